This is an optimization exercise on Yosys and OpenROAD, whose aim is small area, a short achievable clock period and few clock cycles per item, not a production implementation. Where RTL was checked, it was by simulation tests only, not by an equivalence proof against the original. Order is by start time. A run may have started before the one above it ended, and the first run may already hold edits. The series may have gaps, and a smaller design here may also do less where the tests do not look. No functional check of the RTL was part of runs 2 to 12, 18 to 20, 23, 25 to 27 and 34. Power figures rest on the tool's default switching activity, not on a simulated workload.

$ cat design/flow/constraint.sdc
create_clock -name core_clock -period 6.0 [get_ports {clk}]
set_input_delay 1.2000 -clock core_clock [delete_from_list [all_inputs] [get_ports {clk}]]
set_output_delay 1.2000 -clock core_clock [all_outputs]
set_load 0.01 [all_outputs]
$ cat design/flow/run.sh
#!/bin/bash
# synth_recipe.tcl (not shown) runs the flow's synth.tcl, then flattens the netlist and writes it again
# the make line also repeats each setting of config.mk as NAME=value (left out here)
make -C /OpenROAD-flow-scripts/flow DESIGN_CONFIG=/design/flow/config.mk WORK_HOME=/design/flow/orfs CLKGATE_MAP_FILE= SYNTH_SCRIPT=/design/flow/synth_recipe.tcl finish
$ cat design/flow/design.v
module cache_controller(
    input  logic         clk,
    input  logic         rst_n,
    input  logic         read_req,      
    input  logic         write_req,     
    input  logic         cache_flush,   
    input  logic [31:0]  p_addr,        
    output logic [31:0]  m_addr,        
    input  logic [31:0]  p_w_data,      
    output logic [31:0]  p_r_data,      
    input  logic [127:0] m_r_data,      
    output logic [127:0] m_w_data,      
    input  logic         main_mem_ack,  
    output logic         mem_write,     
    output logic         mem_read,      
    output logic         stall,         
    output logic         p_ready        
);
    logic [127:0] line;     
    logic [27:0]  tag;      
    logic         valid;
    logic         dirty;
    logic [1:0]   off;
    logic         rw, hit, wb, fill, fill_done;
    logic [3:0]   wsel;
    assign off  = p_addr[3:2];
    assign rw   = read_req | write_req;
    assign hit  = valid && (tag == p_addr[31:4]);
    assign wb   = dirty && ((rw && !hit) || cache_flush);
    assign fill = rw && !hit && !dirty;
    assign mem_write = wb;
    assign mem_read  = fill;
    assign m_addr    = {(wb ? tag : p_addr[31:4]), 4'b0000};
    assign m_w_data  = line;
    assign fill_done = fill && main_mem_ack;
    assign p_ready   = (rw && hit) || fill_done || (cache_flush && (!dirty || main_mem_ack));
    assign stall     = (read_req | write_req | cache_flush) & ~p_ready;
    always_comb begin
        case (off)
        2'd0: p_r_data = hit ? line[31:0]   : m_r_data[31:0];
        2'd1: p_r_data = hit ? line[63:32]  : m_r_data[63:32];
        2'd2: p_r_data = hit ? line[95:64]  : m_r_data[95:64];
        default: p_r_data = hit ? line[127:96] : m_r_data[127:96];
        endcase
    end
    always_comb begin
        for (int k = 0; k < 4; k++)
            wsel[k] = write_req && (hit || fill_done) && (off == 2'(k));
    end
    always_ff @(posedge clk) begin
        for (int k = 0; k < 4; k++) begin
            if (wsel[k])
                line[32*k +: 32] <= p_w_data;
            else if (fill_done)
                line[32*k +: 32] <= m_r_data[32*k +: 32];
        end
        if (fill_done)
            tag <= p_addr[31:4];
    end
    always_ff @(posedge clk or negedge rst_n) begin
        if (!rst_n) begin
            valid <= 1'b0;
            dirty <= 1'b0;
        end else begin
            if (fill_done)
                valid <= 1'b1;
            if (wb && main_mem_ack)
                dirty <= 1'b0;
            else if (write_req && (hit || fill_done))
                dirty <= 1'b1;
        end
    end
endmodule
$ cat design/flow/config.mk
export PLATFORM = sky130hd
export DESIGN_NAME = cache_controller
export DESIGN_NICKNAME = cache_controller
export VERILOG_FILES = /design/flow/design.v
export SDC_FILE = /design/flow/constraint.sdc
export NUM_CORES = 4
export LEC_CHECK = 0
export CAP_MARGIN = 20
export CORE_MARGIN = 2
export CORE_UTILIZATION = 40
export SLEW_MARGIN = 20
==> results of run 1 <==
==> power breakdown <==
group | internal [mW] | leakage, nW | total (mW) | switching (mW)
sequential | 1.32 | 1.49 | 1.37 | 0.0459
combinational | 0.495 | 2.97 | 0.832 | 0.337
clock | 0.579 | 0.267 | 1.06 | 0.478
total | 2.39 | 4.72 | 3.25 | 0.861
==> kinds of logic after synthesis <==
kind of cell / after synthesis / share of synthesized area [%]
simple gates: 29 / 1.99
compound gates: 22 / 1.60
xor+xnor: 23 / 2.23
other cells: 1 / 0.0414
flops: 158 / 52.3
buf+inv: 47 / 2.52
mux: 252 / 39.3
==> critical path, stage by stage <==
cell and delay [ps]:
clkdlybuf4s50_1 520, xnor2_1 130, nand4_1 130, nor4_1 420, buf_4 190, nand4_4 100, a31oi_2 190, buf_4 370
mux2_2 390, clkdlybuf4s50_1 490
==> registers in the layout, summed over array words and instances (netlist names) <==
| name | cells |
|---|---|
| line | 128 |
| tag | 28 |
| dirty | 1 |
| valid | 1 |
==> cells in the mapped netlist, types with 2 or more instances <==
master / number
buf_2: 20
o21ai_0: 3
mux4_2: 64
and2_1: 2
clkbuf_1: 8
nand4_1: 5
a31oi_1: 2
xnor2_1: 20
a21oi_1: 6
nand2_1: 2
a21oi_2: 4
dfrtp_1: 2
nand3b_1: 3
mux2i_1: 2
inv_1: 9
xor2_1: 3
nand2b_1: 2
mux2_2: 174
edfxtp_1: 156
buf_1: 4
o22ai_1: 3
buf_4: 5
nor4_1: 3
nor2_1: 4
mux2_1: 12
==> layout make-up <==
class | instances | share of cell area (%)
repair buffers | 403 | 29.1
inverters | 9 | 0.242
clock inverters | 14 | 0.961
multi-input cells | 330 | 30.1
diodes | 3 | 0.0539
well taps | 285 | 2.56
flip-flops and latches | 158 | 34.0
clock buffers | 18 | 3.08
==> cells in the final DEF, fill, tap and decap left out, types with 4 or more instances in the layout <==
cell type / n
clkdlybuf4s50_1: 385
mux2_2: 174
edfxtp_1: 156
mux4_2: 64
xnor2_1: 20
clkbuf_16: 17
buf_4: 13
mux2_1: 12
inv_1: 9
a21oi_4: 8
nand4_1: 5
buf_12: 5
conb_1: 4
inv_6: 4
==> worst paths after layout <==
check	to	slack [ps]	depth (start not counted)	startpoint
hold / removal	valid	480	1	valid
max in group asynchronous	valid	4940	1	rst_n
setup reg to reg	line[62]	2530	9	tag[5]
setup / recovery	m_addr[21]	650	10	p_addr[5]
hold reg to reg	valid	480	1	valid
min in group asynchronous	dirty	940	1	rst_n
==> layer usage <==
layer / share of wire, % / GRT usage, % / vias to the layer above / wire length, um
met5: 0 / 0 / - / 0
met4: 2.5 / 9.17 / 0 / 771
met3: 8.5 / 8.13 / 49 / 2630
met2: 52 / 46.7 / 319 / 16300
met1: 37 / 29.8 / 3362 / 11400
li1: - / - / 2955 / -
==> through the flow <==
step           utilization, %  power, mW  hold WS (ps)  setup slack [ps]  area (um^2)
2_1_floorplan               -       1.74           436              1390         9060
3_3_place_gp             59.6       2.21           471               631        13400
3_5_place_dp             59.6       2.22           469               611        13400
4_1_cts                  62.1       3.28           489               587        13900
5_1_grt                  62.1       3.37           512               403        13900
6_report                 62.1       3.25           485               647        13900
==> summary.txt, run 1 <==
outcome=complete, no violations; Clock Path Buffers=2; Setup-failing EPs final=0; multi-input logic area=4190 um^2; RSZ-0062 raised after global routing=false; Syn. warnings=1; Core Footprint=22400 um^2; Clock Root Buffer=clkbuf_16; row count=55; Port Buffers=387; Crit. End Element=output port; final WL=31000 um; Cells after Synth=532; minimum clock period=5350 ps; io pins=394; HPWL after DPL=21900 um; largest net degree at the start of global routing=69; Die Wd=154 um; GRT overflow=0; fmax=187 MHz; prevailing post-synth register cell=edfxtp_1; Die Ht=154 um; area of the die=23800 um^2; Reg area=4730 um^2; DR pass1 iterations=4; Post-Synthesis Cell Area=9050 um^2; Final Hold Fails=0; Area contributors post-synth=edfxtp_1 (52%), mux2_2 (22%), mux4_2 (16%); max-cap viol count=0; drt via density=5.48; number of antenna violations at the first check in global routing=4; ys async rst share=1.27%; Area Overhead vs Synth=54.0%; H-tree depth reported by CTS=4; Avg Inst Size Synth=17.0 um^2; Clock Latency Late Sink=430 ps; # nets final=1117; total setup buffers inserted after CTS=0; TritonCTS buffer count=17; GP Congestion=0.876; CTS tree=done; Routed Antenna Nets=0; vias in the first global route=7420; CTS Hold Bufs=0; first-pass GRT wire length=46200 um; clock sink total=158; initial drt markers=328; setup TNS=0 ps; worst endpoint required time=4800 ps; GRT Total Usage=26.2%; initial core utilization=40.3%; Slew @ Worst Pin=1060 ps; power density over cell area=233 nW/um^2; Post-synth EDFFs=156; leakage=4.72 nW; # resized after CTS=0; startpoint types=primary input; DR vias=6685; CP Class=in2out; final cell count without fillers=1220; worst min path class=reg2reg; placed cell count=1185; Worst-path clk slew=60 ps; critical path arrival=4150 ps; WL/cell=25.4 um; post-synthesis register bit count=158; CP max FO=29; DRC Markers=0; Worst VDD drop=0.182 mV; number of distinct library cells after synthesis=39; largest area contributor in the netlist=edfxtp_1; ratio of cells with drive above 1 in the final layout=32.0%; fill cell count=1686; Final period util=89.2%; Layout Skew=9.80 ps; final-report max-slew violation count=0; register area share after synthesis=52.3%; top cell type's share of synthesized area=51.8%; slew margin rel.=29.6%
Testbench counts, summed over its fixed seeds: cycles 62,113, items 12,008.
==> run 2: changes to the inputs <==
--- a/design/flow/design.v
+++ b/design/flow/design.v
@@ -22,4 +22,7 @@
     logic         dirty;
+    logic         hit_r;    
+    logic         rd_r;     
+    logic         wr_r;     
     logic [1:0]   off;
-    logic         rw, hit, wb, fill, fill_done;
+    logic         rw, idle, hit, fill_done;
     logic [3:0]   wsel;
@@ -27,11 +30,10 @@
     assign rw   = read_req | write_req;
+    assign idle = !hit_r && !rd_r && !wr_r;
     assign hit  = valid && (tag == p_addr[31:4]);
-    assign wb   = dirty && ((rw && !hit) || cache_flush);
-    assign fill = rw && !hit && !dirty;
-    assign mem_write = wb;
-    assign mem_read  = fill;
-    assign m_addr    = {(wb ? tag : p_addr[31:4]), 4'b0000};
+    assign mem_write = wr_r;
+    assign mem_read  = rd_r;
+    assign m_addr    = {(wr_r ? tag : p_addr[31:4]), 4'b0000};
     assign m_w_data  = line;
-    assign fill_done = fill && main_mem_ack;
-    assign p_ready   = (rw && hit) || fill_done || (cache_flush && (!dirty || main_mem_ack));
+    assign fill_done = rd_r && main_mem_ack;
+    assign p_ready   = hit_r || fill_done || (cache_flush && ((idle && !dirty) || (wr_r && main_mem_ack)));
     assign stall     = (read_req | write_req | cache_flush) & ~p_ready;
@@ -39,6 +41,6 @@
         case (off)
-        2'd0: p_r_data = hit ? line[31:0]   : m_r_data[31:0];
-        2'd1: p_r_data = hit ? line[63:32]  : m_r_data[63:32];
-        2'd2: p_r_data = hit ? line[95:64]  : m_r_data[95:64];
-        default: p_r_data = hit ? line[127:96] : m_r_data[127:96];
+        2'd0: p_r_data = main_mem_ack ? m_r_data[31:0]   : line[31:0];
+        2'd1: p_r_data = main_mem_ack ? m_r_data[63:32]  : line[63:32];
+        2'd2: p_r_data = main_mem_ack ? m_r_data[95:64]  : line[95:64];
+        default: p_r_data = main_mem_ack ? m_r_data[127:96] : line[127:96];
         endcase
@@ -47,3 +49,3 @@
         for (int k = 0; k < 4; k++)
-            wsel[k] = write_req && (hit || fill_done) && (off == 2'(k));
+            wsel[k] = write_req && ((idle && hit) || fill_done) && (off == 2'(k));
     end
@@ -63,9 +65,32 @@
             dirty <= 1'b0;
+            hit_r <= 1'b0;
+            rd_r  <= 1'b0;
+            wr_r  <= 1'b0;
         end else begin
-            if (fill_done)
+            hit_r <= 1'b0;
+            if (idle) begin
+                if (rw) begin
+                    if (hit) begin
+                        hit_r <= 1'b1;
+                        if (write_req)
+                            dirty <= 1'b1;
+                    end else if (dirty) begin
+                        wr_r <= 1'b1;
+                    end else begin
+                        rd_r <= 1'b1;
+                    end
+                end else if (cache_flush && dirty) begin
+                    wr_r <= 1'b1;
+                end
+            end
+            if (wr_r && main_mem_ack) begin
+                wr_r  <= 1'b0;
+                dirty <= 1'b0;
+                rd_r  <= rw;
+            end
+            if (fill_done) begin
+                rd_r  <= 1'b0;
                 valid <= 1'b1;
-            if (wb && main_mem_ack)
-                dirty <= 1'b0;
-            else if (write_req && (hit || fill_done))
-                dirty <= 1'b1;
+                dirty <= write_req;
+            end
         end
==> run 2 against run 1 <==
Critical path depth down 5. Combinational power increased by 85%. Critical endpoint is now p_r_data[10]. Via count rose by 1.8%. Non-clock buffer count rose by 5. Clock skew up 5.9 ps. Still clean.
==> summary.txt, run 2 <==
placed cell count=1236; initial drt markers=371; io pins=394; final-report max-slew violation count=0; largest net degree at the start of global routing=52; Avg Inst Size Synth=17.3 um^2; total setup buffers inserted after CTS=0; Synth top cells by count=edfxtp_1 (156), mux2_2 (134), mux4_2 (64), mux2_4 (50), xor2_1 (18); ys async rst share=3.11%; post-synthesis register bit count=161; outcome=complete, no violations; adder-cell area share of the yosys netlist=0%; worst endpoint required time=4800 ps; DR pass1 iterations=5; Placed Area=13700 um^2; Worst VDD drop=0.207 mV; Clock Path Buffers=2; number of antenna violations at the first check in global routing=4; GRT overflow=0; Top Family by Delay on Critical Path=buffers and inverters; CTS tree=done; ratio of cells with drive above 1 in the final layout=32.6%; commonest non-fill, non-tap cell in the layout=clkdlybuf4s50_1; mux share of post-synthesis cell area=39.4%; CP max FO=51; first-pass GRT wire length=45900 um; TritonCTS buffer count=17; CP Class=in2out; Die Wd=158 um; vias in the first global route=7385; Bufs and invs on worst path=3; Reg with most FFs=line; row count=56; leading registers by flop count=line: 128 flops, tag: 28 flops; max-cap viol count=0; Core Footprint=23300 um^2; Setup-failing EPs final=0; worst min path class=reg2reg; Crit. End Element=output port; initial core utilization=40.4%; Routed Antenna Nets=0; Post-Synthesis Cell Area=9430 um^2; drt via density=5.36; xor and xnor area share after synthesis=1.95%; final WL=31800 um; RSZ-0062 raised after global routing=false; total power=4.32 mW; largest area contributor in the netlist=edfxtp_1; startpoint types=primary input; DRC Markers=0; DR vias=6807; Clock Latency Late Sink=420 ps; Clock Root Buffer=clkbuf_16; number of distinct library cells after synthesis=40; critical path arrival=3690 ps; Die Ht=158 um; Crit path top cell by count=buf_4; clock sink total=161; fmax=205 MHz; area of the die=24800 um^2; largest family of logic cells by synthesized area=multiplexers; # nets final=1134; fin area=14300 um^2; slowest stage cell, crit path=buf_4; Port Buffers=387; HPWL after DPL=23600 um; GP Congestion=0.821; slew margin rel.=31.0%; Synth Area in Simple Gates=2.48%; final cell count without fillers=1271; Area Overhead vs Synth=52.0%; minimum clock period=4890 ps; Layout Skew=15.7 ps; # resized after CTS=0; crit path cell chain=buf_4, buf_4, mux4_2, mux2_2, clkdlybuf4s50_1; Syn. warnings=1; Post-Place Worst Slack=1020 ps; most used cells in the layout excluding fill and tap cells=clkdlybuf4s50_1 (384), edfxtp_1 (156), mux2_2 (134); Final period util=81.5%; H-tree depth reported by CTS=4; Worst-path clk slew=60 ps; Post-synth EDFFs=156; register area share after synthesis=51.0%; GRT Total Usage=25.4%; Cells after Synth=545; WL/cell=25.1 um; prevailing post-synth register cell=edfxtp_1; Final Hold Fails=0; top cell type's share of synthesized area=49.7%; Util after Layout=61.4%; power density over cell area=301 nW/um^2; Area contributors post-synth=edfxtp_1 (50%), mux2_2 (16%), mux4_2 (15%); CTS Hold Bufs=0; leakage=4.97 nW; number of flip-flops in the largest register=128; hold_ws=518 ps; Slew @ Worst Pin=1040 ps; Worst Slack Setup Final=1110 ps; Synth Area in Compound Gates=2.04%; slowest cell delay on critical path=690 ps; setup TNS=0 ps; top-count cell post-synth=edfxtp_1
[run 2: cell families (layout without fill, tap and decap cells)]
logic type,count (synthesis),after routing
AND/OR/NAND/NOR,42,42
flip-flops,161,161
buffers and inverters,48,448
XOR/XNOR,21,21
AO/OA/AOI/OAI,23,23
other,1,8
multiplexers,249,249
[run 2: routing by layer]
layer / GRT usage, % / up-vias / routed length, um / share of wire (%)
met5: 0 / - / 13 / 0.041
met4: 7.32 / 2 / 631 / 2.0
met3: 9.17 / 38 / 2870 / 9.0
met2: 43.8 / 322 / 16200 / 51
met1: 29.9 / 3441 / 12200 / 38
li1: - / 3004 / - / -
[run 2: area by class of cell]
cell class,count,area [um^2]
clock buffer,19,433
fill,1769,9000
tap,319,399
timing repair buffer,408,4080
sequential,161,4810
clock inverter,12,184
multi-input combinational,339,4380
inverter,9,33.8
antenna,4,10.0
[run 2: final timing paths]
path	startpoint	endpoint	slack [ps]	cells after the start
max in group asynchronous	rst_n	wr_r	4780	1
setup reg to reg	tag[4]	line[52]	2240	7
hold reg to reg	valid	valid	520	1
setup / recovery	p_addr[2]	p_r_data[10]	1110	5
hold / removal	valid	valid	520	1
min in group asynchronous	rst_n	valid	1020	1
[run 2: power by group]
part,switching (mW),total [mW],internal (mW)
logic,0.672,1.54,0.868
clock network,0.457,1.15,0.698
registers,0.123,1.62,1.50
total,1.25,4.32,3.07
==> run 3: changes to the inputs <==
==> design/flow/design.v (replaced) <==
module cache_controller(
    input  logic         clk,
    input  logic         rst_n,
    input  logic         read_req,      
    input  logic         write_req,     
    input  logic         cache_flush,   
    input  logic [31:0]  p_addr,        
    output logic [31:0]  m_addr,        
    input  logic [31:0]  p_w_data,      
    output logic [31:0]  p_r_data,      
    input  logic [127:0] m_r_data,      
    output logic [127:0] m_w_data,      
    input  logic         main_mem_ack,  
    output logic         mem_write,     
    output logic         mem_read,      
    output logic         stall,         
    output logic         p_ready        
);
    logic [127:0] line;     
    logic [27:0]  tag;      
    logic         valid;
    logic         dirty;
    logic [1:0]   off;
    logic         rw, hit, wb, fill, fill_done;
    logic [3:0]   wsel;
    assign off  = p_addr[3:2];
    assign rw   = read_req | write_req;
    assign hit  = valid && (tag == p_addr[31:4]);
    assign wb   = dirty && ((rw && !hit) || cache_flush);
    assign fill = rw && !hit && !dirty;
    assign mem_write = wb;
    assign mem_read  = fill;
    assign m_addr    = {(dirty ? tag : p_addr[31:4]), 4'b0000};
    assign m_w_data  = line;
    assign fill_done = fill && main_mem_ack;
    assign p_ready   = (rw && hit) || fill_done || (cache_flush && (!dirty || main_mem_ack));
    assign stall     = (read_req | write_req | cache_flush) & ~p_ready;
    always_comb begin
        case (off)
        2'd0: p_r_data = main_mem_ack ? m_r_data[31:0] : line[31:0];
        2'd1: p_r_data = main_mem_ack ? m_r_data[63:32] : line[63:32];
        2'd2: p_r_data = main_mem_ack ? m_r_data[95:64] : line[95:64];
        default: p_r_data = main_mem_ack ? m_r_data[127:96] : line[127:96];
        endcase
    end
    always_comb begin
        for (int k = 0; k < 4; k++)
            wsel[k] = write_req && (hit || fill_done) && (off == 2'(k));
    end
    always_ff @(posedge clk) begin
        for (int k = 0; k < 4; k++) begin
            if (wsel[k])
                line[32*k +: 32] <= p_w_data;
            else if (fill_done)
                line[32*k +: 32] <= m_r_data[32*k +: 32];
        end
        if (fill_done)
            tag <= p_addr[31:4];
    end
    always_ff @(posedge clk or negedge rst_n) begin
        if (!rst_n) begin
            valid <= 1'b0;
            dirty <= 1'b0;
        end else begin
            if (fill_done)
                valid <= 1'b1;
            if (wb && main_mem_ack)
                dirty <= 1'b0;
            else if (write_req && (hit || fill_done))
                dirty <= 1'b1;
        end
    end
endmodule
==> design/flow/flow/run.sh (new file) <==
#!/bin/bash
# Standard layout, with plain buffers on the ports.
cp standard.sh standard_sh_copy.txt
export BUFFER_PORTS_ARGS="-buffer_cell sky130_fd_sc_hd__buf_2"
bash standard.sh > standard.log 2>&1
==> design/flow/standard.sh (new file) <==
#!/bin/bash
# synth_recipe.tcl (not shown) runs the flow's synth.tcl, then flattens the netlist and writes it again
# the make line also repeats each setting of config.mk as NAME=value (left out here)
make -C /OpenROAD-flow-scripts/flow DESIGN_CONFIG=/design/flow/config.mk WORK_HOME=/design/flow/orfs CLKGATE_MAP_FILE= SYNTH_SCRIPT=/design/flow/synth_recipe.tcl "${@:-finish}"
removed: design/flow/run.sh
==> run 3 against run 2 <==
Still clean. Utilization is 12 points lower. Sequential power is 13% lower. Critical path depth is 4 higher. Combinational power is 39% lower. Non-clock buffer count is 1 lower. Clock-buffer cell count is 2 lower. Critical path type unchanged. Largest cell class is now multi-input combinational cells.
==> summary.txt, run 3 <==
Final Hold Fails=0; most used cells in the layout excluding fill and tap cells=buf_2 (384), edfxtp_1 (156), nor4_1 (131); clock sink total=158; DR vias=11743; Die Ht=180 um; setup TNS=0 ps; Post-Place Worst Slack=977 ps; Bufs and invs on worst path=4; Syn. warnings=1; area of the die=32200 um^2; number of flip-flops in the largest register=128; fmax=197 MHz; worst min path class=reg2reg; minimum clock period=5080 ps; Synth top cells by count=edfxtp_1 (156), a311o_1 (132), nor4_1 (131), a21o_1 (129), a21boi_0 (128); io pins=394; number of distinct library cells after synthesis=36; RSZ-0062 raised after global routing=false; commonest non-fill, non-tap cell in the layout=buf_2; Post-Synthesis Cell Area=12300 um^2; ratio of cells with drive above 1 in the final layout=42.2%; R2R depth=8; worst endpoint required time=4800 ps; Util after Layout=49.0%; HPWL after DPL=29200 um; GRT overflow=0; routed wl met2=21800 um; Port Buffers=387; Reg with most FFs=line; H-tree depth reported by CTS=4; final cell count without fillers=1779; GP Congestion=0.811; row count=64; TritonCTS buffer count=17; number of antenna violations at the first check in global routing=7; total setup buffers inserted after CTS=0; Metal-1 WL=19500 um; fill cell count=2822; top-count cell post-synth=edfxtp_1; leakage=5.90 nW; critical path arrival=3880 ps; drt via density=6.60; CTS tree=done; # resized after CTS=0; Worst-path clk slew=70 ps; first-pass GRT wire length=69600 um; power density over cell area=232 nW/um^2; post-synthesis register bit count=158; Clock Path Buffers=2; top sig layer=met5; Die Wd=180 um; Setup-failing EPs final=0; final WL=45800 um; Avg Inst Size Synth=11.4 um^2; slew margin rel.=26.9%; slowest cell delay on critical path=860 ps; Clock Latency Late Sink=440 ps; Min-Delay Path Depth=1; Clock Root Buffer=clkbuf_16; leading registers by flop count=line: 128 flops, tag: 28 flops; Crit. End Element=output port; DR pass1 iterations=5; outcome=complete, no violations; Core Footprint=30400 um^2; Final period util=84.7%; CTS Hold Bufs=0; Hold Crit Endpoint=valid; DRC Markers=0; placed cell count=1740; CP Class=in2out; initial core utilization=40.5%; crit path cell chain=buf_2, xor2_1, nor4_1, nand4_1, buf_4, buf_4, nor2_1, nor3_1, buf_2; Hold Crit Start=valid; top cell type's share of synthesized area=38.0%; largest net degree at the start of global routing=91; final-report max-slew violation count=0; Top Family by Delay on Critical Path=buffers and inverters; Layout Skew=10.4 ps; Worst VDD drop=0.195 mV; # nets final=1561; register area share after synthesis=38.4%; CP max FO=84; WL/cell=25.7 um; R2R Path Start=tag[9]; Area Overhead vs Synth=21.0%; ys async rst share=1.27%; R2R Path End=line[96]; prevailing post-synth register cell=edfxtp_1; Routed Antenna Nets=0; initial drt markers=1139; GRT Total Usage=27.4%; Post-synth EDFFs=156; Slew @ Worst Pin=1100 ps; R2R Setup Slk=1850 ps; slowest stage cell, crit path=buf_4; Met3 Wirelength=3240 um; vias in the first global route=11258; Cells after Synth=1083; hold_ws=521 ps; largest area contributor in the netlist=edfxtp_1; startpoint types=primary input; Worst Slack Setup Final=917 ps; max-cap viol count=0; Area contributors post-synth=edfxtp_1 (38%), mux4_2 (12%), a311o_1 (11%)
[run 3: layout make-up]
| cell class | instances | area (um^2) | area share [%] |
|---|---|---|---|
| Clock buffer | 17 | 425 | 2.85 |
| Timing Repair Buffer | 407 | 2110 | 14.1 |
| Multi-Input combinational cell | 779 | 6980 | 46.8 |
| Tap cell | 396 | 495 | 3.32 |
| Antenna cell | 7 | 17.5 | 0.117 |
| Sequential cell | 158 | 4730 | 31.8 |
| Clock inverter | 15 | 148 | 0.990 |
[run 3: worst max-delay path by stage]
stage               cells after the start        from  slack (ps)       end
floorplan                               5   write_req        1540    tag[0]
global placement                        9  p_addr[13]        1010  mem_read
detailed placement                      9  p_addr[13]         980  mem_read
CTS                                     9  p_addr[13]         970  mem_read
global route                            9  p_addr[13]         790  mem_read
finish                                  9  p_addr[13]         920  mem_read
[run 3: per-stage QoR]
step                      area (um^2)  total power, mW
after global placement          14300             2.35
after global routing            14900             3.60
after CTS                       14900             3.47
after detailed placement        14300             2.37
after floorplan                 12300             1.98
final                           14900             3.45
[run 3: kinds of logic (layout without fill, tap and decap cells)]
logic type	count (synthesis)	after routing	share of synthesized area, %
compound gates	400	400	27.0
xor+xnor	28	28	1.99
buf+inv	149	439	5.46
flops	158	158	38.4
mux	124	124	17.2
other cells	1	11	0.0304
simple gates	223	223	9.87
[run 3: metal layers]
layer / vias to the layer above / GRT usage, %
met3: 71 / 4.15
met2: 620 / 43.4
met1: 5960 / 38.3
met4: 2 / 9.63
met5: - / 0
li1: 5090 / -
[run 3: where the power goes]
group | total (mW) | internal (mW) | switching [mW]
sequential | 1.41 | 1.35 | 0.0590
clock | 1.11 | 0.584 | 0.522
combinational | 0.941 | 0.418 | 0.522
total | 3.45 | 2.35 | 1.10
==> run 4: changes to the inputs <==
==> design/flow/design.v: back to that of run 2 <==
==> run 4 against run 3 <==
Still clean. Utilization up 3.9 points. Combinational power up 28%. Clock power about the same. Synthesized area down 23%. Global-route usage down 4.6 points. Via count down 43%. Die area down 23%. Critical endpoint is now p_r_data[9]. Highest routed layer unchanged.
==> summary.txt, run 4 <==
Setup-failing EPs final=0; placed cell count=1229; Die Wd=158 um; minimum clock period=4420 ps; RSZ-0062 raised after global routing=false; number of flip-flops in the largest register=128; area of the die=24800 um^2; first-pass GRT wire length=41500 um; Post-Synthesis Cell Area=9430 um^2; H-tree depth reported by CTS=4; worst min path class=reg2reg; worst endpoint required time=4800 ps; io pins=394; CTS Hold Bufs=0; slew margin rel.=29.6%; CP Class=in2out; power density over cell area=318 nW/um^2; Area Overhead vs Synth=30.8%; Clock Path Buffers=2; Port Buffers=387; Layout Skew=10.2 ps; GRT overflow=0; ratio of cells with drive above 1 in the final layout=73.0%; CP max FO=33; total power=3.93 mW; Reg with most FFs=line; final WL=28700 um; GP Congestion=0.769; DRC Markers=0; mux share of post-synthesis cell area=39.4%; row count=56; vias in the first global route=6922; initial drt markers=370; commonest non-fill, non-tap cell in the layout=buf_2; TritonCTS buffer count=17; GRT Total Usage=22.9%; hold_ws=540 ps; Reg area=4810 um^2; leading registers by flop count=line: 128 flops, tag: 28 flops; Clock Latency Late Sink=420 ps; startpoint types=primary input; Final Hold Fails=0; final-report max-slew violation count=0; DR vias=6683; Crit. End Element=output port; Worst-path clk slew=60 ps; # nets final=1127; number of distinct library cells after synthesis=40; Post-synth EDFFs=156; leakage=4.93 nW; final cell count without fillers=1263; initial core utilization=40.4%; Die Ht=158 um; CTS tree=done; Placed Area=11700 um^2; post-synthesis register bit count=161; total setup buffers inserted after CTS=0; DR pass1 iterations=6; largest family of logic cells by synthesized area=multiplexers; Syn. warnings=1; top cell type's share of synthesized area=49.7%; # resized after CTS=0; ys async rst share=3.11%; fin area=12300 um^2; largest net degree at the start of global routing=69; multi-input logic area=4380 um^2; Routed Antenna Nets=0; HPWL after DPL=20400 um; Worst VDD drop=0.160 mV; Synth Area in Compound Gates=2.04%; most used cells in the layout excluding fill and tap cells=buf_2 (385), edfxtp_1 (156), mux2_2 (134); WL/cell=22.8 um; critical path arrival=3220 ps; outcome=complete, no violations; prevailing post-synth register cell=edfxtp_1; setup TNS=0 ps; register area share after synthesis=51.0%; top-count cell post-synth=edfxtp_1; xor and xnor area share after synthesis=1.95%; Synth top cells by count=edfxtp_1 (156), mux2_2 (134), mux4_2 (64), mux2_4 (50), xor2_1 (18); largest area contributor in the netlist=edfxtp_1; Area contributors post-synth=edfxtp_1 (50%), mux2_2 (16%), mux4_2 (15%); Core Footprint=23300 um^2; Cells after Synth=545; Clock Root Buffer=clkbuf_16; max-cap viol count=0; Slew @ Worst Pin=1060 ps; fmax=226 MHz; Synth Area in Simple Gates=2.48%; Avg Inst Size Synth=17.3 um^2; drt via density=5.29; fill cell count=2036; Final period util=73.7%; clock sink total=161; number of antenna violations at the first check in global routing=5; adder-cell area share of the yosys netlist=0%
==> run 4: per-layer routing <==
layer,track usage [%],up-vias,share of wire [%],routed length [um]
met5,0,-,0.080,23
met4,6.62,4,1.7,475
met3,7.74,33,9.5,2740
met2,38.8,321,50,14300
met1,27.7,3339,39,11200
li1,-,2986,-,-
==> run 4: path summary, 6_finish.rpt <==
kind,start,end,slack (ps),cells past startpoint
max,p_addr[2],p_r_data[9],1580,5
min,valid,valid,540,1
max reg2reg,wr_r,line[87],2220,8
min reg2reg,valid,valid,540,1
max in group asynchronous,rst_n,valid,5270,1
min in group asynchronous,rst_n,hit_r,590,1
==> run 4: power breakdown <==
part	internal, mW	switching (mW)
combinational	0.551	0.648
clock	0.656	0.460
sequential	1.50	0.109
==> run 4: metrics by stage <==
stage                     setup WS, ps  util (%)
after floorplan                    833         -
after global placement            1390      50.3
after detailed placement          1340      50.3
after CTS                         1480      52.8
after global routing              1360      52.8
final                             1580      52.9
==> run 4: logic make-up after synthesis <==
group,count (synthesis)
other,1
XOR/XNOR,21
AO/OA/AOI/OAI,23
buffers and inverters,48
multiplexers,249
AND/OR/NAND/NOR,42
flip-flops,161
==> run 4: area by class of cell <==
type	count	area share, %
Antenna cell	3	0.0609
Inverter	9	0.274
Clock inverter	12	1.28
Sequential cell	161	39.0
Timing Repair Buffer	401	17.1
Multi-Input combinational cell	339	35.5
Clock buffer	19	3.51
Tap cell	319	3.24
==> run 4: critical path: stages <==
cell	delay, ps
buf_4	500
buf_4	480
mux4_2	550
mux2_2	300
buf_2	150
==> run 5: changes to the inputs <==
==> design/flow/design.v (replaced) <==
module cache_controller(
    input  logic         clk,
    input  logic         rst_n,
    input  logic         read_req,      
    input  logic         write_req,     
    input  logic         cache_flush,   
    input  logic [31:0]  p_addr,        
    output logic [31:0]  m_addr,        
    input  logic [31:0]  p_w_data,      
    output logic [31:0]  p_r_data,      
    input  logic [127:0] m_r_data,      
    output logic [127:0] m_w_data,      
    input  logic         main_mem_ack,  
    output logic         mem_write,     
    output logic         mem_read,      
    output logic         stall,         
    output logic         p_ready        
);
    logic [127:0] line;     
    logic [27:0]  tag;      
    logic         valid;
    logic         dirty;
    logic         rw, hit, fill, fill_done;
    logic [3:0]   word;     
    logic [3:0]   wsel;     
    logic [3:0]   fsel;     
    logic [3:0]   hold;     
    logic [127:0] line_d;
    assign rw   = read_req | write_req;
    assign hit  = valid && (tag == p_addr[31:4]);
    assign fill = rw && !hit && !dirty;
    assign fill_done = fill && main_mem_ack;
    assign mem_write = dirty && ((rw && !hit) || cache_flush);
    assign mem_read  = fill;
    assign m_addr    = {(dirty ? tag : p_addr[31:4]), 4'b0000};
    assign m_w_data  = line;
    assign p_ready = (rw && hit) || fill_done || (cache_flush && (!dirty || main_mem_ack));
    assign stall   = (read_req | write_req | cache_flush) & ~p_ready;
    always_comb begin
        for (int k = 0; k < 4; k++) begin
            word[k] = (p_addr[3:2] == 2'(k));
            wsel[k] = write_req && word[k] && (hit || fill_done);
            fsel[k] = fill_done && !wsel[k];
            hold[k] = !wsel[k] && !fill_done;
        end
    end
    always_comb begin
        p_r_data = 32'd0;
        for (int k = 0; k < 4; k++)
            p_r_data = p_r_data
                     | ({32{word[k] &  main_mem_ack}} & m_r_data[32*k +: 32])
                     | ({32{word[k] & ~main_mem_ack}} & line[32*k +: 32]);
    end
    always_comb begin
        for (int k = 0; k < 4; k++)
            line_d[32*k +: 32] = ({32{hold[k]}} & line[32*k +: 32])
                               | ({32{wsel[k]}} & p_w_data)
                               | ({32{fsel[k]}} & m_r_data[32*k +: 32]);
    end
    always_ff @(posedge clk) begin
        line <= line_d;
        if (fill_done)
            tag <= p_addr[31:4];
    end
    always_ff @(posedge clk or negedge rst_n) begin
        if (!rst_n) begin
            valid <= 1'b0;
            dirty <= 1'b0;
        end else begin
            if (fill_done)
                valid <= 1'b1;
            if (mem_write && main_mem_ack)
                dirty <= 1'b0;
            else if (write_req && (hit || fill_done))
                dirty <= 1'b1;
        end
    end
endmodule
--- a/design/flow/config.mk
+++ b/design/flow/config.mk
@@ -10,2 +10,3 @@
 export CORE_UTILIZATION = 40
+export SETUP_SLACK_MARGIN = 2.0
 export SLEW_MARGIN = 20
==> run 5 against run 4 <==
Fmax grew 13%. Critical path depth grew 3. Clock-buffer cell count is the same. Combinational power grew 33%. Final cell count grew 27%. Non-clock buffer count grew 18. Clock skew grew 2.3 ps. Highest routed layer is now met4.
==> summary.txt, run 5 <==
DR pass1 iterations=6; top-count cell post-synth=nand3_1; first-pass GRT wire length=55000 um; adder-cell area share of the yosys netlist=0%; largest net degree at the start of global routing=58; post-synthesis register bit count=158; Final Hold Fails=0; slowest stage cell, crit path=a22o_1; leakage=5.12 nW; final-report max-slew violation count=0; xor and xnor area share after synthesis=2.90%; register area share after synthesis=40.8%; Synth Area in Simple Gates=14.2%; initial core utilization=40.5%; outcome=complete, no violations; Worst VDD drop=0.184 mV; Core Footprint=20900 um^2; RSZ-0062 raised after global routing=true; Clock Root Buffer=clkbuf_16; Cells after Synth=953; Clock Path Buffers=2; Synth Area in Compound Gates=26.6%; fmax=255 MHz; max-cap viol count=0; Die Wd=149 um; Top Family by Delay on Critical Path=buffers and inverters; total power=4.41 mW; Worst-path clk slew=60 ps; Clock Latency Late Sink=430 ps; Port Buffers=387; number of flip-flops in the largest register=128; io pins=394; Area Overhead vs Synth=36.9%; Slew @ Worst Pin=1180 ps; DRC Markers=0; minimum clock period=3920 ps; vias in the first global route=9217; CTS Hold Bufs=0; mux share of post-synthesis cell area=5.22%; drt via density=6.03; largest area contributor in the netlist=dfxtp_1; top cell type's share of synthesized area=30.3%; H-tree depth reported by CTS=4; leading registers by flop count=line: 128 flops, tag: 28 flops; row count=53; TritonCTS buffer count=17; HPWL after DPL=24100 um; R2R depth=8; Layout Skew=12.6 ps; CTS tree=done; Bufs and invs on worst path=4; startpoint types=primary input; number of antenna violations at the first check in global routing=5; clock sink total=158; slew margin rel.=21.4%; Post-synth EDFFs=28; GRT Total Usage=32.8%; Die Ht=149 um; largest family of logic cells by synthesized area=compound AO/OA/AOI/OAI gates; # nets final=1506; prevailing post-synth register cell=dfxtp_1; CP max FO=13; CP Class=in2out; Syn. warnings=1; commonest non-fill, non-tap cell in the layout=buf_2; power density over cell area=381 nW/um^2; worst min path class=reg2reg; GRT overflow=0; Area contributors post-synth=dfxtp_1 (30%), o221ai_1 (13%), edfxtp_1 (9.9%); setup TNS=0 ps; slowest cell delay on critical path=250 ps; Setup-failing EPs final=0; Min-Delay Path Depth=2; worst endpoint required time=4800 ps; fill cell count=1990; DR vias=9667; Avg Inst Size Synth=8.88 um^2; Synth top cells by count=nand3_1 (147), inv_1 (130), dfxtp_1 (128), o221ai_1 (122), a22oi_1 (79); crit path cell chain=clkbuf_4, buf_12, and2_1, buf_4, a22o_1, a221oi_1, nand3_1, buf_2; Crit. End Element=output port; initial drt markers=694; Levels on crit path=8; GP Congestion=0.862; Final period util=65.4%; ys async rst share=1.27%; final WL=38700 um; Reg with most FFs=line; Post-Synthesis Cell Area=8460 um^2; ratio of cells with drive above 1 in the final layout=39.9%; critical path arrival=2720 ps; Routed Antenna Nets=0; WL/cell=24.1 um; number of distinct library cells after synthesis=36; area of the die=22300 um^2; most used cells in the layout excluding fill and tap cells=buf_2 (384), nand3_1 (146), inv_1 (130)
[run 5: cell types whose count changed in the layout (fill, tap and decap cells not counted), sizes merged, moves of 64 or more]
cell,before,now
inv,12,135
dfxtp,0,128
nand3,3,147
o221ai,0,132
mux2,185,33
mux4,64,0
a22oi,2,79
edfxtp,156,28
[run 5: logic make-up after synthesis]
family | after synthesis
AOI/OAI and AO/OA | 267
and+or+nand+nor | 239
buffers and inverters | 220
DFF | 158
muxes | 40
xor gates and xnor gates | 28
other | 1
[run 5: cell type report]
class | count | area, um^2 | share of cell area (%)
Clock inverter | 13 | 156 | 1.35
Inverter | 130 | 488 | 4.21
Multi-Input combinational cell | 582 | 4390 | 37.9
Timing Repair Buffer | 419 | 2300 | 19.9
Sequential cell | 158 | 3450 | 29.8
Clock buffer | 19 | 433 | 3.74
Antenna cell | 6 | 15.0 | 0.130
Tap cell | 275 | 344 | 2.97
[run 5: final timing paths]
path                         startpoint      endpoint  slack [ps]
setup / recovery           main_mem_ack  p_r_data[13]        2080
hold / removal                 line[46]      line[46]         520
setup reg to reg                 tag[9]      line[86]        3020
hold reg to reg                line[46]      line[46]         520
max in group asynchronous         rst_n         valid        5360
min in group asynchronous         rst_n         dirty         550
[run 5: tightest hold or removal path: cells and delay by family, from the launching register on]
family,cells,cell delay (ps)
flip-flops,1,320
AO/OA/AOI/OAI,1,90
buffers and inverters,1,50
[run 5: power by group]
| group | switching, mW | internal [mW] | leakage [nW] | total [mW] |
|---|---|---|---|---|
| clock network | 0.487 | 0.624 | 0.275 | 1.11 |
| logic | 0.903 | 0.691 | 3.49 | 1.59 |
| registers | 0.284 | 1.42 | 1.35 | 1.71 |
| total | 1.67 | 2.74 | 5.12 | 4.41 |
[run 5: repair_timing]
action | 4_1_cts | 5_1_grt
pin swaps | 7 | 7
gates resized for setup | 14 | 14
setup endpoints to repair | 30 | 92
cloned | 2 | 3
setup buffers | 6 | 9
[run 5: per-layer routing]
layer	up-vias	track usage (%)	share of wire, %
li1	4329	-	-
met1	4642	41.0	39
met2	606	53.9	47
met3	90	7.41	10
met4	0	15.2	3.2
met5	-	0	0
[run 5: metrics by stage]
step | utilization (%) | cells | setup WS (ps) | cell area, um^2 | hold WS [ps]
final | 55.4 | 1602 | 2080 | 11600 | 518
after floorplan | - | 956 | 2200 | 8470 | 439
after global placement | 50.8 | 1543 | 1200 | 10600 | 462
after detailed placement | 50.8 | 1543 | 1190 | 10600 | 464
after global routing | 55.4 | 1600 | 1990 | 11600 | 514
after CTS | 54.2 | 1583 | 2010 | 11300 | 480
==> run 6: changes to the inputs <==
--- a/design/flow/config.mk
+++ b/design/flow/config.mk
@@ -10,3 +10,3 @@
 export CORE_UTILIZATION = 40
-export SETUP_SLACK_MARGIN = 2.0
+export SETUP_SLACK_MARGIN = 2.6
 export SLEW_MARGIN = 20
==> run 6 against run 5 <==
Register-to-register slack got worse by 70 ps. Global-route usage increased by 3.3 points. Wire length rose by 12%. Sequential share of layout area is 3.4 points lower. Clock power fell by 4%. Die area stayed put. Largest power group unchanged.
==> summary.txt, run 6 <==
outcome=complete, no violations; number of distinct library cells after synthesis=36; Power Internal=2.77 mW; initial core utilization=40.5%; GRT Total Usage=36.2%; R2R depth=8; # nets final=1583; largest net degree at the start of global routing=65; fmax=263 MHz; CP max FO=3; R2R Path Start=tag[5]; HPWL after DPL=24000 um; Reg with most FFs=line; final-report max-slew violation count=0; multi-input logic area=4880 um^2; Setup-failing EPs final=0; Port Buffers=387; leading registers by flop count=line: 128 flops, tag: 28 flops; Synth top cells by count=nand3_1 (147), inv_1 (130), dfxtp_1 (128), o221ai_1 (122), a22oi_1 (79); startpoint types=primary input; register area share after synthesis=40.8%; slew margin rel.=20.6%; switching fraction of total power=38.9%; CTS Hold Bufs=0; first-pass GRT wire length=60200 um; setup TNS=0 ps; R2R Path End=line[58]; Post-synth EDFFs=28; prevailing post-synth register cell=dfxtp_1; CTS tree=done; commonest non-fill, non-tap cell in the layout=buf_2; clock sink total=158; fill cell count=1791; H-tree depth reported by CTS=4; Final period util=63.3%; Area Overhead vs Synth=54.3%; Slew @ Worst Pin=1190 ps; R2R Setup Slk=2950 ps; row count=53; DRC Markers=0; worst min path class=reg2reg; switching power=1.77 mW; final WL=43400 um; Layout Skew=13.3 ps; ys async rst share=1.27%; GRT overflow=0; Post-Synthesis Cell Area=8460 um^2; ratio of cells with drive above 1 in the final layout=48.1%; Worst-path clk slew=60 ps; Hold Crit Start=valid; Clock Path Buffers=2; top cell type's share of synthesized area=30.3%; Routed Antenna Nets=0; number of flip-flops in the largest register=128; Avg Inst Size Synth=8.88 um^2; Area contributors post-synth=dfxtp_1 (30%), o221ai_1 (13%), edfxtp_1 (9.9%); largest area contributor in the netlist=dfxtp_1; critical path arrival=2600 ps; area of the die=22300 um^2; Clock Latency Late Sink=440 ps; Comb pwr share=38.3%; power density over cell area=348 nW/um^2; Final Hold Fails=0; total power=4.54 mW; Crit. End Element=output port; Core Footprint=20900 um^2; Syn. warnings=1; max-cap viol count=0; Die Ht=149 um; Reg area=3450 um^2; initial drt markers=910; CP Class=in2out; DR pass1 iterations=7; clock network power share=23.5%; top-count cell post-synth=nand3_1; most used cells in the layout excluding fill and tap cells=buf_2 (370), nand3_1 (146), inv_1 (130); Cells after Synth=953; GP Congestion=0.830; Hold Crit Endpoint=valid; RSZ-0062 raised after global routing=true; post-synthesis register bit count=158; TritonCTS buffer count=17; Flop pwr share=38.2%; io pins=394; leakage=5.79 nW; minimum clock period=3800 ps; DR vias=10307; Min-Delay Path Depth=1; Worst VDD drop=0.178 mV; Die Wd=149 um; vias in the first global route=9857; worst endpoint required time=4800 ps; number of antenna violations at the first check in global routing=2; drt via density=6.15; WL/cell=25.9 um; Clock Root Buffer=clkbuf_16
## run 6: final cells by class
class,instances,share of cell area [%]
repair buffers,488,25.5
well taps,275,2.63
clock inverters,15,1.05
inverters,130,3.74
diodes,2,0.0383
flip-flops and latches,158,26.4
multi-input cells,590,37.3
clock buffers,17,3.26
## run 6: what timing repair did
action / in CTS / in global routing
gates cloned: 14 / 4
gates resized for setup: 103 / 67
setup endpoints to repair: 111 / 175
pin swaps: 53 / 60
buffers inserted: 66 / 15
## run 6: kinds of logic (layout without fill, tap and decap cells)
logic type | after synthesis | after routing | share of synthesized area (%)
xor gates and xnor gates | 28 | 28 | 2.90
AOI/OAI and AO/OA | 267 | 270 | 26.6
DFF | 158 | 158 | 40.8
and+or+nand+nor | 239 | 248 | 14.2
other | 1 | 6 | 0.0443
muxes | 40 | 40 | 5.22
buffers and inverters | 220 | 650 | 10.2
## run 6: metrics by stage
step	hold WS, ps	utilization [%]	cell area, um^2	setup WS, ps	std cells
2_1_floorplan	439	-	8730	2540	956
3_3_place_gp	453	51.2	10700	1410	1541
3_5_place_dp	457	51.2	10700	1490	1542
4_1_cts	472	60.2	12600	2220	1654
5_1_grt	499	62.5	13100	2140	1675
6_report	483	62.5	13100	2200	1675
## run 6: routing by layer
metal	global-route usage, %	share of wire [%]
met1	42.8	37
met2	59.9	47
met3	11.0	12
met4	17.2	4.4
met5	0	0
## run 6: worst max-delay path by stage
stage | slack (ps) | end | from
floorplan | 2540 | stall | p_addr[17]
global placement | 1410 | p_r_data[4] | main_mem_ack
detailed placement | 1490 | p_r_data[28] | p_addr[3]
CTS | 2220 | stall | p_addr[28]
global route | 2140 | mem_write | p_addr[8]
finish | 2200 | mem_write | p_addr[8]
## run 6: power by group through the flow
stage	logic [mW]	registers, mW	clock network, mW
final	1.74	1.74	1.07
after global routing	1.86	1.77	1.12
after CTS	1.66	1.71	1.07
after detailed placement	1.56	1.72	0
after global placement	1.54	1.72	0
after floorplan	0.727	1.81	0
## run 6: worst max-delay path: stages
cell     delay, ps
buf_2          120
xnor2_1        160
nand4_1        160
nor4_4         340
buf_4          200
nand2_4         60
a21oi_4        150
nor2_2          50
buf_2          140
==> run 7: changes to the inputs <==
==> design/flow/design.v (replaced) <==
module cache_controller(
    input  logic         clk,
    input  logic         rst_n,
    input  logic         read_req,      
    input  logic         write_req,     
    input  logic         cache_flush,   
    input  logic [31:0]  p_addr,        
    output logic [31:0]  m_addr,        
    input  logic [31:0]  p_w_data,      
    output logic [31:0]  p_r_data,      
    input  logic [127:0] m_r_data,      
    output logic [127:0] m_w_data,      
    input  logic         main_mem_ack,  
    output logic         mem_write,     
    output logic         mem_read,      
    output logic         stall,         
    output logic         p_ready        
);
    logic [127:0] line;     
    logic [27:0]  tag;      
    logic         valid;
    logic         dirty;
    logic         hit_r;    
    logic         rd_r;     
    logic         wr_r;     
    logic         fl_r;     
    logic [3:0]   ws_r;     
    logic         rw, idle, hit, fill_done;
    logic [3:0]   word;     
    logic [3:0]   wsel;     
    logic [3:0]   fsel;     
    logic [3:0]   hold;     
    logic [127:0] line_d;
    assign rw   = read_req | write_req;
    assign idle = !hit_r && !rd_r && !wr_r;
    assign hit  = valid && (tag == p_addr[31:4]);
    assign fill_done = rd_r && main_mem_ack;
    assign mem_write = wr_r;
    assign mem_read  = rd_r;
    assign m_addr    = {(wr_r ? tag : p_addr[31:4]), 4'b0000};
    assign m_w_data  = line;
    assign p_ready = hit_r || (main_mem_ack && (rd_r || fl_r)) || (cache_flush && idle && !dirty);
    assign stall   = (read_req | write_req | cache_flush) & ~p_ready;
    always_comb begin
        p_r_data = 32'd0;
        for (int k = 0; k < 4; k++)
            p_r_data = p_r_data
                     | ({32{ws_r[k] &  rd_r}} & m_r_data[32*k +: 32])
                     | ({32{ws_r[k] & ~rd_r}} & line[32*k +: 32]);
    end
    always_comb begin
        for (int k = 0; k < 4; k++) begin
            word[k] = (p_addr[3:2] == 2'(k));
            wsel[k] = write_req && word[k] && ((idle && hit) || fill_done);
            fsel[k] = fill_done && !wsel[k];
            hold[k] = !wsel[k] && !fill_done;
            line_d[32*k +: 32] = ({32{hold[k]}} & line[32*k +: 32])
                               | ({32{wsel[k]}} & p_w_data)
                               | ({32{fsel[k]}} & m_r_data[32*k +: 32]);
        end
    end
    always_ff @(posedge clk) begin
        line <= line_d;
        if (fill_done)
            tag <= p_addr[31:4];
        if (idle)
            ws_r <= word;
    end
    always_ff @(posedge clk or negedge rst_n) begin
        if (!rst_n) begin
            valid <= 1'b0;
            dirty <= 1'b0;
            hit_r <= 1'b0;
            rd_r  <= 1'b0;
            wr_r  <= 1'b0;
            fl_r  <= 1'b0;
        end else begin
            hit_r <= 1'b0;
            if (idle) begin
                if (rw) begin
                    if (hit) begin
                        hit_r <= 1'b1;
                        if (write_req)
                            dirty <= 1'b1;
                    end else if (dirty) begin
                        wr_r <= 1'b1;
                    end else begin
                        rd_r <= 1'b1;
                    end
                end else if (cache_flush && dirty) begin
                    wr_r <= 1'b1;
                    fl_r <= 1'b1;
                end
            end
            if (wr_r && main_mem_ack) begin
                wr_r  <= 1'b0;
                fl_r  <= 1'b0;
                dirty <= 1'b0;
                rd_r  <= !fl_r;
            end
            if (fill_done) begin
                rd_r  <= 1'b0;
                valid <= 1'b1;
                dirty <= write_req;
            end
        end
    end
endmodule
--- a/design/flow/config.mk
+++ b/design/flow/config.mk
@@ -10,3 +10,3 @@
 export CORE_UTILIZATION = 40
-export SETUP_SLACK_MARGIN = 2.6
+export SETUP_SLACK_MARGIN = 2.8
 export SLEW_MARGIN = 20
==> run 7 against run 6 <==
Clock skew up 4.1 ps. Combinational power up 110%. Sequential cell count up 8.
==> summary.txt, run 7 <==
leading registers by flop count=line: 128 flops, tag: 28 flops, ws_r: 4 flops; Setup-failing EPs final=0; GP Congestion=0.843; HPWL after DPL=24100 um; final WL=39100 um; Post-Synthesis Cell Area=8470 um^2; worst endpoint required time=4800 ps; outcome=complete, no violations; WL/cell=26.4 um; row count=53; minimum clock period=3330 ps; initial drt markers=898; final-report max-slew violation count=0; mux share of post-synthesis cell area=5.05%; commonest non-fill, non-tap cell in the layout=buf_2; DR vias=9386; slew margin rel.=44.1%; total power=6.90 mW; ys async rst share=3.61%; DRC Markers=0; prevailing post-synth register cell=dfxtp_1; placed cell count=1401; Avg Inst Size Synth=10.6 um^2; worst min path class=reg2reg; largest net degree at the start of global routing=89; Worst VDD drop=0.250 mV; Syn. warnings=1; Final Hold Fails=0; Top Family by Delay on Critical Path=compound AO/OA/AOI/OAI gates; ratio of cells with drive above 1 in the final layout=57.9%; register area share after synthesis=43.4%; initial core utilization=40.6%; Routed Antenna Nets=0; drt via density=6.32; CTS Hold Bufs=0; first-pass GRT wire length=56000 um; io pins=394; GRT Total Usage=33.5%; max-cap viol count=0; Port Buffers=387; Synth top cells by count=or3_1 (129), dfxtp_1 (128), o221a_2 (128), a22oi_1 (111), clkbuf_1 (61); Clock Root Buffer=clkbuf_16; Layout Skew=17.4 ps; slowest stage cell, crit path=a222oi_1; Util after Layout=57.5%; Reg with most FFs=line; largest area contributor in the netlist=dfxtp_1; top cell type's share of synthesized area=30.2%; GRT overflow=0; vias in the first global route=8956; Crit. End Element=output port; power density over cell area=574 nW/um^2; TritonCTS buffer count=17; Clock Path Buffers=2; startpoint types=primary input; Worst-path clk slew=70 ps; slowest cell delay on critical path=310 ps; Post-synth EDFFs=32; leakage=4.90 nW; Cells after Synth=803; number of flip-flops in the largest register=128; Clock Latency Late Sink=440 ps; CP max FO=2; Synth Area in Simple Gates=15.1%; fill cell count=1888; number of antenna violations at the first check in global routing=9; Area Overhead vs Synth=41.8%; Synth Area in Compound Gates=29.8%; H-tree depth reported by CTS=4; setup TNS=0 ps; CTS tree=done; CP Class=in2out; fmax=300 MHz; top-count cell post-synth=or3_1; xor and xnor area share after synthesis=2.07%; clock sink total=166; adder-cell area share of the yosys netlist=0%; area of the die=22400 um^2; critical path arrival=2130 ps; largest family of logic cells by synthesized area=compound AO/OA/AOI/OAI gates; Slew @ Worst Pin=838 ps; Die Wd=150 um; RSZ-0062 raised after global routing=true; final cell count without fillers=1485; crit path cell chain=buf_6, mux2_4, a222oi_1, nand3_1, buf_2; Bufs and invs on worst path=2; post-synthesis register bit count=166; most used cells in the layout excluding fill and tap cells=buf_2 (383), or3_1 (128), o221a_2 (128), dfxtp_1 (128), a22oi_1 (89); Core Footprint=20900 um^2; DR pass1 iterations=7; number of distinct library cells after synthesis=46; Area contributors post-synth=dfxtp_1 (30%), o221a_2 (17%), edfxtp_1 (11%); Final period util=55.6%; Die Ht=150 um; # nets final=1389
[run 7: changes by cell type in the layout (fill, tap and decap cells not counted), moves of 41 or more]
cell	change
inv_1	-122
nand3_1	-137
or3_1	+128
o221ai_1	-120
a22oi_1	+41
o221a_2	+128
[run 7: cell type report]
| class | instances | area [um^2] | area share [%] |
|---|---|---|---|
| sequential | 166 | 3680 | 30.6 |
| multi-input combinational | 552 | 4770 | 39.7 |
| clock buffer | 17 | 425 | 3.54 |
| inverter | 10 | 46.3 | 0.385 |
| tap | 275 | 344 | 2.86 |
| timing repair buffer | 444 | 2610 | 21.7 |
| antenna | 7 | 17.5 | 0.146 |
| clock inverter | 14 | 126 | 1.05 |
[run 7: report_power, final]
part / internal (mW) / switching (mW) / total [mW]
clock: 0.573 / 0.489 / 1.06
sequential: 1.66 / 0.450 / 2.11
combinational: 1.81 / 1.93 / 3.74
[run 7: cells by family after synthesis]
logic type | Yosys count
xor gates and xnor gates | 20
and+or+nand+nor | 210
AOI/OAI and AO/OA | 273
buffers and inverters | 95
muxes | 38
other | 1
DFF | 166
[run 7: per-stage QoR]
step           setup WS [ps]  hold WS [ps]  area [um^2]
6_report                2670           486        12000
5_1_grt                 2530           525        12000
4_1_cts                 2670           490        11800
3_5_place_dp            1700           468        10600
3_3_place_gp            1740           470        10600
2_1_floorplan           2820           435         8480
[run 7: per-layer routing]
layer / wire length (um) / global-route usage (%)
met5: 27 / 0
met2: 18600 / 54.2
met4: 1180 / 13.6
met1: 14900 / 42.5
met3: 4450 / 8.69
[run 7: worst register-to-register path, cell delays in order (launching register included)]
cell and delay (ps):
dfrtp_4 550, buf_8 200, nand2_4 350, clkinvlp_4 450, o21ai_4 430, buf_4 450
o221a_2 280
[run 7: path summary, 6_finish.rpt]
kind / from / to / slack, ps / depth (start not counted)
setup / recovery: m_r_data[96] / p_r_data[0] / 2670 / 5
hold / removal: valid / valid / 490 / 1
setup reg to reg: rd_r / line[84] / 3240 / 6
hold reg to reg: valid / valid / 490 / 1
max in group asynchronous: rst_n / rd_r / 5240 / 1
min in group asynchronous: rst_n / rd_r / 580 / 1
[run 7: repair_timing]
item | 4_1_cts | 5_1_grt
pin swaps | 6 | 16
gates cloned | 6 | 1
buffers inserted | 35 | 4
gates resized for setup | 34 | 46
endpoints found under the setup margin | 162 | 139
==> run 8: changes to the inputs <==
--- a/design/flow/config.mk
+++ b/design/flow/config.mk
@@ -10,3 +10,3 @@
 export CORE_UTILIZATION = 40
-export SETUP_SLACK_MARGIN = 2.8
+export SETUP_SLACK_MARGIN = 3.1
 export SLEW_MARGIN = 20
==> run 8 against run 7 <==
Still clean. Die area is the same. Sequential power increased by 5%. Worst setup slack worse by 86 ps. Largest power group unchanged. Highest routed layer unchanged.
==> summary.txt, run 8 <==
Layout Skew=13.4 ps; max-cap viol count=0; GRT overflow=0; top cell type's share of synthesized area=30.2%; Post-Place Worst Slack=1750 ps; Syn. warnings=1; Area Overhead vs Synth=78.9%; post-synthesis register bit count=166; DR pass1 iterations=6; Clock Root Buffer=clkbuf_16; Worst Slack Setup Final=2580 ps; row count=53; fill cell count=1490; CTS tree=done; initial drt markers=860; Worst-path clk slew=70 ps; commonest non-fill, non-tap cell in the layout=buf_2; slew margin rel.=47.3%; Slew @ Worst Pin=790 ps; Clock Path Buffers=2; H-tree depth reported by CTS=4; Final Hold Fails=0; prevailing post-synth register cell=dfxtp_1; Crit. End Element=output port; TritonCTS buffer count=17; GP Congestion=0.825; Post-Synthesis Cell Area=8470 um^2; setup TNS=0 ps; final WL=45500 um; most used cells in the layout excluding fill and tap cells=buf_2 (336), or3_1 (128), o221a_4 (128), dfxtp_1 (128), buf_6 (71); drt via density=6.47; register area share after synthesis=43.4%; leading registers by flop count=line: 128 flops, tag: 28 flops, ws_r: 4 flops; final-report max-slew violation count=0; critical path arrival=2220 ps; clock sink total=166; Worst VDD drop=0.349 mV; io pins=394; R2R Setup Slk=3120 ps; R2R Path Start=rd_r; minimum clock period=3420 ps; CP startpoint=rd_r; power density over cell area=555 nW/um^2; largest net degree at the start of global routing=74; number of distinct library cells after synthesis=46; # nets final=1474; Flop pwr share=26.3%; Final period util=57.0%; Area contributors post-synth=dfxtp_1 (30%), o221a_2 (17%), edfxtp_1 (11%); number of antenna violations at the first check in global routing=7; worst endpoint required time=4800 ps; Post-synth EDFFs=32; Synth top cells by count=or3_1 (129), dfxtp_1 (128), o221a_2 (128), a22oi_1 (111), clkbuf_1 (61); Avg Inst Size Synth=10.6 um^2; top-count cell post-synth=or3_1; Die Ht=150 um; Reg with most FFs=line; CP Class=reg2out; worst min path class=reg2reg; startpoint types=flop; switching fraction of total power=40.3%; GRT Total Usage=37.5%; vias in the first global route=9811; Die Wd=150 um; RSZ-0062 raised after global routing=true; leakage=6.17 nW; clock network power share=13.2%; switching power=3.39 mW; total power=8.41 mW; Power Internal=5.02 mW; DR vias=10150; outcome=complete, no violations; ratio of cells with drive above 1 in the final layout=63.8%; Core Footprint=20900 um^2; first-pass GRT wire length=62200 um; ys async rst share=3.61%; DRC Markers=0; CTS Hold Bufs=0; Comb pwr share=60.5%; initial core utilization=40.6%; Port Buffers=387; fmax=292 MHz; largest area contributor in the netlist=dfxtp_1; Clock Latency Late Sink=430 ps; area of the die=22400 um^2; WL/cell=29.0 um; Cells after Synth=803; CP max FO=15; HPWL after DPL=24800 um; number of flip-flops in the largest register=128; Hold Crit Start=valid; Routed Antenna Nets=0; Setup-failing EPs final=0
-- run 8: cell counts after synthesis --
No cell type changed its count.
-- run 8: repair_timing --
item	CTS	global route
endpoints found under the setup margin	186	178
gates resized for setup	215	145
gates cloned	18	5
setup buffers	91	17
pin swaps	49	80
-- run 8: cell families after synthesis --
kind of cell / synth area share (%)
compound gates: 29.8
xor+xnor: 2.07
buf+inv: 4.56
flops: 43.4
mux: 5.05
other cells: 0.0443
simple gates: 15.1
-- run 8: metrics by stage --
stage	hold slack (ps)	cells	utilization (%)	cell area [um^2]
after floorplan	435	806	-	8830
after global placement	466	1401	52.1	10900
after detailed placement	501	1401	52.1	10900
after CTS	560	1542	66.4	13900
after global routing	563	1568	72.6	15200
final	542	1569	72.6	15200
-- run 8: area by class of cell --
class	count	area [um^2]	area share [%]
clock inverters	12	119	0.784
flip-flops and latches	166	3680	24.3
clock buffers	20	467	3.08
well taps	275	344	2.27
diodes	5	12.5	0.0825
multi-input cells	553	6210	40.9
inverters	10	40.0	0.264
repair buffers	528	4290	28.3
-- run 8: power by group through the flow --
stage	registers (mW)	clock network, mW	logic [mW]
after global routing	2.26	1.16	5.28
after detailed placement	2.15	0	3.27
after global placement	2.14	0	3.26
final	2.21	1.11	5.08
after CTS	2.11	1.11	4.44
after floorplan	2.21	0	1.82
-- run 8: worst paths after layout --
kind	endpoint	cells past startpoint
worst min-delay path	valid	1
worst max-delay path	p_r_data[18]	5
min in group asynchronous	wr_r	1
max in group asynchronous	rd_r	1
worst max register to register	line[105]	12
worst min register to register	valid	1
-- run 8: metal layers --
layer | global-route usage [%] | up-vias | wire length (um)
li1 | - | 4312 | -
met1 | 45.4 | 4960 | 17100
met2 | 61.7 | 694 | 21300
met3 | 11.8 | 180 | 4910
met4 | 15.7 | 4 | 2140
met5 | 0 | - | 18
-- run 8: worst max-delay path: stages (launching register included) --
cell	delay, ps
dfrtp_4	490
buf_4	160
and2_2	620
a22oi_1	230
nand4_1	140
buf_2	130
==> run 9: changes to the inputs <==
==> design/flow/design.v (replaced) <==
module cache_controller(
    input  logic         clk,
    input  logic         rst_n,
    input  logic         read_req,      
    input  logic         write_req,     
    input  logic         cache_flush,   
    input  logic [31:0]  p_addr,        
    output logic [31:0]  m_addr,        
    input  logic [31:0]  p_w_data,      
    output logic [31:0]  p_r_data,      
    input  logic [127:0] m_r_data,      
    output logic [127:0] m_w_data,      
    input  logic         main_mem_ack,  
    output logic         mem_write,     
    output logic         mem_read,      
    output logic         stall,         
    output logic         p_ready        
);
    localparam PB = 2;      
    logic [127:0] line;     
    logic [27:0]  tag;      
    logic         valid;
    logic         dirty;
    logic         cont_r;   
    logic         match_r;  
    logic         rd_r;     
    logic         wr_r;     
    logic [3:0]   ws_r;     
    logic         rw, hit, miss, fill_done, wb_done;
    logic [3:0]   word;     
    logic [3:0]   wsel;     
    logic [3:0]   fsel;     
    logic [3:0]   hold;     
    logic [127:0] line_d;
    assign rw   = read_req | write_req;
    assign hit  = cont_r && match_r;
    assign miss = !(valid && (tag[PB-1:0] == p_addr[PB+3:4])) || (cont_r && !match_r);
    assign fill_done = rd_r && main_mem_ack;
    assign wb_done   = wr_r && main_mem_ack;
    assign mem_write = dirty && ((rw && miss) || cache_flush);
    assign mem_read  = rw && !dirty && miss;
    assign m_addr    = {(dirty ? tag : p_addr[31:4]), 4'b0000};
    assign m_w_data  = line;
    assign p_ready = (rw && hit) || fill_done || (cache_flush && (!dirty || wb_done));
    assign stall   = (read_req | write_req | cache_flush) & ~p_ready;
    always_comb begin
        p_r_data = 32'd0;
        for (int k = 0; k < 4; k++)
            p_r_data = p_r_data
                     | ({32{ws_r[k] &  rd_r}} & m_r_data[32*k +: 32])
                     | ({32{ws_r[k] & ~rd_r}} & line[32*k +: 32]);
    end
    always_comb begin
        for (int k = 0; k < 4; k++) begin
            word[k] = (p_addr[3:2] == 2'(k));
            wsel[k] = write_req && word[k] && (hit || fill_done);
            fsel[k] = fill_done && !wsel[k];
            hold[k] = !wsel[k] && !fill_done;
            line_d[32*k +: 32] = ({32{hold[k]}} & line[32*k +: 32])
                               | ({32{wsel[k]}} & p_w_data)
                               | ({32{fsel[k]}} & m_r_data[32*k +: 32]);
        end
    end
    always_ff @(posedge clk) begin
        line    <= line_d;
        match_r <= valid && (tag == p_addr[31:4]);
        ws_r    <= word;
        if (fill_done)
            tag <= p_addr[31:4];
    end
    always_ff @(posedge clk or negedge rst_n) begin
        if (!rst_n) begin
            valid  <= 1'b0;
            dirty  <= 1'b0;
            cont_r <= 1'b0;
            rd_r   <= 1'b0;
            wr_r   <= 1'b0;
        end else begin
            cont_r <= stall;
            rd_r   <= mem_read && !main_mem_ack;
            wr_r   <= mem_write && !main_mem_ack;
            if (fill_done)
                valid <= 1'b1;
            if (wb_done)
                dirty <= 1'b0;
            else if (write_req && (hit || fill_done))
                dirty <= 1'b1;
        end
    end
endmodule
--- a/design/flow/config.mk
+++ b/design/flow/config.mk
@@ -10,3 +10,3 @@
 export CORE_UTILIZATION = 40
-export SETUP_SLACK_MARGIN = 3.1
+export SETUP_SLACK_MARGIN = 2.5
 export SLEW_MARGIN = 20
==> run 9 against run 8 <==
Sequential share of layout area is 7.5 points higher. Cell area is 24% lower. Final cell count is 0.76% lower. Critical path type unchanged.
==> summary.txt, run 9 <==
number of flip-flops in the largest register=128; clock sink total=166; worst min path class=reg2reg; register area share after synthesis=42.3%; max-cap viol count=0; number of distinct library cells after synthesis=42; Area contributors post-synth=dfxtp_1 (31%), mux2i_1 (11%), edfxtp_1 (9.8%); minimum clock period=3420 ps; power density over cell area=477 nW/um^2; Final Hold Fails=0; drt via density=5.70; slowest cell delay on critical path=510 ps; vias in the first global route=8432; Area Overhead vs Synth=33.7%; TritonCTS buffer count=17; Crit. End Element=output port; critical path arrival=2220 ps; Post-Synthesis Cell Area=8580 um^2; Post-synth EDFFs=28; Util after Layout=54.5%; Layout Skew=12.5 ps; CTS tree=done; startpoint types=flop; CP max FO=17; DR pass1 iterations=7; Avg Inst Size Synth=9.44 um^2; outcome=complete, no violations; setup TNS=0 ps; CP Class=reg2out; Final period util=57.1%; top cell type's share of synthesized area=31.0%; Clock Root Buffer=clkbuf_16; HPWL after DPL=23100 um; ratio of cells with drive above 1 in the final layout=39.8%; io pins=394; final-report max-slew violation count=0; Worst-path clk slew=70 ps; DRC Markers=0; # nets final=1462; fin area=11500 um^2; Die Ht=150 um; top-count cell post-synth=dfxtp_1; fmax=292 MHz; Syn. warnings=1; Bufs and invs on worst path=2; prevailing post-synth register cell=dfxtp_1; hold_ws=456 ps; CTS Hold Bufs=0; Placed Area=10600 um^2; Worst VDD drop=0.265 mV; largest net degree at the start of global routing=80; initial core utilization=40.8%; Routed Antenna Nets=0; Core Footprint=21000 um^2; Reg with most FFs=line; first-pass GRT wire length=50700 um; Die Wd=150 um; WL/cell=22.9 um; Port Buffers=387; GRT overflow=0; initial drt markers=709; ys async rst share=3.01%; Clock Latency Late Sink=430 ps; Top Family by Delay on Critical Path=flip-flops; final WL=35700 um; crit path cell chain=buf_8, and2_4, a222oi_1, and3_1, o21ai_0, buf_2; Clock Path Buffers=2; leakage=5.07 nW; largest area contributor in the netlist=dfxtp_1; fill cell count=1988; row count=53; GRT Total Usage=30.1%; Setup-failing EPs final=0; DR vias=8878; RSZ-0062 raised after global routing=false; leading registers by flop count=line: 128 flops, tag: 28 flops, ws_r: 4 flops; post-synthesis register bit count=166; Synth top cells by count=dfxtp_1 (133), a21oi_1 (99), nor2_1 (99), mux2i_1 (98), a22oi_1 (81); area of the die=22600 um^2; GP Congestion=0.838; Cells after Synth=909; slew margin rel.=33.9%; worst endpoint required time=4800 ps; most used cells in the layout excluding fill and tap cells=buf_2 (387), dfxtp_1 (131), nor2_1 (99); commonest non-fill, non-tap cell in the layout=buf_2; slowest stage cell, crit path=dfrtp_4; number of antenna violations at the first check in global routing=3; Slew @ Worst Pin=991 ps; H-tree depth reported by CTS=4
==> run 9: cell types whose count changed after synthesis, moves of 25 or more <==
cell      change
o221a_2     -128
a22oi_1      -30
clkbuf_1     -28
a22o_1       +25
nand3_1      +53
nand2_1      +33
a21oi_1      +97
or3_1       -129
mux2i_1      +98
nor2_1       +95
==> run 9: timing repair <==
item,4_1_cts,5_1_grt
gates resized for setup,18,5
gates cloned,2,2
pin swaps,1,2
setup endpoints to repair,34,19
buffers inserted,5,3
==> run 9: metal layers <==
metal / share of wire (%) / vias up / GRT usage (%)
met5: 0 / - / 0
met4: 2.9 / 0 / 12.9
met3: 10 / 68 / 7.52
met2: 47 / 479 / 49.3
met1: 40 / 4197 / 37.6
li1: - / 4134 / -
==> run 9: where the power goes <==
group / total [mW] / leakage (nW) / switching, mW / internal, mW
logic: 2.28 / 3.34 / 1.22 / 1.06
registers: 2.00 / 1.43 / 0.382 / 1.62
clock network: 1.18 / 0.299 / 0.495 / 0.687
==> run 9: through the flow <==
stage / power [mW] / setup slack [ps] / std cells
2_1_floorplan: 3.21 / 2810 / 912
3_3_place_gp: 4.21 / 2130 / 1508
3_5_place_dp: 4.24 / 2120 / 1508
4_1_cts: 5.46 / 2510 / 1547
5_1_grt: 5.79 / 2500 / 1555
6_report: 5.46 / 2580 / 1557
==> run 9: cell families after synthesis <==
group / Yosys count / synth area share, %
DFF: 166 / 42.3
muxes: 142 / 17.2
xor gates and xnor gates: 28 / 2.86
and+or+nand+nor: 232 / 11.9
buffers and inverters: 82 / 5.12
AOI/OAI and AO/OA: 258 / 20.5
other: 1 / 0.0437
==> run 9: final timing paths <==
kind	startpoint	to	slack, ps	cells after the start
min in group asynchronous	rst_n	cont_r	580	1
min reg2reg	wr_r	dirty	460	1
max in group asynchronous	rst_n	rd_r	5260	1
max reg2reg	rd_r	line[85]	3380	7
max	rd_r	p_r_data[31]	2580	6
min	wr_r	dirty	460	1
==> run 9: layout make-up <==
cell class	count	area, um^2	share of cell area, %
multi-input combinational	666	4600	40.2
sequential	166	3640	31.7
timing repair buffer	411	2230	19.4
clock buffer	19	454	3.96
tap	275	344	3.00
clock inverter	13	169	1.47
inverter	2	16.3	0.142
antenna	5	12.5	0.109
==> run 10: changes to the inputs <==
--- a/design/flow/config.mk
+++ b/design/flow/config.mk
@@ -10,3 +10,3 @@
 export CORE_UTILIZATION = 40
-export SETUP_SLACK_MARGIN = 2.5
+export SETUP_SLACK_MARGIN = 2.8
 export SLEW_MARGIN = 20
==> run 10 against run 9 <==
Power rose by 2.7%. Register-to-register slack got worse by 150 ps. Sequential cell count did not move. Synthesized area did not move. Via count rose by 2.3%. Fmax rose by 1.3%. Critical path type is now in2out. Still clean. Worst hold slack got worse by 4.7 ps. Synthesized cell count did not move.
==> summary.txt, run 10 <==
DR pass1 iterations=6; Port Buffers=387; Clock Path Buffers=2; minimum clock period=3380 ps; Layout Skew=10.7 ps; initial core utilization=40.8%; Clock Latency Late Sink=430 ps; Area contributors post-synth=dfxtp_1 (31%), mux2i_1 (11%), edfxtp_1 (9.8%); commonest non-fill, non-tap cell in the layout=buf_2; Synth top cells by count=dfxtp_1 (133), a21oi_1 (99), nor2_1 (99), mux2i_1 (98), a22oi_1 (81); Die Ht=150 um; GRT overflow=0; most used cells in the layout excluding fill and tap cells=buf_2 (378), dfxtp_1 (131), mux2i_1 (98), a21oi_1 (98), nor2_1 (97); WL/cell=23.0 um; Die Wd=150 um; GP Congestion=0.838; top cell type's share of synthesized area=31.0%; Post-synth EDFFs=28; critical path arrival=2180 ps; ratio of cells with drive above 1 in the final layout=42.8%; Post-Place Worst Slack=2120 ps; DRC Markers=0; Avg Inst Size Synth=9.44 um^2; Slew @ Worst Pin=985 ps; slew margin rel.=34.2%; Syn. warnings=1; Post-Synthesis Cell Area=8580 um^2; Crit. End Element=output port; worst min path class=reg2reg; leakage=5.38 nW; top-count cell post-synth=dfxtp_1; CTS tree=done; drt via density=5.70; largest net degree at the start of global routing=80; number of distinct library cells after synthesis=42; Setup-failing EPs final=0; prevailing post-synth register cell=dfxtp_1; TritonCTS buffer count=17; Routed Antenna Nets=0; setup TNS=0 ps; post-synthesis register bit count=166; number of flip-flops in the largest register=128; H-tree depth reported by CTS=4; row count=53; Clock Root Buffer=clkbuf_16; first-pass GRT wire length=52200 um; area of the die=22600 um^2; max-cap viol count=0; Worst Slack Setup Final=2620 ps; DR vias=9080; number of antenna violations at the first check in global routing=3; Final period util=56.4%; fmax=296 MHz; Worst VDD drop=0.265 mV; RSZ-0062 raised after global routing=true; GRT Total Usage=31.0%; Core Footprint=21000 um^2; CTS Hold Bufs=0; leading registers by flop count=line: 128 flops, tag: 28 flops, ws_r: 4 flops; vias in the first global route=8598; CP max FO=2; Final Hold Fails=0; Area Overhead vs Synth=41.1%; final WL=36600 um; clock sink total=166; CP Class=in2out; Worst-path clk slew=60 ps; final-report max-slew violation count=0; hold_ws=452 ps; largest area contributor in the netlist=dfxtp_1; worst endpoint required time=4800 ps; initial drt markers=780; io pins=394; register area share after synthesis=42.3%; fill cell count=1925; Reg with most FFs=line; outcome=complete, no violations; power density over cell area=463 nW/um^2; ys async rst share=3.01%; startpoint types=primary input; HPWL after DPL=23100 um; Cells after Synth=909; # nets final=1498
[run 10: metal layers]
layer  track usage [%]  vias up  part of all wire [%]
met2              51.2      492                    48
met3              7.55       58                   9.4
met1              39.5     4314                    40
met4              11.0        0                   2.4
li1                  -     4216                     -
met5                 0        -                     0
[run 10: path summary, 6_finish.rpt]
check / slack (ps) / cells past startpoint / endpoint / startpoint
max in group asynchronous: 5260 / 1 / rd_r / rst_n
min: 450 / 1 / dirty / wr_r
max reg2reg: 3230 / 9 / line[85] / rd_r
max: 2620 / 5 / p_r_data[22] / m_r_data[118]
min in group asynchronous: 580 / 1 / cont_r / rst_n
min reg2reg: 450 / 1 / dirty / wr_r
[run 10: repair_timing]
item / in CTS / in global routing
gates cloned: 6 / 0
setup buffers: 34 / 8
pin swaps: 19 / 9
resized for setup: 49 / 27
endpoints found under the setup margin: 36 / 34
[run 10: cell type report]
| type | instances | area (um^2) | share of cell area (%) |
|---|---|---|---|
| clock buffers | 19 | 454 | 3.75 |
| flip-flops and latches | 166 | 3640 | 30.0 |
| multi-input cells | 667 | 4740 | 39.2 |
| inverters | 2 | 16.3 | 0.134 |
| diodes | 4 | 10.0 | 0.0827 |
| well taps | 275 | 344 | 2.84 |
| clock inverters | 13 | 169 | 1.40 |
| repair buffers | 446 | 2730 | 22.6 |
[run 10: per-stage QoR]
step	instances	total power, mW	cell area [um^2]	utilization, %
after floorplan	912	3.21	8590	-
after global placement	1508	4.21	10600	50.4
after detailed placement	1508	4.24	10600	50.4
after CTS	1580	5.58	11900	56.6
after global routing	1590	5.92	12100	57.6
final	1592	5.61	12100	57.6
[run 10: critical path: stages]
cell	delay, ps
buf_6	90
mux2_4	250
a222oi_1	280
o2111ai_1	180
buf_2	180
[run 10: report_power, final]
part           leakage, nW  internal (mW)  switching, mW  total, mW
Clock                0.299          0.687          0.501       1.19
Sequential            1.43           1.62          0.382       2.00
Combinational         3.64           1.16           1.25       2.42
[run 10: cells by family after synthesis]
logic type / after synthesis / synth area share [%]
compound gates: 258 / 20.5
flops: 166 / 42.3
buf+inv: 82 / 5.12
other cells: 1 / 0.0437
mux: 142 / 17.2
xor+xnor: 28 / 2.86
simple gates: 232 / 11.9
==> run 11: changes to the inputs <==
==> design/flow/design.v (replaced) <==
module cache_controller(
    input  logic         clk,
    input  logic         rst_n,
    input  logic         read_req,      
    input  logic         write_req,     
    input  logic         cache_flush,   
    input  logic [31:0]  p_addr,        
    output logic [31:0]  m_addr,        
    input  logic [31:0]  p_w_data,      
    output logic [31:0]  p_r_data,      
    input  logic [127:0] m_r_data,      
    output logic [127:0] m_w_data,      
    input  logic         main_mem_ack,  
    output logic         mem_write,     
    output logic         mem_read,      
    output logic         stall,         
    output logic         p_ready        
);
    logic [127:0] line;     
    logic [27:0]  tag;      
    logic         valid;
    logic         dirty;
    logic         rd_r;     
    logic         wr_r;     
    logic         rw, hit, fill, fill_done;
    logic [3:0]   word;     
    logic [3:0]   wsel;     
    logic [3:0]   fsel;     
    logic [3:0]   hold;     
    logic [127:0] line_d;
    assign rw   = read_req | write_req;
    assign hit  = valid && (tag == p_addr[31:4]);
    assign fill = rw && !hit && !dirty;
    assign fill_done = rd_r && main_mem_ack;
    assign mem_write = dirty && ((rw && !hit) || cache_flush);
    assign mem_read  = fill;
    assign m_addr    = {(dirty ? tag : p_addr[31:4]), 4'b0000};
    assign m_w_data  = line;
    assign p_ready = (rw && hit) || fill_done || (cache_flush && (!dirty || (wr_r && main_mem_ack)));
    assign stall   = (read_req | write_req | cache_flush) & ~p_ready;
    always_comb begin
        for (int k = 0; k < 4; k++) begin
            word[k] = (p_addr[3:2] == 2'(k));
            wsel[k] = write_req && word[k] && (hit || fill_done);
            fsel[k] = fill_done && !wsel[k];
            hold[k] = !wsel[k] && !fill_done;
        end
    end
    always_comb begin
        p_r_data = 32'd0;
        for (int k = 0; k < 4; k++)
            p_r_data = p_r_data
                     | ({32{word[k] &  rd_r}} & m_r_data[32*k +: 32])
                     | ({32{word[k] & ~rd_r}} & line[32*k +: 32]);
    end
    always_comb begin
        for (int k = 0; k < 4; k++)
            line_d[32*k +: 32] = ({32{hold[k]}} & line[32*k +: 32])
                               | ({32{wsel[k]}} & p_w_data)
                               | ({32{fsel[k]}} & m_r_data[32*k +: 32]);
    end
    always_ff @(posedge clk) begin
        line <= line_d;
        if (fill_done)
            tag <= p_addr[31:4];
    end
    always_ff @(posedge clk or negedge rst_n) begin
        if (!rst_n) begin
            valid <= 1'b0;
            dirty <= 1'b0;
            rd_r  <= 1'b0;
            wr_r  <= 1'b0;
        end else begin
            rd_r  <= mem_read && !main_mem_ack;
            wr_r  <= mem_write && !main_mem_ack;
            if (fill_done)
                valid <= 1'b1;
            if (wr_r && main_mem_ack)
                dirty <= 1'b0;
            else if (write_req && (hit || fill_done))
                dirty <= 1'b1;
        end
    end
endmodule
--- a/design/flow/config.mk
+++ b/design/flow/config.mk
@@ -10,3 +10,3 @@
 export CORE_UTILIZATION = 40
-export SETUP_SLACK_MARGIN = 2.8
+export SETUP_SLACK_MARGIN = 2.0
 export SLEW_MARGIN = 20
==> run 11 against run 10 <==
Non-clock buffer count is 29 lower. Sequential cell count is 6 lower. Power is 5.0% lower. Cell area is 5.4% lower. Largest power group unchanged. Critical path depth is 3 higher.
==> summary.txt, run 11 <==
initial core utilization=40.8%; register area share after synthesis=40.7%; Layout Skew=11.2 ps; post-synthesis register bit count=160; GRT overflow=0; slew margin rel.=33.6%; number of distinct library cells after synthesis=48; top-count cell post-synth=or3_1; Setup-failing EPs final=0; Post-synth EDFFs=28; CTS tree=done; Final period util=65.3%; commonest non-fill, non-tap cell in the layout=buf_2; Worst VDD drop=0.201 mV; minimum clock period=3920 ps; Reg with most FFs=line; ratio of cells with drive above 1 in the final layout=43.7%; leading registers by flop count=line: 128 flops, tag: 28 flops; Clock Root Buffer=clkbuf_16; RSZ-0062 raised after global routing=true; Final Hold Fails=0; area of the die=22700 um^2; Worst-path clk slew=60 ps; initial drt markers=683; top cell type's share of synthesized area=29.8%; row count=53; Slew @ Worst Pin=996 ps; max-cap viol count=0; fmax=255 MHz; TritonCTS buffer count=17; drt via density=6.27; number of antenna violations at the first check in global routing=7; largest area contributor in the netlist=dfxtp_1; power density over cell area=465 nW/um^2; fill cell count=1989; startpoint types=primary input; Synth top cells by count=or3_1 (129), dfxtp_1 (128), o221a_1 (128), a22oi_1 (99), clkbuf_1 (55); final WL=36800 um; GRT Total Usage=31.3%; hold_ws=545 ps; Die Wd=151 um; H-tree depth reported by CTS=4; CP max FO=31; final-report max-slew violation count=0; worst min path class=reg2reg; Clock Latency Late Sink=430 ps; Avg Inst Size Synth=10.6 um^2; worst endpoint required time=4800 ps; Core Footprint=21100 um^2; Syn. warnings=1; Routed Antenna Nets=0; Clock Path Buffers=2; DRC Markers=0; CP Class=in2out; Die Ht=151 um; Area Overhead vs Synth=33.2%; largest net degree at the start of global routing=79; DR vias=9101; outcome=complete, no violations; CTS Hold Bufs=0; number of flip-flops in the largest register=128; Crit. End Element=output port; prevailing post-synth register cell=dfxtp_1; setup TNS=0 ps; Port Buffers=387; # nets final=1357; most used cells in the layout excluding fill and tap cells=buf_2 (385), or3_1 (129), o221a_1 (128), dfxtp_1 (128), a22oi_1 (99); vias in the first global route=8988; Cells after Synth=811; ys async rst share=2.50%; Area contributors post-synth=dfxtp_1 (30%), o221a_1 (17%), edfxtp_1 (9.8%); WL/cell=25.3 um; io pins=394; leakage=4.49 nW; Post-Synthesis Cell Area=8600 um^2; GP Congestion=0.827; first-pass GRT wire length=53600 um; DR pass1 iterations=5; clock sink total=160; critical path arrival=2720 ps; HPWL after DPL=24300 um
[run 11: changes by cell type in the layout (fill, tap and decap cells not counted), sizes merged, moves of 6 or more]
cell,delta
a222oi,-23
nor2,-90
a22oi,+18
mux2i,-87
a22o,-26
nand3,-60
mux2,-14
nand2,-23
a21oi,-95
nand4,+30
buf,-27
o221a,+128
a221oi,-6
or3,+129
[run 11: cell type report]
type	count	area, um^2	share of cell area (%)
diodes	6	15.0	0.131
clock buffers	22	507	4.42
clock inverters	9	120	1.05
inverters	3	16.3	0.142
multi-input cells	560	4760	41.6
flip-flops and latches	160	3510	30.6
well taps	275	344	3.00
repair buffers	417	2180	19.1
[run 11: report_power, final]
group / internal [mW] / switching [mW] / leakage (nW)
Sequential: 1.57 / 0.419 / 1.38
Combinational: 1.10 / 1.08 / 2.81
Clock: 0.689 / 0.473 / 0.304
[run 11: final timing paths]
| kind | startpoint | endpoint | slack [ps] | cells after the start |
|---|---|---|---|---|
| max | p_addr[3] | p_r_data[10] | 2080 | 8 |
| min | line[126] | line[126] | 540 | 1 |
| max in group asynchronous | rst_n | rd_r | 5290 | 1 |
| max reg2reg | rd_r | line[117] | 3070 | 4 |
| min reg2reg | line[126] | line[126] | 540 | 1 |
| min in group asynchronous | rst_n | wr_r | 570 | 1 |
[run 11: worst max-delay path, stage by stage]
cell and delay [ps]:
buf_6 260, nor2b_2 100, nor2b_4 150, buf_4 210, a22oi_1 160, o211ai_1 130
a221o_1 330, buf_2 160
[run 11: layer usage]
layer	GRT usage, %	wire length (um)	up-vias
li1	-	-	4028
met1	40.4	14300	4388
met2	51.4	17500	614
met3	6.94	4120	69
met4	11.4	782	2
met5	0	13	-
[run 11: cells by family (layout without fill, tap and decap cells)]
group | count (synthesis) | in the layout | synth area share, %
DFF | 160 | 160 | 40.7
buffers and inverters | 94 | 451 | 5.94
other | 1 | 10 | 0.0436
AOI/OAI and AO/OA | 261 | 261 | 28.7
xor gates and xnor gates | 28 | 28 | 2.85
muxes | 45 | 45 | 6.26
and+or+nand+nor | 222 | 222 | 15.5
[run 11: timing repair]
action / in CTS / in global routing
cloned: 0 / 0
endpoints found under the setup margin: 35 / 23
setup buffers: 5 / 2
pin swaps: 2 / 6
resized for setup: 23 / 10
[run 11: per-stage QoR]
stage               setup WS [ps]  util (%)  cell area (um^2)  std cells  power (mW)
floorplan                    2350         -              8610        814        3.14
global placement             1440      50.3             10600       1408        4.13
global route                 1980      54.3             11500       1451        5.61
CTS                          2010      53.9             11400       1444        5.33
detailed placement           1440      50.3             10600       1408        4.15
finish                       2080      54.3             11500       1452        5.33
==> run 12: changes to the inputs <==
--- a/design/flow/config.mk
+++ b/design/flow/config.mk
@@ -10,3 +10,3 @@
 export CORE_UTILIZATION = 40
-export SETUP_SLACK_MARGIN = 2.0
+export SETUP_SLACK_MARGIN = 2.4
 export SLEW_MARGIN = 20
==> run 12 against run 11 <==
Still clean on timing, DRC and antenna. Synthesized cell count did not move. Fmax increased by 2.9%. First-iteration DRC count shrank 5.4%. Non-clock buffer count up 21. Critical path depth unchanged.
==> summary.txt, run 12 <==
TritonCTS buffer count=17; WL/cell=26.0 um; Worst Slack Setup Final=2190 ps; clock network power share=18.9%; Clock Path Buffers=2; setup TNS=0 ps; clock sink total=160; CTS Hold Bufs=0; DR vias=9094; Crit. End Element=output port; Post-synth EDFFs=28; leakage=4.74 nW; Worst VDD drop=0.192 mV; commonest non-fill, non-tap cell in the layout=buf_2; area of the die=22700 um^2; Placed Area=10600 um^2; CP Class=in2out; Syn. warnings=1; Area Overhead vs Synth=40.4%; largest area contributor in the netlist=dfxtp_1; crit path cell chain=buf_2, xnor2_1, nand4_1, nor4_1, and2_4, nor2_1, o21a_1, buf_6; initial core utilization=40.8%; slew margin rel.=30.3%; Flop pwr share=37.5%; Routed Antenna Nets=0; number of antenna violations at the first check in global routing=6; fin area=12100 um^2; Die Wd=151 um; H-tree depth reported by CTS=4; number of flip-flops in the largest register=128; fmax=263 MHz; worst endpoint required time=4800 ps; largest net degree at the start of global routing=80; Port Buffers=387; register area share after synthesis=40.7%; most used cells in the layout excluding fill and tap cells=buf_2 (373), or3_1 (129), o221a_1 (128), dfxtp_1 (128), a22oi_1 (80); worst min path class=reg2reg; critical path arrival=2610 ps; row count=53; prevailing post-synth register cell=dfxtp_1; top-count cell post-synth=or3_1; switching power=2.00 mW; slowest stage cell, crit path=nor4_1; GP Congestion=0.855; power density over cell area=438 nW/um^2; Cells after Synth=811; Area contributors post-synth=dfxtp_1 (30%), o221a_1 (17%), edfxtp_1 (9.8%); Reg with most FFs=line; Post-Synthesis Cell Area=8600 um^2; total power=5.28 mW; first-pass GRT wire length=54000 um; GRT overflow=0; final WL=38300 um; final-report max-slew violation count=0; DRC Markers=0; Comb pwr share=43.6%; outcome=complete, no violations; top cell type's share of synthesized area=29.8%; ratio of cells with drive above 1 in the final layout=47.7%; HPWL after DPL=24300 um; placed cell count=1408; Power Internal=3.29 mW; Setup-failing EPs final=0; initial drt markers=646; switching fraction of total power=37.8%; RSZ-0062 raised after global routing=true; Core Footprint=21100 um^2; Clock Latency Late Sink=420 ps; # nets final=1378; leading registers by flop count=line: 128 flops, tag: 28 flops; R2R depth=5; final cell count without fillers=1475; Die Ht=151 um; Post-Place Worst Slack=1640 ps; io pins=394; Clock Root Buffer=clkbuf_16; Synth top cells by count=or3_1 (129), dfxtp_1 (128), o221a_1 (128), a22oi_1 (99), clkbuf_1 (55); Worst-path clk slew=60 ps; max-cap viol count=0; Layout Skew=11.1 ps; minimum clock period=3810 ps; Final Hold Fails=0; DR pass1 iterations=5; CP max FO=3; ys async rst share=2.50%; startpoint types=primary input; Final period util=63.4%; post-synthesis register bit count=160; vias in the first global route=8797; slowest cell delay on critical path=320 ps; Slew @ Worst Pin=1050 ps; Avg Inst Size Synth=10.6 um^2; CTS tree=done; drt via density=6.17; GRT Total Usage=31.9%; Min-Delay Path Depth=1; number of distinct library cells after synthesis=48
-- run 12: cell counts after synthesis --
Identical to the previous run, type by type.
-- run 12: worst paths after layout --
| kind | start | to | slack [ps] |
|---|---|---|---|
| worst min-delay path | line[81] | line[81] | 550 |
| worst max register to register | rd_r | line[111] | 2900 |
| min in group asynchronous | rst_n | wr_r | 580 |
| worst max-delay path | p_addr[17] | mem_write | 2190 |
| max in group asynchronous | rst_n | rd_r | 5280 |
| worst min register to register | line[81] | line[81] | 550 |
-- run 12: through the flow --
step	utilization, %	hold WS (ps)
final	57.2	553
after global routing	57.2	561
after CTS	55.1	547
after detailed placement	50.3	531
after global placement	50.3	522
after floorplan	-	458
-- run 12: layout make-up --
type | instances | area, um^2
Clock inverter | 11 | 65.1
Timing Repair Buffer | 438 | 2630
Multi-Input combinational cell | 560 | 5030
Sequential cell | 160 | 3510
Fill cell | 1930 | 9020
Antenna cell | 8 | 20.0
Clock buffer | 20 | 459
Inverter | 3 | 13.8
Tap cell | 275 | 344
-- run 12: cells by family (layout without fill, tap and decap cells) --
kind of cell           Yosys count  after routing  synth area share (%)
multiplexers                    45             45                  6.26
other                            1             12                0.0436
buffers and inverters           94            472                  5.94
AO/OA/AOI/OAI                  261            261                  28.7
flip-flops                     160            160                  40.7
XOR/XNOR                        28             28                  2.85
AND/OR/NAND/NOR                222            222                  15.5
-- run 12: what timing repair did --
| item | 4_1_cts | 5_1_grt |
|---|---|---|
| endpoints found under the setup margin | 36 | 28 |
| gates cloned | 2 | 1 |
| pin swaps | 10 | 24 |
| gates resized for setup | 67 | 57 |
| buffers inserted | 16 | 9 |
| hold endpoints to repair | 0 | 0 |
-- run 12: per-layer routing --
layer / up-vias / global-route usage (%) / part of all wire (%)
met2: 552 / 52.2 / 47
li1: 4068 / - / -
met3: 77 / 6.76 / 9.7
met1: 4397 / 41.8 / 41
met5: - / 0 / 0
met4: 0 / 10.9 / 2.4
-- run 12: worst max-delay path: cells and delay by family --
family                    cells  cell delay (ps)
AOI/OAI and AO/OA             1              210
buffers and inverters         2              240
and+or+nand+nor               4              720
xor gates and xnor gates      1              230
-- run 12: power groups by stage --
stage | Sequential (mW) | Clock (mW) | Combinational (mW)
final | 1.98 | 0.999 | 2.30
after floorplan | 2.09 | 0 | 1.05
after CTS | 1.97 | 1.01 | 2.23
after global placement | 1.98 | 0 | 2.15
after detailed placement | 1.97 | 0 | 2.17
after global routing | 2.04 | 1.06 | 2.46
==> run 13: changes to the inputs <==
--- a/design/flow/design.v
+++ b/design/flow/design.v
@@ -18,2 +18,3 @@
 );
+    localparam PB = 3;      
     logic [127:0] line;     
@@ -22,5 +23,9 @@
     logic         dirty;
+    logic         cont_r;   
+    logic         match_r;  
     logic         rd_r;     
     logic         wr_r;     
-    logic         rw, hit, fill, fill_done;
+    logic [3:0]   selm_r;   
+    logic [3:0]   sell_r;   
+    logic         rw, hit, miss, fill_done, wb_done;
     logic [3:0]   word;     
@@ -31,11 +36,19 @@
     assign rw   = read_req | write_req;
-    assign hit  = valid && (tag == p_addr[31:4]);
-    assign fill = rw && !hit && !dirty;
+    assign hit  = cont_r && match_r;
+    assign miss = !(valid && (tag[PB-1:0] == p_addr[PB+3:4])) || (cont_r && !match_r);
     assign fill_done = rd_r && main_mem_ack;
-    assign mem_write = dirty && ((rw && !hit) || cache_flush);
-    assign mem_read  = fill;
+    assign wb_done   = wr_r && main_mem_ack;
+    assign mem_write = dirty && ((rw && miss) || cache_flush);
+    assign mem_read  = rw && !dirty && miss;
     assign m_addr    = {(dirty ? tag : p_addr[31:4]), 4'b0000};
     assign m_w_data  = line;
-    assign p_ready = (rw && hit) || fill_done || (cache_flush && (!dirty || (wr_r && main_mem_ack)));
+    assign p_ready = (rw && hit) || fill_done || (cache_flush && (!dirty || wb_done));
     assign stall   = (read_req | write_req | cache_flush) & ~p_ready;
+    always_comb begin
+        p_r_data = 32'd0;
+        for (int k = 0; k < 4; k++)
+            p_r_data = p_r_data
+                     | ({32{selm_r[k]}} & m_r_data[32*k +: 32])
+                     | ({32{sell_r[k]}} & line[32*k +: 32]);
+    end
     always_comb begin
@@ -46,13 +59,2 @@
             hold[k] = !wsel[k] && !fill_done;
-        end
-    end
-    always_comb begin
-        p_r_data = 32'd0;
-        for (int k = 0; k < 4; k++)
-            p_r_data = p_r_data
-                     | ({32{word[k] &  rd_r}} & m_r_data[32*k +: 32])
-                     | ({32{word[k] & ~rd_r}} & line[32*k +: 32]);
-    end
-    always_comb begin
-        for (int k = 0; k < 4; k++)
             line_d[32*k +: 32] = ({32{hold[k]}} & line[32*k +: 32])
@@ -60,5 +62,9 @@
                                | ({32{fsel[k]}} & m_r_data[32*k +: 32]);
+        end
     end
     always_ff @(posedge clk) begin
-        line <= line_d;
+        line    <= line_d;
+        match_r <= valid && (tag == p_addr[31:4]);
+        selm_r  <= word & {4{mem_read && !main_mem_ack}};
+        sell_r  <= word & {4{!(mem_read && !main_mem_ack)}};
         if (fill_done)
@@ -68,12 +74,14 @@
         if (!rst_n) begin
-            valid <= 1'b0;
-            dirty <= 1'b0;
-            rd_r  <= 1'b0;
-            wr_r  <= 1'b0;
+            valid  <= 1'b0;
+            dirty  <= 1'b0;
+            cont_r <= 1'b0;
+            rd_r   <= 1'b0;
+            wr_r   <= 1'b0;
         end else begin
-            rd_r  <= mem_read && !main_mem_ack;
-            wr_r  <= mem_write && !main_mem_ack;
+            cont_r <= stall;
+            rd_r   <= mem_read && !main_mem_ack;
+            wr_r   <= mem_write && !main_mem_ack;
             if (fill_done)
                 valid <= 1'b1;
-            if (wr_r && main_mem_ack)
+            if (wb_done)
                 dirty <= 1'b0;
--- a/design/flow/config.mk
+++ b/design/flow/config.mk
@@ -10,3 +10,3 @@
 export CORE_UTILIZATION = 40
-export SETUP_SLACK_MARGIN = 2.4
+export SETUP_SLACK_MARGIN = 2.5
 export SLEW_MARGIN = 20
==> run 13 against run 12 <==
Non-clock buffer count decreased by 40. Clock power increased by 23%. Via count decreased by 5.2%. Sequential power increased by 7%. Power increased by 3.6%. Wire length decreased by 13%. Combinational power decreased by 7%. Critical path type unchanged.
==> summary.txt, run 13 <==
number of distinct library cells after synthesis=37; Top Family by Delay on Critical Path=simple AND/OR/NAND/NOR gates; WL/cell=22.1 um; Setup-failing EPs final=0; area of the die=22200 um^2; Clock Path Buffers=2; Post-Synthesis Cell Area=8400 um^2; Die Ht=149 um; fmax=295 MHz; Final Hold Fails=0; prevailing post-synth register cell=dfxtp_1; Cells after Synth=865; top cell type's share of synthesized area=32.7%; ratio of cells with drive above 1 in the final layout=38.7%; Port Buffers=387; most used cells in the layout excluding fill and tap cells=buf_2 (387), dfxtp_1 (131), a22oi_1 (128); leakage=4.77 nW; vias in the first global route=8418; Post-synth EDFFs=28; slowest stage cell, crit path=nor2_1; hold_ws=479 ps; fin area=11200 um^2; number of flip-flops in the largest register=128; Flop pwr share=38.6%; met3 Use GR=6.45%; largest net degree at the start of global routing=78; power density over cell area=490 nW/um^2; post-synthesis register bit count=170; setup TNS=0 ps; switching power=2.06 mW; Slew @ Worst Pin=1060 ps; DR pass1 iterations=6; Post-Place Worst Slack=2530 ps; GRT overflow=0; DR vias=8625; row count=53; initial core utilization=40.3%; Worst-path clk slew=70 ps; leading registers by flop count=line: 128 flops, tag: 28 flops; final WL=33200 um; Bufs and invs on worst path=2; Placed Area=10500 um^2; Die Wd=149 um; Worst Slack Setup Final=2610 ps; Routed Antenna Nets=0; grt peak-use layer=met2; Syn. warnings=1; drt via density=5.74; Final period util=56.5%; H-tree depth reported by CTS=4; Power Internal=3.41 mW; critical path arrival=2190 ps; RSZ-0062 raised after global routing=false; met2 Resource Use GR=49.1%; CTS tree=done; ys async rst share=2.94%; GRT Total Usage=29.0%; register area share after synthesis=44.2%; largest area contributor in the netlist=dfxtp_1; number of antenna violations at the first check in global routing=5; CP Class=in2out; # nets final=1408; crit path cell chain=buf_2, nor2_1, o21ai_0, a21o_1, nor2_1, buf_2; outcome=complete, no violations; Crit. End Element=output port; max-cap viol count=0; minimum clock period=3390 ps; first-pass GRT wire length=49100 um; Reg with most FFs=line; Clock Root Buffer=clkbuf_16; CP max FO=9; final-report max-slew violation count=0; worst endpoint required time=4800 ps; commonest non-fill, non-tap cell in the layout=buf_2; total setup buffers inserted after CTS=0; Avg Inst Size Synth=9.71 um^2; Area contributors post-synth=dfxtp_1 (33%), mux2i_1 (11%), a22oi_1 (11%); clock network power share=22.5%; grt met1 use=36.5%; initial drt markers=497; slowest cell delay on critical path=180 ps; Layout Skew=13.5 ps; Core Footprint=20800 um^2; Area Overhead vs Synth=33.0%; HPWL after DPL=22200 um; startpoint types=primary input; GP Congestion=0.863; Comb pwr share=38.8%; TritonCTS buffer count=17; clock sink total=170; switching fraction of total power=37.7%; io pins=394; slew margin rel.=29.3%; Synth top cells by count=dfxtp_1 (137), a22oi_1 (128), mux2i_1 (96), nand2_1 (71), o21ai_0 (58); worst min path class=reg2reg; Worst VDD drop=0.234 mV; top-count cell post-synth=dfxtp_1; DRC Markers=0; Clock Latency Late Sink=430 ps
==> run 13: changes by cell type in the layout (fill, tap and decap cells not counted), sizes merged, moves of 39 or more <==
cell | before | now
or3 | 129 | 0
o221a | 128 | 0
mux2i | 11 | 96
o21ai | 12 | 66
nand2 | 20 | 71
buf | 437 | 398
==> run 13: final cells by class <==
type | count | area [um^2]
clock inverter | 14 | 218
clock buffer | 18 | 439
timing repair buffer | 398 | 2030
sequential | 170 | 3720
inverter | 2 | 12.5
multi-input combinational | 621 | 4400
antenna | 5 | 12.5
tap | 275 | 344
fill | 1991 | 9650
==> run 13: worst reg2reg max path, delay by kind of cell, from the launching register on <==
kind	cells	cell delay, ps
buf+inv	2	1250
flops	1	410
mux	1	300
simple gates	1	160
compound gates	1	70
==> run 13: cells by family after synthesis <==
family	after synthesis	synth area share [%]
xor+xnor	28	2.92
mux	124	15.2
compound gates	264	21.7
other cells	1	0.0446
flops	170	44.2
buf+inv	77	4.11
simple gates	201	11.9
==> run 13: timing repair <==
item | 4_1_cts | 5_1_grt
hold buffers | 0 | 0
setup endpoints to repair | 0 | 1
resized for setup | 0 | 1
endpoints found under the hold margin | 0 | 0
==> run 13: per-stage QoR <==
stage	std cells	util, %	total power [mW]
3_3_place_gp	1465	50.3	4.23
6_report	1503	53.6	5.47
5_1_grt	1501	53.6	5.79
4_1_cts	1497	53.5	5.49
3_5_place_dp	1465	50.3	4.25
2_1_floorplan	868	-	3.20
==> run 13: power groups by stage <==
stage,Sequential (mW),Clock (mW),Combinational [mW]
2_1_floorplan,2.21,0,0.990
3_3_place_gp,2.12,0,2.11
3_5_place_dp,2.12,0,2.13
4_1_cts,2.10,1.25,2.14
5_1_grt,2.17,1.30,2.31
6_report,2.12,1.23,2.13
==> run 13: worst paths after layout <==
| path | slack (ps) | start | cells after the start | end |
|---|---|---|---|---|
| setup reg to reg | 3690 | rd_r | 5 | line[61] |
| min in group asynchronous | 570 | rst_n | 1 | valid |
| max in group asynchronous | 5300 | rst_n | 1 | dirty |
| hold reg to reg | 480 | valid | 1 | valid |
| setup / recovery | 2610 | write_req | 6 | stall |
| hold / removal | 480 | valid | 1 | valid |
==> run 13: layer usage <==
| layer | up-vias | routed length [um] |
|---|---|---|
| met5 | - | 13 |
| met4 | 2 | 867 |
| met3 | 63 | 2860 |
| met2 | 458 | 15800 |
| met1 | 4101 | 13600 |
| li1 | 4001 | - |
Testbench counts for the RTL of run 13, summed over its fixed seeds: cycles 67,648, items 12,008.
==> run 14: changes to the inputs <==
==> design/flow/flow/run.sh (replaced) <==
#!/bin/bash
# Standard layout, with plain buffers on the ports.
cp standard.sh standard_sh_copy.txt
export BUFFER_PORTS_ARGS="-buffer_cell sky130_fd_sc_hd__buf_1"
bash standard.sh > standard.log 2>&1
--- a/design/flow/config.mk
+++ b/design/flow/config.mk
@@ -9,3 +9,3 @@
 export CORE_MARGIN = 2
-export CORE_UTILIZATION = 40
+export CORE_UTILIZATION = 60
 export SETUP_SLACK_MARGIN = 2.5
==> run 14 against run 13 <==
Still clean on timing, DRC and antenna. Critical path depth shrank 2. Worst setup slack lost 87 ps. Via count increased by 3.0%. Global-route usage up 10 points. Critical endpoint is now p_r_data[1]. Largest cell class unchanged.
==> summary.txt, run 14 <==
number of antenna violations at the first check in global routing=2; Clock Root Buffer=clkbuf_16; DR pass1 iterations=5; Clock Latency Late Sink=440 ps; final-report max-slew violation count=0; DRC Markers=0; Slew @ Worst Pin=1080 ps; WL/cell=21.8 um; number of flip-flops in the largest register=128; slew margin rel.=27.6%; Worst Slack Setup Final=2530 ps; RSZ-0062 raised after global routing=false; outcome=complete, no violations; final WL=30800 um; Met3 Wirelength=3690 um; minimum clock period=3470 ps; top sig layer=met4; post-synthesis register bit count=170; Routed Antenna Nets=0; GRT overflow=0; Die Wd=122 um; fmax=288 MHz; io pins=394; DR vias=8884; Synth top cells by count=dfxtp_1 (137), a22oi_1 (128), mux2i_1 (96), nand2_1 (71), o21ai_0 (58); Cells after Synth=865; worst endpoint required time=4800 ps; CTS Hold Bufs=0; number of distinct library cells after synthesis=37; row count=43; HPWL after DPL=20900 um; Port Buffers=387; Post-synth EDFFs=28; power density over cell area=489 nW/um^2; Area Overhead vs Synth=25.7%; Final Hold Fails=0; Setup-failing EPs final=0; clock sink total=170; GRT Total Usage=39.5%; H-tree depth reported by CTS=4; Avg Inst Size Synth=9.71 um^2; register area share after synthesis=44.2%; max-cap viol count=0; Final period util=57.9%; drt via density=6.28; total power=5.16 mW; routed wl met2=14600 um; top-count cell post-synth=dfxtp_1; Reg with most FFs=line; CP max FO=17; largest net degree at the start of global routing=62; ys async rst share=2.94%; area of the die=15000 um^2; Post-Synthesis Cell Area=8400 um^2; Layout Skew=9.42 ps; CP Class=reg2out; Metal-1 WL=11200 um; TritonCTS buffer count=17; Crit. End Element=output port; Die Ht=122 um; Syn. warnings=1; GP Congestion=0.880; Clock Path Buffers=2; most used cells in the layout excluding fill and tap cells=buf_1 (386), dfxtp_1 (135), a22oi_1 (128); Core Footprint=13800 um^2; top cell type's share of synthesized area=32.7%; vias in the first global route=8261; startpoint types=flop; Area contributors post-synth=dfxtp_1 (33%), mux2i_1 (11%), a22oi_1 (11%); initial drt markers=829; setup TNS=0 ps; Post-Place Worst Slack=2040 ps; # nets final=1416; critical path arrival=2270 ps; Worst-path clk slew=60 ps; leakage=3.68 nW; largest area contributor in the netlist=dfxtp_1; initial core utilization=61.0%; fill cell count=1062; ratio of cells with drive above 1 in the final layout=7.31%; CTS tree=done; leading registers by flop count=line: 128 flops, tag: 28 flops; first-pass GRT wire length=45100 um; Worst VDD drop=0.273 mV; worst min path class=reg2reg; commonest non-fill, non-tap cell in the layout=buf_1; prevailing post-synth register cell=dfxtp_1
-- run 14: cell types whose count changed in the layout (fill, tap and decap cells not counted), moves of 2 or more --
cell / previous run / this run
buf_4: 10 / 17
dfxtp_2: 6 / 2
clkbuf_1: 0 / 2
clkinv_2: 0 / 5
inv_6: 5 / 1
dfxtp_1: 131 / 135
buf_1: 0 / 386
buf_2: 387 / 0
diode_2: 5 / 3
bufinv_16: 4 / 1
clkbuf_8: 1 / 6
inv_8: 2 / 0
-- run 14: power breakdown --
group	internal [mW]	switching (mW)	total [mW]
registers	1.66	0.435	2.10
clock network	0.634	0.448	1.08
logic	0.833	1.15	1.98
-- run 14: timing repair --
| action | CTS | global route |
|---|---|---|
| setup buffers | 0 | 2 |
| endpoints found under the setup margin | 2 | 3 |
| pin swaps | 0 | 1 |
| resized for setup | 2 | 4 |
| cloned | 0 | 0 |
-- run 14: per-stage QoR --
step                      util [%]  cell area [um^2]  hold slack, ps  std cells
after CTS                     76.2             10500             493       1407
after detailed placement      71.9              9900             479       1375
after global routing          76.6             10600             503       1413
after floorplan                  -              8410             434        868
final                         76.6             10600             492       1414
after global placement        71.9              9900             460       1375
-- run 14: layout make-up --
type                       count  area [um^2]  share of cell area, %
sequential                   170         3710                   35.2
timing repair buffer         406         1620                   15.3
inverter                       2         12.5                  0.119
multi-input combinational    621         4400                   41.7
tap                          180          225                   2.13
clock inverter                 7         62.6                  0.593
antenna                        3         7.51                 0.0711
clock buffer                  25          515                   4.88
-- run 14: cell families (layout without fill, tap and decap cells) --
family	after synthesis	in the layout	share of synthesized area, %
flops	170	170	44.2
simple gates	201	201	11.9
compound gates	264	264	21.7
buf+inv	77	440	4.11
xor+xnor	28	28	2.92
other cells	1	7	0.0446
mux	124	124	15.2
-- run 14: metal layers --
layer,GRT usage (%),vias up
met1,47.3,4116
met4,18.6,0
met3,11.4,109
met2,65.4,650
met5,0,-
li1,-,4009
-- run 14: worst paths after layout --
| check | from | end | slack, ps | cells after the start |
|---|---|---|---|---|
| max in group asynchronous | rst_n | cont_r | 5160 | 1 |
| max | selm_r[3] | p_r_data[1] | 2530 | 4 |
| max reg2reg | rd_r | line[92] | 3630 | 6 |
| min | valid | valid | 490 | 1 |
| min reg2reg | valid | valid | 490 | 1 |
| min in group asynchronous | rst_n | dirty | 610 | 1 |
-- run 14: critical path, stage by stage, from the launching register on --
cell and delay [ps]:
dfxtp_1 950, buf_4 440, a22oi_1 120, nand4_1 110, buf_1 220
==> run 15: changes to the inputs <==
--- a/design/flow/design.v
+++ b/design/flow/design.v
@@ -23,9 +23,10 @@
     logic         dirty;
-    logic         cont_r;   
-    logic         match_r;  
+    logic         hit_r;    
+    logic         miss_r;   
     logic         rd_r;     
     logic         wr_r;     
+    logic         ack_r;    
     logic [3:0]   selm_r;   
     logic [3:0]   sell_r;   
-    logic         rw, hit, miss, fill_done, wb_done;
+    logic         rw, match, miss, fill_done, wb_done;
     logic [3:0]   word;     
@@ -35,5 +36,5 @@
     logic [127:0] line_d;
-    assign rw   = read_req | write_req;
-    assign hit  = cont_r && match_r;
-    assign miss = !(valid && (tag[PB-1:0] == p_addr[PB+3:4])) || (cont_r && !match_r);
+    assign rw    = read_req | write_req;
+    assign match = valid && (tag == p_addr[31:4]);
+    assign miss  = !(valid && (tag[PB-1:0] == p_addr[PB+3:4])) || miss_r;
     assign fill_done = rd_r && main_mem_ack;
@@ -44,3 +45,3 @@
     assign m_w_data  = line;
-    assign p_ready = (rw && hit) || fill_done || (cache_flush && (!dirty || wb_done));
+    assign p_ready = (rw && hit_r) || (main_mem_ack && ack_r) || (cache_flush && !dirty);
     assign stall   = (read_req | write_req | cache_flush) & ~p_ready;
@@ -56,3 +57,3 @@
             word[k] = (p_addr[3:2] == 2'(k));
-            wsel[k] = write_req && word[k] && (hit || fill_done);
+            wsel[k] = write_req && word[k] && (hit_r || fill_done);
             fsel[k] = fill_done && !wsel[k];
@@ -65,6 +66,5 @@
     always_ff @(posedge clk) begin
-        line    <= line_d;
-        match_r <= valid && (tag == p_addr[31:4]);
-        selm_r  <= word & {4{mem_read && !main_mem_ack}};
-        sell_r  <= word & {4{!(mem_read && !main_mem_ack)}};
+        line   <= line_d;
+        selm_r <= word & {4{mem_read && !main_mem_ack}};
+        sell_r <= word & {4{!(mem_read && !main_mem_ack)}};
         if (fill_done)
@@ -76,9 +76,13 @@
             dirty  <= 1'b0;
-            cont_r <= 1'b0;
+            hit_r  <= 1'b0;
+            miss_r <= 1'b0;
             rd_r   <= 1'b0;
             wr_r   <= 1'b0;
+            ack_r  <= 1'b0;
         end else begin
-            cont_r <= stall;
+            hit_r  <= stall && match;
+            miss_r <= stall && !match;
             rd_r   <= mem_read && !main_mem_ack;
             wr_r   <= mem_write && !main_mem_ack;
+            ack_r  <= (mem_read || (mem_write && cache_flush)) && !main_mem_ack;
             if (fill_done)
@@ -87,3 +91,3 @@
                 dirty <= 1'b0;
-            else if (write_req && (hit || fill_done))
+            else if (write_req && (hit_r || fill_done))
                 dirty <= 1'b1;
==> run 15 against run 14 <==
Still clean on timing, DRC and antenna. Worst setup slack improved by 2.2 ps. First-iteration DRC count shrank 2.7%. Critical path depth is the same. Global-route usage is 1.2 points lower. Critical endpoint is now p_r_data[24]. Utilization shrank 0.23 points. Clock-buffer cell count is the same. Largest cell class unchanged. Clock power hardly changed.
==> summary.txt, run 15 <==
leading registers by flop count=line: 128 flops, tag: 28 flops; CP Class=reg2out; initial core utilization=61.5%; first-pass GRT wire length=44100 um; RSZ-0062 raised after global routing=true; Port Buffers=387; worst endpoint required time=4800 ps; CP max FO=18; Worst Slack Setup Final=2530 ps; clock sink total=171; leakage=3.55 nW; Layout Skew=7.96 ps; CTS tree=done; Worst-path clk slew=60 ps; number of distinct library cells after synthesis=37; Util after Layout=76.4%; Clock Latency Late Sink=430 ps; commonest non-fill, non-tap cell in the layout=buf_1; Crit. End Element=output port; prevailing post-synth register cell=dfxtp_1; GRT overflow=0; Post-Synthesis Cell Area=8570 um^2; Clock Path Buffers=2; HPWL after DPL=21300 um; Post-Place Worst Slack=2430 ps; TritonCTS buffer count=17; fill cell count=1110; # nets final=1449; GRT Total Usage=38.3%; area of the die=15300 um^2; Core Footprint=13900 um^2; Power Internal=3.11 mW; ratio of cells with drive above 1 in the final layout=6.57%; total power=5.12 mW; max-cap viol count=0; fmax=288 MHz; clock network power share=21.5%; WL/cell=21.0 um; register area share after synthesis=43.6%; drt via density=6.13; Die Wd=124 um; io pins=394; Final period util=57.9%; minimum clock period=3470 ps; placed cell count=1411; slew margin rel.=31.0%; number of flip-flops in the largest register=128; Slew @ Worst Pin=1030 ps; Avg Inst Size Synth=9.58 um^2; Die Ht=124 um; GP Congestion=0.868; Area Overhead vs Synth=24.2%; outcome=complete, no violations; largest net degree at the start of global routing=102; critical path arrival=2270 ps; Worst VDD drop=0.243 mV; Setup-failing EPs final=0; ys async rst share=4.09%; initial drt markers=807; Area contributors post-synth=dfxtp_1 (32%), mux2i_1 (15%), a22oi_1 (11%); Cells after Synth=895; Synth top cells by count=dfxtp_1 (136), a22oi_1 (129), mux2i_1 (128), nand2_1 (99), o21ai_0 (91); Clock Root Buffer=clkbuf_16; largest area contributor in the netlist=dfxtp_1; Routed Antenna Nets=0; top cell type's share of synthesized area=31.8%; final WL=30300 um; # diodes=0; vias in the first global route=8289; top-count cell post-synth=dfxtp_1; Syn. warnings=1; DRC Markers=0; most used cells in the layout excluding fill and tap cells=buf_1 (387), dfxtp_1 (135), a22oi_1 (129); final cell count without fillers=1444; Final Hold Fails=0; Post-synth EDFFs=28; final-report max-slew violation count=0; worst min path class=reg2reg; Reg with most FFs=line; DR pass1 iterations=5; H-tree depth reported by CTS=4; switching fraction of total power=39.3%; startpoint types=flop; power density over cell area=481 nW/um^2; Comb pwr share=37.6%; row count=43; Flop pwr share=40.9%; switching power=2.01 mW; post-synthesis register bit count=171; setup TNS=0 ps; number of antenna violations at the first check in global routing=0; DR vias=8856
## run 15: cell types whose count changed after synthesis, sizes merged, moves of 4 or more
cell / previous run / this run
a211oi: 0 / 4
a221o: 32 / 0
and3: 32 / 0
buf: 22 / 34
clkbuf: 53 / 36
inv: 2 / 8
mux2i: 96 / 128
nand2: 71 / 100
o21ai: 66 / 99
## run 15: layer usage
layer  GRT usage, %  vias to the layer above  wire (um)  part of all wire (%)
li1               -                     4030          -                     -
met5              0                        -          0                     0
met4           20.3                        0       1470                   4.8
met2           64.0                      575      14600                    48
met1           45.3                     4141      11100                    37
met3           9.64                      110       3070                    10
## run 15: kinds of logic after synthesis
logic type / synth area share, %
muxes: 18.6
xor gates and xnor gates: 2.86
other: 0.0438
and+or+nand+nor: 9.96
DFF: 43.6
buffers and inverters: 4.41
AOI/OAI and AO/OA: 20.5
## run 15: worst paths after layout
kind,start,end,slack (ps),cells after the start
worst max-delay path,selm_r[3],p_r_data[24],2530,4
worst min-delay path,wr_r,dirty,450,1
worst max register to register,rd_r,line[6],3610,5
worst min register to register,wr_r,dirty,450,1
max in group asynchronous,rst_n,rd_r,5020,1
min in group asynchronous,rst_n,miss_r,670,1
## run 15: timing repair
action | in CTS | in global routing
buffers inserted | 0 | 0
endpoints found under the setup margin | 0 | 10
resized for setup | 0 | 2
hold buffers | 0 | 0
## run 15: final cells by class
cell class / instances / area, um^2 / share of cell area [%]
Clock buffer: 25 / 505 / 4.75
Sequential cell: 171 / 3740 / 35.1
Inverter: 8 / 37.5 / 0.353
Timing Repair Buffer: 404 / 1580 / 14.9
Clock inverter: 7 / 87.6 / 0.823
Tap cell: 180 / 225 / 2.12
Multi-Input combinational cell: 649 / 4470 / 42.0
## run 15: power groups by stage
stage,Clock (mW),Combinational (mW),Sequential (mW)
after detailed placement,0,1.92,2.09
after CTS,1.11,1.92,2.08
after global routing,1.16,2.12,2.14
after global placement,0,1.88,2.08
after floorplan,0,0.946,2.22
final,1.10,1.93,2.10
## run 15: per-stage QoR
stage	area [um^2]	hold slack [ps]
after CTS	10600	450
after detailed placement	10000	441
after global placement	10000	440
final	10600	452
after global routing	10600	471
after floorplan	8580	422
## run 15: worst max-delay path, cell delays in order, from the launching register on
cell     delay [ps]
dfxtp_1         950
buf_4           440
a22oi_1         110
nand4_1         100
buf_1           250
Testbench counts for the RTL of run 15, summed over its fixed seeds: cycles 67,648, items 12,008.
==> run 16: changes to the inputs <==
--- a/design/flow/config.mk
+++ b/design/flow/config.mk
@@ -10,3 +10,3 @@
 export CORE_UTILIZATION = 60
-export SETUP_SLACK_MARGIN = 2.5
+export SETUP_SLACK_MARGIN = 2.8
 export SLEW_MARGIN = 20
==> run 16 against run 15 <==
Worst setup slack better by 180 ps. Largest power group unchanged. Clock skew increased by 0.80 ps. Non-clock buffer count rose by 5. Global-route usage increased by 0.23 points. Worst hold slack lost 2.8 ps. Highest routed layer unchanged. Clock-buffer cell count stayed put. Via count grew 0.19%. Power is 0.47% higher. Critical endpoint is now mem_write. Cell area increased by 1.3%. Critical path depth increased by 2. Die area unchanged.
==> summary.txt, run 16 <==
outcome=complete, no violations; Reg with most FFs=line; most used cells in the layout excluding fill and tap cells=buf_1 (378), dfxtp_1 (132), a22oi_1 (129); Core Footprint=13900 um^2; clock sink total=171; H-tree depth reported by CTS=4; Port Buffers=387; # nets final=1454; worst min path class=reg2reg; slowest stage cell, crit path=nand4_1; Hold Crit Endpoint=dirty; Layout Skew=8.76 ps; area of the die=15300 um^2; Worst Slack Setup Final=2710 ps; setup TNS=0 ps; final WL=30300 um; Final Hold Fails=0; drt via density=6.12; Post-Synthesis Cell Area=8570 um^2; CP Class=in2out; ratio of cells with drive above 1 in the final layout=8.43%; largest area contributor in the netlist=dfxtp_1; Min-Delay Path Depth=1; slew margin rel.=30.9%; Top Family by Delay on Critical Path=compound AO/OA/AOI/OAI gates; CTS Hold Bufs=0; Post-Place Worst Slack=2430 ps; DRC Markers=0; startpoint types=primary input; Worst VDD drop=0.242 mV; ys async rst share=4.09%; Setup-failing EPs final=0; Die Wd=124 um; Area Overhead vs Synth=25.9%; DR pass1 iterations=5; Clock Path Buffers=2; largest net degree at the start of global routing=102; Cells after Synth=895; Area contributors post-synth=dfxtp_1 (32%), mux2i_1 (15%), a22oi_1 (11%); first-pass GRT wire length=44400 um; critical path arrival=2090 ps; leading registers by flop count=line: 128 flops, tag: 28 flops; Slew @ Worst Pin=1030 ps; final-report max-slew violation count=0; WL/cell=20.9 um; commonest non-fill, non-tap cell in the layout=buf_1; Syn. warnings=1; R2R Path Start=hit_r; R2R Setup Slk=3620 ps; worst endpoint required time=4800 ps; GRT Total Usage=38.5%; Synth top cells by count=dfxtp_1 (136), a22oi_1 (129), mux2i_1 (128), nand2_1 (99), o21ai_0 (91); fmax=304 MHz; R2R Path End=line[103]; Die Ht=124 um; number of distinct library cells after synthesis=37; Routed Antenna Nets=0; Clock Root Buffer=clkbuf_16; total power=5.15 mW; register area share after synthesis=43.6%; CTS tree=done; minimum clock period=3290 ps; CP max FO=4; number of flip-flops in the largest register=128; Final period util=54.9%; top cell type's share of synthesized area=31.8%; initial core utilization=61.5%; max-cap viol count=0; Hold Crit Start=wr_r; Worst-path clk slew=70 ps; Post-synth EDFFs=28; hold_ws=450 ps; power density over cell area=477 nW/um^2; DR vias=8873; number of antenna violations at the first check in global routing=0; HPWL after DPL=21300 um; row count=43; # diodes=0; Crit. End Element=output port; leakage=3.63 nW; R2R depth=4; Avg Inst Size Synth=9.58 um^2; slowest cell delay on critical path=240 ps; Bufs and invs on worst path=2; io pins=394; prevailing post-synth register cell=dfxtp_1; post-synthesis register bit count=171; Clock Latency Late Sink=430 ps; TritonCTS buffer count=17; fill cell count=1084; crit path cell chain=buf_8, xnor2_2, nand4_1, o22ai_2, a21oi_2, clkbuf_2; vias in the first global route=8350; GP Congestion=0.868; RSZ-0062 raised after global routing=true; initial drt markers=843; GRT overflow=0; top-count cell post-synth=dfxtp_1
## run 16: final cells by class
cell class              count  area, um^2  area share, %
repair buffers            409        1670           15.5
well taps                 180         225           2.09
inverters                   8        37.5          0.348
clock buffers              25         505           4.69
multi-input cells         649        4520           41.9
clock inverters             7        87.6          0.812
flip-flops and latches    171        3740           34.7
## run 16: cells by family after synthesis
family                    share of synthesized area, %
AOI/OAI and AO/OA                                 20.5
xor gates and xnor gates                          2.86
buffers and inverters                             4.41
DFF                                               43.6
muxes                                             18.6
other                                           0.0438
and+or+nand+nor                                   9.96
## run 16: per-stage QoR
stage          instances  cell area, um^2  util, %
6_report            1449            10800     77.4
5_1_grt             1449            10800     77.4
4_1_cts             1448            10700     77.1
3_5_place_dp        1411            10000     72.0
3_3_place_gp        1411            10000     72.0
2_1_floorplan        898             8580        -
## run 16: power breakdown
group / internal (mW) / leakage (nW) / switching, mW
clock network: 0.666 / 0.293 / 0.435
logic: 0.787 / 1.85 / 1.16
registers: 1.67 / 1.49 / 0.423
total: 3.13 / 3.63 / 2.02
## run 16: how the worst max path moves through the flow
| stage | start | end | slack [ps] | cells past startpoint |
|---|---|---|---|---|
| global route | p_addr[5] | mem_read | 2660 | 6 |
| finish | p_addr[5] | mem_write | 2710 | 6 |
| floorplan | read_req | stall | 2890 | 4 |
| detailed placement | main_mem_ack | line[73] | 2430 | 5 |
| global placement | main_mem_ack | line[69] | 2490 | 5 |
| CTS | p_addr[5] | mem_write | 2720 | 6 |
## run 16: timing repair
item                                    in CTS  in global routing
endpoints found under the setup margin      33                 12
hold endpoints to repair                     0                  0
setup buffers                                5                  0
pin swaps                                    5                  4
gates cloned                                 0                  0
gates resized for setup                     23                 10
## run 16: metal layers
| metal | up-vias | part of all wire (%) | GRT usage (%) |
|---|---|---|---|
| met4 | 0 | 5.0 | 21.0 |
| met5 | - | 0 | 0 |
| li1 | 4038 | - | - |
| met1 | 4155 | 37 | 45.6 |
| met2 | 562 | 48 | 64.0 |
| met3 | 118 | 10 | 9.78 |
==> run 17: changes to the inputs <==
--- a/design/flow/config.mk
+++ b/design/flow/config.mk
@@ -10,3 +10,3 @@
 export CORE_UTILIZATION = 60
-export SETUP_SLACK_MARGIN = 2.8
+export SETUP_SLACK_MARGIN = 3.0
 export SLEW_MARGIN = 20
==> run 17 against run 16 <==
First-iteration DRC count is 27% higher. Largest cell class unchanged. Highest routed layer unchanged. Critical endpoint unchanged. Combinational power is 4% higher. Still clean on timing, DRC and antenna. Die area stayed put.
==> summary.txt, run 17 <==
outcome=complete, no violations; area of the die=15300 um^2; Avg Inst Size Synth=9.58 um^2; number of distinct library cells after synthesis=37; fmax=304 MHz; Clock Path Buffers=2; Setup-failing EPs final=0; CP startpoint=p_addr[6]; io pins=394; GP Congestion=0.869; Area contributors post-synth=dfxtp_1 (32%), mux2i_1 (15%), a22oi_1 (11%); Crit. End Element=output port; Post-synth EDFFs=28; worst endpoint required time=4800 ps; register area share after synthesis=43.6%; H-tree depth reported by CTS=4; crit path cell chain=buf_6, xnor2_2, nand4_1, buf_6, o22ai_4, a21oi_2, buf_2; Clock Root Buffer=clkbuf_16; final-report max-slew violation count=0; Flop pwr share=40.8%; critical path arrival=2090 ps; TritonCTS buffer count=17; GRT Total Usage=39.5%; Worst VDD drop=0.354 mV; vias in the first global route=8449; WL/cell=21.9 um; prevailing post-synth register cell=dfxtp_1; Hold Crit Start=wr_r; switching fraction of total power=40.3%; CTS Hold Bufs=0; ys async rst share=4.09%; Power Internal=3.09 mW; top cell type's share of synthesized area=31.8%; Reg with most FFs=line; Final Hold Fails=0; Final period util=54.8%; Post-Synthesis Cell Area=8570 um^2; CP Class=in2out; number of flip-flops in the largest register=128; Area Overhead vs Synth=29.3%; DR vias=9071; CTS tree=done; Core Footprint=13900 um^2; power density over cell area=467 nW/um^2; fin area=11100 um^2; max-cap viol count=0; post-synthesis register bit count=171; commonest non-fill, non-tap cell in the layout=buf_1; leakage=3.75 nW; Clock Latency Late Sink=430 ps; first-pass GRT wire length=45500 um; hold_ws=461 ps; DRC Markers=0; Routed Antenna Nets=0; Crit path top cell by count=buf_6; Port Buffers=387; final WL=32100 um; Placed Area=10000 um^2; RSZ-0062 raised after global routing=true; total power=5.17 mW; minimum clock period=3290 ps; Syn. warnings=1; row count=43; worst min path class=reg2reg; Worst-path clk slew=60 ps; initial core utilization=61.5%; slew margin rel.=25.0%; slowest stage cell, crit path=buf_6; drt via density=6.20; switching power=2.09 mW; ratio of cells with drive above 1 in the final layout=12.9%; Slew @ Worst Pin=1120 ps; R2R Path Start=tag[1]; Bufs and invs on worst path=3; top-count cell post-synth=dfxtp_1; Reg area=3760 um^2; fill cell count=1036; initial drt markers=1074; DR pass1 iterations=6; # nets final=1467; leading registers by flop count=line: 128 flops, tag: 28 flops; multi-input logic area=4690 um^2; Cells after Synth=895; number of antenna violations at the first check in global routing=0; Top Family by Delay on Critical Path=buffers and inverters; largest area contributor in the netlist=dfxtp_1; CP max FO=4; most used cells in the layout excluding fill and tap cells=buf_1 (362), dfxtp_1 (129), mux2i_1 (128); clock network power share=20.0%; Die Ht=124 um; largest net degree at the start of global routing=105; startpoint types=primary input; Comb pwr share=39.3%; clock sink total=171; setup TNS=0 ps; Synth top cells by count=dfxtp_1 (136), a22oi_1 (129), mux2i_1 (128), nand2_1 (99), o21ai_0 (91); slowest cell delay on critical path=160 ps; HPWL after DPL=21000 um; Layout Skew=8.43 ps; Die Wd=124 um; GRT overflow=0
## run 17: cell counts after synthesis
No cell type changed its count.
## run 17: cell type report
| type | count | share of cell area, % |
|---|---|---|
| clock inverter | 9 | 0.643 |
| timing repair buffer | 420 | 16.5 |
| sequential | 171 | 33.9 |
| tap | 180 | 2.03 |
| inverter | 8 | 0.384 |
| multi-input combinational | 651 | 42.3 |
| antenna | 2 | 0.0452 |
| clock buffer | 23 | 4.22 |
## run 17: kinds of logic after synthesis
family	synth area share [%]
buffers and inverters	4.41
xor gates and xnor gates	2.86
DFF	43.6
AOI/OAI and AO/OA	20.5
muxes	18.6
and+or+nand+nor	9.96
other	0.0438
## run 17: final timing paths
check	endpoint	cells after the start	slack (ps)
max	mem_write	7	2710
min	dirty	1	460
min in group asynchronous	miss_r	1	670
max reg2reg	sell_r[3]	15	3210
min reg2reg	dirty	1	460
max in group asynchronous	wr_r	1	5030
## run 17: timing repair
action / 4_1_cts / 5_1_grt
gates resized for setup: 47 / 55
setup endpoints to repair: 121 / 63
pin swaps: 11 / 15
setup buffers: 17 / 1
gates cloned: 0 / 2
## run 17: routing by layer
| metal | wire length (um) | global-route usage, % |
|---|---|---|
| met1 | 11500 | 46.2 |
| met2 | 15200 | 64.8 |
| met4 | 1710 | 23.4 |
| met5 | 0 | 0 |
| met3 | 3680 | 10.8 |
## run 17: power groups by stage
stage	clock network [mW]	registers [mW]	logic (mW)
final	1.03	2.11	2.03
after global routing	1.08	2.16	2.21
after CTS	1.03	2.08	1.97
after detailed placement	0	2.08	1.92
after global placement	0	2.07	1.89
after floorplan	0	2.22	0.948
## run 17: through the flow
step	std cells	setup WS (ps)	util (%)
final	1464	2710	79.5
after global routing	1462	2660	79.5
after CTS	1458	2730	77.8
after detailed placement	1409	2220	72.0
after global placement	1409	2240	72.0
after floorplan	898	3010	-
==> run 18: changes to the inputs <==
--- a/design/flow/design.v
+++ b/design/flow/design.v
@@ -38,3 +38,3 @@
     assign match = valid && (tag == p_addr[31:4]);
-    assign miss  = !(valid && (tag[PB-1:0] == p_addr[PB+3:4])) || miss_r;
+    assign miss  = (tag[PB-1:0] != p_addr[PB+3:4]) || miss_r;
     assign fill_done = rd_r && main_mem_ack;
@@ -77,3 +77,3 @@
             hit_r  <= 1'b0;
-            miss_r <= 1'b0;
+            miss_r <= 1'b1;
             rd_r   <= 1'b0;
@@ -83,3 +83,3 @@
             hit_r  <= stall && match;
-            miss_r <= stall && !match;
+            miss_r <= (stall && !match) || !(valid || fill_done);
             rd_r   <= mem_read && !main_mem_ack;
--- a/design/flow/config.mk
+++ b/design/flow/config.mk
@@ -10,3 +10,3 @@
 export CORE_UTILIZATION = 60
-export SETUP_SLACK_MARGIN = 3.0
+export SETUP_SLACK_MARGIN = 2.8
 export SLEW_MARGIN = 20
==> run 18 against run 17 <==
First-iteration DRC count shrank 26%. Synthesized cell count is 0.45% lower. Wire length fell by 4.5%. Clock-buffer cell count is 3 lower.
==> summary.txt, run 18 <==
outcome=complete, no violations; placed cell count=1405; fmax=295 MHz; commonest non-fill, non-tap cell in the layout=buf_1; first-pass GRT wire length=44400 um; Clock Root Buffer=clkbuf_16; RSZ-0062 raised after global routing=true; Worst-path clk slew=60 ps; power density over cell area=491 nW/um^2; GP Congestion=0.886; Post-Place Worst Slack=2470 ps; GRT overflow=0; register area share after synthesis=43.6%; Port Buffers=387; Syn. warnings=1; Die Wd=124 um; ratio of cells with drive above 1 in the final layout=9.93%; Final period util=56.5%; hold_ws=417 ps; Synth top cells by count=nor2_1 (138), dfxtp_1 (136), a21oi_1 (130), a22oi_1 (128), mux2i_1 (128); Area Overhead vs Synth=27.3%; Worst VDD drop=0.306 mV; DRC Markers=0; slowest stage cell, crit path=a221o_1; largest area contributor in the netlist=dfxtp_1; TritonCTS buffer count=17; prevailing post-synth register cell=dfxtp_1; Area contributors post-synth=dfxtp_1 (32%), mux2i_1 (15%), a22oi_1 (11%); Post-Synthesis Cell Area=8570 um^2; critical path arrival=2190 ps; post-synthesis register bit count=171; leading registers by flop count=line: 128 flops, tag: 28 flops; slowest cell delay on critical path=310 ps; fill cell count=1030; Layout Skew=6.88 ps; CP Class=in2out; drt via density=6.08; minimum clock period=3390 ps; area of the die=15300 um^2; clock sink total=171; setup TNS=0 ps; vias in the first global route=8184; Clock Latency Late Sink=430 ps; Util after Layout=78.3%; ys async rst share=4.09%; startpoint types=primary input; most used cells in the layout excluding fill and tap cells=buf_1 (378), nor2_1 (138), a21oi_1 (130); largest net degree at the start of global routing=67; Slew @ Worst Pin=1050 ps; CTS Hold Bufs=0; worst endpoint required time=4800 ps; CTS tree=done; Setup-failing EPs final=0; WL/cell=21.0 um; top-count cell post-synth=nor2_1; GRT Total Usage=38.4%; number of antenna violations at the first check in global routing=1; Routed Antenna Nets=0; Die Ht=124 um; multi-input logic area=4490 um^2; DR pass1 iterations=5; Cells after Synth=891; Post-synth EDFFs=28; slew margin rel.=30.1%; DR vias=8876; Reg area=3750 um^2; H-tree depth reported by CTS=4; io pins=394; max-cap viol count=0; Worst Slack Setup Final=2610 ps; leakage=3.90 nW; crit path cell chain=buf_1, or2_1, a221o_1, o21bai_4, inv_2, buf_6; Clock Path Buffers=2; CP max FO=2; Reg with most FFs=line; final-report max-slew violation count=0; worst min path class=reg2reg; number of flip-flops in the largest register=128; final cell count without fillers=1460; row count=43; top cell type's share of synthesized area=31.8%; # nets final=1464; number of distinct library cells after synthesis=37; final WL=30600 um; HPWL after DPL=20300 um; Avg Inst Size Synth=9.62 um^2; Final Hold Fails=0; Crit. End Element=output port; Core Footprint=13900 um^2; initial core utilization=61.5%; initial drt markers=790
run 18: worst max-delay path, delay by kind of cell:
family          cells  cell delay (ps)
buf+inv             3              270
compound gates      2              490
simple gates        1              240
run 18: layout make-up:
type                            instances  area share, %
Clock buffer                           20           4.48
Timing Repair Buffer                  423           16.5
Tap cell                              180           2.06
Sequential cell                       171           34.4
Clock inverter                         12           1.28
Multi-Input combinational cell        649           41.1
Inverter                                4          0.184
Antenna cell                            1         0.0229
run 18: path summary, 6_finish.rpt:
path	startpoint	endpoint	slack, ps	cells after the start
max	read_req	stall	2610	6
min	wr_r	dirty	420	1
min reg2reg	wr_r	dirty	420	1
min in group asynchronous	rst_n	valid	670	1
max reg2reg	dirty	miss_r	2960	20
max in group asynchronous	rst_n	miss_r	5000	1
run 18: power breakdown:
| group | switching (mW) | internal, mW |
|---|---|---|
| registers | 0.429 | 1.68 |
| clock network | 0.458 | 0.710 |
| logic | 1.18 | 0.900 |
run 18: routing by layer:
metal	up-vias	share of wire, %	global-route usage, %
li1	4067	-	-
met1	4103	36	45.1
met2	592	49	62.9
met3	114	11	11.6
met4	0	4.7	20.5
met5	-	0	0
run 18: cell families (layout without fill, tap and decap cells):
| logic type | count (synthesis) | after routing | share of synthesized area (%) |
|---|---|---|---|
| xor+xnor | 28 | 28 | 2.86 |
| other cells | 1 | 5 | 0.0437 |
| buf+inv | 74 | 459 | 4.93 |
| mux | 156 | 156 | 18.6 |
| simple gates | 196 | 196 | 10.3 |
| flops | 171 | 171 | 43.6 |
| compound gates | 265 | 265 | 19.6 |
run 18: repair_timing:
item / 4_1_cts / 5_1_grt
gates cloned: 0 / 0
resized for setup: 29 / 13
hold endpoints to repair: 0 / 0
buffers inserted: 18 / 4
pin swaps: 6 / 6
endpoints found under the setup margin: 36 / 27
run 18: stage by stage:
stage,area (um^2),power [mW]
global route,10900,5.64
finish,10900,5.36
CTS,10800,5.30
detailed placement,9970,4.06
floorplan,8580,3.25
global placement,9970,4.03
==> run 19: changes to the inputs <==
--- a/design/flow/design.v
+++ b/design/flow/design.v
@@ -18,3 +18,3 @@
 );
-    localparam PB = 3;      
+    localparam PB = 2;      
     logic [127:0] line;     
==> run 19 against run 18 <==
Still clean on timing, DRC and antenna. Clock power decreased by 18%. Wire length increased by 2.0%. Global-route usage about the same. Highest routed layer unchanged.
==> summary.txt, run 19 <==
Clock Root Buffer=clkbuf_16; Core Footprint=13900 um^2; largest net degree at the start of global routing=93; Worst-path clk slew=60 ps; slowest cell delay on critical path=340 ps; mux share of post-synthesis cell area=18.7%; minimum clock period=3470 ps; total power=5.18 mW; Placed Area=9970 um^2; Synth Area in Simple Gates=10.3%; ys async rst share=4.09%; area of the die=15200 um^2; hold_ws=440 ps; switching fraction of total power=40.2%; DRC Markers=0; Crit. End Element=output port; Area contributors post-synth=dfxtp_1 (32%), mux2i_1 (15%), a22oi_1 (11%); Die Ht=123 um; Flop pwr share=40.8%; vias in the first global route=8459; setup TNS=0 ps; Syn. warnings=1; number of distinct library cells after synthesis=37; commonest non-fill, non-tap cell in the layout=buf_1; Die Wd=123 um; largest family of logic cells by synthesized area=compound AO/OA/AOI/OAI gates; Clock Latency Late Sink=430 ps; io pins=394; RSZ-0062 raised after global routing=true; Slew @ Worst Pin=781 ps; number of antenna violations at the first check in global routing=1; top cell type's share of synthesized area=32.0%; fmax=288 MHz; Port Buffers=387; GRT Total Usage=38.4%; worst min path class=reg2reg; xor and xnor area share after synthesis=2.88%; initial core utilization=61.4%; outcome=complete, no violations; GP Congestion=0.917; TritonCTS buffer count=17; startpoint types=primary input; Setup-failing EPs final=0; clock network power share=18.4%; GRT overflow=0; CTS tree=done; fill cell count=1025; HPWL after DPL=20100 um; Comb pwr share=40.8%; switching power=2.08 mW; final WL=31300 um; clock sink total=171; Worst VDD drop=0.267 mV; Cells after Synth=894; Synth top cells by count=dfxtp_1 (136), nor2_1 (135), a21oi_1 (131), a22oi_1 (128), mux2i_1 (128); leakage=3.85 nW; first-pass GRT wire length=44600 um; Final period util=57.8%; CP max FO=2; Top Family by Delay on Critical Path=compound AO/OA/AOI/OAI gates; max-cap viol count=0; leading registers by flop count=line: 128 flops, tag: 28 flops; post-synthesis register bit count=171; critical path arrival=2270 ps; slew margin rel.=47.9%; final-report max-slew violation count=0; fin area=10800 um^2; Final Hold Fails=0; initial drt markers=973; Crit path top cell by count=buf_6; Power Internal=3.10 mW; most used cells in the layout excluding fill and tap cells=buf_1 (379), nor2_1 (135), a21oi_1 (130), dfxtp_1 (130); Area Overhead vs Synth=26.8%; DR vias=8976; register area share after synthesis=43.9%; WL/cell=21.3 um; Clock Path Buffers=2; top-count cell post-synth=dfxtp_1; adder-cell area share of the yosys netlist=0%; number of flip-flops in the largest register=128; Synth Area in Compound Gates=19.6%; Reg with most FFs=line; power density over cell area=480 nW/um^2; Post-Synthesis Cell Area=8520 um^2; # nets final=1468; crit path cell chain=buf_6, or2_4, a221o_1, o21bai_4, inv_2, buf_6; Routed Antenna Nets=0; drt via density=6.13; H-tree depth reported by CTS=4; ratio of cells with drive above 1 in the final layout=9.51%; slowest stage cell, crit path=a221o_1; DR pass1 iterations=8; Post-synth EDFFs=28; Avg Inst Size Synth=9.53 um^2; Layout Skew=7.51 ps; row count=43; Bufs and invs on worst path=3; prevailing post-synth register cell=dfxtp_1; CP Class=in2out; worst endpoint required time=4800 ps; largest area contributor in the netlist=dfxtp_1
==> run 19: changes by cell type in the layout (fill, tap and decap cells not counted), moves of 3 or more <==
cell	change
nor2_1	-3
bufinv_16	-3
clkinv_1	+6
inv_1	+3
==> run 19: worst paths after layout <==
check                           cells past startpoint  slack [ps]       from     end
worst max-delay path                                6        2530  write_req   stall
worst min-delay path                                1         440       wr_r   dirty
worst max register to register                     19        3140      dirty  miss_r
worst min register to register                      1         440       wr_r   dirty
max in group asynchronous                           1        5020      rst_n  miss_r
min in group asynchronous                           1         660      rst_n   dirty
==> run 19: kinds of logic (layout without fill, tap and decap cells) <==
group / Yosys count / count (layout)
xor+xnor: 28 / 28
mux: 156 / 156
other cells: 1 / 6
simple gates: 195 / 195
buf+inv: 78 / 464
flops: 171 / 171
compound gates: 265 / 265
==> run 19: timing repair <==
action	in CTS	in global routing
pin swaps	7	5
setup buffers	23	2
resized for setup	31	8
cloned	0	0
setup endpoints to repair	107	41
hold buffers	0	0
==> run 19: layer usage <==
metal / routed length, um / vias to the layer above / GRT usage, %
met2: 15400 / 590 / 63.8
li1: - / 4082 / -
met3: 3360 / 110 / 12.3
met4: 1190 / 0 / 19.5
met5: 0 / - / 0
met1: 11300 / 4194 / 44.5
==> run 19: area by class of cell <==
| type | count | area (um^2) | area share [%] |
|---|---|---|---|
| Sequential cell | 171 | 3750 | 34.7 |
| Multi-Input combinational cell | 648 | 4490 | 41.5 |
| Inverter | 6 | 35.0 | 0.324 |
| Timing Repair Buffer | 426 | 1810 | 16.8 |
| Tap cell | 180 | 225 | 2.09 |
| Clock buffer | 19 | 433 | 4.01 |
| Clock inverter | 13 | 60.1 | 0.556 |
| Antenna cell | 2 | 5.00 | 0.0463 |
==> run 19: power by group through the flow <==
stage	Combinational (mW)	Sequential, mW	Clock [mW]
2_1_floorplan	1.02	2.23	0
3_3_place_gp	1.94	2.09	0
3_5_place_dp	1.98	2.09	0
4_1_cts	2.07	2.08	0.959
5_1_grt	2.28	2.15	1.01
6_report	2.11	2.11	0.955
==> run 19: stage by stage <==
step | util [%] | setup WS [ps] | std cells
4_1_cts | 77.3 | 2630 | 1461
2_1_floorplan | - | 2700 | 897
5_1_grt | 77.8 | 2520 | 1464
6_report | 77.8 | 2530 | 1465
3_3_place_gp | 71.8 | 2320 | 1406
3_5_place_dp | 71.8 | 2280 | 1406
==> run 20: changes to the inputs <==
--- a/design/flow/design.v
+++ b/design/flow/design.v
@@ -18,3 +18,3 @@
 );
-    localparam PB = 2;      
+    localparam PB = 3;      
     logic [127:0] line;     
@@ -30,3 +30,3 @@
     logic [3:0]   sell_r;   
-    logic         rw, match, miss, fill_done, wb_done;
+    logic         rw, any, done, match, miss, fill_done, wb_done;
     logic [3:0]   word;     
@@ -37,2 +37,3 @@
     assign rw    = read_req | write_req;
+    assign any   = read_req | write_req | cache_flush;
     assign match = valid && (tag == p_addr[31:4]);
@@ -45,4 +46,5 @@
     assign m_w_data  = line;
-    assign p_ready = (rw && hit_r) || (main_mem_ack && ack_r) || (cache_flush && !dirty);
-    assign stall   = (read_req | write_req | cache_flush) & ~p_ready;
+    assign done    = hit_r || (main_mem_ack && ack_r) || (cache_flush && !dirty);
+    assign p_ready = any && done;
+    assign stall   = any && !done;
     always_comb begin
@@ -82,3 +84,3 @@
         end else begin
-            hit_r  <= stall && match;
+            hit_r  <= stall && rw && match;
             miss_r <= (stall && !match) || !(valid || fill_done);
==> run 20 against run 19 <==
Via count up 1.1%. Clock power up about 30%. Sequential share of layout area down 1.6 points. Sequential cell count unchanged. Critical endpoint is now mem_write. Die area up 5.8%. Synthesized cell count down 0.34%. Highest routed layer is now met5. Power up 7.3%. Clock skew down 4.2 ps. Register-to-register slack better by 410 ps. Critical path type unchanged.
==> summary.txt, run 20 <==
initial drt markers=924; Slew @ Worst Pin=842 ps; Clock Path Buffers=2; # nets final=1447; drt via density=6.28; power density over cell area=491 nW/um^2; R2R depth=7; Port Buffers=387; slew margin rel.=43.9%; Final Hold Fails=0; Worst Slack Setup Final=2680 ps; final WL=32100 um; DR vias=9076; top-count cell post-synth=dfxtp_1; Crit. End Element=output port; critical path arrival=2120 ps; Post-synth EDFFs=28; R2R Path End=line[0]; R2R Setup Slk=3550 ps; startpoint types=primary input; ys async rst share=4.09%; WL/cell=22.2 um; Clock Root Buffer=clkbuf_16; DR pass1 iterations=5; Post-Place Worst Slack=2070 ps; H-tree depth reported by CTS=4; Layout Skew=3.32 ps; area of the die=16100 um^2; max-cap viol count=0; Synth top cells by count=dfxtp_1 (136), a22oi_1 (128), mux2i_1 (128), nor2_1 (83), a21oi_2 (82); row count=44; Core Footprint=14600 um^2; number of antenna violations at the first check in global routing=1; number of distinct library cells after synthesis=40; multi-input logic area=5030 um^2; Worst-path clk slew=60 ps; Reg area=3750 um^2; Final period util=55.4%; Reg with most FFs=line; worst min path class=reg2reg; leading registers by flop count=line: 128 flops, tag: 28 flops; CTS tree=done; io pins=394; CP max FO=3; Post-Synthesis Cell Area=9030 um^2; Area Overhead vs Synth=25.4%; # diodes=0; Area contributors post-synth=dfxtp_1 (30%), mux2i_1 (14%), a22oi_1 (11%); vias in the first global route=8745; worst endpoint required time=4800 ps; fill cell count=1092; CP Class=in2out; commonest non-fill, non-tap cell in the layout=buf_1; Bufs and invs on worst path=2; Die Ht=127 um; most used cells in the layout excluding fill and tap cells=buf_1 (379), dfxtp_1 (131), mux2i_1 (128), a22oi_1 (128), nor2_1 (83); Setup-failing EPs final=0; Util after Layout=77.3%; outcome=complete, no violations; top cell type's share of synthesized area=30.1%; RSZ-0062 raised after global routing=true; prevailing post-synth register cell=dfxtp_1; Hold Crit Endpoint=dirty; post-synthesis register bit count=171; placed cell count=1406; crit path cell chain=buf_6, xnor2_4, nand3_2, o22a_1, o21a_1, buf_6; final cell count without fillers=1446; clock sink total=171; HPWL after DPL=20400 um; minimum clock period=3320 ps; Worst VDD drop=0.264 mV; TritonCTS buffer count=17; first-pass GRT wire length=47600 um; Top Family by Delay on Critical Path=compound AO/OA/AOI/OAI gates; leakage=3.87 nW; Die Wd=127 um; GRT overflow=0; total power=5.56 mW; GP Congestion=0.885; Min-Delay Path Depth=1; Syn. warnings=1; slowest cell delay on critical path=200 ps; final-report max-slew violation count=0; DRC Markers=0; Hold Crit Start=wr_r; Cells after Synth=891; Clock Latency Late Sink=420 ps; slowest stage cell, crit path=o22a_1; largest net degree at the start of global routing=81; register area share after synthesis=41.4%; Crit path top cell by count=buf_6; initial core utilization=61.7%; ratio of cells with drive above 1 in the final layout=19.3%; R2R Path Start=rd_r; fmax=301 MHz; largest area contributor in the netlist=dfxtp_1; setup TNS=0 ps; number of flip-flops in the largest register=128; Avg Inst Size Synth=10.1 um^2; GRT Total Usage=38.0%; Routed Antenna Nets=0
[run 20: changes by cell type in the layout (fill, tap and decap cells not counted), moves of 6 or more]
cell	change
bufinv_16	+6
buf_4	-26
nor2_1	-52
nor2_2	+56
clkinv_2	-6
a21oi_2	+81
a21oi_1	-82
[run 20: how the worst max path moves through the flow]
stage | startpoint | to | slack (ps) | depth (start not counted)
floorplan | cache_flush | stall | 2980 | 2
global placement | main_mem_ack | line[65] | 2050 | 6
detailed placement | main_mem_ack | line[99] | 2070 | 7
CTS | p_addr[4] | mem_write | 2700 | 6
global route | p_addr[6] | mem_write | 2630 | 6
finish | p_addr[6] | mem_write | 2680 | 6
[run 20: kinds of logic (layout without fill, tap and decap cells)]
group	Yosys count	count (layout)	share of synthesized area, %
compound gates	265	265	22.0
xor+xnor	28	28	2.71
buf+inv	73	438	4.82
flops	171	171	41.4
mux	156	156	17.7
other cells	1	4	0.0415
simple gates	197	200	11.4
[run 20: power breakdown]
part / switching, mW / total [mW] / leakage, nW / internal [mW]
clock network: 0.464 / 1.24 / 0.301 / 0.773
registers: 0.432 / 2.11 / 1.49 / 1.68
logic: 1.26 / 2.21 / 2.08 / 0.957
total: 2.15 / 5.56 / 3.87 / 3.41
[run 20: what timing repair did]
item / 4_1_cts / 5_1_grt
gates cloned: 3 / 0
endpoints found under the setup margin: 190 / 38
endpoints found under the hold margin: 0 / 0
gates resized for setup: 29 / 23
hold buffers: 0 / 0
pin swaps: 6 / 6
setup buffers: 4 / 1
[run 20: metrics by stage]
stage / hold slack (ps) / area [um^2]
detailed placement: 413 / 10400
finish: 423 / 11300
global placement: 410 / 10400
CTS: 423 / 11200
floorplan: 398 / 9050
global route: 446 / 11300
[run 20: final cells by class]
cell class	instances	area share, %
clock inverter	15	2.01
inverter	3	0.210
multi-input combinational	653	44.4
timing repair buffer	403	14.5
tap	184	2.03
sequential	171	33.1
clock buffer	17	3.76
[run 20: metal layers]
| layer | share of wire [%] | routed length, um | track usage (%) | vias to the layer above |
|---|---|---|---|---|
| met5 | 0.040 | 13 | 0 | - |
| met1 | 37 | 12000 | 46.8 | 4301 |
| met2 | 47 | 15300 | 63.1 | 619 |
| met3 | 10 | 3320 | 8.81 | 122 |
| li1 | - | - | - | 4032 |
| met4 | 4.8 | 1540 | 18.5 | 2 |
==> run 21: changes to the inputs <==
--- a/design/flow/design.v
+++ b/design/flow/design.v
@@ -30,3 +30,3 @@
     logic [3:0]   sell_r;   
-    logic         rw, any, done, match, miss, fill_done, wb_done;
+    logic         rw, match, miss, fill_done, wb_done;
     logic [3:0]   word;     
@@ -37,5 +37,4 @@
     assign rw    = read_req | write_req;
-    assign any   = read_req | write_req | cache_flush;
     assign match = valid && (tag == p_addr[31:4]);
-    assign miss  = (tag[PB-1:0] != p_addr[PB+3:4]) || miss_r;
+    assign miss  = !(valid && (tag[PB-1:0] == p_addr[PB+3:4])) || miss_r;
     assign fill_done = rd_r && main_mem_ack;
@@ -46,5 +45,4 @@
     assign m_w_data  = line;
-    assign done    = hit_r || (main_mem_ack && ack_r) || (cache_flush && !dirty);
-    assign p_ready = any && done;
-    assign stall   = any && !done;
+    assign p_ready = (rw && hit_r) || (main_mem_ack && ack_r) || (cache_flush && !dirty);
+    assign stall   = (read_req | write_req | cache_flush) & ~p_ready;
     always_comb begin
@@ -79,3 +77,3 @@
             hit_r  <= 1'b0;
-            miss_r <= 1'b1;
+            miss_r <= 1'b0;
             rd_r   <= 1'b0;
@@ -84,4 +82,4 @@
         end else begin
-            hit_r  <= stall && rw && match;
-            miss_r <= (stall && !match) || !(valid || fill_done);
+            hit_r  <= stall && match;
+            miss_r <= stall && !match;
             rd_r   <= mem_read && !main_mem_ack;
--- a/design/flow/config.mk
+++ b/design/flow/config.mk
@@ -10,2 +10,4 @@
 export CORE_UTILIZATION = 60
+export CTS_BUF_LIST = sky130_fd_sc_hd__clkbuf_4 sky130_fd_sc_hd__clkbuf_8
+export CTS_CLUSTER_SIZE = 30
 export SETUP_SLACK_MARGIN = 2.8
==> run 21 against run 20 <==
Power down 12%. Critical path depth unchanged. First-iteration DRC count down 14%. Via count decreased by 2.6%. Clock-buffer cell count is 8 higher. Combinational power down 12%. Utilization decreased by 0.97 points. Final cell count rose by 0.48%. Global-route usage increased by 0.25 points. Sequential power about the same. Critical endpoint unchanged. Largest cell class unchanged. Highest routed layer is now met4.
==> summary.txt, run 21 <==
vias in the first global route=8300; Clock Root Buffer=clkbuf_8; Post-Synthesis Cell Area=8570 um^2; Setup-failing EPs final=0; Area Overhead vs Synth=24.2%; minimum clock period=3300 ps; first-pass GRT wire length=44100 um; leakage=3.57 nW; CTS Hold Bufs=0; Bufs and invs on worst path=2; worst min path class=reg2reg; Slew @ Worst Pin=1000 ps; Top Family by Delay on Critical Path=compound AO/OA/AOI/OAI gates; power density over cell area=459 nW/um^2; Levels on crit path=6; most used cells in the layout excluding fill and tap cells=buf_1 (379), dfxtp_1 (132), a22oi_1 (129); Synth top cells by count=dfxtp_1 (136), a22oi_1 (129), mux2i_1 (128), nand2_1 (99), o21ai_0 (91); leading registers by flop count=line: 128 flops, tag: 28 flops; Post-Place Worst Slack=2430 ps; drt via density=6.09; Port Buffers=387; R2R Setup Slk=3630 ps; top sig layer=met4; TritonCTS buffer count=17; largest area contributor in the netlist=dfxtp_1; ratio of cells with drive above 1 in the final layout=8.81%; final-report max-slew violation count=0; clock sink total=171; CP max FO=4; Final Hold Fails=0; top cell type's share of synthesized area=31.8%; Avg Inst Size Synth=9.58 um^2; Hold Crit Start=wr_r; DRC Markers=0; max-cap viol count=0; slowest cell delay on critical path=220 ps; RSZ-0062 raised after global routing=true; GP Congestion=0.868; DR vias=8843; outcome=complete, no violations; area of the die=15300 um^2; Post-synth EDFFs=28; crit path cell chain=buf_8, xnor2_2, nand4_1, o22ai_2, a21oi_2, buf_2; routed wl met2=14800 um; prevailing post-synth register cell=dfxtp_1; worst setup path endpoint=mem_write; fill cell count=1113; Worst-path clk slew=90 ps; setup TNS=0 ps; final cell count without fillers=1453; worst endpoint required time=4800 ps; Reg with most FFs=line; post-synthesis register bit count=171; Die Wd=124 um; Syn. warnings=1; CTS tree=done; slowest stage cell, crit path=nand4_1; R2R depth=4; Die Ht=124 um; placed cell count=1411; Layout Skew=16.4 ps; number of antenna violations at the first check in global routing=0; Util after Layout=76.4%; Met3 Wirelength=3100 um; # nets final=1457; Worst Slack Setup Final=2700 ps; initial drt markers=795; R2R Path Start=hit_r; initial core utilization=61.5%; register area share after synthesis=43.6%; CP Class=in2out; Clock Latency Late Sink=470 ps; startpoint types=primary input; io pins=394; CP startpoint=p_addr[5]; number of distinct library cells after synthesis=37; DR pass1 iterations=5; largest net degree at the start of global routing=102; Clock Path Buffers=2; Metal-1 WL=11000 um; hold_ws=452 ps; GRT Total Usage=38.2%; critical path arrival=2100 ps; Worst VDD drop=0.242 mV; Routed Antenna Nets=0; slew margin rel.=32.8%; final WL=30300 um; Final period util=55.0%; R2R Path End=line[100]; ys async rst share=4.09%; GRT overflow=0; Cells after Synth=895; fmax=303 MHz; top-count cell post-synth=dfxtp_1; commonest non-fill, non-tap cell in the layout=buf_1; Core Footprint=13900 um^2; WL/cell=20.8 um; H-tree depth reported by CTS=4; Crit. End Element=output port; number of flip-flops in the largest register=128; row count=43; HPWL after DPL=21300 um; Area contributors post-synth=dfxtp_1 (32%), mux2i_1 (15%), a22oi_1 (11%)
-- run 21: cell families after synthesis --
| kind of cell | count (synthesis) | synth area share (%) |
|---|---|---|
| AOI/OAI and AO/OA | 271 | 20.5 |
| and+or+nand+nor | 190 | 9.96 |
| DFF | 171 | 43.6 |
| muxes | 156 | 18.6 |
| buffers and inverters | 78 | 4.41 |
| xor gates and xnor gates | 28 | 2.86 |
| other | 1 | 0.0438 |
-- run 21: final cells by class --
type / count / area (um^2) / share of cell area [%]
Inverter: 8 / 37.5 / 0.353
Clock inverter: 7 / 87.6 / 0.823
Sequential cell: 171 / 3750 / 35.2
Tap cell: 180 / 225 / 2.12
Clock buffer: 25 / 325 / 3.06
Multi-Input combinational cell: 649 / 4520 / 42.4
Antenna cell: 1 / 2.50 / 0.0235
Timing Repair Buffer: 412 / 1700 / 16.0
-- run 21: worst register-to-register path, cell delays in order (launching register included) --
cell	delay [ps]
dfrtp_1	430
inv_1	190
a211oi_4	890
buf_4	530
o21ai_0	180
-- run 21: worst min-delay path by stage --
stage / endpoint / slack, ps / cells after the start
3_3_place_gp: dirty / 440 / 1
3_5_place_dp: dirty / 440 / 1
5_1_grt: dirty / 470 / 1
4_1_cts: dirty / 450 / 1
6_report: dirty / 450 / 1
2_1_floorplan: dirty / 420 / 1
-- run 21: power by group --
part	total (mW)	switching (mW)	leakage, nW	internal [mW]
sequential	2.09	0.425	1.49	1.67
combinational	1.95	1.16	1.86	0.789
clock	0.842	0.405	0.216	0.437
total	4.89	1.99	3.57	2.90
-- run 21: what timing repair did --
action                     4_1_cts  5_1_grt
gates resized for setup         25       11
pin swaps                        5        7
setup endpoints to repair       34       23
buffers inserted                 4        4
-- run 21: metrics by stage --
| step | power, mW | cell area [um^2] |
|---|---|---|
| 4_1_cts | 4.85 | 10600 |
| 3_5_place_dp | 4.01 | 10000 |
| 5_1_grt | 5.18 | 10600 |
| 2_1_floorplan | 3.17 | 8580 |
| 6_report | 4.89 | 10600 |
| 3_3_place_gp | 3.96 | 10000 |
-- run 21: per-layer routing --
layer | global-route usage (%) | up-vias
li1 | - | 4049
met5 | 0 | -
met4 | 19.6 | 0
met2 | 64.1 | 575
met3 | 9.23 | 99
met1 | 45.5 | 4120
Testbench counts for the RTL of run 21, summed over its fixed seeds: cycles 67,648, items 12,008.
==> run 22: changes to the inputs <==
--- a/design/flow/config.mk
+++ b/design/flow/config.mk
@@ -10,4 +10,3 @@
 export CORE_UTILIZATION = 60
-export CTS_BUF_LIST = sky130_fd_sc_hd__clkbuf_4 sky130_fd_sc_hd__clkbuf_8
-export CTS_CLUSTER_SIZE = 30
+export CTS_BUF_LIST = sky130_fd_sc_hd__clkbuf_8
 export SETUP_SLACK_MARGIN = 2.8
==> run 22 against run 21 <==
Still clean on timing, DRC and antenna. Highest routed layer unchanged. First-iteration DRC count fell by 6.3%. Worst setup slack improved by 2.4 ps. Clock-buffer cell count fell by 3. Register-to-register slack barely moved.
==> summary.txt, run 22 <==
slew margin rel.=32.7%; ratio of cells with drive above 1 in the final layout=8.57%; Die Ht=124 um; Worst VDD drop=0.243 mV; final-report max-slew violation count=0; Synth top cells by count=dfxtp_1 (136), a22oi_1 (129), mux2i_1 (128), nand2_1 (99), o21ai_0 (91); number of flip-flops in the largest register=128; Final Hold Fails=0; R2R Path Start=hit_r; Reg with most FFs=line; row count=43; Bufs and invs on worst path=2; prevailing post-synth register cell=dfxtp_1; area of the die=15300 um^2; setup TNS=0 ps; GRT Total Usage=38.2%; switching fraction of total power=40.9%; first-pass GRT wire length=44100 um; outcome=complete, no violations; number of antenna violations at the first check in global routing=0; GRT overflow=0; Clock Latency Late Sink=460 ps; placed cell count=1411; Post-Synthesis Cell Area=8570 um^2; minimum clock period=3300 ps; ys async rst share=4.09%; commonest non-fill, non-tap cell in the layout=buf_1; register area share after synthesis=43.6%; CP max FO=4; total power=4.87 mW; H-tree depth reported by CTS=4; Crit. End Element=output port; largest net degree at the start of global routing=102; CTS Hold Bufs=0; R2R Setup Slk=3630 ps; fmax=303 MHz; TritonCTS buffer count=17; Port Buffers=387; Post-Place Worst Slack=2430 ps; post-synthesis register bit count=171; fill cell count=1113; Post-synth EDFFs=28; WL/cell=20.9 um; Power Internal=2.88 mW; switching power=1.99 mW; top cell type's share of synthesized area=31.8%; initial drt markers=745; Layout Skew=14.6 ps; Flop pwr share=43.0%; Comb pwr share=40.0%; Die Wd=124 um; DRC Markers=0; DR vias=8921; leakage=3.57 nW; Clock Root Buffer=clkbuf_8; DR pass1 iterations=6; final cell count without fillers=1453; number of distinct library cells after synthesis=37; leading registers by flop count=line: 128 flops, tag: 28 flops; final WL=30400 um; io pins=394; # nets final=1457; Cells after Synth=895; RSZ-0062 raised after global routing=true; slowest cell delay on critical path=220 ps; Util after Layout=76.3%; Area contributors post-synth=dfxtp_1 (32%), mux2i_1 (15%), a22oi_1 (11%); clock network power share=16.9%; largest area contributor in the netlist=dfxtp_1; Worst-path clk slew=90 ps; worst min path class=reg2reg; CP startpoint=p_addr[5]; startpoint types=primary input; top-count cell post-synth=dfxtp_1; worst setup path endpoint=mem_write; Levels on crit path=6; Setup-failing EPs final=0; Clock Path Buffers=2; most used cells in the layout excluding fill and tap cells=buf_1 (379), dfxtp_1 (132), a22oi_1 (129); hold_ws=457 ps; Syn. warnings=1; HPWL after DPL=21300 um; R2R depth=4; fin area=10600 um^2; Placed Area=10000 um^2; drt via density=6.14; clock sink total=171; CP Class=in2out; Area Overhead vs Synth=24.0%; Routed Antenna Nets=0; R2R Path End=line[103]; CTS tree=done; Top Family by Delay on Critical Path=compound AO/OA/AOI/OAI gates; max-cap viol count=0; slowest stage cell, crit path=nand4_1; Avg Inst Size Synth=9.58 um^2; crit path cell chain=buf_8, xnor2_2, nand4_1, o22ai_2, a21oi_2, buf_2; Slew @ Worst Pin=1010 ps; GP Congestion=0.868; critical path arrival=2100 ps; initial core utilization=61.5%; vias in the first global route=8291; Worst Slack Setup Final=2700 ps; Core Footprint=13900 um^2; worst endpoint required time=4800 ps; power density over cell area=458 nW/um^2; Final period util=55.0%
-- run 22: kinds of logic after synthesis --
family / after synthesis / share of synthesized area, %
simple gates: 190 / 9.96
other cells: 1 / 0.0438
flops: 171 / 43.6
compound gates: 271 / 20.5
xor+xnor: 28 / 2.86
buf+inv: 78 / 4.41
mux: 156 / 18.6
-- run 22: power groups by stage --
stage	Combinational, mW	Clock [mW]	Sequential [mW]
floorplan	0.946	0	2.22
global placement	1.88	0	2.08
detailed placement	1.92	0	2.09
CTS	1.93	0.824	2.08
global route	2.14	0.874	2.14
finish	1.95	0.824	2.10
-- run 22: worst register-to-register path: stages, from the launching register on --
cell and delay [ps]:
dfrtp_1 420, inv_1 190, a211oi_4 890, buf_4 530, o21ai_0 190
-- run 22: layout make-up --
cell class	instances	area, um^2	share of cell area, %
clock buffer	22	303	2.85
sequential	171	3750	35.2
inverter	8	37.5	0.353
antenna	1	2.50	0.0235
tap	180	225	2.12
timing repair buffer	412	1700	16.0
clock inverter	10	98.8	0.930
multi-input combinational	649	4520	42.5
-- run 22: how the worst min path moves through the flow --
stage / cells after the start / to / from / slack, ps
2_1_floorplan: 1 / dirty / wr_r / 420
4_1_cts: 1 / dirty / wr_r / 450
6_report: 1 / dirty / wr_r / 460
3_5_place_dp: 1 / dirty / wr_r / 440
5_1_grt: 1 / dirty / wr_r / 470
3_3_place_gp: 1 / dirty / wr_r / 440
-- run 22: timing repair --
action,CTS,global route
resized for setup,24,12
buffers inserted,4,4
pin swaps,5,7
endpoints found under the setup margin,33,29
-- run 22: per-layer routing --
metal | global-route usage, % | vias to the layer above | part of all wire [%]
met1 | 45.8 | 4198 | 37
met3 | 9.36 | 105 | 10
met5 | 0 | - | 0
li1 | - | 4048 | -
met2 | 63.5 | 570 | 48
met4 | 19.8 | 0 | 4.6
==> run 23: changes to the inputs <==
--- a/design/flow/design.v
+++ b/design/flow/design.v
@@ -25,2 +25,4 @@
     logic         miss_r;   
+    logic         wreq_r;   
+    logic [3:0]   ws_r;     
     logic         rd_r;     
@@ -28,4 +30,2 @@
     logic         ack_r;    
-    logic [3:0]   selm_r;   
-    logic [3:0]   sell_r;   
     logic         rw, match, miss, fill_done, wb_done;
@@ -33,4 +33,2 @@
     logic [3:0]   wsel;     
-    logic [3:0]   fsel;     
-    logic [3:0]   hold;     
     logic [127:0] line_d;
@@ -48,18 +46,13 @@
     always_comb begin
+        for (int k = 0; k < 4; k++) begin
+            word[k] = (p_addr[3:2] == 2'(k));
+            wsel[k] = ws_r[k] && wreq_r && (hit_r || rd_r);
+            line_d[32*k +: 32] = wsel[k] ? p_w_data :
+                                 rd_r    ? m_r_data[32*k +: 32] : line[32*k +: 32];
+        end
+    end
+    always_comb begin
         p_r_data = 32'd0;
         for (int k = 0; k < 4; k++)
-            p_r_data = p_r_data
-                     | ({32{selm_r[k]}} & m_r_data[32*k +: 32])
-                     | ({32{sell_r[k]}} & line[32*k +: 32]);
-    end
-    always_comb begin
-        for (int k = 0; k < 4; k++) begin
-            word[k] = (p_addr[3:2] == 2'(k));
-            wsel[k] = write_req && word[k] && (hit_r || fill_done);
-            fsel[k] = fill_done && !wsel[k];
-            hold[k] = !wsel[k] && !fill_done;
-            line_d[32*k +: 32] = ({32{hold[k]}} & line[32*k +: 32])
-                               | ({32{wsel[k]}} & p_w_data)
-                               | ({32{fsel[k]}} & m_r_data[32*k +: 32]);
-        end
+            p_r_data = p_r_data | ({32{ws_r[k]}} & line_d[32*k +: 32]);
     end
@@ -67,4 +60,4 @@
         line   <= line_d;
-        selm_r <= word & {4{mem_read && !main_mem_ack}};
-        sell_r <= word & {4{!(mem_read && !main_mem_ack)}};
+        ws_r   <= word;
+        wreq_r <= write_req;
         if (fill_done)
@@ -91,3 +84,3 @@
                 dirty <= 1'b0;
-            else if (write_req && (hit_r || fill_done))
+            else if (wreq_r && (hit_r || fill_done))
                 dirty <= 1'b1;
==> design/flow/flow/run.sh (replaced) <==
#!/bin/bash
# Standard layout with two changes:
#  - synthesis maps the logic with an area-oriented ABC script
#    (flow/abc_area.script) instead of ORFS's speed script; everything else
#    in the standard flow's synthesis script (synth_recipe.tcl) is kept;
#  - the ports get plain buf_1 buffers (buffer_ports -buffer_cell).
set -euo pipefail
W=$PWD
# synth_recipe.tcl with a wrapper that swaps the ABC script
{
  head -n 1 synth_recipe.tcl
  cat <<EOT
proc abc {args} {
  set i [lsearch -exact \$args -script]
  if {\$i >= 0} { set args [lreplace \$args [expr {\$i+1}] [expr {\$i+1}] $W/flow/abc_area.script] }
  yosys abc {*}\$args
}
EOT
  tail -n +2 synth_recipe.tcl
} > synth_area.tcl
sed "s#SYNTH_SCRIPT=[^ ]*synth_recipe.tcl#SYNTH_SCRIPT=$W/synth_area.tcl#" standard.sh > standard_area.sh
grep -q "SYNTH_SCRIPT=$W/synth_area.tcl" standard_area.sh
export BUFFER_PORTS_ARGS="-buffer_cell sky130_fd_sc_hd__buf_1"
bash standard_area.sh > standard.log 2>&1
==> design/flow/flow/abc_area.script (new file) <==
strash
&get -n
&fraig -x
&put
dc2
strash
&get -n
&dch -f
&nf
&put
==> run 23 against run 22 <==
The flow now stops in 5_1_grt. Synthesized cell count shrank 13%. Synthesized area fell by 12%.
==> summary.txt, run 23 <==
Cells after Synth=782; largest area contributor in the netlist=dfxtp_1; Synth top cells by count=nor2_1 (135), a21oi_1 (133), dfxtp_1 (133), mux2i_1 (128), nand2_1 (71); Post-Place Worst Slack=2480 ps; prevailing post-synth register cell=dfxtp_1; row count=41; number of antenna violations at the first check in global routing=10; Error=[ERROR GRT-0232] Routing congestion too high. Check the congestion heatmap in the GUI.; TritonCTS buffer count=17; H-tree depth reported by CTS=4; Clock Root Buffer=clkbuf_8; placed cell count=1358; GP Congestion=0.858; Port Buffers=387; Avg Inst Size Synth=9.68 um^2; outcome=aborted with a tool error; ys async rst share=4.17%; register area share after synthesis=48.6%; Post-synth EDFFs=28; initial core utilization=60.7%; classification of the worst endpoint=primary output; Die Wd=116 um; number of distinct library cells after synthesis=33; HPWL after DPL=18500 um; largest net degree at the start of global routing=41; top-count cell post-synth=nor2_1; Area contributors post-synth=dfxtp_1 (35%), mux2i_1 (17%), edfxtp_1 (11%); clock sink total=168; top cell type's share of synthesized area=35.2%; Halt Stage=5_1_grt; Syn. warnings=1; GRT overflow=29; io pins=394; Die Ht=116 um; Clock Path Buffers=2; Post-Synthesis Cell Area=7570 um^2; GRT worst endpoint=p_r_data[26]; GRT Total Usage=77.7%; post-synthesis register bit count=168
[run 23: cell types whose count changed after synthesis, sizes merged, moves of 35 or more]
cell    change
o21ai      -93
a22oi     -127
a21oi      +99
nor2       +96
clkbuf     -36
nand4      -35
[run 23: what timing repair did]
action                     CTS
gates resized for setup    108
pin swaps                   38
hold buffers                 0
setup endpoints to repair   35
hold endpoints to repair     0
gates cloned                16
buffers inserted            44
[run 23: cell families after synthesis]
logic type	Yosys count	share of synthesized area, %
flops	168	48.6
compound gates	193	16.0
xor+xnor	5	0.579
simple gates	251	13.9
buf+inv	17	1.04
mux	147	19.8
other cells	1	0.0496
[run 23: power by group through the flow]
stage	Clock, mW	Combinational [mW]	Sequential [mW]
detailed placement	0	2.08	1.93
CTS	0.846	2.37	1.89
floorplan	0	0.975	2.23
global placement	0	2.05	1.92
[run 23: metal layers]
metal / GRT usage, % / overflow
met5: 26.7 / 0
met3: 66.4 / 0
met4: 71.7 / 15
met1: 79.8 / 0
met2: 92.1 / 14
[run 23: how the worst min path moves through the flow]
stage | startpoint | endpoint | slack (ps) | cells after the start
2_1_floorplan | wr_r | dirty | 420 | 1
3_3_place_gp | wr_r | dirty | 420 | 1
3_5_place_dp | wr_r | dirty | 440 | 1
4_1_cts | wr_r | dirty | 450 | 1
[run 23: metrics by stage]
| stage | hold WS [ps] | cell area, um^2 |
|---|---|---|
| 2_1_floorplan | 417 | 7580 |
| 3_3_place_gp | 421 | 9370 |
| 3_5_place_dp | 439 | 9370 |
| 4_1_cts | 450 | 10900 |
==> run 24: changes to the inputs <==
--- a/design/flow/design.v
+++ b/design/flow/design.v
@@ -25,4 +25,2 @@
     logic         miss_r;   
-    logic         wreq_r;   
-    logic [3:0]   ws_r;     
     logic         rd_r;     
@@ -30,2 +28,4 @@
     logic         ack_r;    
+    logic [3:0]   selm_r;   
+    logic [3:0]   sell_r;   
     logic         rw, match, miss, fill_done, wb_done;
@@ -33,2 +33,4 @@
     logic [3:0]   wsel;     
+    logic [3:0]   fsel;     
+    logic [3:0]   hold;     
     logic [127:0] line_d;
@@ -46,13 +48,18 @@
     always_comb begin
+        p_r_data = 32'd0;
+        for (int k = 0; k < 4; k++)
+            p_r_data = p_r_data
+                     | ({32{selm_r[k]}} & m_r_data[32*k +: 32])
+                     | ({32{sell_r[k]}} & line[32*k +: 32]);
+    end
+    always_comb begin
         for (int k = 0; k < 4; k++) begin
             word[k] = (p_addr[3:2] == 2'(k));
-            wsel[k] = ws_r[k] && wreq_r && (hit_r || rd_r);
-            line_d[32*k +: 32] = wsel[k] ? p_w_data :
-                                 rd_r    ? m_r_data[32*k +: 32] : line[32*k +: 32];
+            wsel[k] = write_req && word[k] && (hit_r || fill_done);
+            fsel[k] = fill_done && !wsel[k];
+            hold[k] = !wsel[k] && !fill_done;
+            line_d[32*k +: 32] = ({32{hold[k]}} & line[32*k +: 32])
+                               | ({32{wsel[k]}} & p_w_data)
+                               | ({32{fsel[k]}} & m_r_data[32*k +: 32]);
         end
-    end
-    always_comb begin
-        p_r_data = 32'd0;
-        for (int k = 0; k < 4; k++)
-            p_r_data = p_r_data | ({32{ws_r[k]}} & line_d[32*k +: 32]);
     end
@@ -60,4 +67,4 @@
         line   <= line_d;
-        ws_r   <= word;
-        wreq_r <= write_req;
+        selm_r <= word & {4{mem_read && !main_mem_ack}};
+        sell_r <= word & {4{!(mem_read && !main_mem_ack)}};
         if (fill_done)
@@ -84,3 +91,3 @@
                 dirty <= 1'b0;
-            else if (wreq_r && (hit_r || fill_done))
+            else if (write_req && (hit_r || fill_done))
                 dirty <= 1'b1;
--- a/design/flow/config.mk
+++ b/design/flow/config.mk
@@ -9,3 +9,3 @@
 export CORE_MARGIN = 2
-export CORE_UTILIZATION = 60
+export CORE_UTILIZATION = 45
 export CTS_BUF_LIST = sky130_fd_sc_hd__clkbuf_8
==> run 24 against run 23 <==
The run now finishes clean. Synthesized area down 0.81%. Synthesized cell count is 9.6% lower.
==> summary.txt, run 24 <==
outcome=complete, no violations; Post-synth EDFFs=28; Clock Path Buffers=2; drt via density=6.53; Area Overhead vs Synth=35.9%; leading registers by flop count=line: 128 flops, tag: 28 flops; setup TNS=0 ps; CTS tree=done; Worst VDD drop=0.200 mV; Setup-failing EPs final=0; Syn. warnings=1; Port Buffers=387; GRT Total Usage=36.7%; GRT overflow=0; Synth top cells by count=a222oi_1 (190), clkinv_1 (142), dfxtp_1 (136), a22oi_1 (34), nand3_1 (31); slew margin rel.=21.0%; fmax=295 MHz; worst min path class=reg2reg; vias in the first global route=8374; Area contributors post-synth=dfxtp_1 (36%), a222oi_1 (25%), edfxtp_1 (11%); Reg with most FFs=line; DR pass1 iterations=13; ratio of cells with drive above 1 in the final layout=8.98%; prevailing post-synth register cell=dfxtp_1; top-count cell post-synth=a222oi_1; Crit. End Element=flop; HPWL after DPL=22600 um; CP Class=in2reg; Cells after Synth=707; Core Footprint=16500 um^2; largest net degree at the start of global routing=44; Avg Inst Size Synth=10.6 um^2; final WL=34700 um; Post-Synthesis Cell Area=7500 um^2; ys async rst share=4.09%; final-report max-slew violation count=0; fill cell count=1557; post-synthesis register bit count=171; max-cap viol count=0; Placed Area=9440 um^2; H-tree depth reported by CTS=4; minimum clock period=3390 ps; power density over cell area=488 nW/um^2; commonest non-fill, non-tap cell in the layout=buf_1; Die Ht=133 um; Worst Slack Setup Final=2610 ps; RSZ-0062 raised after global routing=true; CTS Hold Bufs=0; CP max FO=16; most used cells in the layout excluding fill and tap cells=buf_1 (370), a222oi_1 (190), clkinv_1 (144); clock sink total=171; Clock Latency Late Sink=470 ps; Die Wd=133 um; Final Hold Fails=0; top cell type's share of synthesized area=36.3%; initial core utilization=45.6%; DR vias=9011; Layout Skew=14.3 ps; Util after Layout=61.9%; register area share after synthesis=49.8%; Final period util=56.5%; hold_ws=467 ps; Post-Place Worst Slack=2280 ps; first-pass GRT wire length=49900 um; initial drt markers=1950; leakage=3.60 nW; io pins=394; DRC Markers=0; Worst-path clk slew=90 ps; critical path arrival=3790 ps; Slew @ Worst Pin=1180 ps; area of the die=17700 um^2; number of antenna violations at the first check in global routing=0; worst endpoint required time=6400 ps; number of distinct library cells after synthesis=36; startpoint types=primary input; # nets final=1343; fin area=10200 um^2; Clock Root Buffer=clkbuf_8; WL/cell=25.2 um; number of flip-flops in the largest register=128; row count=47; GP Congestion=0.871; largest area contributor in the netlist=dfxtp_1; TritonCTS buffer count=17; Routed Antenna Nets=0
run 24: cell types whose count changed after synthesis, sizes merged, moves of 4 or more:
| cell | delta |
|---|---|
| a21oi | -128 |
| clkinv | +129 |
| mux2i | -128 |
| xor2 | +8 |
| a22oi | +32 |
| a2111o | -4 |
| nand3 | +30 |
| nor2b | -6 |
| a222oi | +158 |
| o211ai | -4 |
| nand2 | -57 |
| nor2 | -114 |
run 24: worst paths after layout:
check	startpoint	end	slack (ps)	cells after the start
setup / recovery	main_mem_ack	line[116]	2610	6
hold / removal	wr_r	dirty	470	1
setup reg to reg	rd_r	line[116]	3090	5
hold reg to reg	wr_r	dirty	470	1
max in group asynchronous	rst_n	rd_r	5090	1
min in group asynchronous	rst_n	wr_r	620	1
run 24: critical path: stages:
cell and delay [ps]:
clkbuf_2 150, nand2_1 430, clkinv_1 640, nor2_2 1090, a222oi_1 170, clkinv_1 90
run 24: routing by layer:
layer,GRT usage (%),share of wire (%),wire (um)
met2,60.4,47,16400
met4,16.5,4.0,1380
met5,0,0,0
met3,9.74,14,4720
met1,45.4,35,12200
run 24: final cells by class:
type | instances | area, um^2 | area share, %
diodes | 1 | 2.50 | 0.0245
repair buffers | 416 | 1810 | 17.8
clock inverters | 15 | 180 | 1.77
inverters | 142 | 533 | 5.23
flip-flops and latches | 171 | 3750 | 36.8
well taps | 220 | 275 | 2.70
multi-input cells | 397 | 3410 | 33.5
clock buffers | 17 | 234 | 2.29
run 24: repair_timing:
item	CTS	global route
hold endpoints to repair	0	0
gates resized for setup	26	40
gates cloned	2	2
pin swaps	10	16
setup endpoints to repair	61	119
buffers inserted	6	8
run 24: logic make-up (layout without fill, tap and decap cells):
logic type      after synthesis  count (layout)  share of synthesized area, %
simple gates                108             112                          7.37
mux                          18              18                          2.70
xor+xnor                     12              12                          1.40
compound gates              251             251                          31.2
other cells                   1               5                        0.0500
flops                       171             171                          49.8
buf+inv                     146             590                          7.50
run 24: stage by stage:
stage	power (mW)	std cells
2_1_floorplan	3.13	710
3_3_place_gp	4.01	1328
3_5_place_dp	4.02	1328
4_1_cts	4.92	1368
5_1_grt	5.23	1378
6_report	4.97	1379
run 24: power by group:
part           switching (mW)  internal (mW)
sequential              0.419           1.64
clock                   0.433          0.445
combinational            1.23          0.803
total                    2.08           2.89
Testbench counts for the RTL of run 24, summed over its fixed seeds: cycles 67,648, items 12,008.
==> run 25: changes to the inputs <==
--- a/design/flow/design.v
+++ b/design/flow/design.v
@@ -25,2 +25,4 @@
     logic         miss_r;   
+    logic         wreq_r;   
+    logic [3:0]   ws_r;     
     logic         rd_r;     
@@ -28,4 +30,2 @@
     logic         ack_r;    
-    logic [3:0]   selm_r;   
-    logic [3:0]   sell_r;   
     logic         rw, match, miss, fill_done, wb_done;
@@ -33,4 +33,2 @@
     logic [3:0]   wsel;     
-    logic [3:0]   fsel;     
-    logic [3:0]   hold;     
     logic [127:0] line_d;
@@ -48,18 +46,13 @@
     always_comb begin
+        for (int k = 0; k < 4; k++) begin
+            word[k] = (p_addr[3:2] == 2'(k));
+            wsel[k] = ws_r[k] && wreq_r && (hit_r || rd_r);
+            line_d[32*k +: 32] = wsel[k] ? p_w_data :
+                                 rd_r    ? m_r_data[32*k +: 32] : line[32*k +: 32];
+        end
+    end
+    always_comb begin
         p_r_data = 32'd0;
         for (int k = 0; k < 4; k++)
-            p_r_data = p_r_data
-                     | ({32{selm_r[k]}} & m_r_data[32*k +: 32])
-                     | ({32{sell_r[k]}} & line[32*k +: 32]);
-    end
-    always_comb begin
-        for (int k = 0; k < 4; k++) begin
-            word[k] = (p_addr[3:2] == 2'(k));
-            wsel[k] = write_req && word[k] && (hit_r || fill_done);
-            fsel[k] = fill_done && !wsel[k];
-            hold[k] = !wsel[k] && !fill_done;
-            line_d[32*k +: 32] = ({32{hold[k]}} & line[32*k +: 32])
-                               | ({32{wsel[k]}} & p_w_data)
-                               | ({32{fsel[k]}} & m_r_data[32*k +: 32]);
-        end
+            p_r_data = p_r_data | ({32{ws_r[k]}} & line_d[32*k +: 32]);
     end
@@ -67,4 +60,4 @@
         line   <= line_d;
-        selm_r <= word & {4{mem_read && !main_mem_ack}};
-        sell_r <= word & {4{!(mem_read && !main_mem_ack)}};
+        ws_r   <= word;
+        wreq_r <= write_req;
         if (fill_done)
@@ -91,3 +84,3 @@
                 dirty <= 1'b0;
-            else if (write_req && (hit_r || fill_done))
+            else if (wreq_r && (hit_r || fill_done))
                 dirty <= 1'b1;
==> run 25 against run 24 <==
Still clean on timing, DRC and antenna. Fmax down 5.0%. Worst setup slack worse by 180 ps. Synthesized cell count rose by 11%. Wire length fell by 4.8%. Critical path type is now reg2out. Critical endpoint is now p_r_data[6].
==> summary.txt, run 25 <==
outcome=complete, no violations; minimum clock period=3570 ps; Area Overhead vs Synth=55.9%; R2R Path End=ack_r; top cell type's share of synthesized area=35.2%; clock sink total=168; critical path arrival=2370 ps; drt via density=5.60; Power Internal=3.30 mW; final WL=33100 um; CP startpoint=rd_r; row count=47; slowest stage cell, crit path=dfrtp_4; Area contributors post-synth=dfxtp_1 (35%), mux2i_1 (17%), edfxtp_1 (11%); Layout Skew=11.1 ps; number of antenna violations at the first check in global routing=1; commonest non-fill, non-tap cell in the layout=buf_1; prevailing post-synth register cell=dfxtp_1; Port Buffers=387; clock network power share=16.3%; vias in the first global route=7870; Crit. End Element=output port; setup TNS=0 ps; Die Wd=134 um; Hold Crit Start=wr_r; Worst-path clk slew=90 ps; switching power=2.21 mW; CP Class=reg2out; Final Hold Fails=0; worst endpoint required time=4800 ps; io pins=394; first-pass GRT wire length=45400 um; final-report max-slew violation count=0; ys async rst share=4.17%; RSZ-0062 raised after global routing=true; max-cap viol count=0; number of flip-flops in the largest register=128; TritonCTS buffer count=17; Flop pwr share=34.7%; largest net degree at the start of global routing=41; initial core utilization=45.8%; Worst VDD drop=0.206 mV; initial drt markers=734; CP max FO=15; top-count cell post-synth=nor2_1; slew margin rel.=65.3%; startpoint types=flop; largest area contributor in the netlist=dfxtp_1; most used cells in the layout excluding fill and tap cells=buf_1 (349), dfxtp_1 (133), nor2_1 (122); R2R Path Start=tag[0]; worst min path class=reg2reg; Post-Place Worst Slack=2300 ps; slowest cell delay on critical path=540 ps; R2R depth=22; H-tree depth reported by CTS=4; Syn. warnings=1; power density over cell area=467 nW/um^2; leakage=4.67 nW; Clock Latency Late Sink=470 ps; Setup-failing EPs final=0; Post-Synthesis Cell Area=7570 um^2; crit path cell chain=buf_12, buf_16, mux2i_2, a21oi_2, a222oi_1, nand2_1, buf_2; leading registers by flop count=line: 128 flops, tag: 28 flops, ws_r: 4 flops; GP Congestion=0.883; Worst Slack Setup Final=2430 ps; Util after Layout=71.4%; Reg with most FFs=line; worst setup path endpoint=p_r_data[6]; post-synthesis register bit count=168; Cells after Synth=782; Clock Path Buffers=2; HPWL after DPL=19500 um; Avg Inst Size Synth=9.68 um^2; area of the die=17900 um^2; CTS Hold Bufs=0; Routed Antenna Nets=0; Die Ht=134 um; DR vias=8519; Core Footprint=16500 um^2; WL/cell=21.7 um; register area share after synthesis=48.6%; Slew @ Worst Pin=520 ps; # nets final=1484; Clock Root Buffer=clkbuf_8; R2R Setup Slk=2940 ps; Synth top cells by count=nor2_1 (135), a21oi_1 (133), dfxtp_1 (133), mux2i_1 (128), nand2_1 (71); fmax=280 MHz; Comb pwr share=49.0%; Final period util=59.5%; number of distinct library cells after synthesis=33; GRT Total Usage=33.5%; CTS tree=done; DRC Markers=0; Post-synth EDFFs=28; DR pass1 iterations=6; ratio of cells with drive above 1 in the final layout=17.9%; switching fraction of total power=40.1%; GRT overflow=0
==> run 25: changes by cell type after synthesis, sizes merged, moves of 6 or more <==
| cell | delta |
|---|---|
| a21oi | +128 |
| a222oi | -158 |
| a22oi | -32 |
| clkinv | -129 |
| mux2i | +128 |
| nand2 | +57 |
| nand3 | -30 |
| nor2 | +114 |
| nor2b | +6 |
| xor2 | -8 |
==> run 25: worst min path at each step <==
stage                     cells after the start  slack, ps  endpoint
after floorplan                               1        420     dirty
after global placement                        1        430     dirty
after detailed placement                      1        440     dirty
after CTS                                     1        450     dirty
after global routing                          1        480     dirty
final                                         1        450     dirty
==> run 25: cells by family (layout without fill, tap and decap cells) <==
group / Yosys count / in the layout / synth area share [%]
xor+xnor: 5 / 5 / 0.579
flops: 168 / 168 / 48.6
compound gates: 193 / 193 / 16.0
simple gates: 251 / 251 / 13.9
buf+inv: 17 / 531 / 1.04
mux: 147 / 147 / 19.8
other cells: 1 / 5 / 0.0496
==> run 25: what timing repair did <==
| action | in CTS | in global routing |
|---|---|---|
| buffers inserted | 39 | 18 |
| pin swaps | 24 | 46 |
| endpoints found under the setup margin | 35 | 38 |
| gates resized for setup | 93 | 150 |
| cloned | 15 | 11 |
==> run 25: power by group through the flow <==
stage	Clock (mW)	Combinational [mW]	Sequential (mW)
after floorplan	0	0.975	2.23
after global placement	0	2.08	1.94
after detailed placement	0	2.09	1.95
after CTS	0.901	2.38	1.89
after global routing	0.951	2.88	1.96
final	0.898	2.70	1.92
==> run 25: routing by layer <==
metal	part of all wire, %	vias to the layer above	routed length (um)	global-route usage, %
met5	0	-	0	0
met4	3.7	0	1210	14.5
met3	9.5	86	3150	7.46
met2	49	518	16300	56.4
met1	38	4011	12400	41.3
li1	-	3904	-	-
==> run 25: area by class of cell <==
class | instances | area (um^2)
multi-input cells | 600 | 4170
well taps | 220 | 275
flip-flops and latches | 168 | 3680
fillers | 1345 | 4730
repair buffers | 486 | 3180
clock buffers | 18 | 248
clock inverters | 14 | 181
inverters | 13 | 51.3
diodes | 1 | 2.50
==> run 25: stage by stage <==
step / cell area, um^2 / power, mW / hold slack [ps] / instances
CTS: 10900 / 5.17 / 452 / 1490
floorplan: 7580 / 3.20 / 417 / 785
global route: 11800 / 5.80 / 479 / 1520
global placement: 9410 / 4.02 / 428 / 1404
finish: 11800 / 5.51 / 451 / 1520
detailed placement: 9410 / 4.04 / 440 / 1404
==> run 25: worst max-delay path: cells and delay by family (launching register included) <==
family	cells	cell delay, ps
AOI/OAI and AO/OA	2	580
DFF	1	540
buffers and inverters	3	500
muxes	1	210
and+or+nand+nor	1	80
==> run 26: changes to the inputs <==
--- a/design/flow/config.mk
+++ b/design/flow/config.mk
@@ -11,3 +11,3 @@
 export CTS_BUF_LIST = sky130_fd_sc_hd__clkbuf_8
-export SETUP_SLACK_MARGIN = 2.8
+export SETUP_SLACK_MARGIN = 2.2
 export SLEW_MARGIN = 20
==> run 26 against run 25 <==
Cell area fell by 15%. Clock power fell by 4.1%. Worst setup slack got worse by 77 ps. Via count is 10% lower. Synthesized area unchanged. Largest cell class unchanged. Global-route usage down 4.2 points. Power shrank 11%. Sequential share of layout area up 5.6 points. Die area is the same. Combinational power is about 20% lower.
==> summary.txt, run 26 <==
outcome=complete, no violations; xor and xnor area share after synthesis=0.579%; top cell type's share of synthesized area=35.2%; Die Ht=134 um; slowest stage cell, crit path=dfrtp_4; commonest non-fill, non-tap cell in the layout=buf_1; Clock Root Buffer=clkbuf_8; prevailing post-synth register cell=dfxtp_1; initial core utilization=45.8%; CP max FO=13; drt via density=5.27; crit path cell chain=o211ai_1, buf_4, clkbuf_4, nor2_1, a21oi_1, a222oi_1, nand2_1, buf_1; Final Hold Fails=0; Avg Inst Size Synth=9.68 um^2; ratio of cells with drive above 1 in the final layout=4.72%; number of flip-flops in the largest register=128; Post-Synthesis Cell Area=7570 um^2; Final period util=60.8%; Port Buffers=387; clock sink total=168; area of the die=17900 um^2; Reg with most FFs=line; mux share of post-synthesis cell area=19.8%; Worst-path clk slew=80 ps; GRT overflow=0; final WL=27700 um; DR vias=7629; Slew @ Worst Pin=504 ps; CTS Hold Bufs=0; Synth Area in Simple Gates=13.9%; leading registers by flop count=line: 128 flops, tag: 28 flops, ws_r: 4 flops; ys async rst share=4.17%; slowest cell delay on critical path=540 ps; max-cap viol count=0; H-tree depth reported by CTS=4; adder-cell area share of the yosys netlist=0%; io pins=394; Placed Area=9420 um^2; WL/cell=19.1 um; HPWL after DPL=19300 um; initial drt markers=457; critical path arrival=2450 ps; worst min path class=reg2reg; number of antenna violations at the first check in global routing=0; Routed Antenna Nets=0; vias in the first global route=7296; final-report max-slew violation count=0; fmax=274 MHz; power density over cell area=491 nW/um^2; Post-synth EDFFs=28; GRT Total Usage=29.3%; setup TNS=0 ps; DRC Markers=0; Crit. End Element=output port; Die Wd=134 um; TritonCTS buffer count=17; number of distinct library cells after synthesis=33; Clock Path Buffers=2; Cells after Synth=782; Clock Latency Late Sink=450 ps; R2R Setup Slk=4230 ps; DR pass1 iterations=6; first-pass GRT wire length=40200 um; Area contributors post-synth=dfxtp_1 (35%), mux2i_1 (17%), edfxtp_1 (11%); worst endpoint required time=4800 ps; Setup-failing EPs final=0; Area Overhead vs Synth=32.2%; Synth top cells by count=nor2_1 (135), a21oi_1 (133), dfxtp_1 (133), mux2i_1 (128), nand2_1 (71); fin area=10000 um^2; top-count cell post-synth=nor2_1; slew margin rel.=66.4%; minimum clock period=3650 ps; CTS tree=done; Core Footprint=16500 um^2; Worst VDD drop=0.192 mV; post-synthesis register bit count=168; largest net degree at the start of global routing=63; Layout Skew=14.2 ps; largest area contributor in the netlist=dfxtp_1; startpoint types=flop; most used cells in the layout excluding fill and tap cells=buf_1 (387), nor2_1 (135), a21oi_1 (133), dfxtp_1 (133), mux2i_1 (128); row count=47; CP Class=reg2out; # nets final=1413; register area share after synthesis=48.6%; Synth Area in Compound Gates=16.0%; RSZ-0062 raised after global routing=false; leakage=3.81 nW; GP Congestion=0.873; largest family of logic cells by synthesized area=multiplexers; Syn. warnings=1; # diodes=0
## run 26: changes by cell type in the layout (fill, tap and decap cells not counted), moves of 9 or more
| cell | delta |
|---|---|
| buf_6 | -31 |
| buf_4 | -14 |
| buf_1 | +38 |
| clkbuf_2 | -9 |
| buf_2 | -12 |
| a21oi_2 | -32 |
| buf_16 | -11 |
| clkbuf_16 | -9 |
| buf_12 | -20 |
| nor2_1 | +13 |
| a21oi_1 | +36 |
## run 26: cells by family after synthesis
kind of cell	after synthesis
xor+xnor	5
buf+inv	17
flops	168
other cells	1
simple gates	251
compound gates	193
mux	147
## run 26: critical path, delay by kind of cell, from the launching register on
family	cells	cell delay [ps]
flops	1	540
compound gates	3	660
buf+inv	3	650
simple gates	2	150
## run 26: path summary, 6_finish.rpt
kind	from	endpoint	cells after the start
max	rd_r	p_r_data[16]	8
min	wr_r	dirty	1
max reg2reg	dirty	miss_r	6
min reg2reg	wr_r	dirty	1
max in group asynchronous	rst_n	rd_r	1
min in group asynchronous	rst_n	miss_r	1
## run 26: where the power goes
group	internal, mW	leakage [nW]	switching (mW)
logic	0.837	2.12	1.31
registers	1.65	1.46	0.253
clock network	0.450	0.221	0.411
## run 26: timing repair
action                                  in CTS  in global routing
gates resized for setup                      3                  9
buffers inserted                             2                  6
endpoints found under the setup margin      32                 23
cloned                                       0                  3
pin swaps                                    0                  2
## run 26: metal layers
metal / GRT usage, % / wire [um]
met4: 11.8 / 790
met3: 7.80 / 2390
met5: 0 / 0
met2: 50.9 / 13500
met1: 34.4 / 11000
## run 26: area by class of cell
cell class / instances / area [um^2]
Clock buffer: 21 / 289
Clock inverter: 11 / 131
Inverter: 13 / 48.8
Sequential cell: 168 / 3680
Multi-Input combinational cell: 600 / 3820
Fill cell: 1547 / 6520
Tap cell: 220 / 275
Timing Repair Buffer: 415 / 1760
## run 26: metrics by stage
step / std cells / setup slack, ps / total power [mW] / hold WS (ps) / util, %
5_1_grt: 1448 / 2210 / 5.21 / 489 / 60.5
3_3_place_gp: 1405 / 2290 / 4.02 / 423 / 57.0
4_1_cts: 1439 / 2220 / 4.92 / 462 / 59.9
2_1_floorplan: 785 / 473 / 3.20 / 417 / -
6_report: 1448 / 2350 / 4.91 / 474 / 60.5
3_5_place_dp: 1405 / 2250 / 4.03 / 447 / 57.0
==> run 27: changes to the inputs <==
--- a/design/flow/config.mk
+++ b/design/flow/config.mk
@@ -11,3 +11,3 @@
 export CTS_BUF_LIST = sky130_fd_sc_hd__clkbuf_8
-export SETUP_SLACK_MARGIN = 2.2
+export SETUP_SLACK_MARGIN = 2.5
 export SLEW_MARGIN = 20
==> run 27 against run 26 <==
Combinational power up 7%. Utilization rose by 4.3 points. Worst setup slack improved by 100 ps. First-iteration DRC count increased by 7.4%. Critical path type unchanged. Critical endpoint is now p_r_data[30]. Largest power group unchanged.
==> summary.txt, run 27 <==
slowest stage cell, crit path=dfrtp_4; row count=47; Synth top cells by count=nor2_1 (135), a21oi_1 (133), dfxtp_1 (133), mux2i_1 (128), nand2_1 (71); Crit. End Element=output port; initial drt markers=491; DR vias=7879; Slew @ Worst Pin=518 ps; area of the die=17900 um^2; Placed Area=9420 um^2; Clock Path Buffers=2; most used cells in the layout excluding fill and tap cells=buf_1 (366), dfxtp_1 (132), nor2_1 (130); final-report max-slew violation count=0; Worst-path clk slew=80 ps; number of distinct library cells after synthesis=33; CP max FO=6; setup TNS=0 ps; worst endpoint required time=4800 ps; Final Hold Fails=0; Die Ht=134 um; GRT Total Usage=30.8%; final WL=29700 um; slowest cell delay on critical path=470 ps; CTS tree=done; number of flip-flops in the largest register=128; HPWL after DPL=19300 um; Cells after Synth=782; fin area=10700 um^2; first-pass GRT wire length=42000 um; commonest non-fill, non-tap cell in the layout=buf_1; ys async rst share=4.17%; power density over cell area=474 nW/um^2; Post-Synthesis Cell Area=7570 um^2; placed cell count=1405; Area contributors post-synth=dfxtp_1 (35%), mux2i_1 (17%), edfxtp_1 (11%); Clock Root Buffer=clkbuf_8; top cell type's share of synthesized area=35.2%; DR pass1 iterations=5; H-tree depth reported by CTS=4; vias in the first global route=7574; drt via density=5.34; GRT overflow=0; CP Class=reg2out; ratio of cells with drive above 1 in the final layout=10.8%; Post-synth EDFFs=28; number of antenna violations at the first check in global routing=0; largest area contributor in the netlist=dfxtp_1; register area share after synthesis=48.6%; leakage=4.16 nW; prevailing post-synth register cell=dfxtp_1; initial core utilization=45.8%; crit path cell chain=o211ai_1, buf_4, buf_12, buf_8, nor2_2, a21oi_1, a222oi_1, nand2_1, buf_2; Core Footprint=16500 um^2; DRC Markers=0; max-cap viol count=0; startpoint types=flop; # nets final=1439; minimum clock period=3540 ps; post-synthesis register bit count=168; clock sink total=168; worst min path class=reg2reg; Port Buffers=387; RSZ-0062 raised after global routing=true; largest net degree at the start of global routing=41; top-count cell post-synth=nor2_1; CTS Hold Bufs=0; Clock Latency Late Sink=460 ps; fmax=282 MHz; Setup-failing EPs final=0; outcome=complete, no violations; Layout Skew=13.4 ps; Die Wd=134 um; leading registers by flop count=line: 128 flops, tag: 28 flops, ws_r: 4 flops; fill cell count=1465; Routed Antenna Nets=0; Reg with most FFs=line; final cell count without fillers=1475; slew margin rel.=65.5%; critical path arrival=2340 ps; Worst VDD drop=0.203 mV; Syn. warnings=1; Final period util=59.1%; WL/cell=20.1 um; TritonCTS buffer count=17; GP Congestion=0.873; Avg Inst Size Synth=9.68 um^2; Area Overhead vs Synth=41.5%; io pins=394
## run 27: cell counts after synthesis
No cell type changed its count.
## run 27: final timing paths
| kind | start | endpoint | slack [ps] | cells past startpoint |
|---|---|---|---|---|
| max | rd_r | p_r_data[30] | 2460 | 9 |
| min | wr_r | dirty | 470 | 1 |
| max reg2reg | tag[2] | wr_r | 4250 | 6 |
| min reg2reg | wr_r | dirty | 470 | 1 |
| max in group asynchronous | rst_n | rd_r | 5020 | 1 |
| min in group asynchronous | rst_n | miss_r | 640 | 1 |
## run 27: what timing repair did
action | 4_1_cts | 5_1_grt
gates cloned | 5 | 5
resized for setup | 19 | 113
setup endpoints to repair | 32 | 35
setup buffers | 13 | 14
pin swaps | 4 | 30
## run 27: stage by stage
| stage | setup slack [ps] | total power, mW | util [%] | hold slack (ps) |
|---|---|---|---|---|
| global placement | 2290 | 4.02 | 57.0 | 423 |
| detailed placement | 2250 | 4.03 | 57.0 | 447 |
| finish | 2460 | 5.08 | 64.8 | 471 |
| floorplan | 473 | 3.20 | - | 417 |
| CTS | 2440 | 4.96 | 61.2 | 462 |
| global route | 2360 | 5.37 | 64.8 | 489 |
## run 27: final cells by class
cell class / count / area, um^2 / share of cell area (%)
Multi-Input combinational cell: 600 / 3980 / 37.2
Sequential cell: 168 / 3680 / 34.4
Clock inverter: 11 / 131 / 1.23
Antenna cell: 1 / 2.50 / 0.0234
Inverter: 13 / 48.8 / 0.456
Timing Repair Buffer: 441 / 2300 / 21.4
Tap cell: 220 / 275 / 2.57
Clock buffer: 21 / 289 / 2.70
## run 27: metal layers
layer  wire [um]  track usage, %  share of wire (%)  vias to the layer above
met3        2470            7.84                8.3                       59
met1       11700            35.9                 39                     3609
met5           0               0                  0                        -
met4        1010            13.4                3.4                        0
li1            -               -                  -                     3804
met2       14500            53.7                 49                      407
## run 27: kinds of logic after synthesis
group / after synthesis / share of synthesized area, %
xor gates and xnor gates: 5 / 0.579
and+or+nand+nor: 251 / 13.9
muxes: 147 / 19.8
AOI/OAI and AO/OA: 193 / 16.0
buffers and inverters: 17 / 1.04
other: 1 / 0.0496
DFF: 168 / 48.6
## run 27: critical path: cells and delay by family, from the launching register on
kind / cells / cell delay [ps]
AO/OA/AOI/OAI: 3 / 640
buffers and inverters: 4 / 600
flip-flops: 1 / 470
AND/OR/NAND/NOR: 2 / 180
## run 27: power by group
part,switching (mW),internal [mW]
Combinational,1.37,0.941
Sequential,0.258,1.65
Clock,0.415,0.450
Total,2.04,3.04
==> run 28: changes to the inputs <==
--- a/design/flow/design.v
+++ b/design/flow/design.v
@@ -25,4 +25,2 @@
     logic         miss_r;   
-    logic         wreq_r;   
-    logic [3:0]   ws_r;     
     logic         rd_r;     
@@ -30,2 +28,4 @@
     logic         ack_r;    
+    logic [3:0]   selm_r;   
+    logic [3:0]   sell_r;   
     logic         rw, match, miss, fill_done, wb_done;
@@ -33,2 +33,4 @@
     logic [3:0]   wsel;     
+    logic [3:0]   fsel;     
+    logic [3:0]   hold;     
     logic [127:0] line_d;
@@ -46,13 +48,18 @@
     always_comb begin
+        p_r_data = 32'd0;
+        for (int k = 0; k < 4; k++)
+            p_r_data = p_r_data
+                     | ({32{selm_r[k]}} & m_r_data[32*k +: 32])
+                     | ({32{sell_r[k]}} & line[32*k +: 32]);
+    end
+    always_comb begin
         for (int k = 0; k < 4; k++) begin
             word[k] = (p_addr[3:2] == 2'(k));
-            wsel[k] = ws_r[k] && wreq_r && (hit_r || rd_r);
-            line_d[32*k +: 32] = wsel[k] ? p_w_data :
-                                 rd_r    ? m_r_data[32*k +: 32] : line[32*k +: 32];
+            wsel[k] = write_req && word[k] && (hit_r || fill_done);
+            fsel[k] = fill_done && !wsel[k];
+            hold[k] = !wsel[k] && !fill_done;
+            line_d[32*k +: 32] = ({32{hold[k]}} & line[32*k +: 32])
+                               | ({32{wsel[k]}} & p_w_data)
+                               | ({32{fsel[k]}} & m_r_data[32*k +: 32]);
         end
-    end
-    always_comb begin
-        p_r_data = 32'd0;
-        for (int k = 0; k < 4; k++)
-            p_r_data = p_r_data | ({32{ws_r[k]}} & line_d[32*k +: 32]);
     end
@@ -60,4 +67,4 @@
         line   <= line_d;
-        ws_r   <= word;
-        wreq_r <= write_req;
+        selm_r <= word & {4{mem_read && !main_mem_ack}};
+        sell_r <= word & {4{!(mem_read && !main_mem_ack)}};
         if (fill_done)
@@ -84,3 +91,3 @@
                 dirty <= 1'b0;
-            else if (wreq_r && (hit_r || fill_done))
+            else if (write_req && (hit_r || fill_done))
                 dirty <= 1'b1;
--- a/design/flow/config.mk
+++ b/design/flow/config.mk
@@ -9,3 +9,3 @@
 export CORE_MARGIN = 2
-export CORE_UTILIZATION = 45
+export CORE_UTILIZATION = 50
 export CTS_BUF_LIST = sky130_fd_sc_hd__clkbuf_8
==> run 28 against run 27 <==
Utilization is 2.5 points higher. Synthesized cell count down 9.6%. Worst setup slack improved by 160 ps. Combinational power shrank 14%. Final cell count shrank 10%. Sequential power increased by 8%. Global-route usage grew 8.3 points. Non-clock buffer count fell by 38. Fmax is 4.6% higher. Synthesized area decreased by 0.81%.
==> summary.txt, run 28 <==
CTS tree=done; fill cell count=1245; io pins=394; DR pass1 iterations=19; Cells after Synth=707; startpoint types=primary input; adder-cell area share of the yosys netlist=0%; Synth Area in Compound Gates=31.2%; Clock Latency Late Sink=470 ps; Core Footprint=14600 um^2; critical path arrival=2190 ps; GP Congestion=0.896; Post-synth EDFFs=28; Synth Area in Simple Gates=7.37%; Area Overhead vs Synth=30.8%; Die Ht=127 um; ys async rst share=4.09%; Crit path top cell by count=buf_1; leading registers by flop count=line: 128 flops, tag: 28 flops; final WL=33000 um; final-report max-slew violation count=0; Worst-path clk slew=80 ps; clock sink total=171; Power Internal=2.86 mW; max-cap viol count=0; minimum clock period=3390 ps; drt via density=6.71; Die Wd=127 um; Area contributors post-synth=dfxtp_1 (36%), a222oi_1 (25%), edfxtp_1 (11%); total setup buffers inserted after CTS=0; Bufs and invs on worst path=2; largest net degree at the start of global routing=39; Post-Synthesis Cell Area=7500 um^2; outcome=complete, no violations; largest family of logic cells by synthesized area=compound AO/OA/AOI/OAI gates; GRT Total Usage=39.2%; Final period util=56.5%; Levels on crit path=6; post-synthesis register bit count=171; Top Family by Delay on Critical Path=compound AO/OA/AOI/OAI gates; Setup-failing EPs final=0; Synth top cells by count=a222oi_1 (190), clkinv_1 (142), dfxtp_1 (136), a22oi_1 (34), nand3_1 (31); slowest stage cell, crit path=nor3_2; number of distinct library cells after synthesis=36; ratio of cells with drive above 1 in the final layout=4.91%; GRT overflow=0; power density over cell area=499 nW/um^2; Avg Inst Size Synth=10.6 um^2; register area share after synthesis=49.8%; # resized after CTS=0; leakage=3.43 nW; xor and xnor area share after synthesis=1.40%; worst endpoint required time=4800 ps; CTS Hold Bufs=0; Slew @ Worst Pin=1140 ps; CP max FO=3; CP Class=in2out; initial drt markers=2355; hold_ws=415 ps; Crit. End Element=output port; Final Hold Fails=0; H-tree depth reported by CTS=4; Clock Root Buffer=clkbuf_8; slowest cell delay on critical path=270 ps; fmax=295 MHz; row count=44; DRC Markers=0; worst min path class=reg2reg; top-count cell post-synth=a222oi_1; most used cells in the layout excluding fill and tap cells=buf_1 (387), a222oi_1 (190), clkinv_1 (144); switching fraction of total power=41.5%; TritonCTS buffer count=17; R2R depth=6; first-pass GRT wire length=48100 um; Routed Antenna Nets=0; R2R Path End=line[57]; switching power=2.03 mW; HPWL after DPL=22000 um; initial core utilization=51.4%; R2R Setup Slk=3140 ps; R2R Path Start=rd_r; number of antenna violations at the first check in global routing=1; # nets final=1326; slew margin rel.=23.9%; vias in the first global route=8173; RSZ-0062 raised after global routing=false; top cell type's share of synthesized area=36.3%; clock network power share=17.6%; Layout Skew=12.7 ps; CP startpoint=p_addr[6]; worst setup path endpoint=mem_write; number of flip-flops in the largest register=128; area of the die=16000 um^2; Port Buffers=387; commonest non-fill, non-tap cell in the layout=buf_1; Worst VDD drop=0.281 mV; largest area contributor in the netlist=dfxtp_1; setup TNS=0 ps; Flop pwr share=42.0%; DR vias=8894; mux share of post-synthesis cell area=2.70%; prevailing post-synth register cell=dfxtp_1; Clock Path Buffers=2; Comb pwr share=40.4%; crit path cell chain=buf_1, xor2_1, nor3_2, a31oi_1, o21a_1, buf_1; Reg with most FFs=line; WL/cell=24.9 um; Syn. warnings=1
==> run 28: metrics by stage <==
stage / utilization, % / instance area (um^2) / power, mW / cells / worst slack (ps)
after CTS: 67.2 / 9800 / 4.87 / 1325 / 2500
after floorplan: - / 7570 / 3.13 / 710 / 2430
after global placement: 64.4 / 9390 / 3.98 / 1293 / 2320
after detailed placement: 64.4 / 9390 / 4.01 / 1293 / 2250
after global routing: 67.3 / 9810 / 5.15 / 1326 / 2510
final: 67.3 / 9810 / 4.90 / 1326 / 2610
==> run 28: layer usage <==
layer / share of wire [%] / routed length, um / GRT usage (%)
met5: 0 / 0 / 0
met2: 46 / 15200 / 60.8
met3: 15 / 5010 / 11.6
met4: 3.8 / 1240 / 17.8
met1: 35 / 11600 / 50.5
==> run 28: cell families (layout without fill, tap and decap cells) <==
logic type / Yosys count / in the layout
buffers and inverters: 146 / 577
xor gates and xnor gates: 12 / 12
and+or+nand+nor: 108 / 108
other: 1 / 5
DFF: 171 / 171
muxes: 18 / 18
AOI/OAI and AO/OA: 251 / 251
==> run 28: power by group through the flow <==
stage | Clock, mW | Combinational, mW | Sequential [mW]
finish | 0.863 | 1.98 | 2.06
floorplan | 0 | 0.906 | 2.22
CTS | 0.867 | 1.97 | 2.03
detailed placement | 0 | 1.96 | 2.05
global route | 0.917 | 2.13 | 2.10
global placement | 0 | 1.93 | 2.05
==> run 28: worst min path at each step <==
stage	startpoint	end	slack [ps]	depth (start not counted)
6_report	wr_r	dirty	420	1
5_1_grt	wr_r	dirty	460	1
4_1_cts	wr_r	dirty	420	1
3_5_place_dp	wr_r	dirty	410	1
3_3_place_gp	wr_r	dirty	400	1
2_1_floorplan	wr_r	dirty	400	1
==> run 28: layout make-up <==
class	count	area, um^2	share of cell area [%]
antenna	1	2.50	0.0255
clock buffer	18	248	2.52
clock inverter	14	164	1.67
inverter	142	533	5.43
multi-input combinational	393	3320	33.9
sequential	171	3740	38.1
tap	184	230	2.35
timing repair buffer	403	1570	16.0
Testbench counts for the RTL of run 28, summed over its fixed seeds: cycles 67,648, items 12,008.
==> run 29: changes to the inputs <==
--- a/design/flow/config.mk
+++ b/design/flow/config.mk
@@ -9,5 +9,5 @@
 export CORE_MARGIN = 2
-export CORE_UTILIZATION = 50
+export CORE_UTILIZATION = 60
 export CTS_BUF_LIST = sky130_fd_sc_hd__clkbuf_8
-export SETUP_SLACK_MARGIN = 2.5
+export SETUP_SLACK_MARGIN = 2.8
 export SLEW_MARGIN = 20
==> run 29 against run 28 <==
Sequential cell count did not move. Synthesized area did not move. Utilization up 15 points. Non-clock buffer count increased by 15. First-iteration DRC count is 27% higher. Combinational power increased by 4%. Largest power group unchanged.
==> summary.txt, run 29 <==
outcome=complete, no violations; H-tree depth reported by CTS=4; Port Buffers=387; top-count cell post-synth=a222oi_1; Die Ht=116 um; number of flip-flops in the largest register=128; Worst VDD drop=0.354 mV; critical path arrival=2220 ps; number of antenna violations at the first check in global routing=3; leakage=3.57 nW; Routed Antenna Nets=0; Slew @ Worst Pin=1110 ps; Power Internal=2.81 mW; drt via density=7.13; slowest stage cell, crit path=a311oi_4; Reg area=3750 um^2; switching fraction of total power=43.0%; Flop pwr share=42.4%; clock network power share=15.8%; worst min path class=reg2reg; Cells after Synth=707; Clock Root Buffer=clkbuf_8; HPWL after DPL=22700 um; GRT overflow=0; GP Congestion=0.969; crit path cell chain=buf_6, xor2_4, nor3_4, buf_4, a311oi_4, buf_2; Layout Skew=14.8 ps; routed wl met2=15400 um; Core Footprint=12100 um^2; CP Class=in2out; worst endpoint required time=4800 ps; DR vias=9465; largest area contributor in the netlist=dfxtp_1; TritonCTS buffer count=17; area of the die=13400 um^2; top sig layer=met4; Comb pwr share=41.8%; fin area=10000 um^2; final WL=34400 um; Final period util=57.1%; minimum clock period=3420 ps; Min-Delay Path Depth=1; WL/cell=25.9 um; row count=40; ratio of cells with drive above 1 in the final layout=8.82%; Hold Crit Start=wr_r; Met3 Wirelength=5620 um; most used cells in the layout excluding fill and tap cells=buf_1 (374), a222oi_1 (190), clkinv_1 (141); prevailing post-synth register cell=dfxtp_1; Crit. End Element=output port; fill cell count=809; max-cap viol count=0; Area Overhead vs Synth=33.5%; post-synthesis register bit count=171; largest net degree at the start of global routing=44; slew margin rel.=26.1%; Clock Latency Late Sink=460 ps; initial core utilization=62.0%; Die Wd=116 um; Clock Path Buffers=2; R2R Path End=line[86]; top cell type's share of synthesized area=36.3%; Setup-failing EPs final=0; Hold Crit Endpoint=dirty; register area share after synthesis=49.8%; RSZ-0062 raised after global routing=true; switching power=2.12 mW; R2R Path Start=hit_r; Reg with most FFs=line; CTS Hold Bufs=0; multi-input logic area=3390 um^2; R2R depth=6; Final Hold Fails=0; Post-Synthesis Cell Area=7500 um^2; # nets final=1341; vias in the first global route=8862; Bufs and invs on worst path=3; slowest cell delay on critical path=330 ps; commonest non-fill, non-tap cell in the layout=buf_1; Metal-1 WL=10800 um; final-report max-slew violation count=0; Worst-path clk slew=90 ps; leading registers by flop count=line: 128 flops, tag: 28 flops; CP max FO=3; R2R Setup Slk=3450 ps; Avg Inst Size Synth=10.6 um^2; clock sink total=171; Post-synth EDFFs=28; fmax=292 MHz; DRC Markers=0; Area contributors post-synth=dfxtp_1 (36%), a222oi_1 (25%), edfxtp_1 (11%); first-pass GRT wire length=48700 um; ys async rst share=4.09%; DR pass1 iterations=15; GRT Total Usage=48.0%; Top Family by Delay on Critical Path=buffers and inverters; number of distinct library cells after synthesis=36; initial drt markers=2998; Placed Area=9380 um^2; Syn. warnings=1; io pins=394; setup TNS=0 ps; Synth top cells by count=a222oi_1 (190), clkinv_1 (142), dfxtp_1 (136), a22oi_1 (34), nand3_1 (31); power density over cell area=491 nW/um^2; CTS tree=done; startpoint types=primary input
[run 29: cell counts after synthesis]
Identical to the previous run, type by type.
[run 29: cell type report]
type,count,area share (%)
inverter,142,5.35
clock inverter,11,0.787
timing repair buffer,418,17.5
tap,168,2.10
multi-input combinational,393,33.8
clock buffer,21,2.88
antenna,3,0.0749
sequential,171,37.4
[run 29: cells by family after synthesis]
kind of cell | synth area share [%]
buffers and inverters | 7.50
and+or+nand+nor | 7.37
AOI/OAI and AO/OA | 31.2
other | 0.0500
DFF | 49.8
muxes | 2.70
xor gates and xnor gates | 1.40
[run 29: repair_timing]
item,in CTS,in global routing
cloned,0,0
buffers inserted,3,8
resized for setup,21,35
endpoints found under the setup margin,107,14
pin swaps,6,14
[run 29: through the flow]
step	utilization (%)	hold WS (ps)	power (mW)	setup WS, ps	instances
6_report	82.7	427	4.92	2580	1327
5_1_grt	82.7	440	5.15	2540	1327
4_1_cts	81.0	423	4.79	2640	1316
3_5_place_dp	77.4	411	4.02	2220	1281
3_3_place_gp	77.4	408	3.97	2300	1281
2_1_floorplan	-	398	3.13	2590	710
[run 29: layer usage]
layer,vias to the layer above,GRT usage [%]
li1,3859,-
met1,4296,56.5
met2,1058,75.4
met3,252,17.9
met4,0,28.0
met5,-,0
[run 29: power by group through the flow]
| stage | logic [mW] | clock network (mW) | registers, mW |
|---|---|---|---|
| 2_1_floorplan | 0.908 | 0 | 2.22 |
| 3_3_place_gp | 1.91 | 0 | 2.05 |
| 3_5_place_dp | 1.96 | 0 | 2.06 |
| 4_1_cts | 1.98 | 0.765 | 2.04 |
| 5_1_grt | 2.21 | 0.820 | 2.12 |
| 6_report | 2.06 | 0.777 | 2.09 |
[run 29: worst max-delay path by stage]
stage / from / end / depth (start not counted)
finish: p_addr[6] / mem_read / 6
global route: p_addr[6] / mem_read / 6
CTS: p_addr[5] / mem_write / 6
detailed placement: main_mem_ack / line[10] / 6
global placement: main_mem_ack / line[104] / 7
floorplan: main_mem_ack / line[127] / 5
==> run 30: changes to the inputs <==
--- a/design/flow/design.v
+++ b/design/flow/design.v
@@ -18,3 +18,3 @@
 );
-    localparam PB = 3;      
+    localparam PB = 2;      
     logic [127:0] line;     
@@ -28,5 +28,5 @@
     logic         ack_r;    
-    logic [3:0]   selm_r;   
-    logic [3:0]   sell_r;   
-    logic         rw, match, miss, fill_done, wb_done;
+    logic [3:0]   selm_r [2];  
+    logic [3:0]   sell_r [2];  
+    logic         rw, any, done, match, miss, fill_done, wb_done, fill_next;
     logic [3:0]   word;     
@@ -37,4 +37,5 @@
     assign rw    = read_req | write_req;
+    assign any   = read_req | write_req | cache_flush;
     assign match = valid && (tag == p_addr[31:4]);
-    assign miss  = !(valid && (tag[PB-1:0] == p_addr[PB+3:4])) || miss_r;
+    assign miss  = (tag[PB-1:0] != p_addr[PB+3:4]) || miss_r;
     assign fill_done = rd_r && main_mem_ack;
@@ -45,10 +46,13 @@
     assign m_w_data  = line;
-    assign p_ready = (rw && hit_r) || (main_mem_ack && ack_r) || (cache_flush && !dirty);
-    assign stall   = (read_req | write_req | cache_flush) & ~p_ready;
+    assign done    = hit_r || (main_mem_ack && ack_r) || (cache_flush && !dirty);
+    assign p_ready = any && done;
+    assign stall   = any && !done;
     always_comb begin
-        p_r_data = 32'd0;
-        for (int k = 0; k < 4; k++)
-            p_r_data = p_r_data
-                     | ({32{selm_r[k]}} & m_r_data[32*k +: 32])
-                     | ({32{sell_r[k]}} & line[32*k +: 32]);
+        for (int h = 0; h < 2; h++) begin
+            p_r_data[16*h +: 16] = 16'd0;
+            for (int k = 0; k < 4; k++)
+                p_r_data[16*h +: 16] = p_r_data[16*h +: 16]
+                                     | ({16{selm_r[h][k]}} & m_r_data[32*k+16*h +: 16])
+                                     | ({16{sell_r[h][k]}} & line[32*k+16*h +: 16]);
+        end
     end
@@ -65,6 +69,9 @@
     end
+    assign fill_next = mem_read && !main_mem_ack;
     always_ff @(posedge clk) begin
-        line   <= line_d;
-        selm_r <= word & {4{mem_read && !main_mem_ack}};
-        sell_r <= word & {4{!(mem_read && !main_mem_ack)}};
+        line <= line_d;
+        for (int h = 0; h < 2; h++) begin
+            selm_r[h] <= word & {4{fill_next}};
+            sell_r[h] <= word & {4{!fill_next}};
+        end
         if (fill_done)
@@ -77,3 +84,3 @@
             hit_r  <= 1'b0;
-            miss_r <= 1'b0;
+            miss_r <= 1'b1;
             rd_r   <= 1'b0;
@@ -82,5 +89,5 @@
         end else begin
-            hit_r  <= stall && match;
-            miss_r <= stall && !match;
-            rd_r   <= mem_read && !main_mem_ack;
+            hit_r  <= stall && rw && match;
+            miss_r <= (stall && !match) || !(valid || fill_done);
+            rd_r   <= fill_next;
             wr_r   <= mem_write && !main_mem_ack;
==> design/flow/flow/abc_area.script (replaced) <==
strash
&get -n
&fraig -x
&put
dc2
strash
&get -n
&dch -f
&nf -R 1000
&put
--- a/design/flow/config.mk
+++ b/design/flow/config.mk
@@ -9,3 +9,3 @@
 export CORE_MARGIN = 2
-export CORE_UTILIZATION = 60
+export CORE_UTILIZATION = 50
 export CTS_BUF_LIST = sky130_fd_sc_hd__clkbuf_8
==> run 30 against run 29 <==
Still clean on timing, DRC and antenna. Via count fell by 2.4%. Combinational power rose by 5%. Power rose by 2.3%. Sequential cell count did not move. Fmax rose by 6.8%. Sequential share of layout area fell by 0.22 points. Non-clock buffer count fell by 2. Clock skew fell by 4.8 ps. Worst setup slack improved by 220 ps. Clock power fell by 5.4%. Wire length rose by 3.2%. Largest cell class unchanged. Highest routed layer unchanged.
==> summary.txt, run 30 <==
outcome=complete, no violations; Core Footprint=14500 um^2; CTS Hold Bufs=0; Crit. End Element=output port; drt via density=6.83; Final period util=53.4%; Post-synth EDFFs=28; RSZ-0062 raised after global routing=true; register area share after synthesis=50.4%; setup TNS=0 ps; post-synthesis register bit count=171; top cell type's share of synthesized area=36.7%; R2R Path Start=rd_r; TritonCTS buffer count=17; Layout Skew=10.0 ps; clock sink total=171; area of the die=15800 um^2; largest area contributor in the netlist=dfxtp_1; worst endpoint required time=4800 ps; Clock Latency Late Sink=480 ps; worst setup path endpoint=p_r_data[9]; CTS tree=done; GRT Total Usage=40.2%; leading registers by flop count=line: 128 flops, tag: 28 flops; final WL=35500 um; slew margin rel.=52.1%; prevailing post-synth register cell=dfxtp_1; R2R depth=8; most used cells in the layout excluding fill and tap cells=buf_1 (370), a222oi_1 (186), clkinv_1 (148); HPWL after DPL=21900 um; largest net degree at the start of global routing=50; Reg with most FFs=line; Post-Synthesis Cell Area=7420 um^2; Routed Antenna Nets=0; io pins=394; power density over cell area=499 nW/um^2; WL/cell=26.2 um; Worst VDD drop=0.359 mV; initial core utilization=51.1%; worst min path class=reg2reg; fin area=10100 um^2; startpoint types=flop; slowest cell delay on critical path=640 ps; minimum clock period=3210 ps; final-report max-slew violation count=0; R2R Path End=line[31]; crit path cell chain=buf_4, a22oi_1, nand3_1, buf_2; number of flip-flops in the largest register=128; number of antenna violations at the first check in global routing=1; Clock Root Buffer=clkbuf_8; Synth top cells by count=a222oi_1 (186), clkinv_1 (150), dfxtp_1 (136), a22oi_1 (37); Die Wd=126 um; grt met1 use=50.4%; commonest non-fill, non-tap cell in the layout=buf_1; grt peak-use layer=met2; vias in the first global route=8361; Slew @ Worst Pin=717 ps; top-count cell post-synth=a222oi_1; GP Congestion=0.909; row count=44; CP Class=reg2out; # nets final=1353; Area contributors post-synth=dfxtp_1 (37%), a222oi_1 (25%), edfxtp_1 (11%); Setup-failing EPs final=0; Cells after Synth=713; H-tree depth reported by CTS=4; Clock Path Buffers=2; first-pass GRT wire length=48900 um; leakage=3.58 nW; fmax=312 MHz; DRC Markers=0; max-cap viol count=0; DR pass1 iterations=14; DR vias=9242; ys async rst share=4.09%; Final Hold Fails=0; met2 Resource Use GR=64.1%; number of distinct library cells after synthesis=31; hold_ws=458 ps; CP max FO=18; critical path arrival=2010 ps; Placed Area=9310 um^2; Syn. warnings=3; Avg Inst Size Synth=10.4 um^2; Worst-path clk slew=90 ps; Port Buffers=387; Area Overhead vs Synth=35.8%; ratio of cells with drive above 1 in the final layout=9.34%; Die Ht=126 um; R2R Setup Slk=3310 ps; CP startpoint=selm_r[0][0]; met3 Use GR=11.7%; GRT overflow=0; initial drt markers=2172; slowest stage cell, crit path=dfxtp_2
==> run 30: cell types whose count changed after synthesis, sizes merged, moves of 6 or more <==
| cell | delta |
|---|---|
| nand2b | -14 |
| nor2b | -6 |
| mux2 | -8 |
| o22ai | +7 |
| nand2 | +9 |
| clkinv | +8 |
| o21ai | +7 |
| nor2 | +7 |
==> run 30: how the worst min path moves through the flow <==
| stage | start | to | cells after the start |
|---|---|---|---|
| finish | wr_r | dirty | 1 |
| global placement | wr_r | dirty | 1 |
| floorplan | valid | miss_r | 1 |
| CTS | wr_r | dirty | 1 |
| detailed placement | wr_r | dirty | 1 |
| global route | wr_r | dirty | 1 |
==> run 30: report_power, final <==
group	leakage (nW)	internal, mW	total [mW]	switching [mW]
registers	1.48	1.67	2.13	0.458
logic	1.89	0.856	2.17	1.31
clock network	0.203	0.328	0.735	0.407
total	3.58	2.86	5.03	2.18
==> run 30: area by class of cell <==
class	instances	area, um^2
inverters	150	579
well taps	184	230
repair buffers	416	1820
clock buffers	22	303
diodes	2	5.00
multi-input cells	399	3350
fillers	1293	4450
clock inverters	9	36.3
flip-flops and latches	171	3750
==> run 30: worst max-delay path, delay by kind of cell, from the launching register on <==
family	cells	cell delay, ps
compound gates	1	150
buf+inv	2	550
flops	1	640
simple gates	1	170
==> run 30: metal layers <==
| metal | part of all wire (%) | wire, um |
|---|---|---|
| met1 | 34 | 12200 |
| met2 | 46 | 16400 |
| met3 | 15 | 5450 |
| met4 | 3.9 | 1400 |
| met5 | 0 | 0 |
==> run 30: cells by family after synthesis <==
logic type	Yosys count	share of synthesized area, %
simple gates	98	6.00
compound gates	269	32.9
xor+xnor	10	1.18
mux	10	1.52
other cells	1	0.0505
flops	171	50.4
buf+inv	154	7.99
==> run 30: repair_timing <==
item | 4_1_cts | 5_1_grt
endpoints found under the setup margin | 164 | 143
cloned | 1 | 8
buffers inserted | 5 | 10
hold endpoints to repair | 0 | 0
pin swaps | 7 | 23
gates resized for setup | 19 | 47
==> run 30: per-stage QoR <==
step	power, mW	utilization, %	cells	setup WS, ps
final	5.03	69.4	1353	2790
after CTS	4.88	67.0	1333	2590
after global placement	4.11	64.1	1296	2070
after global routing	5.29	69.3	1352	2730
after floorplan	3.22	-	716	2800
after detailed placement	4.14	64.1	1296	2030
Testbench counts for the RTL of run 30, summed over its fixed seeds: cycles 68,314, items 12,008.
==> run 31: changes to the inputs <==
--- a/design/flow/design.v
+++ b/design/flow/design.v
@@ -18,3 +18,3 @@
 );
-    localparam PB = 2;      
+    localparam PB = 3;      
     logic [127:0] line;     
==> run 31 against run 30 <==
Wire length decreased by 2.3%. Synthesized area about the same. Critical path type is now in2out. Sequential power decreased by 5%. Worst hold slack got worse by 3.0 ps. Critical endpoint is now p_r_data[4]. Register-to-register slack got worse by 150 ps. Highest routed layer unchanged. Still clean. Largest cell class unchanged. Power decreased by 3.6%. Utilization decreased by 0.30 points. Cell area decreased by 0.43%. Fmax decreased by 0.66%. Clock skew increased by 2.6 ps. Non-clock buffer count decreased by 3.
==> summary.txt, run 31 <==
outcome=complete, no violations; setup TNS=0 ps; largest net degree at the start of global routing=53; CTS Hold Bufs=0; post-synthesis register bit count=171; CTS tree=done; area of the die=15800 um^2; Clock Root Buffer=clkbuf_8; first-pass GRT wire length=49000 um; Syn. warnings=3; Reg with most FFs=line; Die Wd=126 um; top-count cell post-synth=a222oi_1; row count=44; clock sink total=171; final WL=34700 um; Power Internal=2.76 mW; number of antenna violations at the first check in global routing=1; multi-input logic area=3360 um^2; H-tree depth reported by CTS=4; CP Class=in2out; Clock Latency Late Sink=490 ps; critical path arrival=2030 ps; Worst-path clk slew=90 ps; Clock Path Buffers=2; GRT overflow=0; Core Footprint=14500 um^2; CP max FO=2; RSZ-0062 raised after global routing=true; Avg Inst Size Synth=10.4 um^2; Cells after Synth=714; DRC Markers=0; DR pass1 iterations=13; # nets final=1348; GRT Total Usage=40.4%; number of distinct library cells after synthesis=32; Port Buffers=387; worst endpoint required time=4800 ps; Setup-failing EPs final=0; Placed Area=9310 um^2; DR vias=9265; clock network power share=17.3%; ratio of cells with drive above 1 in the final layout=8.94%; Post-Synthesis Cell Area=7420 um^2; fmax=310 MHz; slew margin rel.=23.1%; Flop pwr share=41.8%; Area contributors post-synth=dfxtp_1 (37%), a222oi_1 (25%), edfxtp_1 (11%); initial core utilization=51.1%; WL/cell=25.7 um; Die Ht=126 um; Reg area=3750 um^2; final-report max-slew violation count=0; Area Overhead vs Synth=35.3%; crit path cell chain=buf_1, a22o_1, a221oi_2, nand3_1, buf_2; most used cells in the layout excluding fill and tap cells=buf_1 (380), a222oi_1 (188), clkinv_1 (152); Routed Antenna Nets=0; io pins=394; Slew @ Worst Pin=1150 ps; Layout Skew=12.6 ps; max-cap viol count=0; slowest stage cell, crit path=a22o_1; top cell type's share of synthesized area=36.7%; fin area=10000 um^2; leading registers by flop count=line: 128 flops, tag: 28 flops; switching fraction of total power=43.1%; Post-synth EDFFs=28; power density over cell area=484 nW/um^2; Synth top cells by count=a222oi_1 (188), clkinv_1 (153), dfxtp_1 (136), nand3_1 (33), a22oi_1 (31); Final Hold Fails=0; TritonCTS buffer count=17; switching power=2.09 mW; fill cell count=1265; number of flip-flops in the largest register=128; startpoint types=primary input; Worst VDD drop=0.249 mV; minimum clock period=3230 ps; slowest cell delay on critical path=230 ps; ys async rst share=4.09%; HPWL after DPL=21800 um; vias in the first global route=8360; GP Congestion=0.914; commonest non-fill, non-tap cell in the layout=buf_1; Comb pwr share=40.9%; register area share after synthesis=50.4%; prevailing post-synth register cell=dfxtp_1; Crit. End Element=output port; drt via density=6.87; largest area contributor in the netlist=dfxtp_1; leakage=3.55 nW; worst min path class=reg2reg; Final period util=53.8%; initial drt markers=2441
==> run 31: path summary, 6_finish.rpt <==
kind,cells after the start,endpoint,slack (ps),startpoint
worst min register to register,1,dirty,460,wr_r
worst max-delay path,5,p_r_data[4],2770,m_r_data[68]
worst min-delay path,1,dirty,460,wr_r
worst max register to register,13,hit_r,3160,tag[2]
max in group asynchronous,1,miss_r,5110,rst_n
min in group asynchronous,1,ack_r,580,rst_n
==> run 31: metal layers <==
layer  global-route usage, %  share of wire, %  vias to the layer above
met5                       0                 0                        -
met4                    17.8               4.2                        0
met3                    11.9                15                      131
met2                    65.0                46                      888
met1                    50.7                34                     4342
li1                        -                 -                     3904
==> run 31: power by group through the flow <==
stage / Sequential (mW) / Combinational, mW / Clock, mW
floorplan: 2.19 / 0.882 / 0
global placement: 2.02 / 1.88 / 0
detailed placement: 2.01 / 1.91 / 0
CTS: 2.00 / 1.93 / 0.836
global route: 2.07 / 2.14 / 0.882
finish: 2.03 / 1.99 / 0.838
==> run 31: logic make-up (layout without fill, tap and decap cells) <==
family,Yosys count,in the layout,synth area share [%]
other cells,1,5,0.0505
flops,171,171,50.4
compound gates,274,274,33.5
buf+inv,157,598,8.14
simple gates,95,100,5.78
mux,8,8,1.21
xor+xnor,8,8,0.944
==> run 31: critical path: cells and delay by family <==
kind | cells | cell delay, ps
and+or+nand+nor | 1 | 140
AOI/OAI and AO/OA | 2 | 420
buffers and inverters | 2 | 270
==> run 31: through the flow <==
step	setup WS (ps)	hold WS (ps)	util, %	power (mW)	cells
after floorplan	2800	423	-	3.07	717
after global placement	2110	426	64.0	3.90	1297
after detailed placement	2070	441	64.0	3.92	1297
after CTS	2750	454	67.8	4.77	1343
after global routing	2750	473	69.0	5.09	1347
final	2770	455	69.1	4.86	1348
==> run 31: area by class of cell <==
class	instances	share of cell area, %
Clock buffer	18	2.47
Inverter	153	5.88
Tap cell	184	2.29
Multi-Input combinational cell	394	33.5
Sequential cell	171	37.3
Antenna cell	1	0.0249
Timing Repair Buffer	413	17.0
Clock inverter	14	1.46
==> run 31: what timing repair did <==
action                                  in CTS  in global routing
gates resized for setup                     17                 35
cloned                                       2                  3
pin swaps                                    5                 12
setup buffers                               12                  1
endpoints found under the setup margin     131                 82
Testbench counts for the RTL of run 31, summed over its fixed seeds: cycles 67,648, items 12,008.
==> run 32: changes to the inputs <==
--- a/design/flow/config.mk
+++ b/design/flow/config.mk
@@ -11,3 +11,3 @@
 export CTS_BUF_LIST = sky130_fd_sc_hd__clkbuf_8
-export SETUP_SLACK_MARGIN = 2.8
+export SETUP_SLACK_MARGIN = 3.0
 export SLEW_MARGIN = 20
==> run 32 against run 31 <==
Sequential cell count is the same. Synthesized area is the same. Final cell count grew 2.0%. Cell area grew 5.2%. Clock power shrank 6.8%. Wire length grew 4.8%. Worst setup slack gained 41 ps. Non-clock buffer count grew 27. Register-to-register slack gained 40 ps. Critical path type unchanged. Critical endpoint is now mem_write. Largest cell class unchanged. Largest power group is now combinational cells.
==> summary.txt, run 32 <==
slowest cell delay on critical path=180 ps; first-pass GRT wire length=51200 um; Die Wd=126 um; drt via density=6.91; commonest non-fill, non-tap cell in the layout=buf_1; DR vias=9505; H-tree depth reported by CTS=4; # nets final=1377; HPWL after DPL=21900 um; critical path arrival=1990 ps; number of antenna violations at the first check in global routing=0; prevailing post-synth register cell=dfxtp_1; GRT overflow=0; register area share after synthesis=50.4%; # diodes=0; CTS tree=done; Worst-path clk slew=80 ps; initial drt markers=2389; largest area contributor in the netlist=dfxtp_1; initial core utilization=51.1%; Avg Inst Size Synth=10.4 um^2; Clock Root Buffer=clkbuf_8; Die Ht=126 um; max-cap viol count=0; total power=4.93 mW; crit path cell chain=buf_8, xnor2_4, nand3_2, o22ai_4, a21oi_2, buf_2; leading registers by flop count=line: 128 flops, tag: 28 flops; Clock Latency Late Sink=470 ps; ratio of cells with drive above 1 in the final layout=15.7%; vias in the first global route=8651; Comb pwr share=42.7%; switching fraction of total power=42.6%; Port Buffers=387; area of the die=15800 um^2; Crit. End Element=output port; fmax=314 MHz; Area Overhead vs Synth=42.3%; Top Family by Delay on Critical Path=compound AO/OA/AOI/OAI gates; Core Footprint=14500 um^2; GP Congestion=0.897; slew margin rel.=25.4%; Synth top cells by count=a222oi_1 (188), clkinv_1 (153), dfxtp_1 (136), nand3_1 (33), a22oi_1 (31); worst min path class=reg2reg; Flop pwr share=41.5%; startpoint types=primary input; outcome=complete, no violations; DRC Markers=0; Util after Layout=72.6%; row count=44; Bufs and invs on worst path=2; Setup-failing EPs final=0; final WL=36300 um; number of distinct library cells after synthesis=32; TritonCTS buffer count=17; top-count cell post-synth=a222oi_1; RSZ-0062 raised after global routing=true; CP max FO=3; CP Class=in2out; top cell type's share of synthesized area=36.7%; Reg with most FFs=line; Final Hold Fails=0; Clock Path Buffers=2; Worst Slack Setup Final=2810 ps; most used cells in the layout excluding fill and tap cells=buf_1 (330), a222oi_1 (188), clkinv_1 (151); WL/cell=26.4 um; Slew @ Worst Pin=1120 ps; CTS Hold Bufs=0; leakage=3.94 nW; ys async rst share=4.09%; Worst VDD drop=0.312 mV; Post-Synthesis Cell Area=7420 um^2; minimum clock period=3190 ps; Syn. warnings=3; post-synthesis register bit count=171; worst endpoint required time=4800 ps; setup TNS=0 ps; hold_ws=454 ps; Final period util=53.1%; number of flip-flops in the largest register=128; largest net degree at the start of global routing=49; Area contributors post-synth=dfxtp_1 (37%), a222oi_1 (25%), edfxtp_1 (11%); switching power=2.10 mW; Routed Antenna Nets=0; Cells after Synth=714; Power Internal=2.83 mW; Post-synth EDFFs=28; R2R Setup Slk=3200 ps; clock network power share=15.8%; final-report max-slew violation count=0; power density over cell area=467 nW/um^2; slowest stage cell, crit path=o22ai_4; DR pass1 iterations=12; Post-Place Worst Slack=2110 ps; io pins=394; clock sink total=171; GRT Total Usage=42.1%; Layout Skew=9.49 ps
## run 32: cell type report
class | count | area (um^2)
fillers | 1190 | 3980
repair buffers | 440 | 2180
flip-flops and latches | 171 | 3760
well taps | 184 | 230
clock buffers | 21 | 289
multi-input cells | 396 | 3420
inverters | 153 | 603
clock inverters | 10 | 75.1
## run 32: logic make-up (layout without fill, tap and decap cells)
group / count (synthesis) / in the layout / share of synthesized area (%)
AOI/OAI and AO/OA: 274 / 274 / 33.5
DFF: 171 / 171 / 50.4
buffers and inverters: 157 / 624 / 8.14
and+or+nand+nor: 95 / 102 / 5.78
xor gates and xnor gates: 8 / 8 / 0.944
muxes: 8 / 8 / 1.21
other: 1 / 4 / 0.0505
## run 32: metal layers
metal  part of all wire [%]  routed length (um)  track usage, %  vias up
li1                       -                   -               -     3957
met1                     33               12200            52.6     4396
met2                     45               16500            67.3      970
met3                     16                5690            13.1      182
met4                    5.5                2000            18.7        0
met5                      0                   0               0        -
## run 32: path summary, 6_finish.rpt
path / from / endpoint / cells past startpoint
max in group asynchronous: rst_n / miss_r / 1
min in group asynchronous: rst_n / hit_r / 1
setup / recovery: p_addr[6] / mem_write / 6
setup reg to reg: tag[2] / hit_r / 13
hold / removal: wr_r / dirty / 1
hold reg to reg: wr_r / dirty / 1
## run 32: power groups by stage
stage,registers (mW),logic (mW),clock network (mW)
3_5_place_dp,2.02,1.91,0
2_1_floorplan,2.19,0.885,0
4_1_cts,2.01,1.99,0.777
3_3_place_gp,2.03,1.89,0
6_report,2.05,2.11,0.781
5_1_grt,2.09,2.26,0.829
## run 32: worst register-to-register path: stages (launching register included)
cell	delay (ps)
edfxtp_1	500
xnor2_4	220
nand3_2	120
buf_4	150
buf_4	120
buf_4	120
buf_4	120
buf_4	120
buf_4	120
buf_4	120
nor4_2	340
nand4_1	160
nor3_2	330
o211a_1	200
## run 32: through the flow
stage | cell area [um^2] | cells
after floorplan | 7580 | 717
after global placement | 9330 | 1297
after detailed placement | 9330 | 1297
after CTS | 10200 | 1361
after global routing | 10600 | 1375
final | 10600 | 1375
## run 32: repair_timing
item / CTS / global route
gates cloned: 4 / 3
gates resized for setup: 89 / 78
pin swaps: 40 / 39
endpoints found under the setup margin: 174 / 122
setup buffers: 29 / 11
==> run 33: changes to the inputs <==
--- a/design/flow/config.mk
+++ b/design/flow/config.mk
@@ -8,2 +8,3 @@
 export CAP_MARGIN = 20
+export CELL_PAD_IN_SITES_DETAIL_PLACEMENT = 1
 export CORE_MARGIN = 2
@@ -11,3 +12,3 @@
 export CTS_BUF_LIST = sky130_fd_sc_hd__clkbuf_8
-export SETUP_SLACK_MARGIN = 3.0
+export SETUP_SLACK_MARGIN = 2.8
 export SLEW_MARGIN = 20
==> run 33 against run 32 <==
The run now fails in 5_1_grt. Synthesized cell count did not move. Synthesized area stayed put.
==> summary.txt, run 33 <==
outcome=aborted with a tool error; Halt Stage=5_1_grt; Error=[ERROR GRT-0232] Routing congestion too high. Check the congestion heatmap in the GUI.; Syn. warnings=3; HPWL after DPL=25600 um; top cell type's share of synthesized area=36.7%; Post-Place Worst Slack=1990 ps; Cells after Synth=714; Clock Root Buffer=clkbuf_8; mux share of post-synthesis cell area=1.21%; classification of the worst endpoint=primary output; largest net degree at the start of global routing=53; top-count cell post-synth=a222oi_1; row count=44; xor and xnor area share after synthesis=0.944%; TritonCTS buffer count=17; GRT overflow=394; clock sink total=171; GRT Total Usage=93.4%; register area share after synthesis=50.4%; prevailing post-synth register cell=dfxtp_1; Port Buffers=387; largest area contributor in the netlist=dfxtp_1; Post-synth EDFFs=28; Synth Area in Simple Gates=5.78%; io pins=394; Die Wd=126 um; initial core utilization=51.1%; Die Ht=126 um; post-synthesis register bit count=171; number of antenna violations at the first check in global routing=9; Synth Area in Compound Gates=33.5%; Avg Inst Size Synth=10.4 um^2; number of distinct library cells after synthesis=32; GRT worst endpoint=p_r_data[12]; Post-Synthesis Cell Area=7420 um^2; adder-cell area share of the yosys netlist=0%; GP Congestion=0.914; largest family of logic cells by synthesized area=compound AO/OA/AOI/OAI gates; ys async rst share=4.09%; H-tree depth reported by CTS=4; Clock Path Buffers=2; Synth top cells by count=a222oi_1 (188), clkinv_1 (153), dfxtp_1 (136), nand3_1 (33), a22oi_1 (31); Area contributors post-synth=dfxtp_1 (37%), a222oi_1 (25%), edfxtp_1 (11%)
run 33: how the worst min path moves through the flow:
| stage | from | end | slack [ps] | depth (start not counted) |
|---|---|---|---|---|
| after floorplan | wr_r | dirty | 420 | 1 |
| after global placement | wr_r | dirty | 430 | 1 |
| after detailed placement | wr_r | dirty | 470 | 1 |
| after CTS | wr_r | dirty | 490 | 1 |
run 33: power by group through the flow:
stage	clock [mW]	sequential (mW)	combinational [mW]
2_1_floorplan	0	2.19	0.882
3_3_place_gp	0	2.02	1.88
3_5_place_dp	0	2.05	1.97
4_1_cts	0.834	2.04	2.05
run 33: cells by family after synthesis:
| group | after synthesis |
|---|---|
| and+or+nand+nor | 95 |
| muxes | 8 |
| xor gates and xnor gates | 8 |
| buffers and inverters | 157 |
| other | 1 |
| AOI/OAI and AO/OA | 274 |
| DFF | 171 |
run 33: what timing repair did:
action | 4_1_cts
cloned | 4
pin swaps | 11
setup buffers | 11
endpoints found under the setup margin | 132
hold buffers | 0
gates resized for setup | 30
run 33: stage by stage:
stage,instance area [um^2],cells
4_1_cts,9890,1343
3_3_place_gp,9310,1297
2_1_floorplan,7560,717
3_5_place_dp,9310,1297
run 33: per-layer routing:
| metal | track usage, % | GRT overflow |
|---|---|---|
| met1 | 90.4 | 15 |
| met2 | 105 | 227 |
| met3 | 84.1 | 8 |
| met4 | 100 | 142 |
| met5 | 46.4 | 2 |
==> run 34: changes to the inputs <==
--- a/design/flow/design.v
+++ b/design/flow/design.v
@@ -18,3 +18,3 @@
 );
-    localparam PB = 3;      
+    localparam PB = 4;      
     logic [127:0] line;     
--- a/design/flow/config.mk
+++ b/design/flow/config.mk
@@ -8,3 +8,2 @@
 export CAP_MARGIN = 20
-export CELL_PAD_IN_SITES_DETAIL_PLACEMENT = 1
 export CORE_MARGIN = 2
==> run 34 against run 33 <==
Synthesized cell count increased by 0.84%. Synthesized area grew 0.46%. The run now finishes clean.
==> summary.txt, run 34 <==
outcome=complete, no violations; power density over cell area=499 nW/um^2; max-cap viol count=0; Layout Skew=14.2 ps; leakage=3.59 nW; Area Overhead vs Synth=36.9%; Port Buffers=387; CTS Hold Bufs=0; Worst-path clk slew=80 ps; placed cell count=1301; critical path arrival=2050 ps; GRT Total Usage=42.4%; final cell count without fillers=1366; initial drt markers=2375; Avg Inst Size Synth=10.4 um^2; most used cells in the layout excluding fill and tap cells=buf_1 (378), a222oi_1 (179), clkinv_1 (148); row count=44; Reg area=3750 um^2; leading registers by flop count=line: 128 flops, tag: 28 flops; number of antenna violations at the first check in global routing=0; Min-Delay Path Depth=1; number of flip-flops in the largest register=128; grt met1 use=54.2%; fill cell count=1220; worst endpoint required time=4800 ps; Routed Antenna Nets=0; worst min path class=reg2reg; R2R Path End=line[28]; met2 Resource Use GR=68.6%; Synth top cells by count=a222oi_1 (179), clkinv_1 (150), dfxtp_1 (136), a22oi_1 (45), nand2_1 (29); io pins=394; setup TNS=0 ps; Hold Crit Endpoint=dirty; CP startpoint=p_addr[7]; largest area contributor in the netlist=dfxtp_1; Final period util=54.2%; area of the die=15900 um^2; Die Wd=126 um; top cell type's share of synthesized area=36.5%; TritonCTS buffer count=17; Reg with most FFs=line; RSZ-0062 raised after global routing=true; Crit. End Element=output port; post-synthesis register bit count=171; slowest stage cell, crit path=nand4_1; commonest non-fill, non-tap cell in the layout=buf_1; GRT overflow=0; register area share after synthesis=50.2%; Post-Place Worst Slack=1920 ps; drt via density=6.84; total power=5.09 mW; final-report max-slew violation count=0; DR pass1 iterations=13; met3 Use GR=10.7%; Placed Area=9330 um^2; Worst Slack Setup Final=2750 ps; Post-Synthesis Cell Area=7450 um^2; minimum clock period=3250 ps; number of distinct library cells after synthesis=32; Final Hold Fails=0; Clock Root Buffer=clkbuf_8; Util after Layout=70.2%; vias in the first global route=8624; R2R depth=7; H-tree depth reported by CTS=4; grt peak-use layer=met2; HPWL after DPL=21700 um; Syn. warnings=3; ratio of cells with drive above 1 in the final layout=9.73%; startpoint types=primary input; # diodes=0; CP max FO=3; Post-synth EDFFs=28; DRC Markers=0; Setup-failing EPs final=0; prevailing post-synth register cell=dfxtp_1; DR vias=9350; slowest cell delay on critical path=190 ps; multi-input logic area=3410 um^2; WL/cell=26.5 um; Core Footprint=14500 um^2; Clock Latency Late Sink=470 ps; hold_ws=453 ps; Area contributors post-synth=dfxtp_1 (37%), a222oi_1 (24%), edfxtp_1 (11%); Clock Path Buffers=2; # nets final=1367; initial core utilization=51.3%; final WL=36300 um; clock sink total=171; largest net degree at the start of global routing=49; CTS tree=done; Slew @ Worst Pin=1180 ps; fin area=10200 um^2; Die Ht=126 um; slew margin rel.=21.2%; R2R Path Start=rd_r; crit path cell chain=buf_8, xnor2_2, nand4_1, o22ai_2, a21oi_2, buf_2; GP Congestion=0.937; fmax=308 MHz; first-pass GRT wire length=51600 um; Worst VDD drop=0.347 mV; Cells after Synth=720; top-count cell post-synth=a222oi_1; Hold Crit Start=wr_r; CP Class=in2out; ys async rst share=4.09%; R2R Setup Slk=3310 ps
## run 34: cell count changes after synthesis, moves of 4 or more
cell	before	now
nand2_1	21	29
a22oi_1	31	45
a221oi_1	11	6
nand4_1	3	13
nor2b_1	1	5
nand3_1	33	22
a222oi_1	188	179
## run 34: worst max path at each step
stage                endpoint  slack [ps]
finish              mem_write        2750
global route        mem_write        2710
CTS                 mem_write        2790
detailed placement   line[51]        1920
global placement     line[54]        2020
floorplan             line[0]        2800
## run 34: logic make-up after synthesis
| family | count (synthesis) | synth area share, % |
|---|---|---|
| multiplexers | 11 | 1.66 |
| other | 1 | 0.0503 |
| AND/OR/NAND/NOR | 106 | 6.63 |
| AO/OA/AOI/OAI | 268 | 32.5 |
| XOR/XNOR | 9 | 1.06 |
| buffers and inverters | 154 | 7.96 |
| flip-flops | 171 | 50.2 |
## run 34: area by class of cell
type                    count  area share (%)
clock inverters             8           0.882
repair buffers            420            17.7
flip-flops and latches    171            36.7
well taps                 184            2.26
multi-input cells         409            33.4
clock buffers              24            3.24
inverters                 150            5.81
## run 34: where the power goes
group          total, mW  leakage (nW)  switching (mW)  internal [mW]
Combinational       2.15          1.88            1.32          0.827
Sequential          2.08          1.48           0.421           1.66
Clock              0.860         0.223           0.416          0.443
Total               5.09          3.59            2.16           2.93
## run 34: layer usage
layer,routed length [um],part of all wire (%)
met5,0,0
met4,1680,4.6
met3,5510,15
met2,16800,46
met1,12200,34
## run 34: timing repair
| item | 4_1_cts | 5_1_grt |
|---|---|---|
| pin swaps | 18 | 9 |
| cloned | 9 | 3 |
| hold endpoints to repair | 0 | 0 |
| setup endpoints to repair | 162 | 56 |
| setup buffers | 17 | 4 |
| resized for setup | 37 | 12 |
## run 34: worst max-delay path: cells and delay by family
family / cells / cell delay [ps]
compound gates: 2 / 270
buf+inv: 2 / 240
simple gates: 1 / 190
xor+xnor: 1 / 140
==> run 35: changes to the inputs <==
--- a/design/flow/design.v
+++ b/design/flow/design.v
@@ -18,3 +18,3 @@
 );
-    localparam PB = 4;      
+    localparam PB = 3;      
     logic [127:0] line;     
--- a/design/flow/config.mk
+++ b/design/flow/config.mk
@@ -11,3 +11,3 @@
 export CTS_BUF_LIST = sky130_fd_sc_hd__clkbuf_8
-export SETUP_SLACK_MARGIN = 2.8
+export SETUP_SLACK_MARGIN = 2.7
 export SLEW_MARGIN = 20
==> run 35 against run 34 <==
Wire length down 4.9%. Global-route usage fell by 2.2 points. Fmax is 5.7% lower. Clock-buffer cell count fell by 7. Non-clock buffer count shrank 12. First-iteration DRC count rose by 1.1%. Worst hold slack got worse by 1.0 ps. Clock skew fell by 3.9 ps. Combinational power down 9%. Synthesized cell count shrank 0.83%. Synthesized area down 0.45%. Via count shrank 2.5%. Critical path type is now in2reg.
==> summary.txt, run 35 <==
outcome=complete, no violations; Crit. End Element=flop; top-count cell post-synth=a222oi_1; drt via density=6.78; final-report max-slew violation count=0; Top Family by Delay on Critical Path=simple AND/OR/NAND/NOR gates; Reg with most FFs=line; slowest stage cell, crit path=nor2_2; Final period util=57.5%; Routed Antenna Nets=0; Area Overhead vs Synth=33.5%; Synth top cells by count=a222oi_1 (188), clkinv_1 (153), dfxtp_1 (136), nand3_1 (33), a22oi_1 (31); GRT Total Usage=40.2%; Worst-path clk slew=90 ps; slowest cell delay on critical path=990 ps; Die Wd=126 um; Final Hold Fails=0; prevailing post-synth register cell=dfxtp_1; Avg Inst Size Synth=10.4 um^2; # nets final=1346; initial drt markers=2402; CP Class=in2reg; post-synthesis register bit count=171; row count=44; final WL=34500 um; fmax=290 MHz; number of antenna violations at the first check in global routing=0; ys async rst share=4.09%; GP Congestion=0.898; critical path arrival=3860 ps; setup TNS=0 ps; most used cells in the layout excluding fill and tap cells=buf_1 (385), a222oi_1 (188), clkinv_1 (152); number of distinct library cells after synthesis=32; WL/cell=25.6 um; Reg area=3750 um^2; Clock Root Buffer=clkbuf_8; Bufs and invs on worst path=3; worst min path class=reg2reg; DR pass1 iterations=14; power density over cell area=493 nW/um^2; H-tree depth reported by CTS=4; area of the die=15800 um^2; startpoint types=primary input; Setup-failing EPs final=0; ratio of cells with drive above 1 in the final layout=7.49%; TritonCTS buffer count=17; Post-Synthesis Cell Area=7420 um^2; Syn. warnings=3; number of flip-flops in the largest register=128; max-cap viol count=0; Post-Place Worst Slack=1960 ps; fill cell count=1275; CP max FO=37; leakage=3.49 nW; commonest non-fill, non-tap cell in the layout=buf_1; largest area contributor in the netlist=dfxtp_1; largest net degree at the start of global routing=53; CTS tree=done; HPWL after DPL=21600 um; clock sink total=171; first-pass GRT wire length=48900 um; Layout Skew=10.4 ps; Area contributors post-synth=dfxtp_1 (37%), a222oi_1 (25%), edfxtp_1 (11%); Cells after Synth=714; Port Buffers=387; vias in the first global route=8420; DRC Markers=0; Die Ht=126 um; Core Footprint=14500 um^2; slew margin rel.=17.5%; io pins=394; worst endpoint required time=6410 ps; Slew @ Worst Pin=1240 ps; initial core utilization=51.1%; RSZ-0062 raised after global routing=true; Clock Path Buffers=2; Worst Slack Setup Final=2550 ps; register area share after synthesis=50.4%; multi-input logic area=3280 um^2; Worst VDD drop=0.282 mV; # diodes=0; top cell type's share of synthesized area=36.7%; total power=4.89 mW; DR vias=9120; Clock Latency Late Sink=470 ps; minimum clock period=3450 ps; Post-synth EDFFs=28; crit path cell chain=clkbuf_2, nand2_4, clkinv_8, o21ai_4, nor2_4, nor2_2, a222oi_1, clkinv_1; leading registers by flop count=line: 128 flops, tag: 28 flops; CTS Hold Bufs=0; GRT overflow=0
run 35: logic make-up (layout without fill, tap and decap cells):
| group | count (synthesis) | in the layout | synth area share, % |
|---|---|---|---|
| xor gates and xnor gates | 8 | 8 | 0.944 |
| AOI/OAI and AO/OA | 274 | 274 | 33.5 |
| muxes | 8 | 8 | 1.21 |
| other | 1 | 4 | 0.0505 |
| DFF | 171 | 171 | 50.4 |
| and+or+nand+nor | 95 | 103 | 5.78 |
| buffers and inverters | 157 | 593 | 8.14 |
run 35: final cells by class:
| class | instances | share of cell area (%) |
|---|---|---|
| Sequential cell | 171 | 37.8 |
| Multi-Input combinational cell | 397 | 33.1 |
| Timing Repair Buffer | 408 | 16.4 |
| Inverter | 153 | 5.93 |
| Clock buffer | 17 | 2.36 |
| Tap cell | 184 | 2.32 |
| Clock inverter | 15 | 1.98 |
run 35: worst register-to-register path, stage by stage (launching register included):
cell	delay, ps
dfrtp_1	410
nand2_4	250
clkinv_8	270
o21ai_4	490
nor2_4	220
nor2_2	1000
a222oi_1	180
clkinv_1	90
run 35: through the flow:
stage | hold WS (ps) | instances | util [%] | cell area [um^2]
floorplan | 423 | 717 | - | 7550
global placement | 431 | 1297 | 64.0 | 9300
detailed placement | 435 | 1297 | 64.0 | 9300
CTS | 448 | 1333 | 67.2 | 9770
global route | 485 | 1345 | 68.1 | 9900
finish | 452 | 1345 | 68.1 | 9900
run 35: metal layers:
layer	vias up	wire, um	global-route usage (%)
li1	3897	-	-
met1	4210	11800	50.3
met2	885	15600	64.7
met3	128	5760	12.6
met4	0	1400	16.4
met5	-	0	0
run 35: path summary, 6_finish.rpt:
| check | cells past startpoint | slack, ps | to | start |
|---|---|---|---|---|
| hold reg to reg | 1 | 450 | dirty | wr_r |
| hold / removal | 1 | 450 | dirty | wr_r |
| setup / recovery | 8 | 2550 | line[120] | main_mem_ack |
| min in group asynchronous | 1 | 590 | hit_r | rst_n |
| setup reg to reg | 7 | 3040 | line[120] | rd_r |
| max in group asynchronous | 1 | 5100 | miss_r | rst_n |
run 35: timing repair:
action                                  4_1_cts  5_1_grt
buffers inserted                              1        7
endpoints found under the hold margin         0        0
endpoints found under the setup margin      115      145
pin swaps                                     4        8
gates resized for setup                       4       16
gates cloned                                  3        5
run 35: power by group:
group | internal, mW | switching [mW] | total (mW)
clock | 0.452 | 0.444 | 0.896
combinational | 0.733 | 1.23 | 1.96
sequential | 1.63 | 0.403 | 2.03
Testbench counts for the RTL of run 35, summed over its fixed seeds: cycles 67,648, items 12,008.
==> run 36: changes to the inputs <==
--- a/design/flow/config.mk
+++ b/design/flow/config.mk
@@ -11,3 +11,3 @@
 export CTS_BUF_LIST = sky130_fd_sc_hd__clkbuf_8
-export SETUP_SLACK_MARGIN = 2.7
+export SETUP_SLACK_MARGIN = 2.9
 export SLEW_MARGIN = 20
==> run 36 against run 35 <==
Worst setup slack improved by 240 ps. Power fell by 0.53%. Sequential power is essentially flat. Global-route usage increased by 1.3 points. Combinational power increased by 4%. Worst hold slack better by 0.66 ps. Die area unchanged. Critical path type is now in2out. Largest cell class unchanged.
==> summary.txt, run 36 <==
Area Overhead vs Synth=38.5%; slew margin rel.=22.8%; Layout Skew=9.19 ps; Clock Root Buffer=clkbuf_8; ratio of cells with drive above 1 in the final layout=12.8%; DR vias=9267; R2R depth=12; DR pass1 iterations=13; max-cap viol count=0; Reg with most FFs=line; Setup-failing EPs final=0; Routed Antenna Nets=0; minimum clock period=3200 ps; GP Congestion=0.897; startpoint types=primary input; R2R Path Start=tag[2]; # diodes=0; Die Wd=126 um; ys async rst share=4.09%; Syn. warnings=3; HPWL after DPL=21900 um; total power=4.86 mW; TritonCTS buffer count=17; prevailing post-synth register cell=dfxtp_1; row count=44; crit path cell chain=buf_8, xnor2_4, nand3_2, o22ai_4, a21oi_2, buf_2; worst setup path endpoint=mem_write; Worst-path clk slew=80 ps; critical path arrival=2000 ps; final WL=35100 um; R2R Setup Slk=3180 ps; Worst VDD drop=0.311 mV; GRT Total Usage=41.4%; Top Family by Delay on Critical Path=compound AO/OA/AOI/OAI gates; power density over cell area=473 nW/um^2; Levels on crit path=6; final cell count without fillers=1358; area of the die=15800 um^2; Port Buffers=387; largest net degree at the start of global routing=49; Hold Crit Start=wr_r; Final period util=53.4%; number of antenna violations at the first check in global routing=0; io pins=394; # nets final=1360; Reg area=3750 um^2; slowest stage cell, crit path=o22ai_4; leading registers by flop count=line: 128 flops, tag: 28 flops; Final Hold Fails=0; top cell type's share of synthesized area=36.7%; drt via density=6.82; Cells after Synth=714; DRC Markers=0; setup TNS=0 ps; first-pass GRT wire length=50300 um; slowest cell delay on critical path=190 ps; largest area contributor in the netlist=dfxtp_1; Min-Delay Path Depth=1; CP max FO=3; Slew @ Worst Pin=1160 ps; fill cell count=1238; fmax=312 MHz; final-report max-slew violation count=0; worst endpoint required time=4800 ps; multi-input logic area=3390 um^2; post-synthesis register bit count=171; Avg Inst Size Synth=10.4 um^2; initial core utilization=51.1%; R2R Path End=hit_r; Crit. End Element=output port; number of flip-flops in the largest register=128; WL/cell=25.8 um; Bufs and invs on worst path=2; initial drt markers=2334; Post-Synthesis Cell Area=7420 um^2; Area contributors post-synth=dfxtp_1 (37%), a222oi_1 (25%), edfxtp_1 (11%); GRT overflow=0; Synth top cells by count=a222oi_1 (188), clkinv_1 (153), dfxtp_1 (136), nand3_1 (33), a22oi_1 (31); most used cells in the layout excluding fill and tap cells=buf_1 (347), a222oi_1 (188), clkinv_1 (151); CP startpoint=p_addr[6]; Clock Path Buffers=2; placed cell count=1297; H-tree depth reported by CTS=4; Post-synth EDFFs=28; RSZ-0062 raised after global routing=true; leakage=3.75 nW; number of distinct library cells after synthesis=32; commonest non-fill, non-tap cell in the layout=buf_1; Die Ht=126 um; vias in the first global route=8457; Core Footprint=14500 um^2; outcome=complete, no violations; clock sink total=171; Clock Latency Late Sink=460 ps; CTS tree=done; worst min path class=reg2reg; register area share after synthesis=50.4%; top-count cell post-synth=a222oi_1; CP Class=in2out
## run 36: power breakdown
| part | switching, mW | leakage, nW | internal (mW) |
|---|---|---|---|
| Combinational | 1.25 | 2.07 | 0.796 |
| Sequential | 0.409 | 1.49 | 1.63 |
| Clock | 0.416 | 0.201 | 0.363 |
## run 36: worst min-delay path by stage
stage | slack, ps | to
after floorplan | 420 | dirty
after global placement | 430 | dirty
after detailed placement | 430 | dirty
after CTS | 450 | dirty
after global routing | 480 | dirty
final | 450 | dirty
## run 36: cell type report
cell class                      instances  area share, %
Clock buffer                           21           2.81
Clock inverter                         10          0.730
Inverter                              153           5.84
Multi-Input combinational cell        395           33.0
Sequential cell                       171           36.5
Tap cell                              184           2.24
Timing Repair Buffer                  424           18.9
## run 36: repair_timing
action,4_1_cts,5_1_grt
hold buffers,0,0
endpoints found under the hold margin,0,0
cloned,4,2
resized for setup,55,70
pin swaps,20,44
setup buffers,13,11
endpoints found under the setup margin,164,114
## run 36: stage by stage
step / instance area, um^2 / util [%] / setup WS, ps / hold slack [ps]
detailed placement: 9330 / 64.2 / 2110 / 432
floorplan: 7580 / - / 2870 / 423
CTS: 9980 / 68.7 / 2830 / 447
global placement: 9330 / 64.2 / 2120 / 429
finish: 10300 / 70.7 / 2800 / 453
global route: 10300 / 70.7 / 2760 / 484
## run 36: kinds of logic (layout without fill, tap and decap cells)
kind of cell	after synthesis	after routing	share of synthesized area, %
compound gates	274	274	33.5
flops	171	171	50.4
buf+inv	157	608	8.14
simple gates	95	101	5.78
xor+xnor	8	8	0.944
mux	8	8	1.21
other cells	1	4	0.0505
## run 36: routing by layer
layer,part of all wire (%),vias up,GRT usage [%]
li1,-,3924,-
met1,34,4296,52.3
met3,15,150,12.4
met5,0,-,0
met4,5.1,0,17.5
met2,46,897,66.5

-- port drivers added, routing unchanged --
The flow's constraints put no driver on any port. The routed layouts listed below were extracted and timed again, unchanged, in two steps.
Step 1 (the two cells are an assumption about what drives the block):
set clk [get_ports {clk}]
set_driving_cell -lib_cell sky130_fd_sc_hd__clkbuf_16 $clk
set_driving_cell -lib_cell sky130_fd_sc_hd__buf_2 [delete_from_list [all_inputs] $clk]
Step 2 moves the port delays by t, midway between the first and last clock arrival at a register: inputs arrive t later, outputs are due t later. That takes back most of the time a late clock gives input paths.
Three values: no drivers, after step 1, after step 2; two values: the first two.
| run | shift t [ns] | slack for setup (ns) | latest minus earliest clock arrival (ns) |
|---|---|---|---|
| run 1 | 0.473 | 0.647 / 0.622 / 0.622 | 0.011 / 0.011 |
| run 2 | 0.466 | 1.111 / 1.086 / 0.979 | 0.018 / 0.018 |
| run 3 | 0.492 | 0.917 / 0.882 / 0.882 | 0.013 / 0.012 |
| run 4 | 0.462 | 1.579 / 1.554 / 1.348 | 0.013 / 0.012 |
| run 5 | 0.476 | 2.076 / 2.043 / 1.742 | 0.016 / 0.017 |
| run 6 | 0.481 | 2.204 / 2.079 / 2.079 | 0.016 / 0.017 |
| run 7 | 0.480 | 2.666 / 2.609 / 2.459 | 0.019 / 0.019 |
| run 8 | 0.475 | 2.580 / 2.532 / 2.431 | 0.013 / 0.013 |
| run 9 | 0.475 | 2.575 / 2.526 / 2.547 | 0.016 / 0.016 |
| run 10 | 0.474 | 2.619 / 2.567 / 2.567 | 0.015 / 0.014 |
| run 11 | 0.471 | 2.081 / 2.042 / 2.042 | 0.013 / 0.013 |
| run 12 | 0.461 | 2.193 / 2.172 / 2.172 | 0.012 / 0.012 |
| run 13 | 0.468 | 2.612 / 2.594 / 2.594 | 0.017 / 0.017 |
| run 14 | 0.479 | 2.525 / 2.480 / 2.510 | 0.010 / 0.010 |
| run 15 | 0.468 | 2.527 / 2.484 / 2.427 | 0.009 / 0.008 |
| run 16 | 0.468 | 2.708 / 2.670 / 2.617 | 0.010 / 0.010 |
| run 17 | 0.474 | 2.712 / 2.663 / 2.369 | 0.010 / 0.009 |
| run 18 | 0.470 | 2.610 / 2.568 / 2.143 | 0.008 / 0.008 |
| run 19 | 0.475 | 2.533 / 2.488 / 2.062 | 0.010 / 0.010 |
| run 20 | 0.470 | 2.677 / 2.627 / 2.535 | 0.005 / 0.005 |
| run 21 | 0.497 | 2.700 / 2.662 / 2.652 | 0.017 / 0.017 |
| run 22 | 0.489 | 2.702 / 2.664 / 2.664 | 0.015 / 0.015 |
| run 24 | 0.505 | 2.609 / 2.602 / 2.123 | 0.014 / 0.014 |
| run 25 | 0.509 | 2.431 / 2.387 / 2.124 | 0.016 / 0.016 |
| run 26 | 0.487 | 2.354 / 2.314 / 2.485 | 0.016 / 0.015 |
| run 27 | 0.488 | 2.455 / 2.415 / 2.499 | 0.015 / 0.015 |
| run 28 | 0.506 | 2.612 / 2.576 / 2.134 | 0.016 / 0.016 |
| run 29 | 0.491 | 2.576 / 2.531 / 2.398 | 0.015 / 0.016 |
| run 30 | 0.512 | 2.794 / 2.754 / 2.314 | 0.010 / 0.010 |
| run 31 | 0.530 | 2.773 / 2.745 / 2.296 | 0.013 / 0.013 |
| run 32 | 0.510 | 2.814 / 2.775 / 2.395 | 0.016 / 0.015 |
| run 34 | 0.504 | 2.748 / 2.707 / 2.303 | 0.014 / 0.014 |
| run 35 | 0.510 | 2.553 / 2.575 / 2.065 | 0.012 / 0.012 |
| run 36 | 0.500 | 2.796 / 2.757 / 2.334 | 0.015 / 0.015 |
After both steps every run listed still meets setup and hold. The setup slack of run 35, which loses most, moves by +0.022 ns with the drivers and by -0.488 ns with both steps.
